What follows belongs to an exercise in optimizing a design on an open flow for small area; a production flow would make more cautious choices. Only simulation tests tie the RTL to the original design; equivalence was not proved. Runs are listed by start time; runs that overlapped did not see each other's results, and the first one shown may already differ from the original design. The series may have gaps, and a smaller design here may also do less where the tests do not look. No activity file was given, so power comes from the tool's default toggle rates.

--- flow/config.mk ---
export PLATFORM = sky130hd
export DESIGN_NAME = Scope_Overlay
export DESIGN_NICKNAME = Scope_Overlay
export VERILOG_FILES = /design/flow/design.v
export SDC_FILE = /design/flow/constraint.sdc
export NUM_CORES = 4
export LEC_CHECK = 0
export CAP_MARGIN = 20
export CORE_MARGIN = 2
export CORE_UTILIZATION = 40
export SLEW_MARGIN = 20
--- flow/constraint.sdc ---
create_clock -name core_clock -period 12.0 [get_ports {clk}]
set_input_delay 2.4000 -clock core_clock [delete_from_list [all_inputs] [get_ports {clk}]]
set_output_delay 2.4000 -clock core_clock [all_outputs]
set_load 0.01 [all_outputs]
--- flow/design.v ---
`timescale 1ns / 1ps
module Alphabet_Map(
    input [11:0] VGA_HORZ_COORD,
    input [11:0] VGA_VERT_COORD,
    input [11:0] VGA_HORZ_BASE,
    input [11:0] VGA_VERT_BASE,
    input [5:0] char,
    output Is_Draw 
    );
    wire [10:0] col = (VGA_HORZ_COORD >> 1) - (VGA_HORZ_BASE >> 1);
    wire [10:0] row = (VGA_VERT_COORD >> 1) - (VGA_VERT_BASE >> 1);
    assign Is_Draw = (((char == 6'b000000) && (( ((row == 4) || (row == 5) || (row == 7)) && ((col == 7) || (col == 8)) ) ||
                                           ( ((row == 5) || (row == 6) || (row == 7) || (row == 8) || (row == 9) || (row == 10)) && ((col == 6) || (col == 9)) ) ||
                                               ( ((row == 6) || (row == 7) || (row == 8) || (row == 9) || (row == 10)) && ((col == 5) || (col == 10)) )) ) ||
                      ((char == 6'b000001) && (( ((row == 4) || (row == 10) || (row == 7)) && ((col == 7) || (col == 8) || (col == 5)  || (col == 6) || (col == 9)) ) ||
                                           ( ((row == 6) || (row == 5) || (row == 8) || (row == 9)) && ((col == 5) || (col == 6) || (col == 9) || (col == 10)) )) ) ||
                      ((char == 6'b000010) && (( ((row == 4) || (row == 10)) && ((col == 7) || (col == 6) || (col == 9) || (col == 8)) ) ||
                                           ( ((row == 5) || (row == 9)) && ((col == 6) || (col == 5) || (col == 10) || (col == 9)) ) ||
                                               ( ((row == 6) || (row == 7) || (row == 8)) && ((col == 5) || (col == 6)) )) ) ||
                      ((char == 6'b000011) && (( ((row == 4) || (row == 10)) && ((col == 7) || (col == 5) || (col == 6) || (col == 8)) ) ||
                                           ( ((row == 5) || (row == 9)) && ((col == 6) || (col == 5) || (col == 8) || (col == 9)) ) ||
                                               ( ((row == 6) || (row == 7) || (row == 8)) && ((col == 5) || (col == 6) || (col == 9) || (col == 10)) )) ) ||
                      ((char == 6'b000100) && (( ((row == 4) || (row == 10)) && ((col == 5) ||(col == 6) || (col == 7) || (col == 8) || (col == 9) || (col == 10)) ) ||
                                           ( ((row == 7)) && ((col == 6) || (col == 8) ||(col == 5) || (col == 7) || (col == 9)) ) ||
                                               ( ((row == 6) || (row == 5) || (row == 8) || (row == 9)) && ((col == 5) || (col == 6)) )) ) ||
                      ((char == 6'b000101) && (( ((row == 4)) && ((col == 7) || (col == 5) || (col == 6) || (col == 9) || (col == 10) || (col == 8)) ) ||
                                           ( ((row == 7)) && ((col == 6) || (col == 5) || (col == 7) || (col == 8) || (col == 9)) ) ||
                                               ( ((row == 6) || (row == 5) || (row == 8) || (row == 9) || (row == 10)) && ((col == 5) || (col == 6)) )) ) ||
                      ((char == 6'b000110) && (( ((row == 4)) && ((col == 7) || (col == 6) || (col == 9) || (col == 8)) ) ||
                                               ( ((row == 5)) && ((col == 6) || (col == 5) || (col == 10) || (col == 9)) ) ||
                                               ( ((row == 6)) && ((col == 6) || (col == 5)) ) ||
                                               ( ((row == 7)) && ((col == 6) || (col == 8) || (col == 5) || (col == 10) || (col == 9)) ) ||
                                               ( ((row == 8)) && ((col == 6) || (col == 5) || (col == 10)) ) ||
                                               ( ((row == 9)) && ((col == 6) || (col == 5) || (col == 7) || (col == 10) || (col == 9)) ) ||
                                               ( ((row == 10)) && ((col == 8) || (col == 6) || (col == 7) || (col == 9) || (col == 10)) )) ) ||
                      ((char == 6'b000111) && (( ((row == 4) || (row == 5) || (row == 10) || (row == 9) || (row == 8)) && ((col == 5) || (col == 6) || (col == 9) || (col == 10)) ) ||
                                           ( ((row == 6) || (row == 7)) && ((col == 5) || (col == 6) || (col == 9) || (col == 8) || (col == 7) || (col == 10)) )) ) ||
                      ((char == 6'b001000) && (( ((row == 4) || (row == 10)) && ((col == 7) || (col == 6) || (col == 9) || (col == 8)) ) ||
                                               ( ((row == 6) || (row == 7) || (row == 8) || (row == 9) || (row == 5)) && ((col == 8) || (col == 7)) )) ) ||
                      ((char == 6'b001001) && (( ((row == 4)) && ((col == 7) || (col == 5) || (col == 6) || (col == 9) || (col == 10) || (col == 8)) ) ||
                                           ( ((row == 5) || (row == 6)) && ((col == 7) || (col == 8)) ) ||
                                               ( ((row == 7) || (row == 8) || (row == 9)) && ((col == 7) || (col == 8) || (col == 5)) ) ||
                                               ( ((row == 10)) && ((col == 5) || (col == 6) || (col == 7) || (col == 8)) )) ) ||
                      ((char == 6'b001010) && (( ((row == 4) || (row == 10)) && ((col == 5) || (col == 6) || (col == 9) || (col == 10)) ) ||
                                               ( ((row == 5) || (row == 9)) && ((col == 6) || (col == 5) || (col == 8) || (col == 9)) ) ||
                                               ( ((row == 6) || (row == 8)) && ((col == 6) || (col == 5) || (col == 8) || (col == 7)) ) ||
                                               ( ((row == 7)) && ((col == 5) || (col == 6) || (col == 7)) )) ) ||
                      ((char == 6'b001011) && (( ((row == 4) || (row == 5) || (row == 7)|| (row == 6) || (row == 8)) && ((col == 5) || (col == 6)) ) ||
                                               ( ((row == 9) || (row == 10)) && ((col == 5) || (col == 6) || (col == 9) || (col == 7) || (col == 8) ||  (col == 10)) )) ) ||
                      ((char == 6'b001100) && (( ((row == 4) || (row == 9) || (row == 10)) && ((col == 4) || (col == 5) || (col == 9) || (col == 10)) ) ||
                                           ( ((row == 5)) && ((col == 6) || (col == 4) || (col == 5) || (col == 9) || (col == 8) || (col == 10)) ) ||
                                               ( ((row == 8)) && ((col == 4) || (col == 5) || (col == 10) || (col == 7) || (col == 9)) ) ||
                                               ( ((row == 6) || (row == 7)) && ((col == 5) || (col == 6) || (col == 4) || (col == 7) || (col == 9) || (col == 8) || (col == 10)) )) ) ||
                      ((char == 6'b001101) && (( ((row == 4) || (row == 10)) && ((col == 4) || (col == 5) || (col == 9) || (col == 10)) ) ||
                                               ( ((row == 5)) && ((col == 4) || (col == 5) || (col == 6) || (col == 9) || (col == 10)) ) ||
                                               ( ((row == 6)) && ((col == 4) || (col == 5) || (col == 6) || (col == 7) || (col == 9) || (col == 10)) ) ||
                                               ( ((row == 7)) && ((col == 4) || (col == 5) || (col == 6) || (col == 7) || (col == 8) ||(col == 9) || (col == 10)) ) ||
                                               ( ((row == 8)) && ((col == 4) || (col == 5) || (col == 7) || (col == 8) ||(col == 9) || (col == 10)) ) ||
                                               ( ((row == 9)) && ((col == 5) || (col == 4) || (col == 9) || (col == 8) || (col == 10)) )) ) ||
                      ((char == 6'b001110) && (( ((row == 4) || (row == 10)) && ((col == 7) || (col == 6) || (col == 9) || (col == 8)) ) ||
                                           ( ((row == 6) || (row == 7) || (row == 8) || (row == 5) || (row == 9)) && ((col == 5) || (col == 6) || (col == 10) || (col == 9)) )) ) ||
                      ((char == 6'b001111) && (( ((row == 4) || (row == 7)) && ((col == 7) || (col == 5) || (col == 6) || (col ==9) || (col == 8)) ) ||
                                               ( ((row == 5) || (row == 6)) && ((col == 6) || (col == 5) || (col == 10) || (col == 9)) ) ||
                                               ( ((row == 8)) && ((col == 6) || (col == 5) || (col == 7) || (col == 8)) ) ||
                                               ( ((row == 9) || (row == 10)) && ((col == 5) || (col == 6)) )) ) ||
                      ((char == 6'b010000) && (( ((row == 4) || (row == 9)) && ((col == 6) || (col == 7) || (col == 8) || (col == 9)) ) ||
                                           ( ((row == 5) || (row == 6) || (row == 7) || (row == 8)) && ((col == 6) || (col == 5) || (col == 10) || (col == 9)) ) ||
                                               ( ((row == 10)) && ((col == 9) || (col == 8) || (col == 10)) )) ) ||
                      ((char == 6'b010001) && (( ((row == 4) || (row == 7)) && ((col == 7) || (col == 5) || (col == 6) || (col ==9) || (col == 8)) ) ||
                                               ( ((row == 5) || (row == 6)) && ((col == 6) || (col == 5) || (col == 10) || (col == 9)) ) ||
                                               ( ((row == 8)) && ((col == 6) || (col == 5) || (col == 7) || (col == 8)) ) ||
                                               ( ((row == 9) || (row == 10)) && ((col == 5) || (col == 6) || (col == 9) || (col == 10)) )) ) ||
                      ((char == 6'b010010) && (( ((row == 4) || (row == 10)) && ((col == 6) || (col == 7) || (col == 8) || (col == 9)) ) ||
                                           ( ((row == 5) || (row == 9)) && ((col == 6) || (col == 5) || (col == 10) || (col == 9)) ) ||
                                               ( ((row == 6)) && ((col == 6) || (col == 5)) ) ||
                                               ( ((row == 7)) && ((col == 6) || (col == 7) || (col == 8) || (col == 9)) ) ||
                                               ( ((row == 8)) && ((col == 9) || (col == 10)) )) ) ||
                      ((char == 6'b010011) && (( ((row == 4) || (row == 5)) && ((col == 7) || (col == 5) || (col == 6) || (col == 9) || (col == 10) || (col == 8)) ) ||
                                               ( ((row == 6) || (row == 7) || (row == 8) || (row == 9) || (row == 10)) && ((col == 7) || (col == 8)) )) ) ||
                      ((char == 6'b010100) && (( ((row == 4) || (row == 5) || (row == 6) || (row == 7) || (row == 8)) && ((col == 5) || (col == 6) || (col == 9) || (col == 10)) ) ||
                                           ( ((row == 9)) && ((col == 7) || (col == 8) || (col == 5) || (col == 6) || (col == 9) || (col == 10)) ) ||
                                               ( ((row == 10)) && ((col == 7) || (col == 8) || (col == 6) || (col == 9)) )) ) ||
                      ((char == 6'b010101) && (( ((row == 4) || (row == 5) || (row == 6) || (row == 7)) && ((col == 5) || (col == 6) || (col == 9) || (col == 10)) ) ||
                                               ( ((row == 8)) && ((col == 7) || (col == 8) || (col == 5) || (col == 6) || (col == 9) || (col == 10)) ) ||
                                               ( ((row == 9)) && ((col == 6) || (col == 7) || (col == 8) || (col == 9)) ) ||
                                               ( ((row == 10)) && ((col == 7) || (col == 8)) )) ) ||
                      ((char == 6'b010110) && (( ((row == 4)) && ((col == 4) || (col == 5) || (col == 9) || (col == 10)) ) ||
                                               ( ((row == 5) || (row == 6) || (row == 7)) && ((col == 4) || (col == 5) || (col == 7) || (col == 9) || (col == 10)) ) ||
                                               ( ((row == 8)) && ((col == 4) || (col == 5) || (col == 6) || (col == 7) || (col == 8) || (col == 9) || (col == 10)) ) ||
                                           ( ((row == 9)) && ((col == 6) || (col == 5) || (col == 7) || (col == 8) || (col == 9)) ) ||
                                               ( ((row == 10)) && ((col == 5) || (col == 6) || (col == 8) || (col == 9)) )) ) ||
                      ((char == 6'b010111) && (( ((row == 4) || (row == 10) || (row == 5) || (row == 9)) && ((col == 6) || (col == 5) || (col == 9) || (col == 10)) ) ||
                                               ( ((row == 6) || (row == 8)) && ((col == 6) || (col == 7) || (col == 8) || (col == 9)) ) ||
                                               ( ((row == 7)) && ((col == 7) || (col == 8)) )) ) ||
                      ((char == 6'b011000) && (( ((row == 4) || (row == 5) || (row == 6)) && ((col == 5) || (col == 6) || (col == 9) || (col == 10)) ) ||
                                               ( ((row == 7)) && ((col == 6) || (col == 7) || (col == 8) || (col == 9)) ) ||
                                               ( ((row == 8) || (row == 9) || (row == 10)) && ((col == 7) || (col == 8)) )) ) ||
                      ((char == 6'b011001) && (( ((row == 4) || (row == 10)) && ((col == 7) || (col == 5) || (col == 6) || (col == 9) || (col == 10) || (col == 8)) ) ||
                                           ( ((row == 5) || (row == 9)) && ((col == 6) || (col == 5) || (col == 10) || (col == 9)) ) ||
                                               ( ((row == 6)) && ((col == 8) || (col == 9)) ) ||
                                               ( ((row == 7)) && ((col == 7) || (col == 8)) ) ||
                                               ( ((row == 8)) && ((col == 7) || (col == 6)) )) ) ||
                      ((char == 6'b011010) && (( ((row == 4) || (row == 10)) && ((col == 7) || (col == 6) || (col == 9) || (col == 8)) ) || 
                                               ( ((row == 6)) && ((col == 8)) ) ||
                                               ( ((row == 7)) && ((col == 7)) ) ||
                                           ( ((row == 6) || (row == 7) || (row == 8) || (row == 9) || (row == 5)) && ((col == 5) || (col == 6) || (col == 9) || (col == 10)) )) ) ||
                      ((char == 6'b011011) && (( ((row == 6)) && ((col == 6) || (col == 7) || (col == 8)) ) ||
                                               ( ((row == 5) || (row == 4) || (row == 7) || (row == 8) || (row == 9) || (row == 10)) && ((col == 7) || (col == 8)) ) ||
                                               ( ((row == 10)) && ((col == 7) || (col == 5) || (col == 6) || (col == 9) || (col == 10) || (col == 8)) )) ) ||
                      ((char == 6'b011100) && (( ((row == 4)) && ((col == 6) || (col == 7) || (col == 8) || (col == 9)) ) ||
                                           ( ((row == 5)) && ((col == 5) || (col == 6) || (col == 9) || (col == 10)) ) ||
                                               ( ((row == 6)) && ((col == 9) || (col == 10)) ) ||
                                               ( ((row == 7)) && ((col == 9) || (col == 8)) ) ||
                                               ( ((row == 8)) && ((col == 7) || (col == 6)) ) ||
                                               ( ((row == 9)) && ((col == 5) || (col == 6)) ) ||
                                               ( ((row == 10)) && ((col == 7) || (col == 5) || (col == 6) || (col == 9) || (col == 10) || (col == 8)) )) ) ||
                      ((char == 6'b011101) && (( ((row == 4) || (row == 10)) && ((col == 6) || (col == 7) || (col == 8) || (col == 9)) ) ||
                                               ( ((row == 5) || (row == 9)) && ((col == 5) || (col == 6) || (col == 9) || (col == 10)) ) ||
                                               ( ((row == 6) || (row == 8)) && ((col == 9) || (col == 10)) ) ||
                                               ( ((row == 7)) && ((col == 7) || (col == 8) || (col == 9)) )) ) ||
                      ((char == 6'b011110) && (( ((row == 4) || (row == 9) || (row == 10)) && ((col == 9) || (col == 8)) ) ||
                                               ( ((row == 5)) && ((col == 9) || (col == 8) || (col == 7)) ) ||
                                               ( ((row == 6)) && ((col == 9) || (col == 8) || (col == 7) || (col == 6)) ) ||
                                               ( ((row == 7)) && ((col == 4) || (col == 5) || (col == 8) || (col == 9)) ) ||
                                               ( ((row == 8)) && ((col == 5) || (col == 4) || (col == 6) || (col == 7) || (col == 8) || (col == 9) || (col == 10)) )) ) ||
                      ((char == 6'b011111) && (( ((row == 4)) && ((col == 5) || (col == 6) || (col == 7) || (col == 8) || (col == 9) || (col == 10)) ) ||
                                           ( ((row == 5)) && ((col == 6) || (col == 5)) ) ||
                                               ( ((row == 6)) && ((col == 6) || (col == 5) || (col == 7) || (col == 8) || (col == 9)) ) ||
                                               ( ((row == 7) || (row == 8)) && ((col == 9) || (col == 10)) ) ||
                                               ( ((row == 9)) && ((col == 6) || (col == 5) || (col == 9) || (col == 10)) ) ||
                                               ( ((row == 10)) && ((col == 6) || (col == 7) || (col == 8) || (col == 9)) )) ) ||
                      ((char == 6'b100000) && (( ((row == 4) || (row == 10)) && ((col == 7) || (col == 6) || (col == 9) || (col == 8)) ) ||
                                               ( ((row == 5) || (row == 8) || (row == 9)) && ((col == 6) || (col == 5) || (col == 10) || (col == 9)) ) ||
                                               ( ((row == 6)) && ((col == 7) || (col == 6) || (col == 5)) ) ||
                                               ( ((row == 7)) && ((col == 5) || (col == 6) || (col == 7) || (col == 8) || (col == 9)) )) ) ||
                      ((char == 6'b100001) && (( ((row == 4)) && ((col == 7) || (col == 5) || (col == 6) || (col == 9) || (col == 10) || (col == 8)) ) ||
                                               ( ((row == 5)) && ((col == 5) || (col == 6) || (col == 9) || (col == 10)) ) ||
                                               ( ((row == 6)) && ((col == 8) || (col == 9)) ) ||
                                               ( ((row == 7) || (row == 8) || (row == 9) || (row == 10)) && ((col == 7) || (col == 8)) )) ) ||
                      ((char == 6'b100010) && (( ((row == 4) || (row == 10) || (row == 7)) && ((col == 7) || (col == 6) || (col == 9) || (col == 8)) ) ||
                                               ( ((row == 6) || (row == 5) || (row == 8) || (row == 9)) && ((col == 5) || (col == 6) || (col == 9) || (col == 10)) )) ) ||
                      ((char == 6'b100011) && (( ((row == 4) || (row == 10)) && ((col == 7) || (col == 6) || (col == 9) || (col == 8)) ) ||
                                           ( ((row == 5) || (row == 6) || (row == 9)) && ((col == 5) || (col == 6) || (col == 9) || (col == 10)) ) ||
                                               ( ((row == 7)) && ((col == 7) || (col == 8) || (col == 6) || (col == 9) || (col == 10)) ) ||
                                               ( ((row == 8)) && ((col == 9) || (col == 10)) )) )) ? 1'b1 : 1'b0;
endmodule
`timescale 1ns / 1ps
module OnOff_Dis(
    input on,
    output [11:0] horz_coor,
    output [5:0] char
    );
    assign horz_coor = on ? 12'd1120 : 12'd1135;
    assign char = on ? 6'b1101 : 6'b101;
endmodule
`timescale 1ns / 1ps
module Digit_Display(
    input [3:0] number,
    output [5:0] display
    );
    assign display[5:0] = (number != 0) ? 
                          (number != 1) ? 
                          (number != 2) ? 
                          (number != 3) ? 
                          (number != 4) ? 
                          (number != 5) ? 
                          (number != 6) ? 
                          (number != 7) ? 
                          (number != 8) ? 6'b100011 : 6'b100010: 6'b100001 : 6'b100000 : 6'b011111 : 6'b011110 : 6'b011101 : 6'b011100 : 6'b011011 : 6'b011010;
endmodule
`timescale 1ns / 1ps
module Draw_Menu(
    input [11:0] VGA_HORZ_COORD,
    input [11:0] VGA_VERT_COORD,
    input Menu_Sw,
    input [23:0] Clock_Time, 
    input Axis_On,
    input Grid_On,
    input Tick_On,
    input Wave_On,
    output Condition_For_Menu_Box,
    output Condition_For_Menu_Border,
    output Condition_For_Menu_Text
    );
    assign Condition_For_Menu_Box = (VGA_HORZ_COORD >= 1040) & (VGA_VERT_COORD >= 640) & Menu_Sw;
    assign Condition_For_Menu_Border = Menu_Sw & ( ((VGA_HORZ_COORD >= 1040) & (VGA_HORZ_COORD <= 1042) & (VGA_VERT_COORD >= 640)) |
                                       ((VGA_VERT_COORD >= 640) & (VGA_VERT_COORD <= 642) & (VGA_HORZ_COORD >= 1040)) );
    wire [55:0] a;
    Alphabet_Map letter1(VGA_HORZ_COORD, VGA_VERT_COORD, 12'd1110, 12'd640, 6'b1100, a[0]);
    Alphabet_Map letter2(VGA_HORZ_COORD, VGA_VERT_COORD, 12'd1130, 12'd640, 6'b100, a[1]);
    Alphabet_Map letter3(VGA_HORZ_COORD, VGA_VERT_COORD, 12'd1150, 12'd640, 6'b1101, a[2]);
    Alphabet_Map letter4(VGA_HORZ_COORD, VGA_VERT_COORD, 12'd1170, 12'd640, 6'b10100, a[3]);
    Alphabet_Map letter5(VGA_HORZ_COORD, VGA_VERT_COORD, 12'd1105, 12'd688, 6'b1110, a[4]);
    wire [11:0] Coor_For_Axis;
    wire [5:0] Char_Axis;
    OnOff_Dis d1(Axis_On, Coor_For_Axis, Char_Axis);
    Alphabet_Map letter6(VGA_HORZ_COORD, VGA_VERT_COORD, 12'd1120, 12'd688, Char_Axis, a[5]);
    Alphabet_Map letter6A(VGA_HORZ_COORD, VGA_VERT_COORD, Coor_For_Axis, 12'd688, Char_Axis, a[45]);
    Alphabet_Map letter7(VGA_HORZ_COORD, VGA_VERT_COORD, 12'd1160, 12'd688, 6'b0000, a[6]);
    Alphabet_Map letter8(VGA_HORZ_COORD, VGA_VERT_COORD, 12'd1175, 12'd688, 6'b10111, a[7]);
    Alphabet_Map letter9(VGA_HORZ_COORD, VGA_VERT_COORD, 12'd1190, 12'd688, 6'b1000, a[8]);
    Alphabet_Map letter10(VGA_HORZ_COORD, VGA_VERT_COORD, 12'd1205, 12'd688, 6'b10010, a[9]);
    Alphabet_Map letter11(VGA_HORZ_COORD, VGA_VERT_COORD, 12'd1105, 12'd712, 6'b1110, a[10]);
    wire [11:0] Coor_For_Grid;
    wire [5:0] Char_Grid;
    OnOff_Dis d2(Grid_On, Coor_For_Grid, Char_Grid);
    Alphabet_Map letter12(VGA_HORZ_COORD, VGA_VERT_COORD, 12'd1120, 12'd712, Char_Grid, a[11]);
    Alphabet_Map letter12A(VGA_HORZ_COORD, VGA_VERT_COORD, Coor_For_Grid, 12'd712, Char_Grid, a[46]);
    Alphabet_Map letter13(VGA_HORZ_COORD, VGA_VERT_COORD, 12'd1160, 12'd712, 6'b110, a[12]);
    Alphabet_Map letter14(VGA_HORZ_COORD, VGA_VERT_COORD, 12'd1175, 12'd712, 6'b10001, a[13]);
    Alphabet_Map letter15(VGA_HORZ_COORD, VGA_VERT_COORD, 12'd1190, 12'd712, 6'b1000, a[14]);
    Alphabet_Map letter16(VGA_HORZ_COORD, VGA_VERT_COORD, 12'd1205, 12'd712, 6'b11, a[15]);
    Alphabet_Map letter17(VGA_HORZ_COORD, VGA_VERT_COORD, 12'd1105, 12'd736, 6'b1110, a[16]);
    wire [11:0] Coor_For_Tick;
    wire [5:0] Char_Tick;
    OnOff_Dis d3(Tick_On, Coor_For_Tick, Char_Tick);
    Alphabet_Map letter18(VGA_HORZ_COORD, VGA_VERT_COORD, 12'd1120, 12'd736, Char_Tick, a[17]);
    Alphabet_Map letter18A(VGA_HORZ_COORD, VGA_VERT_COORD, Coor_For_Tick, 12'd736, Char_Tick, a[47]);
    Alphabet_Map letter19(VGA_HORZ_COORD, VGA_VERT_COORD, 12'd1160, 12'd736, 6'b10011, a[18]);
    Alphabet_Map letter20(VGA_HORZ_COORD, VGA_VERT_COORD, 12'd1175, 12'd736, 6'b1000, a[19]);
    Alphabet_Map letter21(VGA_HORZ_COORD, VGA_VERT_COORD, 12'd1190, 12'd736, 6'b10, a[20]);
    Alphabet_Map letter22(VGA_HORZ_COORD, VGA_VERT_COORD, 12'd1205, 12'd736, 6'b1010, a[21]);
    Alphabet_Map letter23(VGA_HORZ_COORD, VGA_VERT_COORD, 12'd1105, 12'd760, 6'b1110, a[22]);
    wire [11:0] Coor_For_Wave;
    wire [5:0] Char_Wave;
    OnOff_Dis d4(Wave_On, Coor_For_Wave, Char_Wave);
    Alphabet_Map letter24(VGA_HORZ_COORD, VGA_VERT_COORD, 12'd1120, 12'd760, Char_Wave, a[23]);
    Alphabet_Map letter24A(VGA_HORZ_COORD, VGA_VERT_COORD, Coor_For_Wave, 12'd760, Char_Wave, a[48]);
    Alphabet_Map letter25(VGA_HORZ_COORD, VGA_VERT_COORD, 12'd1160, 12'd760, 6'b10110, a[24]);
    Alphabet_Map letter26(VGA_HORZ_COORD, VGA_VERT_COORD, 12'd1175, 12'd760, 6'b0, a[25]);
    Alphabet_Map letter27(VGA_HORZ_COORD, VGA_VERT_COORD, 12'd1190, 12'd760, 6'b10101, a[26]);
    Alphabet_Map letter28(VGA_HORZ_COORD, VGA_VERT_COORD, 12'd1205, 12'd760, 6'b100, a[27]);
    Alphabet_Map letter48(VGA_HORZ_COORD, VGA_VERT_COORD, 12'd1105, 12'd784, 6'b1110, a[49]);
    Alphabet_Map letter49(VGA_HORZ_COORD, VGA_VERT_COORD, 12'd1120, 12'd784, 6'b1101, a[50]);
    Alphabet_Map letter51(VGA_HORZ_COORD, VGA_VERT_COORD, 12'd1160, 12'd784, 6'b1000, a[52]);
    Alphabet_Map letter52(VGA_HORZ_COORD, VGA_VERT_COORD, 12'd1175, 12'd784, 6'b1100, a[53]);
    Alphabet_Map letter53(VGA_HORZ_COORD, VGA_VERT_COORD, 12'd1190, 12'd784, 6'b1, a[54]);
    Alphabet_Map letter54(VGA_HORZ_COORD, VGA_VERT_COORD, 12'd1205, 12'd784, 6'b0, a[51]);
    Alphabet_Map letter29(VGA_HORZ_COORD, VGA_VERT_COORD, 12'd1040, 12'd960, 6'b100, a[28]);
    Alphabet_Map letter30(VGA_HORZ_COORD, VGA_VERT_COORD, 12'd1055, 12'd960, 6'b100, a[29]);
    Alphabet_Map letter31(VGA_HORZ_COORD, VGA_VERT_COORD, 12'd1070, 12'd960, 6'b011100, a[30]);
    Alphabet_Map letter32(VGA_HORZ_COORD, VGA_VERT_COORD, 12'd1085, 12'd960, 6'b011010, a[31]);
    Alphabet_Map letter33(VGA_HORZ_COORD, VGA_VERT_COORD, 12'd1100, 12'd960, 6'b011100, a[32]);
    Alphabet_Map letter34(VGA_HORZ_COORD, VGA_VERT_COORD, 12'd1115, 12'd960, 6'b100000, a[33]);
    Alphabet_Map letter35(VGA_HORZ_COORD, VGA_VERT_COORD, 12'd1145, 12'd960, 6'b001111, a[34]);
    Alphabet_Map letter36(VGA_HORZ_COORD, VGA_VERT_COORD, 12'd1160, 12'd960, 6'b010001, a[35]);
    Alphabet_Map letter37(VGA_HORZ_COORD, VGA_VERT_COORD, 12'd1175, 12'd960, 6'b001110, a[36]);
    Alphabet_Map letter38(VGA_HORZ_COORD, VGA_VERT_COORD, 12'd1190, 12'd960, 6'b001001, a[37]);
    Alphabet_Map letter39(VGA_HORZ_COORD, VGA_VERT_COORD, 12'd1205, 12'd960, 6'b100, a[38]);
    Alphabet_Map letter40(VGA_HORZ_COORD, VGA_VERT_COORD, 12'd1220, 12'd960, 6'b10, a[39]);
    Alphabet_Map letter41(VGA_HORZ_COORD, VGA_VERT_COORD, 12'd1235, 12'd960, 6'b010011, a[40]);
    Alphabet_Map letter42(VGA_HORZ_COORD, VGA_VERT_COORD, 12'd1040, 12'd984, Clock_Time[23:18], a[41]);
    Alphabet_Map letter43(VGA_HORZ_COORD, VGA_VERT_COORD, 12'd1055, 12'd984, Clock_Time[17:12], a[42]);
    Alphabet_Map letter44(VGA_HORZ_COORD, VGA_VERT_COORD, 12'd1085, 12'd984, Clock_Time[11:6], a[43]);
    Alphabet_Map letter45(VGA_HORZ_COORD, VGA_VERT_COORD, 12'd1100, 12'd984, Clock_Time[5:0], a[44]);
    assign Condition_For_Menu_Text = (a[0] | a[1] | a[2] | a[3] | a[4] | a[5] | a[6] | a[7] | a[8] | a[9] | a[10] | a[11] | a[12] | a[13] | a[14] | a[15] | a[16] | a[17] | a[18] | a[19] | a[20] | a[21] | a[22] | a[23] | a[24] | a[25] | a[26] | a[27] | a[28] | a[29] | a[30] | a[31] | a[32] | a[33] | a[34] | a[35]
    | a[36] | a[37] | a[38] | a[39] | a[40] | a[41] | a[42] | a[43] | a[44] | a[45] | a[46] | a[47] | a[48] | a[49] | a[50] | a[51] | a[52] | a[53] | a[54]) & Menu_Sw;
endmodule
`timescale 1ns / 1ps
module Scrolling_Display(
    input [11:0] VGA_HORZ_COORD,
    input [11:0] VGA_VERT_COORD,
    input [3:0] vol,
    input Scrolling_Sw,
    input clk,
    input rst,
    input step,
    output Condition_For_Text1,
    output Condition_For_Text2
    );
    reg [11:0] base_horz;
    reg [11:0] base_horz2;
    always @ (posedge clk)
    begin
    if (rst)
        begin
        base_horz <= 640;
        base_horz2 <= 3700;
        end
    else if (step)
        begin
        base_horz <= (base_horz == 2999) ? 640 : base_horz - 1;
        base_horz2 <= (base_horz2 == 2999) ? 640 : base_horz2 - 1;
        end
    end   
    wire [18:0] d;
    Alphabet_Map letter0(VGA_HORZ_COORD, VGA_VERT_COORD, base_horz, 12'd6, 6'b0, d[0]);
    Alphabet_Map letter1(VGA_HORZ_COORD, VGA_VERT_COORD, base_horz + 15, 12'd6, 6'b10100, d[1]);
    Alphabet_Map letter2(VGA_HORZ_COORD, VGA_VERT_COORD, base_horz + 30, 12'd6, 6'b11, d[2]);
    Alphabet_Map letter3(VGA_HORZ_COORD, VGA_VERT_COORD, base_horz + 45, 12'd6, 6'b1000, d[3]);
    Alphabet_Map letter4(VGA_HORZ_COORD, VGA_VERT_COORD, base_horz + 60, 12'd6, 6'b1110, d[4]);
    Alphabet_Map letter5(VGA_HORZ_COORD, VGA_VERT_COORD, base_horz + 90, 12'd6, 6'b10101, d[5]);
    Alphabet_Map letter6(VGA_HORZ_COORD, VGA_VERT_COORD, base_horz + 105, 12'd6, 6'b1000, d[6]);
    Alphabet_Map letter7(VGA_HORZ_COORD, VGA_VERT_COORD, base_horz + 120, 12'd6, 6'b10010, d[7]);
    Alphabet_Map letter8(VGA_HORZ_COORD, VGA_VERT_COORD, base_horz + 135, 12'd6, 6'b10100, d[8]);
    Alphabet_Map letter9(VGA_HORZ_COORD, VGA_VERT_COORD, base_horz + 150, 12'd6, 6'b0, d[9]);
    Alphabet_Map letter10(VGA_HORZ_COORD, VGA_VERT_COORD, base_horz + 165, 12'd6, 6'b1011, d[10]);
    Alphabet_Map letter11(VGA_HORZ_COORD, VGA_VERT_COORD, base_horz + 180, 12'd6, 6'b1000, d[11]);
    Alphabet_Map letter12(VGA_HORZ_COORD, VGA_VERT_COORD, base_horz + 195, 12'd6, 6'b11001, d[12]);
    Alphabet_Map letter13(VGA_HORZ_COORD, VGA_VERT_COORD, base_horz + 210, 12'd6, 6'b100, d[13]);
    Alphabet_Map letter14(VGA_HORZ_COORD, VGA_VERT_COORD, base_horz + 225, 12'd6, 6'b10001, d[14]);
    Alphabet_Map letter15(VGA_HORZ_COORD, VGA_VERT_COORD, base_horz + 255, 12'd6, 6'b11100, d[15]);
    Alphabet_Map letter16(VGA_HORZ_COORD, VGA_VERT_COORD, base_horz + 270, 12'd6, 6'b11010, d[16]);
    Alphabet_Map letter17(VGA_HORZ_COORD, VGA_VERT_COORD, base_horz + 285, 12'd6, 6'b11011, d[17]);
    Alphabet_Map letter18(VGA_HORZ_COORD, VGA_VERT_COORD, base_horz + 300, 12'd6, 6'b100011, d[18]);
    assign Condition_For_Text1 = Scrolling_Sw & (d[0] | d[1] | d[2] | d[3] | d[4] | d[5] | d[6] | d[7] | d[8] | d[9] | d[10] | d[11] | d[12] | d[13] |
                              d[14] | d[15] | d[16] | d[17] | d[18]);
    wire [14:0] e;
    Alphabet_Map etter0(VGA_HORZ_COORD, VGA_VERT_COORD, base_horz2, 12'd64, 6'b0, e[0]);
    Alphabet_Map etter1(VGA_HORZ_COORD, VGA_VERT_COORD, base_horz2 + 15, 12'd64, 6'b10100, e[1]);
    Alphabet_Map etter2(VGA_HORZ_COORD, VGA_VERT_COORD, base_horz2 + 30, 12'd64, 6'b11, e[2]);
    Alphabet_Map etter3(VGA_HORZ_COORD, VGA_VERT_COORD, base_horz2 + 45, 12'd64, 6'b1000, e[3]);
    Alphabet_Map etter4(VGA_HORZ_COORD, VGA_VERT_COORD, base_horz2 + 60, 12'd64, 6'b1110, e[4]);
    Alphabet_Map etter5(VGA_HORZ_COORD, VGA_VERT_COORD, base_horz2 + 90, 12'd64, 6'b10101, e[5]);
    Alphabet_Map etter6(VGA_HORZ_COORD, VGA_VERT_COORD, base_horz2 + 105, 12'd64, 6'b1110, e[6]);
    Alphabet_Map etter7(VGA_HORZ_COORD, VGA_VERT_COORD, base_horz2 + 120, 12'd64, 6'b1011, e[7]);
    Alphabet_Map etter8(VGA_HORZ_COORD, VGA_VERT_COORD, base_horz2 + 135, 12'd64, 6'b10100, e[8]);
    Alphabet_Map etter9(VGA_HORZ_COORD, VGA_VERT_COORD, base_horz2 + 150, 12'd64, 6'b1100, e[9]);
    Alphabet_Map etter10(VGA_HORZ_COORD, VGA_VERT_COORD, base_horz2 + 165, 12'd64, 6'b100, e[10]);
    Alphabet_Map etter11(VGA_HORZ_COORD, VGA_VERT_COORD, base_horz2 + 195, 12'd64, 6'b1000, e[11]);
    Alphabet_Map etter12(VGA_HORZ_COORD, VGA_VERT_COORD, base_horz2 + 210, 12'd64, 6'b10010, e[12]);
    wire [11:0] number;
    Digit_Display d1(vol / 10, number[5:0]);
    Digit_Display d2(vol % 10, number[11:6]);
    Alphabet_Map etter13(VGA_HORZ_COORD, VGA_VERT_COORD, base_horz2 + 240, 12'd64, number[5:0] , e[13]);
    Alphabet_Map etter14(VGA_HORZ_COORD, VGA_VERT_COORD, base_horz2 + 255, 12'd64, number[11:6], e[14]);
    assign Condition_For_Text2 = Scrolling_Sw & (e[0] | e[1] | e[2] | e[3] | e[4] | e[5] | e[6] | e[7] | e[8] | e[9] | e[10] | e[11] | e[12] | e[13] |
                                  e[14]);
endmodule
`timescale 1ns / 1ps
module Draw_Background(
    input [11:0] VGA_HORZ_COORD,
    input [11:0] VGA_VERT_COORD,
    input CLK_VGA,
    input [1:0] Color_Scheme,
    input Axis_On,  
    input Grid_On,  
    input Tick_On,  
    input Condition_For_Menu_Box,  
    input Condition_For_Menu_Border,  
    input Condition_For_Menu_Text,  
    input Condition_For_Cursor,  
    input Condition_For_Cursor_Menu,  
    input Condition_For_Cursor_Border,  
    input Condition_For_Cursor_Text1,  
    input Condition_For_Cursor_Text2,  
    input Condition_For_Scroll_Text1,  
    input Condition_For_Scroll_Text2,  
    output [3:0] VGA_Red_Grid,
    output [3:0] VGA_Green_Grid,
    output [3:0] VGA_Blue_Grid
    );
    wire Condition_For_Axis = ((VGA_HORZ_COORD == 640) || (VGA_VERT_COORD == 512)) & Axis_On;
    wire Condition_For_Grid = ((VGA_HORZ_COORD % 80 == 0) || (VGA_VERT_COORD % 64 == 0)) & Grid_On;
    wire Condition_For_Ticks = (((VGA_VERT_COORD > 502 &&  VGA_VERT_COORD < 522 && (VGA_HORZ_COORD % 20 == 0)) || 
            (VGA_HORZ_COORD > 634 && VGA_HORZ_COORD < 646 && (VGA_VERT_COORD % 16 == 0))) | ((VGA_VERT_COORD % 16 == 0) && (VGA_HORZ_COORD % 80 == 0)) || 
                ((VGA_VERT_COORD % 64 == 0) && (VGA_HORZ_COORD % 20 == 0))) & Tick_On  ;     
    reg [11:0] colorHack;
    always @(posedge CLK_VGA)
    begin
    if (Condition_For_Cursor)
        begin
        colorHack = 12'hFFF;
        end
    else if (Condition_For_Cursor_Border | Condition_For_Menu_Border)
        begin
        case (Color_Scheme)
            0: colorHack = 12'hC00;  
            1: colorHack = 12'h00C;  
            2: colorHack = 12'h0C0;  
            3: colorHack = 12'hCC0;  
        endcase
        end
    else if (Condition_For_Menu_Text | Condition_For_Cursor_Text1 | Condition_For_Cursor_Text2)
        begin
        case (Color_Scheme)
            0: colorHack = 12'h9F6;  
            1: colorHack = 12'hCFC;  
            2: colorHack = 12'hFC9;  
            3: colorHack = 12'hF39;  
        endcase
        end
    else if (Condition_For_Menu_Box | Condition_For_Cursor_Menu)
        begin
        case (Color_Scheme)
            0: colorHack = 12'h600;  
            1: colorHack = 12'h606;  
            2: colorHack = 12'h060;  
            3: colorHack = 12'h633;  
        endcase
        end
    else if (Condition_For_Scroll_Text1)
        begin
        case (Color_Scheme)
            0: colorHack = 12'hC0C;  
            1: colorHack = 12'h99F;  
            2: colorHack = 12'h0CC;  
            3: colorHack = 12'hF90;  
        endcase
        end
    else if (Condition_For_Scroll_Text2)
        begin
        case (Color_Scheme)
            0: colorHack = 12'h33F;  
            1: colorHack = 12'h3FC;  
            2: colorHack = 12'h0CF;  
            3: colorHack = 12'hFF3;  
        endcase
        end
    else if (Condition_For_Axis)
        begin
        case (Color_Scheme)
            0: colorHack = 12'h0F0;  
            1: colorHack = 12'hFF0;  
            2: colorHack = 12'hF00;  
            3: colorHack = 12'h00F;  
        endcase
        end
    else if (Condition_For_Ticks)
        begin
        case (Color_Scheme)
            0: colorHack = 12'hFFC;  
            1: colorHack = 12'hFF9;  
            2: colorHack = 12'hCFF;  
            3: colorHack = 12'hF9F;  
        endcase
        end
    else if (Condition_For_Grid)
        begin
        case (Color_Scheme)
            0: colorHack = 12'h00F;  
            1: colorHack = 12'hF00;  
            2: colorHack = 12'hFF0;  
            3: colorHack = 12'h0F0;  
        endcase
        end
    else
        begin
        colorHack = 12'h000;
        end
    end
    assign VGA_Red_Grid = colorHack[11:8];
    assign VGA_Green_Grid = colorHack[7:4];
    assign VGA_Blue_Grid = colorHack[3:0];
endmodule
`timescale 1ns / 1ps
module Scope_Overlay(
    input clk,
    input rst,
    input [11:0] VGA_HORZ_COORD,
    input [11:0] VGA_VERT_COORD,
    input [1:0] Color_Scheme,
    input Axis_On,
    input Grid_On,
    input Tick_On,
    input Wave_On,
    input Menu_Sw,
    input [23:0] Clock_Time,
    input [3:0] vol,
    input Scrolling_Sw,
    input scroll_step,
    input Condition_For_Cursor,
    input Condition_For_Cursor_Menu,
    input Condition_For_Cursor_Border,
    input Condition_For_Cursor_Text1,
    input Condition_For_Cursor_Text2,
    output [3:0] VGA_Red_Grid,
    output [3:0] VGA_Green_Grid,
    output [3:0] VGA_Blue_Grid
    );
    wire Condition_For_Menu_Box;
    wire Condition_For_Menu_Border;
    wire Condition_For_Menu_Text;
    wire Condition_For_Scroll_Text1;
    wire Condition_For_Scroll_Text2;
    Scrolling_Display scroll(VGA_HORZ_COORD, VGA_VERT_COORD, vol, Scrolling_Sw, clk, rst, scroll_step,
        Condition_For_Scroll_Text1, Condition_For_Scroll_Text2);
    Draw_Menu normal_menu(VGA_HORZ_COORD, VGA_VERT_COORD, Menu_Sw, Clock_Time,
        Axis_On, Grid_On, Tick_On, Wave_On,
        Condition_For_Menu_Box, Condition_For_Menu_Border, Condition_For_Menu_Text);
    Draw_Background draw_back(VGA_HORZ_COORD, VGA_VERT_COORD, clk,
        Color_Scheme, Axis_On, Grid_On, Tick_On,
        Condition_For_Menu_Box, Condition_For_Menu_Border, Condition_For_Menu_Text,
        Condition_For_Cursor, Condition_For_Cursor_Menu, Condition_For_Cursor_Border,
        Condition_For_Cursor_Text1, Condition_For_Cursor_Text2, Condition_For_Scroll_Text1, Condition_For_Scroll_Text2,
        VGA_Red_Grid, VGA_Green_Grid, VGA_Blue_Grid);
endmodule
--- flow/run.sh ---
#!/bin/bash
# synth_recipe.tcl (not shown) runs the flow's synth.tcl, then flattens the netlist and writes it again
# the make line also repeats each setting of config.mk as NAME=value (left out here)
make -C /OpenROAD-flow-scripts/flow DESIGN_CONFIG=/design/flow/config.mk WORK_HOME=/design/flow/orfs CLKGATE_MAP_FILE= SYNTH_SCRIPT=/design/flow/synth_recipe.tcl finish
==> run_results.csv, run 1 <==
group,metric,value,unit
layout,utilization,43.2,%
worst_setup_path,critPathRequiredTime,12210,ps
grt,use_met3,7.79,%
grt,grt_pass1_wl,279,mm
grt,grt_use_total,39.8,%
floorplanning,fp.dieH,303,um
detailed_routing,wl,192,mm
layout,n_fill_cell,9526,
synthesis,synth_warnings,36,
worst_setup_path,arrival,10840,ps
power_and_ir_drop,power.density,83.5,mW/mm2
synthesis,ys_ff_latch,36,
grt,grt-busiest-layer,"met2",
worst_setup_path,critical_path_peak_fanout,15,
outcome,status,"finished clean",
detailed_routing,num_vias,45900,
grt,use_met2,60.6,%
timing,finalHoldViolCount,0,
detailed_routing,drt_iter0_markers,6205,
floorplanning,core_area,0.0885,mm2
timing,maxSlewViolCount,0,
synthesis,synth_area_leaders,"ha_1 13%, xnor2_1 12%, a21oi_1 7.8%",
floorplanning,start_util,40.5,%
timing,rsz0062_at_grt,"no",
floorplanning,rows,109,
min_path,min_path_type,"reg2reg",
worst_setup_path,ff2ff_path_depth,26,
layout,design_area,0.0383,mm2
timing,finalSetupTns,0,ps
detailed_routing,first_pass_iters,6,
power_and_ir_drop,ir_drop,0.0683,mV
timing,finalWorstSetupSlack,1370,ps
clocking,insertion_delay,290,ps
worst_setup_path,r2r_setup_slack,3710,ps
timing,period_minus_slack,10630,ps
placement,port_buffers,79,
detailed_routing,drc,0,
layout,layout.nets,5969,
clocking,hold_buffers,0,
synthesis,synthArstFlopShare,0,%
detailed_routing,antenna_left,0,
timing,period_share,88.6,%
grt,overflow,0,
worst_setup_path,path_class,"in2reg",
clocking,tritoncts,"yes",
clocking,cts_buffers,5,
clocking,htree_levels,2,
placement,place_ws,1300,ps
clocking,cts_buffer_depth,2,
grt,grt_use_met1,53.9,%
clocking,cts_setup_buffers,0,
worst_setup_path,r2r-end,"draw_back.colorHack[1]",
detailed_routing,vias_per_cell,6.86,
worst_setup_path,start_kind,"input port",
timing,slew_headroom,10.8,%
synthesis,synth_edf_count,0,
detailed_routing,wl_per_cell,28.6,um
placement,postPlaceCellArea,0.0381,mm2
synthesis,syn_nets,6047,
synthesis,synth_area_per_cell,6.40,um2
power_and_ir_drop,fin_total_pwr,3200,uW
grt,grt_pass1_vias,41700,
synthesis,ys_types,108,
layout,seq_area,721,um2
power_and_ir_drop,p_leak,0.0141,uW
synthesis,netlist.area_leader.share,12.6,%
timing,tightest_slew,1330,ps
timing,setup_viol,0,
worst_setup_path,startpoint,"VGA_HORZ_COORD[3]",
timing,fmax,94.1,MHz
placement,gp_congestion,1.09,
synthesis,yosysSeqAreaShare,2.01,%
clocking,cts-root-buf,"clkbuf_16",
timing,fin_worst_skew,4.74,ps
run,drv_cap,0,
layout,drive_gt1_share,5.29,%
worst_setup_path,worstReg2RegStart,"scroll.base_horz2[4]",
floorplanning,die_area,0.0919,mm2
synthesis,synth.cell_area,0.0358,mm2
clocking,clk_pin_slew,60,ps
clocking,clock_sinks,36,
synthesis,synth_flop_cell,"dfxtp_1",
floorplanning,dieWidth,303,um
layout,multi_input_area,0.0331,mm2
worst_setup_path,endpoint_kind,"flop",
layout,area_growth,6.87,%
grt,grt_max_degree,110,
placement,place_hpwl,144,mm
synthesis,synthCells,5597,
grt,antenna_found_initial,6,
floorplanning,io_pins,80,
worst_setup_path,critPathCapture,"draw_back.colorHack[6]",
clocking,cts_resized,0,
synthesis,yosys.area.top_type,"ha_1",
## how the worst min path moves through the flow
stage                          from              endpoint  slack, ps  cells past startpoint
2_1_floorplan  scroll.base_horz[11]  scroll.base_horz[11]        520                      2
3_3_place_gp   scroll.base_horz2[0]  scroll.base_horz2[0]        670                      2
3_5_place_dp   scroll.base_horz2[0]  scroll.base_horz2[0]        670                      2
4_1_cts        scroll.base_horz2[0]  scroll.base_horz2[0]        680                      2
5_1_grt        scroll.base_horz[11]  scroll.base_horz[11]        720                      2
6_report       scroll.base_horz2[0]  scroll.base_horz2[0]        700                      2
## critical path: stages
cell and delay, ps:
buf_4 150, inv_1 230, ha_1 530, nand4bb_4 310, or3_1 570, a21o_1 320, nand3_1 190, mux2_2 400
a32oi_4 390, o211a_1 450, mux2i_2 140, a311oi_4 470, or3_1 410, o32ai_4 190, nor4_2 430, nor3_1 80
a21oi_1 440, o32ai_1 180, or4_1 530, nor4_2 490, o31a_1 610, nand2_1 160, a211oi_1 360, o221ai_1 190
a22oi_1 190
## metrics by stage
stage                     hold WS (ps)  std cells
after floorplan                    519       5597
after global placement             666       6676
after detailed placement           666       6676
after CTS                          675       6684
after global routing               724       6686
final                              699       6687
## metal layers
metal | routed length [um] | up-vias
met2 | 80200 | 3055
met4 | 10700 | 6
met5 | 44 | -
met3 | 21800 | 618
li1 | - | 20600
met1 | 78900 | 21600
## registers in the layout (all words and copies together) (netlist names)
signal and cells:
draw_back.colorHack 12, scroll.base_horz2 12, scroll.base_horz 12
## cell usage in the layout (no fill, tap or decap), drive strengths merged, types with 54 or more instances in the layout
cell type      netlist  final
clkdlybuf4s50        0     67
a21oi              558    558
nor2               564    564
ha                 362    362
a211oi              54     54
nor3               208    208
a31oi              108    108
nor2b               78     78
nand3              154    154
xnor2              489    489
nor4                65     65
inv                200    200
o21a                59     59
xor2               109    109
buf                 63    183
nand4               72     72
nand2              542    542
o22ai              103    103
o21ai              452    452
o21bai              70     70
nand2b              75     75
a21o               148    148
## where the power goes
part / internal, uW / switching [uW] / total, uW
Clock: 97.8 / 55.1 / 153
Sequential: 130 / 15.3 / 145
Combinational: 1100 / 1800 / 2900
Total: 1330 / 1870 / 3200
## final cells by class
cell class / count / area share [%]
antenna: 2 / 0.0131
clock buffer: 6 / 0.337
clock inverter: 2 / 0.0915
inverter: 209 / 2.05
multi-input combinational: 5017 / 86.4
sequential: 36 / 1.88
tap: 1165 / 3.81
timing repair buffer: 250 / 5.43
## cells in the mapped netlist, types with 60 or more instances
library cell and count:
inv_1 194, a21o_1 148, nand2b_1 75, a21oi_1 556, clkbuf_1 271, nand3_1 153, a31oi_1 106, nor3_1 206
nor4_1 60, nand4_1 72, o21ai_0 440, nand2_1 542, nor2_1 561, nor2b_1 78, o21bai_1 70, ha_1 362
o22ai_1 103, xnor2_1 488, xor2_1 109
## cells by family after synthesis
kind of cell	count (synthesis)	share of synthesized area, %
xor+xnor	598	14.6
mux	29	0.849
compound gates	2027	36.4
buf+inv	544	5.86
simple gates	1977	26.3
fa+ha+maj	386	13.9
flops	36	2.01
--- run 2: outline of the changes from run 1 ---
flow/design.v: 487 -> 2883 lines; modules unchanged: 0
  Scope_Overlay: edited, 41 -> 2883 lines, shown in part
  removed: Alphabet_Map, OnOff_Dis, Digit_Display, Draw_Menu, Scrolling_Display, Draw_Background
  code outside the modules changed too, not shown
==> module Scope_Overlay as of run 2, first 70 of 2883 lines <==
module Scope_Overlay(clk, rst, VGA_HORZ_COORD, VGA_VERT_COORD, Color_Scheme, Axis_On, Grid_On, Tick_On, Wave_On, Menu_Sw, Clock_Time, vol, Scrolling_Sw, scroll_step, Condition_For_Cursor, Condition_For_Cursor_Menu, Condition_For_Cursor_Border, Condition_For_Cursor_Text1, Condition_For_Cursor_Text2, VGA_Red_Grid, VGA_Green_Grid
, VGA_Blue_Grid);
  input clk;
  wire clk;
  input rst;
  wire rst;
  input [11:0] VGA_HORZ_COORD;
  wire [11:0] VGA_HORZ_COORD;
  input [11:0] VGA_VERT_COORD;
  wire [11:0] VGA_VERT_COORD;
  input [1:0] Color_Scheme;
  wire [1:0] Color_Scheme;
  input Axis_On;
  wire Axis_On;
  input Grid_On;
  wire Grid_On;
  input Tick_On;
  wire Tick_On;
  input Wave_On;
  wire Wave_On;
  input Menu_Sw;
  wire Menu_Sw;
  input [23:0] Clock_Time;
  wire [23:0] Clock_Time;
  input [3:0] vol;
  wire [3:0] vol;
  input Scrolling_Sw;
  wire Scrolling_Sw;
  input scroll_step;
  wire scroll_step;
  input Condition_For_Cursor;
  wire Condition_For_Cursor;
  input Condition_For_Cursor_Menu;
  wire Condition_For_Cursor_Menu;
  input Condition_For_Cursor_Border;
  wire Condition_For_Cursor_Border;
  input Condition_For_Cursor_Text1;
  wire Condition_For_Cursor_Text1;
  input Condition_For_Cursor_Text2;
  wire Condition_For_Cursor_Text2;
  output [3:0] VGA_Red_Grid;
  reg [3:0] VGA_Red_Grid;
  output [3:0] VGA_Green_Grid;
  reg [3:0] VGA_Green_Grid;
  output [3:0] VGA_Blue_Grid;
  reg [3:0] VGA_Blue_Grid;
  wire _0000_;
  wire _0001_;
  wire _0002_;
  wire _0003_;
  wire _0004_;
  wire _0005_;
  wire _0006_;
  wire _0007_;
  wire _0008_;
  wire _0009_;
  wire _0010_;
  wire _0011_;
  wire _0012_;
  wire _0013_;
  wire _0014_;
  wire _0015_;
  wire _0016_;
  wire _0017_;
  wire _0018_;
  wire _0019_;
  wire _0020_;
  wire _0021_;
  wire _0022_;
  wire _0023_;
--- a/flow/config.mk
+++ b/flow/config.mk
@@ -5,7 +5,8 @@
 export SDC_FILE = /design/flow/constraint.sdc
 export NUM_CORES = 4
 export LEC_CHECK = 0
+export ABC_AREA = 1
 export CAP_MARGIN = 20
 export CORE_MARGIN = 2
-export CORE_UTILIZATION = 40
+export CORE_UTILIZATION = 55
 export SLEW_MARGIN = 20
==> run_results.csv, run 2 <==
group,metric,value,unit
clocking,clock_sinks,23,
grt,grt_pass1_vias,9506,
detailed_routing,wl_per_cell,20.3,um
grt,grt_pass1_wl,45.9,mm
timing,finalSetupTns,-3990,ps
synthesis,synthTopCellsByCount,"373 x nand2_1, 198 x inv_1, 168 x nor2_1",
timing,period_share,104,%
layout,area_growth,52.1,%
min_path,hold_path_depth,2,
worst_setup_path,cp.depth,65,
layout,largest_register,"R",
synthesis,synth_area_per_cell,5.46,um2
worst_setup_path,worstReg2RegStart,"R[5]",
grt,antenna_found_initial,0,
synthesis,yosys.area.top_type,"nand2_1",
synthesis,synthArstFlopShare,0,%
placement,place_ws,-933,ps
clocking,tritoncts,"yes",
clocking,hold_buffers,0,
layout,layout_common_cells,"339 x nand2_1, 218 x buf_4, 175 x inv_1",
layout,layout_commonest_cell,"nand2_1",
layout,layout.nets,1726,
worst_setup_path,crit_path_frequent_cell,"buf_4",
worst_setup_path,startpoint,"VGA_VERT_COORD[9]",
placement,dp_cells,1710,
worst_setup_path,arrival,12580,ps
power_and_ir_drop,power.density,83.5,mW/mm2
clocking,insertion_delay,270,ps
worst_setup_path,crit_buf_inv,19,
timing,rsz0062_at_grt,"yes",
timing,finalWorstSetupSlack,-434,ps
floorplanning,dieWidth,117,um
floorplanning,io_pins,80,
detailed_routing,vias_per_cell,6.29,
detailed_routing,drc,0,
worst_setup_path,critical_path_peak_fanout,7,
worst_setup_path,endpoint_kind,"flop",
power_and_ir_drop,ir_drop,0.106,mV
layout,utilization,85.3,%
min_path,min_path_type,"reg2reg",
layout,final_cells,1763,
timing,slew_headroom,29.3,%
floorplanning,die_area,0.0137,mm2
power_and_ir_drop,p_leak,0.00562,uW
synthesis,synth_warnings,1,
synthesis,synth_edf_count,0,
grt,grt_use_total,42.2,%
detailed_routing,first_pass_iters,8,
timing,period_minus_slack,12430,ps
timing,finalHoldViolCount,0,
layout,drive_gt1_share,31.4,%
grt,grt_max_degree,17,
run,drv_cap,0,
clocking,htree_levels,1,
synthesis,synth_area_leaders,"nand2_1 20%, inv_1 11%, ha_1 9.8%",
floorplanning,core_area,0.0126,mm2
floorplanning,start_util,56.1,%
timing,maxSlewViolCount,0,
floorplanning,rows,41,
worst_setup_path,start_kind,"input port",
timing,whs,515,ps
synthesis,synthCells,1291,
synthesis,synth_flop_cell,"dfxtp_1",
clocking,clk_pin_slew,70,ps
detailed_routing,num_vias,11100,
detailed_routing,wl,35.8,mm
worst_setup_path,cp_slowest_cell,"fa_2",
outcome,status,"complete, but fails checks",
placement,place_hpwl,23.5,mm
timing,fin_worst_skew,4.63,ps
synthesis,ys_types,57,
timing,fmax,80.4,MHz
synthesis,yosysMostFrequentCell,"nand2_1",
placement,port_buffers,79,
worst_setup_path,cpPeakStageDelay,530,ps
worst_setup_path,path_class,"in2reg",
detailed_routing,antenna_left,0,
min_path,min_from,"R[3]",
clocking,cts_buffer_depth,2,
timing,setup_viol,12,
clocking,cts-root-buf,"clkbuf_16",
detailed_routing,drt_iter0_markers,1749,
worst_setup_path,critPathTopFamily,"adder cells",
synthesis,syn_nets,1425,
layout,diodes,0,
synthesis,synth.cell_area,0.00705,mm2
synthesis,ys_ff_latch,23,
placement,gp_congestion,1.05,
floorplanning,fp.dieH,117,um
grt,overflow,0,
synthesis,yosysSeqAreaShare,6.53,%
layout,n_fill_cell,778,
worst_setup_path,critPathRequiredTime,12140,ps
worst_setup_path,ff2ff_path_depth,60,
timing,tightest_slew,1050,ps
layout,largest_reg_flops,11,
synthesis,netlist.area_leader.share,19.9,%
clocking,cts_buffers,3,
outcome,so_faults,"negative setup slack",
[run 2: worst paths after layout]
| path | end | slack [ps] |
|---|---|---|
| setup reg to reg | VGA_Blue_Grid[0] | 2050 |
| setup / recovery | VGA_Blue_Grid[0] | -430 |
| hold / removal | R[3] | 510 |
| hold reg to reg | R[3] | 510 |
[run 2: kinds of logic (layout without fill, tap and decap cells)]
family          after synthesis  count (layout)  synth area share, %
xor+xnor                      4               4                0.497
fa+ha+maj                    66              66                 12.9
buf+inv                     236             535                 13.6
flops                        23              23                 6.53
simple gates                818             819                 53.9
compound gates              144             144                 12.5
[run 2: final cells by class]
cell class / instances / area (um2) / share of cell area (%)
clock buffers: 3 / 75.1 / 0.700
clock inverters: 1 / 5.00 / 0.0467
inverters: 215 / 845 / 7.87
multi-input cells: 1033 / 6430 / 59.9
flip-flops and latches: 23 / 460 / 4.29
well taps: 172 / 215 / 2.01
repair buffers: 316 / 2700 / 25.1
[run 2: report_power, final]
| part | total (uW) | internal [uW] | switching, uW |
|---|---|---|---|
| registers | 84.4 | 81.1 | 3.26 |
| logic | 735 | 300 | 435 |
| clock network | 76.7 | 45.0 | 31.7 |
[run 2: metal layers]
layer | up-vias | global-route usage [%] | wire length (um)
met1 | 4802 | 51.6 | 11800
met4 | 0 | 23.0 | 3450
li1 | 4765 | - | -
met5 | - | 0 | 0
met2 | 1120 | 71.0 | 15600
met3 | 396 | 6.80 | 5020
[run 2: per-stage QoR]
stage	cell area, um2	total power [uW]
after detailed placement	9370	667
after global placement	9370	656
after global routing	10700	941
after floorplan	7090	427
after CTS	9770	766
final	10700	896
[run 2: tightest hold or removal path, stage by stage (launching register included)]
cell	delay, ps
dfxtp_1	320
nand2_1	70
o211ai_1	80
[run 2: what timing repair did]
item                       CTS  global route
gates resized for setup     40           224
setup endpoints to repair   12            12
gates cloned                 1             3
buffers inserted            22            24
pin swaps                   33           104
==> inputs of run 3 (changes only) <==
==> flow/design.v (replaced) <==
`timescale 1ns / 1ps
module Scope_Overlay(
    input clk,
    input rst,
    input [11:0] VGA_HORZ_COORD,
    input [11:0] VGA_VERT_COORD,
    input [1:0] Color_Scheme,
    input Axis_On,
    input Grid_On,
    input Tick_On,
    input Wave_On,
    input Menu_Sw,
    input [23:0] Clock_Time,
    input [3:0] vol,
    input Scrolling_Sw,
    input scroll_step,
    input Condition_For_Cursor,
    input Condition_For_Cursor_Menu,
    input Condition_For_Cursor_Border,
    input Condition_For_Cursor_Text1,
    input Condition_For_Cursor_Text2,
    output [3:0] VGA_Red_Grid,
    output [3:0] VGA_Green_Grid,
    output [3:0] VGA_Blue_Grid
    );
    wire [11:0] X = VGA_HORZ_COORD;
    wire [11:0] Y = VGA_VERT_COORD;
    wire [10:0] b = Y[11:1];
    reg [10:0] R;
    always @(posedge clk)
        if (rst | (scroll_step & (R == 11'd0))) R <= 11'd1737;
        else if (scroll_step) R <= R - 11'd1;
    wire flag = (R >= 11'd1036);
    wire [3:0] region0;
    wire [2:0] r;
    reg [6:0] rowdec_t;
    always @*
        case (b[8:0])
            9'd7: rowdec_t = 7'd8;
            9'd8: rowdec_t = 7'd9;
            9'd9: rowdec_t = 7'd10;
            9'd10: rowdec_t = 7'd11;
            9'd11: rowdec_t = 7'd12;
            9'd12: rowdec_t = 7'd13;
            9'd13: rowdec_t = 7'd14;
            9'd36: rowdec_t = 7'd16;
            9'd37: rowdec_t = 7'd17;
            9'd38: rowdec_t = 7'd18;
            9'd39: rowdec_t = 7'd19;
            9'd40: rowdec_t = 7'd20;
            9'd41: rowdec_t = 7'd21;
            9'd42: rowdec_t = 7'd22;
            9'd324: rowdec_t = 7'd24;
            9'd325: rowdec_t = 7'd25;
            9'd326: rowdec_t = 7'd26;
            9'd327: rowdec_t = 7'd27;
            9'd328: rowdec_t = 7'd28;
            9'd329: rowdec_t = 7'd29;
            9'd330: rowdec_t = 7'd30;
            9'd348: rowdec_t = 7'd32;
            9'd349: rowdec_t = 7'd33;
            9'd350: rowdec_t = 7'd34;
            9'd351: rowdec_t = 7'd35;
            9'd352: rowdec_t = 7'd36;
            9'd353: rowdec_t = 7'd37;
            9'd354: rowdec_t = 7'd38;
            9'd360: rowdec_t = 7'd40;
            9'd361: rowdec_t = 7'd41;
            9'd362: rowdec_t = 7'd42;
            9'd363: rowdec_t = 7'd43;
            9'd364: rowdec_t = 7'd44;
            9'd365: rowdec_t = 7'd45;
            9'd366: rowdec_t = 7'd46;
            9'd372: rowdec_t = 7'd48;
            9'd373: rowdec_t = 7'd49;
            9'd374: rowdec_t = 7'd50;
            9'd375: rowdec_t = 7'd51;
            9'd376: rowdec_t = 7'd52;
            9'd377: rowdec_t = 7'd53;
            9'd378: rowdec_t = 7'd54;
            9'd384: rowdec_t = 7'd56;
            9'd385: rowdec_t = 7'd57;
            9'd386: rowdec_t = 7'd58;
            9'd387: rowdec_t = 7'd59;
            9'd388: rowdec_t = 7'd60;
            9'd389: rowdec_t = 7'd61;
            9'd390: rowdec_t = 7'd62;
            9'd396: rowdec_t = 7'd64;
            9'd397: rowdec_t = 7'd65;
            9'd398: rowdec_t = 7'd66;
            9'd399: rowdec_t = 7'd67;
            9'd400: rowdec_t = 7'd68;
            9'd401: rowdec_t = 7'd69;
            9'd402: rowdec_t = 7'd70;
            9'd484: rowdec_t = 7'd72;
            9'd485: rowdec_t = 7'd73;
            9'd486: rowdec_t = 7'd74;
            9'd487: rowdec_t = 7'd75;
            9'd488: rowdec_t = 7'd76;
            9'd489: rowdec_t = 7'd77;
            9'd490: rowdec_t = 7'd78;
            9'd496: rowdec_t = 7'd80;
            9'd497: rowdec_t = 7'd81;
            9'd498: rowdec_t = 7'd82;
            9'd499: rowdec_t = 7'd83;
            9'd500: rowdec_t = 7'd84;
            9'd501: rowdec_t = 7'd85;
            9'd502: rowdec_t = 7'd86;
            default: rowdec_t = 7'd0;
        endcase
    assign {region0, r} = rowdec_t;
    wire [3:0] region = (b[10:9] == 2'd0) ? region0 : 4'd0;
    wire ban = (region == 4'd1) | (region == 4'd2);
    wire xsel = (X >= 12'd1160);
    wire sw = (region == 4'd4) ? Axis_On : (region == 4'd5) ? Grid_On : (region == 4'd6) ? Tick_On : Wave_On;
    wire [11:0] Km;
    reg [11:0] Km_t;
    always @*
        case ({region, xsel})
            5'd0: Km_t = 12'd3049;
            5'd1: Km_t = 12'd3049;
            5'd2: Km_t = 12'd3049;
            5'd3: Km_t = 12'd3049;
            5'd4: Km_t = 12'd3049;
            5'd5: Km_t = 12'd3049;
            5'd6: Km_t = 12'd2979;
            5'd7: Km_t = 12'd2979;
            5'd8: Km_t = 12'd2984;
            5'd9: Km_t = 12'd2929;
            5'd10: Km_t = 12'd2984;
            5'd11: Km_t = 12'd2929;
            5'd12: Km_t = 12'd2984;
            5'd13: Km_t = 12'd2929;
            5'd14: Km_t = 12'd2984;
            5'd15: Km_t = 12'd2929;
            5'd16: Km_t = 12'd2984;
            5'd17: Km_t = 12'd2929;
            5'd18: Km_t = 12'd3049;
            5'd19: Km_t = 12'd3049;
            5'd20: Km_t = 12'd3049;
            5'd21: Km_t = 12'd3049;
            5'd22: Km_t = 12'd3049;
            5'd23: Km_t = 12'd3049;
            5'd24: Km_t = 12'd3049;
            5'd25: Km_t = 12'd3049;
            5'd26: Km_t = 12'd3049;
            5'd27: Km_t = 12'd3049;
            5'd28: Km_t = 12'd3049;
            5'd29: Km_t = 12'd3049;
            5'd30: Km_t = 12'd3049;
            5'd31: Km_t = 12'd3049;
            default: Km_t = 12'd0;
        endcase
    assign Km = Km_t;
    wire [11:0] Kb = (region == 4'd2) ? (flag ? 12'd2127 : 12'd389) : 12'd1091;
    wire [11:0] T = ban ? ({1'b1, ~R} + Kb) : Km;
    wire [11:0] P = {X[11:1], 1'b0} + T;
    wire pwin = (P[11:9] == 3'd0);
    wire [4:0] hi = P[8:4];
    wire [5:0] s = hi + P[3:0];
    wire [1:0] d = (s >= 6'd45) ? 2'd3 : (s >= 6'd30) ? 2'd2 : (s >= 6'd15) ? 2'd1 : 2'd0;
    wire [3:0] m = s - {d, 4'd0} + {4'd0, d};
    wire [5:0] k = hi + d;
    wire [9:0] ctab;    
    reg [9:0] ctab_t;
    always @*
        case ({region, xsel, sw, k})
            12'd256: ctab_t = 10'd512;
            12'd257: ctab_t = 10'd532;
            12'd258: ctab_t = 10'd515;
            12'd259: ctab_t = 10'd520;
            12'd260: ctab_t = 10'd526;
            12'd262: ctab_t = 10'd533;
            12'd263: ctab_t = 10'd520;
            12'd264: ctab_t = 10'd530;
            12'd265: ctab_t = 10'd532;
            12'd266: ctab_t = 10'd512;
            12'd267: ctab_t = 10'd523;
            12'd268: ctab_t = 10'd520;
            12'd269: ctab_t = 10'd537;
            12'd270: ctab_t = 10'd516;
            12'd271: ctab_t = 10'd529;
            12'd273: ctab_t = 10'd540;
            12'd274: ctab_t = 10'd538;
            12'd275: ctab_t = 10'd539;
            12'd276: ctab_t = 10'd547;
            12'd320: ctab_t = 10'd512;
            12'd321: ctab_t = 10'd532;
            12'd322: ctab_t = 10'd515;
            12'd323: ctab_t = 10'd520;
            12'd324: ctab_t = 10'd526;
            12'd326: ctab_t = 10'd533;
            12'd327: ctab_t = 10'd520;
            12'd328: ctab_t = 10'd530;
            12'd329: ctab_t = 10'd532;
            12'd330: ctab_t = 10'd512;
            12'd331: ctab_t = 10'd523;
            12'd332: ctab_t = 10'd520;
            12'd333: ctab_t = 10'd537;
            12'd334: ctab_t = 10'd516;
            12'd335: ctab_t = 10'd529;
            12'd337: ctab_t = 10'd540;
            12'd338: ctab_t = 10'd538;
            12'd339: ctab_t = 10'd539;
            12'd340: ctab_t = 10'd547;
            12'd384: ctab_t = 10'd512;
            12'd385: ctab_t = 10'd532;
            12'd386: ctab_t = 10'd515;
            12'd387: ctab_t = 10'd520;
            12'd388: ctab_t = 10'd526;
            12'd390: ctab_t = 10'd533;
            12'd391: ctab_t = 10'd520;
            12'd392: ctab_t = 10'd530;
            12'd393: ctab_t = 10'd532;
            12'd394: ctab_t = 10'd512;
            12'd395: ctab_t = 10'd523;
            12'd396: ctab_t = 10'd520;
            12'd397: ctab_t = 10'd537;
            12'd398: ctab_t = 10'd516;
            12'd399: ctab_t = 10'd529;
            12'd401: ctab_t = 10'd540;
            12'd402: ctab_t = 10'd538;
            12'd403: ctab_t = 10'd539;
            12'd404: ctab_t = 10'd547;
            12'd448: ctab_t = 10'd512;
            12'd449: ctab_t = 10'd532;
            12'd450: ctab_t = 10'd515;
            12'd451: ctab_t = 10'd520;
            12'd452: ctab_t = 10'd526;
            12'd454: ctab_t = 10'd533;
            12'd455: ctab_t = 10'd520;
            12'd456: ctab_t = 10'd530;
            12'd457: ctab_t = 10'd532;
            12'd458: ctab_t = 10'd512;
            12'd459: ctab_t = 10'd523;
            12'd460: ctab_t = 10'd520;
            12'd461: ctab_t = 10'd537;
            12'd462: ctab_t = 10'd516;
            12'd463: ctab_t = 10'd529;
            12'd465: ctab_t = 10'd540;
            12'd466: ctab_t = 10'd538;
            12'd467: ctab_t = 10'd539;
            12'd468: ctab_t = 10'd547;
            12'd512: ctab_t = 10'd512;
            12'd513: ctab_t = 10'd532;
            12'd514: ctab_t = 10'd515;
            12'd515: ctab_t = 10'd520;
            12'd516: ctab_t = 10'd526;
            12'd518: ctab_t = 10'd533;
            12'd519: ctab_t = 10'd526;
            12'd520: ctab_t = 10'd523;
            12'd521: ctab_t = 10'd532;
            12'd522: ctab_t = 10'd524;
            12'd523: ctab_t = 10'd516;
            12'd525: ctab_t = 10'd520;
            12'd526: ctab_t = 10'd530;
            12'd528: ctab_t = 10'd832;
            12'd529: ctab_t = 10'd896;
            12'd576: ctab_t = 10'd512;
            12'd577: ctab_t = 10'd532;
            12'd578: ctab_t = 10'd515;
            12'd579: ctab_t = 10'd520;
            12'd580: ctab_t = 10'd526;
            12'd582: ctab_t = 10'd533;
            12'd583: ctab_t = 10'd526;
            12'd584: ctab_t = 10'd523;
            12'd585: ctab_t = 10'd532;
            12'd586: ctab_t = 10'd524;
            12'd587: ctab_t = 10'd516;
            12'd589: ctab_t = 10'd520;
            12'd590: ctab_t = 10'd530;
            12'd592: ctab_t = 10'd832;
            12'd593: ctab_t = 10'd896;
            12'd640: ctab_t = 10'd512;
            12'd641: ctab_t = 10'd532;
            12'd642: ctab_t = 10'd515;
            12'd643: ctab_t = 10'd520;
            12'd644: ctab_t = 10'd526;
            12'd646: ctab_t = 10'd533;
            12'd647: ctab_t = 10'd526;
            12'd648: ctab_t = 10'd523;
            12'd649: ctab_t = 10'd532;
            12'd650: ctab_t = 10'd524;
            12'd651: ctab_t = 10'd516;
            12'd653: ctab_t = 10'd520;
            12'd654: ctab_t = 10'd530;
            12'd656: ctab_t = 10'd832;
            12'd657: ctab_t = 10'd896;
            12'd704: ctab_t = 10'd512;
            12'd705: ctab_t = 10'd532;
            12'd706: ctab_t = 10'd515;
            12'd707: ctab_t = 10'd520;
            12'd708: ctab_t = 10'd526;
            12'd710: ctab_t = 10'd533;
            12'd711: ctab_t = 10'd526;
            12'd712: ctab_t = 10'd523;
            12'd713: ctab_t = 10'd532;
            12'd714: ctab_t = 10'd524;
            12'd715: ctab_t = 10'd516;
            12'd717: ctab_t = 10'd520;
            12'd718: ctab_t = 10'd530;
            12'd720: ctab_t = 10'd832;
            12'd721: ctab_t = 10'd896;
            12'd1024: ctab_t = 10'd526;
            12'd1025: ctab_t = 10'd517;
            12'd1026: ctab_t = 10'd517;
            12'd1088: ctab_t = 10'd526;
            12'd1089: ctab_t = 10'd525;
            12'd1152: ctab_t = 10'd512;
            12'd1153: ctab_t = 10'd535;
            12'd1154: ctab_t = 10'd520;
            12'd1155: ctab_t = 10'd530;
            12'd1216: ctab_t = 10'd512;
            12'd1217: ctab_t = 10'd535;
            12'd1218: ctab_t = 10'd520;
            12'd1219: ctab_t = 10'd530;
            12'd1280: ctab_t = 10'd526;
            12'd1281: ctab_t = 10'd517;
            12'd1282: ctab_t = 10'd517;
            12'd1344: ctab_t = 10'd526;
            12'd1345: ctab_t = 10'd525;
            12'd1408: ctab_t = 10'd518;
            12'd1409: ctab_t = 10'd529;
            12'd1410: ctab_t = 10'd520;
            12'd1411: ctab_t = 10'd515;
            12'd1472: ctab_t = 10'd518;
            12'd1473: ctab_t = 10'd529;
            12'd1474: ctab_t = 10'd520;
            12'd1475: ctab_t = 10'd515;
            12'd1536: ctab_t = 10'd526;
            12'd1537: ctab_t = 10'd517;
            12'd1538: ctab_t = 10'd517;
            12'd1600: ctab_t = 10'd526;
            12'd1601: ctab_t = 10'd525;
            12'd1664: ctab_t = 10'd531;
            12'd1665: ctab_t = 10'd520;
            12'd1666: ctab_t = 10'd514;
            12'd1667: ctab_t = 10'd522;
            12'd1728: ctab_t = 10'd531;
            12'd1729: ctab_t = 10'd520;
            12'd1730: ctab_t = 10'd514;
            12'd1731: ctab_t = 10'd522;
            12'd1792: ctab_t = 10'd526;
            12'd1793: ctab_t = 10'd517;
            12'd1794: ctab_t = 10'd517;
            12'd1856: ctab_t = 10'd526;
            12'd1857: ctab_t = 10'd525;
            12'd1920: ctab_t = 10'd534;
            12'd1921: ctab_t = 10'd512;
            12'd1922: ctab_t = 10'd533;
            12'd1923: ctab_t = 10'd516;
            12'd1984: ctab_t = 10'd534;
            12'd1985: ctab_t = 10'd512;
            12'd1986: ctab_t = 10'd533;
            12'd1987: ctab_t = 10'd516;
            12'd2048: ctab_t = 10'd526;
            12'd2049: ctab_t = 10'd525;
            12'd2112: ctab_t = 10'd526;
            12'd2113: ctab_t = 10'd525;
            12'd2176: ctab_t = 10'd520;
            12'd2177: ctab_t = 10'd524;
            12'd2178: ctab_t = 10'd513;
            12'd2179: ctab_t = 10'd512;
            12'd2240: ctab_t = 10'd520;
            12'd2241: ctab_t = 10'd524;
            12'd2242: ctab_t = 10'd513;
            12'd2243: ctab_t = 10'd512;
            12'd2304: ctab_t = 10'd516;
            12'd2305: ctab_t = 10'd516;
            12'd2306: ctab_t = 10'd540;
            12'd2307: ctab_t = 10'd538;
            12'd2308: ctab_t = 10'd540;
            12'd2309: ctab_t = 10'd544;
            12'd2311: ctab_t = 10'd527;
            12'd2312: ctab_t = 10'd529;
            12'd2313: ctab_t = 10'd526;
            12'd2314: ctab_t = 10'd521;
            12'd2315: ctab_t = 10'd516;
            12'd2316: ctab_t = 10'd514;
            12'd2317: ctab_t = 10'd531;
            12'd2368: ctab_t = 10'd516;
            12'd2369: ctab_t = 10'd516;
            12'd2370: ctab_t = 10'd540;
            12'd2371: ctab_t = 10'd538;
            12'd2372: ctab_t = 10'd540;
            12'd2373: ctab_t = 10'd544;
            12'd2375: ctab_t = 10'd527;
            12'd2376: ctab_t = 10'd529;
            12'd2377: ctab_t = 10'd526;
            12'd2378: ctab_t = 10'd521;
            12'd2379: ctab_t = 10'd516;
            12'd2380: ctab_t = 10'd514;
            12'd2381: ctab_t = 10'd531;
            12'd2432: ctab_t = 10'd516;
            12'd2433: ctab_t = 10'd516;
            12'd2434: ctab_t = 10'd540;
            12'd2435: ctab_t = 10'd538;
            12'd2436: ctab_t = 10'd540;
            12'd2437: ctab_t = 10'd544;
            12'd2439: ctab_t = 10'd527;
            12'd2440: ctab_t = 10'd529;
            12'd2441: ctab_t = 10'd526;
            12'd2442: ctab_t = 10'd521;
            12'd2443: ctab_t = 10'd516;
            12'd2444: ctab_t = 10'd514;
            12'd2445: ctab_t = 10'd531;
            12'd2496: ctab_t = 10'd516;
            12'd2497: ctab_t = 10'd516;
            12'd2498: ctab_t = 10'd540;
            12'd2499: ctab_t = 10'd538;
            12'd2500: ctab_t = 10'd540;
            12'd2501: ctab_t = 10'd544;
            12'd2503: ctab_t = 10'd527;
            12'd2504: ctab_t = 10'd529;
            12'd2505: ctab_t = 10'd526;
            12'd2506: ctab_t = 10'd521;
            12'd2507: ctab_t = 10'd516;
            12'd2508: ctab_t = 10'd514;
            12'd2509: ctab_t = 10'd531;
            12'd2560: ctab_t = 10'd576;
            12'd2561: ctab_t = 10'd640;
            12'd2563: ctab_t = 10'd704;
            12'd2564: ctab_t = 10'd768;
            12'd2624: ctab_t = 10'd576;
            12'd2625: ctab_t = 10'd640;
            12'd2627: ctab_t = 10'd704;
            12'd2628: ctab_t = 10'd768;
            12'd2688: ctab_t = 10'd576;
            12'd2689: ctab_t = 10'd640;
            12'd2691: ctab_t = 10'd704;
            12'd2692: ctab_t = 10'd768;
            12'd2752: ctab_t = 10'd576;
            12'd2753: ctab_t = 10'd640;
            12'd2755: ctab_t = 10'd704;
            12'd2756: ctab_t = 10'd768;
            default: ctab_t = 10'd0;
        endcase
    assign ctab = ctab_t;
    wire [9:0] l0;      
    reg [9:0] l0_t;
    always @*
        case (P[6:0])
            7'd0: l0_t = 10'd524;
            7'd1: l0_t = 10'd524;
            7'd2: l0_t = 10'd588;
            7'd3: l0_t = 10'd588;
            7'd4: l0_t = 10'd652;
            7'd5: l0_t = 10'd652;
            7'd6: l0_t = 10'd716;
            7'd7: l0_t = 10'd716;
            7'd8: l0_t = 10'd780;
            7'd9: l0_t = 10'd780;
            7'd10: l0_t = 10'd844;
            7'd11: l0_t = 10'd844;
            7'd12: l0_t = 10'd908;
            7'd13: l0_t = 10'd908;
            7'd20: l0_t = 10'd516;
            7'd21: l0_t = 10'd516;
            7'd22: l0_t = 10'd580;
            7'd23: l0_t = 10'd580;
            7'd24: l0_t = 10'd644;
            7'd25: l0_t = 10'd644;
            7'd26: l0_t = 10'd708;
            7'd27: l0_t = 10'd708;
            7'd28: l0_t = 10'd772;
            7'd29: l0_t = 10'd772;
            7'd30: l0_t = 10'd836;
            7'd31: l0_t = 10'd836;
            7'd32: l0_t = 10'd900;
            7'd33: l0_t = 10'd900;
            7'd40: l0_t = 10'd525;
            7'd41: l0_t = 10'd525;
            7'd42: l0_t = 10'd589;
            7'd43: l0_t = 10'd589;
            7'd44: l0_t = 10'd653;
            7'd45: l0_t = 10'd653;
            7'd46: l0_t = 10'd717;
            7'd47: l0_t = 10'd717;
            7'd48: l0_t = 10'd781;
            7'd49: l0_t = 10'd781;
            7'd50: l0_t = 10'd845;
            7'd51: l0_t = 10'd845;
            7'd52: l0_t = 10'd909;
            7'd53: l0_t = 10'd909;
            7'd60: l0_t = 10'd532;
            7'd61: l0_t = 10'd532;
            7'd62: l0_t = 10'd596;
            7'd63: l0_t = 10'd596;
            7'd64: l0_t = 10'd660;
            7'd65: l0_t = 10'd660;
            7'd66: l0_t = 10'd724;
            7'd67: l0_t = 10'd724;
            7'd68: l0_t = 10'd788;
            7'd69: l0_t = 10'd788;
            7'd70: l0_t = 10'd852;
            7'd71: l0_t = 10'd852;
            7'd72: l0_t = 10'd916;
            7'd73: l0_t = 10'd916;
            default: l0_t = 10'd0;
        endcase
    assign l0 = l0_t;
    wire isl0 = (region == 4'd3);
    wire ten = (vol >= 4'd10);
    wire [3:0] unit = ten ? vol - 4'd10 : vol;
    wire [2:0] sp = ctab[8:6];
    wire [5:0] code = isl0 ? l0[5:0] :
                      (sp == 3'd1) ? Clock_Time[23:18] : (sp == 3'd2) ? Clock_Time[17:12] :
                      (sp == 3'd3) ? Clock_Time[11:6] : (sp == 3'd4) ? Clock_Time[5:0] :
                      (sp == 3'd5) ? {5'b01101, ten} : (sp == 3'd6) ? 6'd26 + unit : ctab[5:0];
    wire [2:0] c = isl0 ? l0[8:6] : m[3:1];
    wire tv = pwin & (isl0 ? (l0[9] & (P[8:7] == 2'd0)) : (ctab[9] & (m != 4'd14)));
    wire [7:0] frow;
    reg [7:0] frow_t;
    always @*
        case ({code, r})
            9'd0: frow_t = 8'd24;
            9'd1: frow_t = 8'd60;
            9'd2: frow_t = 8'd230;
            9'd3: frow_t = 8'd254;
            9'd4: frow_t = 8'd230;
            9'd5: frow_t = 8'd230;
            9'd6: frow_t = 8'd230;
            9'd7: frow_t = 8'd230;
            9'd8: frow_t = 8'd62;
            9'd9: frow_t = 8'd230;
            9'd10: frow_t = 8'd230;
            9'd11: frow_t = 8'd62;
            9'd12: frow_t = 8'd230;
            9'd13: frow_t = 8'd230;
            9'd14: frow_t = 8'd62;
            9'd15: frow_t = 8'd62;
            9'd16: frow_t = 8'd60;
            9'd17: frow_t = 8'd230;
            9'd18: frow_t = 8'd6;
            9'd19: frow_t = 8'd6;
            9'd20: frow_t = 8'd6;
            9'd21: frow_t = 8'd230;
            9'd22: frow_t = 8'd60;
            9'd23: frow_t = 8'd60;
            9'd24: frow_t = 8'd30;
            9'd25: frow_t = 8'd54;
            9'd26: frow_t = 8'd230;
            9'd27: frow_t = 8'd230;
            9'd28: frow_t = 8'd230;
            9'd29: frow_t = 8'd54;
            9'd30: frow_t = 8'd30;
            9'd31: frow_t = 8'd30;
            9'd32: frow_t = 8'd254;
            9'd33: frow_t = 8'd6;
            9'd34: frow_t = 8'd6;
            9'd35: frow_t = 8'd62;
            9'd36: frow_t = 8'd6;
            9'd37: frow_t = 8'd6;
            9'd38: frow_t = 8'd254;
            9'd39: frow_t = 8'd254;
            9'd40: frow_t = 8'd254;
            9'd41: frow_t = 8'd6;
            9'd42: frow_t = 8'd6;
            9'd43: frow_t = 8'd62;
            9'd44: frow_t = 8'd6;
            9'd45: frow_t = 8'd6;
            9'd46: frow_t = 8'd6;
            9'd47: frow_t = 8'd6;
            9'd48: frow_t = 8'd60;
            9'd49: frow_t = 8'd230;
            9'd50: frow_t = 8'd6;
            9'd51: frow_t = 8'd246;
            9'd52: frow_t = 8'd198;
            9'd53: frow_t = 8'd238;
            9'd54: frow_t = 8'd252;
            9'd55: frow_t = 8'd252;
            9'd56: frow_t = 8'd230;
            9'd57: frow_t = 8'd230;
            9'd58: frow_t = 8'd254;
            9'd59: frow_t = 8'd254;
            9'd60: frow_t = 8'd230;
            9'd61: frow_t = 8'd230;
            9'd62: frow_t = 8'd230;
            9'd63: frow_t = 8'd230;
            9'd64: frow_t = 8'd60;
            9'd65: frow_t = 8'd24;
            9'd66: frow_t = 8'd24;
            9'd67: frow_t = 8'd24;
            9'd68: frow_t = 8'd24;
            9'd69: frow_t = 8'd24;
            9'd70: frow_t = 8'd60;
            9'd71: frow_t = 8'd60;
            9'd72: frow_t = 8'd254;
            9'd73: frow_t = 8'd24;
            9'd74: frow_t = 8'd24;
            9'd75: frow_t = 8'd26;
            9'd76: frow_t = 8'd26;
            9'd77: frow_t = 8'd26;
            9'd78: frow_t = 8'd30;
            9'd79: frow_t = 8'd30;
            9'd80: frow_t = 8'd230;
            9'd81: frow_t = 8'd54;
            9'd82: frow_t = 8'd30;
            9'd83: frow_t = 8'd14;
            9'd84: frow_t = 8'd30;
            9'd85: frow_t = 8'd54;
            9'd86: frow_t = 8'd230;
            9'd87: frow_t = 8'd230;
            9'd88: frow_t = 8'd6;
            9'd89: frow_t = 8'd6;
            9'd90: frow_t = 8'd6;
            9'd91: frow_t = 8'd6;
            9'd92: frow_t = 8'd6;
            9'd93: frow_t = 8'd254;
            9'd94: frow_t = 8'd254;
            9'd95: frow_t = 8'd254;
            9'd96: frow_t = 8'd227;
            9'd97: frow_t = 8'd247;
            9'd98: frow_t = 8'd255;
            9'd99: frow_t = 8'd255;
            9'd100: frow_t = 8'd235;
            9'd101: frow_t = 8'd227;
            9'd102: frow_t = 8'd227;
            9'd103: frow_t = 8'd227;
            9'd104: frow_t = 8'd227;
            9'd105: frow_t = 8'd231;
            9'd106: frow_t = 8'd239;
            9'd107: frow_t = 8'd255;
            9'd108: frow_t = 8'd251;
            9'd109: frow_t = 8'd243;
            9'd110: frow_t = 8'd227;
            9'd111: frow_t = 8'd227;
            9'd112: frow_t = 8'd60;
            9'd113: frow_t = 8'd230;
            9'd114: frow_t = 8'd230;
            9'd115: frow_t = 8'd230;
            9'd116: frow_t = 8'd230;
            9'd117: frow_t = 8'd230;
            9'd118: frow_t = 8'd60;
            9'd119: frow_t = 8'd60;
            9'd120: frow_t = 8'd62;
            9'd121: frow_t = 8'd230;
            9'd122: frow_t = 8'd230;
            9'd123: frow_t = 8'd62;
            9'd124: frow_t = 8'd30;
            9'd125: frow_t = 8'd6;
            9'd126: frow_t = 8'd6;
            9'd127: frow_t = 8'd6;
            9'd128: frow_t = 8'd60;
            9'd129: frow_t = 8'd230;
            9'd130: frow_t = 8'd230;
            9'd131: frow_t = 8'd230;
            9'd132: frow_t = 8'd230;
            9'd133: frow_t = 8'd60;
            9'd134: frow_t = 8'd240;
            9'd135: frow_t = 8'd240;
            9'd136: frow_t = 8'd62;
            9'd137: frow_t = 8'd230;
            9'd138: frow_t = 8'd230;
            9'd139: frow_t = 8'd62;
            9'd140: frow_t = 8'd30;
            9'd141: frow_t = 8'd230;
            9'd142: frow_t = 8'd230;
            9'd143: frow_t = 8'd230;
            9'd144: frow_t = 8'd60;
            9'd145: frow_t = 8'd230;
            9'd146: frow_t = 8'd6;
            9'd147: frow_t = 8'd60;
            9'd148: frow_t = 8'd224;
            9'd149: frow_t = 8'd230;
            9'd150: frow_t = 8'd60;
            9'd151: frow_t = 8'd60;
            9'd152: frow_t = 8'd254;
            9'd153: frow_t = 8'd254;
            9'd154: frow_t = 8'd24;
            9'd155: frow_t = 8'd24;
            9'd156: frow_t = 8'd24;
            9'd157: frow_t = 8'd24;
            9'd158: frow_t = 8'd24;
            9'd159: frow_t = 8'd24;
            9'd160: frow_t = 8'd230;
            9'd161: frow_t = 8'd230;
            9'd162: frow_t = 8'd230;
            9'd163: frow_t = 8'd230;
            9'd164: frow_t = 8'd230;
            9'd165: frow_t = 8'd254;
            9'd166: frow_t = 8'd60;
            9'd167: frow_t = 8'd60;
            9'd168: frow_t = 8'd230;
            9'd169: frow_t = 8'd230;
            9'd170: frow_t = 8'd230;
            9'd171: frow_t = 8'd230;
            9'd172: frow_t = 8'd254;
            9'd173: frow_t = 8'd60;
            9'd174: frow_t = 8'd24;
            9'd175: frow_t = 8'd24;
            9'd176: frow_t = 8'd227;
            9'd177: frow_t = 8'd235;
            9'd178: frow_t = 8'd235;
            9'd179: frow_t = 8'd235;
            9'd180: frow_t = 8'd255;
            9'd181: frow_t = 8'd62;
            9'd182: frow_t = 8'd54;
            9'd183: frow_t = 8'd54;
            9'd184: frow_t = 8'd230;
            9'd185: frow_t = 8'd230;
            9'd186: frow_t = 8'd60;
            9'd187: frow_t = 8'd24;
            9'd188: frow_t = 8'd60;
            9'd189: frow_t = 8'd230;
            9'd190: frow_t = 8'd230;
            9'd191: frow_t = 8'd230;
            9'd192: frow_t = 8'd230;
            9'd193: frow_t = 8'd230;
            9'd194: frow_t = 8'd230;
            9'd195: frow_t = 8'd60;
            9'd196: frow_t = 8'd24;
            9'd197: frow_t = 8'd24;
            9'd198: frow_t = 8'd24;
            9'd199: frow_t = 8'd24;
            9'd200: frow_t = 8'd254;
            9'd201: frow_t = 8'd230;
            9'd202: frow_t = 8'd48;
            9'd203: frow_t = 8'd24;
            9'd204: frow_t = 8'd12;
            9'd205: frow_t = 8'd230;
            9'd206: frow_t = 8'd254;
            9'd207: frow_t = 8'd254;
            9'd208: frow_t = 8'd60;
            9'd209: frow_t = 8'd230;
            9'd210: frow_t = 8'd246;
            9'd211: frow_t = 8'd238;
            9'd212: frow_t = 8'd230;
            9'd213: frow_t = 8'd230;
            9'd214: frow_t = 8'd60;
            9'd215: frow_t = 8'd60;
            9'd216: frow_t = 8'd24;
            9'd217: frow_t = 8'd24;
            9'd218: frow_t = 8'd28;
            9'd219: frow_t = 8'd24;
            9'd220: frow_t = 8'd24;
            9'd221: frow_t = 8'd24;
            9'd222: frow_t = 8'd254;
            9'd223: frow_t = 8'd254;
            9'd224: frow_t = 8'd60;
            9'd225: frow_t = 8'd230;
            9'd226: frow_t = 8'd224;
            9'd227: frow_t = 8'd48;
            9'd228: frow_t = 8'd12;
            9'd229: frow_t = 8'd6;
            9'd230: frow_t = 8'd254;
            9'd231: frow_t = 8'd254;
            9'd232: frow_t = 8'd60;
            9'd233: frow_t = 8'd230;
            9'd234: frow_t = 8'd224;
            9'd235: frow_t = 8'd56;
            9'd236: frow_t = 8'd224;
            9'd237: frow_t = 8'd230;
            9'd238: frow_t = 8'd60;
            9'd239: frow_t = 8'd60;
            9'd240: frow_t = 8'd48;
            9'd241: frow_t = 8'd56;
            9'd242: frow_t = 8'd60;
            9'd243: frow_t = 8'd51;
            9'd244: frow_t = 8'd255;
            9'd245: frow_t = 8'd48;
            9'd246: frow_t = 8'd48;
            9'd247: frow_t = 8'd48;
            9'd248: frow_t = 8'd254;
            9'd249: frow_t = 8'd6;
            9'd250: frow_t = 8'd62;
            9'd251: frow_t = 8'd224;
            9'd252: frow_t = 8'd224;
            9'd253: frow_t = 8'd230;
            9'd254: frow_t = 8'd60;
            9'd255: frow_t = 8'd60;
            9'd256: frow_t = 8'd60;
            9'd257: frow_t = 8'd230;
            9'd258: frow_t = 8'd14;
            9'd259: frow_t = 8'd62;
            9'd260: frow_t = 8'd230;
            9'd261: frow_t = 8'd230;
            9'd262: frow_t = 8'd60;
            9'd263: frow_t = 8'd60;
            9'd264: frow_t = 8'd254;
            9'd265: frow_t = 8'd230;
            9'd266: frow_t = 8'd48;
            9'd267: frow_t = 8'd24;
            9'd268: frow_t = 8'd24;
            9'd269: frow_t = 8'd24;
            9'd270: frow_t = 8'd24;
            9'd271: frow_t = 8'd24;
            9'd272: frow_t = 8'd60;
            9'd273: frow_t = 8'd230;
            9'd274: frow_t = 8'd230;
            9'd275: frow_t = 8'd60;
            9'd276: frow_t = 8'd230;
            9'd277: frow_t = 8'd230;
            9'd278: frow_t = 8'd60;
            9'd279: frow_t = 8'd60;
            9'd280: frow_t = 8'd60;
            9'd281: frow_t = 8'd230;
            9'd282: frow_t = 8'd230;
            9'd283: frow_t = 8'd252;
            9'd284: frow_t = 8'd224;
            9'd285: frow_t = 8'd230;
            9'd286: frow_t = 8'd60;
            9'd287: frow_t = 8'd60;
            default: frow_t = 8'd0;
        endcase
    assign frow = frow_t;
    wire pix = frow[c] & tv;
    wire t_b1 = pix & (region == 4'd1) & Scrolling_Sw;
    wire t_b2 = pix & (region == 4'd2) & Scrolling_Sw;
    wire t_menu = pix & ~ban & Menu_Sw;
    wire x20 = (X[1:0] == 2'd0) & ((X[11:2] % 10'd5) == 10'd0);
    wire x80 = x20 & (X[3:2] == 2'd0);
    wire y16 = (Y[3:0] == 4'd0);
    wire y64 = y16 & (Y[5:4] == 2'd0);
    wire c_axis = ((X == 12'd640) | (Y == 12'd512)) & Axis_On;
    wire c_grid = (x80 | y64) & Grid_On;
    wire c_tick = (((Y > 12'd502) & (Y < 12'd522) & x20) | ((X > 12'd634) & (X < 12'd646) & y16) |
                   (y16 & x80) | (y64 & x20)) & Tick_On;
    wire inbox = (X >= 12'd1040) & (Y >= 12'd640) & Menu_Sw;
    wire c_bord = inbox & ((X <= 12'd1042) | (Y <= 12'd642));
    reg [11:0] col;
    always @(posedge clk)
        if (Condition_For_Cursor) col <= 12'hFFF;
        else if (Condition_For_Cursor_Border | c_bord)
            case (Color_Scheme) 0: col <= 12'hC00; 1: col <= 12'h00C; 2: col <= 12'h0C0; 3: col <= 12'hCC0; endcase
        else if (t_menu | Condition_For_Cursor_Text1 | Condition_For_Cursor_Text2)
            case (Color_Scheme) 0: col <= 12'h9F6; 1: col <= 12'hCFC; 2: col <= 12'hFC9; 3: col <= 12'hF39; endcase
        else if (inbox | Condition_For_Cursor_Menu)
            case (Color_Scheme) 0: col <= 12'h600; 1: col <= 12'h606; 2: col <= 12'h060; 3: col <= 12'h633; endcase
        else if (t_b1)
            case (Color_Scheme) 0: col <= 12'hC0C; 1: col <= 12'h99F; 2: col <= 12'h0CC; 3: col <= 12'hF90; endcase
        else if (t_b2)
            case (Color_Scheme) 0: col <= 12'h33F; 1: col <= 12'h3FC; 2: col <= 12'h0CF; 3: col <= 12'hFF3; endcase
        else if (c_axis)
            case (Color_Scheme) 0: col <= 12'h0F0; 1: col <= 12'hFF0; 2: col <= 12'hF00; 3: col <= 12'h00F; endcase
        else if (c_tick)
            case (Color_Scheme) 0: col <= 12'hFFC; 1: col <= 12'hFF9; 2: col <= 12'hCFF; 3: col <= 12'hF9F; endcase
        else if (c_grid)
            case (Color_Scheme) 0: col <= 12'h00F; 1: col <= 12'hF00; 2: col <= 12'hFF0; 3: col <= 12'h0F0; endcase
        else col <= 12'h000;
    assign VGA_Red_Grid = col[11:8];
    assign VGA_Green_Grid = col[7:4];
    assign VGA_Blue_Grid = col[3:0];
endmodule
==> flow/flow/run.sh (new file) <==
#!/bin/bash
# Own layout flow: the standard ORFS flow, with one change in synthesis:
# the ABC script maps for area after a deeper logic optimisation (&deepsyn),
# and Yosys's full/half-adder extraction is skipped so that ABC sees all logic.
# Registers, names, flattening and renaming are those of the standard synthesis.
set -euo pipefail
W=$(pwd)
mkdir -p "$W/own_scripts"
cp -r "$FLOW_HOME/scripts/." "$W/own_scripts/"
cp "$W/flow/abc_area.script" "$W/own_scripts/abc_area.script"
bash "$W/standard.sh" finish SCRIPTS_DIR="$W/own_scripts" ADDER_MAP_FILE= > "$W/orfs_make.log" 2>&1
==> flow/flow/abc_area.script (new file) <==
strash
&get -n
&deepsyn -T 120
&put
dch
map -a
topo
==> flow/standard.sh (new file) <==
#!/bin/bash
# synth_recipe.tcl (not shown) runs the flow's synth.tcl, then flattens the netlist and writes it again
# the make line also repeats each setting of config.mk as NAME=value (left out here)
make -C /OpenROAD-flow-scripts/flow DESIGN_CONFIG=/design/flow/config.mk WORK_HOME=/design/flow/orfs CLKGATE_MAP_FILE= SYNTH_SCRIPT=/design/flow/synth_recipe.tcl "${@:-finish}"
removed: flow/run.sh
==> run_results.csv, run 3 <==
group,metric,value,unit
clocking,cts-root-buf,"clkbuf_8",
clocking,clock_sinks,23,
synthesis,synth_flop_cell,"dfxtp_1",
clocking,cts_buffers,3,
synthesis,ys_types,45,
clocking,cts_setup_buffers,105,
clocking,htree_levels,1,
floorplanning,fp.dieH,108,um
clocking,cts_resized,143,
clocking,cts_buffer_depth,2,
synthesis,synthArstFlopShare,0,%
synthesis,synth_area_per_cell,4.90,um2
placement,postPlaceCellArea,0.00968,mm2
floorplanning,io_pins,80,
synthesis,ys_ff_latch,23,
synthesis,syn_nets,1287,
floorplanning,dieWidth,108,um
placement,place_hpwl,25.1,mm
synthesis,yosysMostFrequentCell,"nor2_1",
synthesis,synth_edf_count,0,
synthesis,yosysSeqAreaShare,7.71,%
synthesis,synth_area_leaders,"nor2_1 19%, clkinv_1 15%, nand2_1 12%",
synthesis,synth.cell_area,0.00597,mm2
outcome,error,"[ERROR DPL-0038] Utilization greater than 100%, impossible to legalize",
clocking,hold_buffers,0,
synthesis,netlist.area_leader.share,18.9,%
outcome,stop_stage,"clock tree synthesis",
floorplanning,rows,38,
synthesis,yosys.area.top_type,"nor2_1",
synthesis,synthCells,1219,
placement,gp_congestion,1.29,
synthesis,synthTopCellsByCount,"300 x nor2_1, 243 x clkinv_1, 194 x nand2_1",
placement,place_ws,-2490,ps
outcome,status,"did not finish",
synthesis,synth_warnings,1,
placement,port_buffers,79,
floorplanning,start_util,55.8,%
-- run 3: kinds of logic after synthesis --
logic type                after synthesis  share of synthesized area, %
AOI/OAI and AO/OA                     294                          30.3
xor gates and xnor gates               12                          1.76
buffers and inverters                 243                          15.3
DFF                                    23                          7.71
and+or+nand+nor                       647                          45.0
-- run 3: worst max-delay path by stage --
stage,slack [ps],start,endpoint,depth (start not counted)
after global placement,-1820,VGA_VERT_COORD[1],col[8],92
after floorplan,-820,VGA_VERT_COORD[1],col[2],94
after detailed placement,-2490,VGA_VERT_COORD[1],col[8],93
-- run 3: stage by stage --
stage                     cells  util (%)  TNS [ps]
after detailed placement   1739      90.4    -27780
after floorplan            1219         -     -7630
after global placement     1739      90.4    -20290
-- run 3: power by group through the flow --
stage / Combinational [uW] / Clock, uW / Sequential (uW)
3_5_place_dp: 530 / 0 / 84.3
3_3_place_gp: 515 / 0 / 84.1
2_1_floorplan: 275 / 0 / 85.6
==> inputs of run 4 (changes only) <==
--- a/flow/design.v
+++ b/flow/design.v
@@ -26,11 +26,12 @@
     wire [11:0] X = VGA_HORZ_COORD;
     wire [11:0] Y = VGA_VERT_COORD;
     wire [10:0] b = Y[11:1];
-    reg [10:0] R;
+    reg [11:0] S;
     always @(posedge clk)
-        if (rst | (scroll_step & (R == 11'd0))) R <= 11'd1737;
-        else if (scroll_step) R <= R - 11'd1;
-    wire flag = (R >= 11'd1036);
+        if (rst | (scroll_step & (S == 12'd1090))) S <= 12'd3449;
+        else if (scroll_step) S <= S + 12'd1;
+    wire flag = S[11] | (S <= 12'd54);
+    wire [11:0] S2 = S + (flag ? 12'd1036 : 12'd3394);
     wire [3:0] region0;
     wire [2:0] r;
     reg [6:0] rowdec_t;
@@ -113,326 +114,885 @@
     wire ban = (region == 4'd1) | (region == 4'd2);
     wire xsel = (X >= 12'd1160);
     wire sw = (region == 4'd4) ? Axis_On : (region == 4'd5) ? Grid_On : (region == 4'd6) ? Tick_On : Wave_On;
-    wire [11:0] Km;
-    reg [11:0] Km_t;
-    always @*
-        case ({region, xsel})
-            5'd0: Km_t = 12'd3049;
-            5'd1: Km_t = 12'd3049;
-            5'd2: Km_t = 12'd3049;
-            5'd3: Km_t = 12'd3049;
-            5'd4: Km_t = 12'd3049;
-            5'd5: Km_t = 12'd3049;
-            5'd6: Km_t = 12'd2979;
-            5'd7: Km_t = 12'd2979;
-            5'd8: Km_t = 12'd2984;
-            5'd9: Km_t = 12'd2929;
-            5'd10: Km_t = 12'd2984;
-            5'd11: Km_t = 12'd2929;
-            5'd12: Km_t = 12'd2984;
-            5'd13: Km_t = 12'd2929;
-            5'd14: Km_t = 12'd2984;
-            5'd15: Km_t = 12'd2929;
-            5'd16: Km_t = 12'd2984;
-            5'd17: Km_t = 12'd2929;
-            5'd18: Km_t = 12'd3049;
-            5'd19: Km_t = 12'd3049;
-            5'd20: Km_t = 12'd3049;
-            5'd21: Km_t = 12'd3049;
-            5'd22: Km_t = 12'd3049;
-            5'd23: Km_t = 12'd3049;
-            5'd24: Km_t = 12'd3049;
-            5'd25: Km_t = 12'd3049;
-            5'd26: Km_t = 12'd3049;
-            5'd27: Km_t = 12'd3049;
-            5'd28: Km_t = 12'd3049;
-            5'd29: Km_t = 12'd3049;
-            5'd30: Km_t = 12'd3049;
-            5'd31: Km_t = 12'd3049;
-            default: Km_t = 12'd0;
-        endcase
-    assign Km = Km_t;
-    wire [11:0] Kb = (region == 4'd2) ? (flag ? 12'd2127 : 12'd389) : 12'd1091;
-    wire [11:0] T = ban ? ({1'b1, ~R} + Kb) : Km;
+    wire [11:0] T = b[8] ? ((b[7:6] == 2'b11) ? 12'd3049 : (b[7:4] == 4'b0100) ? 12'd2979 :
+                            xsel ? 12'd2929 : 12'd2984) :
+                   b[5] ? S2 : S;
     wire [11:0] P = {X[11:1], 1'b0} + T;
     wire pwin = (P[11:9] == 3'd0);
     wire [4:0] hi = P[8:4];
     wire [5:0] s = hi + P[3:0];
     wire [1:0] d = (s >= 6'd45) ? 2'd3 : (s >= 6'd30) ? 2'd2 : (s >= 6'd15) ? 2'd1 : 2'd0;
     wire [3:0] m = s - {d, 4'd0} + {4'd0, d};
-    wire [5:0] k = hi + d;
     wire [9:0] ctab;    
     reg [9:0] ctab_t;
     always @*
-        case ({region, xsel, sw, k})
-            12'd256: ctab_t = 10'd512;
-            12'd257: ctab_t = 10'd532;
-            12'd258: ctab_t = 10'd515;
-            12'd259: ctab_t = 10'd520;
-            12'd260: ctab_t = 10'd526;
-            12'd262: ctab_t = 10'd533;
-            12'd263: ctab_t = 10'd520;
-            12'd264: ctab_t = 10'd530;
-            12'd265: ctab_t = 10'd532;
-            12'd266: ctab_t = 10'd512;
-            12'd267: ctab_t = 10'd523;
-            12'd268: ctab_t = 10'd520;
-            12'd269: ctab_t = 10'd537;
-            12'd270: ctab_t = 10'd516;
-            12'd271: ctab_t = 10'd529;
-            12'd273: ctab_t = 10'd540;
-            12'd274: ctab_t = 10'd538;
-            12'd275: ctab_t = 10'd539;
-            12'd276: ctab_t = 10'd547;
-            12'd320: ctab_t = 10'd512;
-            12'd321: ctab_t = 10'd532;
-            12'd322: ctab_t = 10'd515;
-            12'd323: ctab_t = 10'd520;
-            12'd324: ctab_t = 10'd526;
-            12'd326: ctab_t = 10'd533;
-            12'd327: ctab_t = 10'd520;
-            12'd328: ctab_t = 10'd530;
-            12'd329: ctab_t = 10'd532;
-            12'd330: ctab_t = 10'd512;
-            12'd331: ctab_t = 10'd523;
-            12'd332: ctab_t = 10'd520;
-            12'd333: ctab_t = 10'd537;
-            12'd334: ctab_t = 10'd516;
-            12'd335: ctab_t = 10'd529;
-            12'd337: ctab_t = 10'd540;
-            12'd338: ctab_t = 10'd538;
-            12'd339: ctab_t = 10'd539;
-            12'd340: ctab_t = 10'd547;
-            12'd384: ctab_t = 10'd512;
-            12'd385: ctab_t = 10'd532;
-            12'd386: ctab_t = 10'd515;
-            12'd387: ctab_t = 10'd520;
-            12'd388: ctab_t = 10'd526;
-            12'd390: ctab_t = 10'd533;
-            12'd391: ctab_t = 10'd520;
-            12'd392: ctab_t = 10'd530;
-            12'd393: ctab_t = 10'd532;
-            12'd394: ctab_t = 10'd512;
-            12'd395: ctab_t = 10'd523;
-            12'd396: ctab_t = 10'd520;
-            12'd397: ctab_t = 10'd537;
-            12'd398: ctab_t = 10'd516;
-            12'd399: ctab_t = 10'd529;
-            12'd401: ctab_t = 10'd540;
-            12'd402: ctab_t = 10'd538;
-            12'd403: ctab_t = 10'd539;
-            12'd404: ctab_t = 10'd547;
-            12'd448: ctab_t = 10'd512;
-            12'd449: ctab_t = 10'd532;
-            12'd450: ctab_t = 10'd515;
-            12'd451: ctab_t = 10'd520;
-            12'd452: ctab_t = 10'd526;
-            12'd454: ctab_t = 10'd533;
-            12'd455: ctab_t = 10'd520;
-            12'd456: ctab_t = 10'd530;
-            12'd457: ctab_t = 10'd532;
-            12'd458: ctab_t = 10'd512;
-            12'd459: ctab_t = 10'd523;
-            12'd460: ctab_t = 10'd520;
-            12'd461: ctab_t = 10'd537;
-            12'd462: ctab_t = 10'd516;
-            12'd463: ctab_t = 10'd529;
-            12'd465: ctab_t = 10'd540;
-            12'd466: ctab_t = 10'd538;
-            12'd467: ctab_t = 10'd539;
-            12'd468: ctab_t = 10'd547;
-            12'd512: ctab_t = 10'd512;
-            12'd513: ctab_t = 10'd532;
-            12'd514: ctab_t = 10'd515;
-            12'd515: ctab_t = 10'd520;
-            12'd516: ctab_t = 10'd526;
-            12'd518: ctab_t = 10'd533;
-            12'd519: ctab_t = 10'd526;
-            12'd520: ctab_t = 10'd523;
-            12'd521: ctab_t = 10'd532;
-            12'd522: ctab_t = 10'd524;
-            12'd523: ctab_t = 10'd516;
-            12'd525: ctab_t = 10'd520;
-            12'd526: ctab_t = 10'd530;
-            12'd528: ctab_t = 10'd832;
-            12'd529: ctab_t = 10'd896;
-            12'd576: ctab_t = 10'd512;
-            12'd577: ctab_t = 10'd532;
-            12'd578: ctab_t = 10'd515;
-            12'd579: ctab_t = 10'd520;
-            12'd580: ctab_t = 10'd526;
-            12'd582: ctab_t = 10'd533;
-            12'd583: ctab_t = 10'd526;
-            12'd584: ctab_t = 10'd523;
-            12'd585: ctab_t = 10'd532;
-            12'd586: ctab_t = 10'd524;
-            12'd587: ctab_t = 10'd516;
-            12'd589: ctab_t = 10'd520;
-            12'd590: ctab_t = 10'd530;
-            12'd592: ctab_t = 10'd832;
-            12'd593: ctab_t = 10'd896;
-            12'd640: ctab_t = 10'd512;
-            12'd641: ctab_t = 10'd532;
-            12'd642: ctab_t = 10'd515;
-            12'd643: ctab_t = 10'd520;
-            12'd644: ctab_t = 10'd526;
-            12'd646: ctab_t = 10'd533;
-            12'd647: ctab_t = 10'd526;
-            12'd648: ctab_t = 10'd523;
-            12'd649: ctab_t = 10'd532;
-            12'd650: ctab_t = 10'd524;
-            12'd651: ctab_t = 10'd516;
-            12'd653: ctab_t = 10'd520;
-            12'd654: ctab_t = 10'd530;
-            12'd656: ctab_t = 10'd832;
-            12'd657: ctab_t = 10'd896;
-            12'd704: ctab_t = 10'd512;
-            12'd705: ctab_t = 10'd532;
-            12'd706: ctab_t = 10'd515;
-            12'd707: ctab_t = 10'd520;
-            12'd708: ctab_t = 10'd526;
-            12'd710: ctab_t = 10'd533;
-            12'd711: ctab_t = 10'd526;
-            12'd712: ctab_t = 10'd523;
-            12'd713: ctab_t = 10'd532;
-            12'd714: ctab_t = 10'd524;
-            12'd715: ctab_t = 10'd516;
-            12'd717: ctab_t = 10'd520;
-            12'd718: ctab_t = 10'd530;
-            12'd720: ctab_t = 10'd832;
-            12'd721: ctab_t = 10'd896;
-            12'd1024: ctab_t = 10'd526;
-            12'd1025: ctab_t = 10'd517;
-            12'd1026: ctab_t = 10'd517;
-            12'd1088: ctab_t = 10'd526;
-            12'd1089: ctab_t = 10'd525;
-            12'd1152: ctab_t = 10'd512;
-            12'd1153: ctab_t = 10'd535;
-            12'd1154: ctab_t = 10'd520;
-            12'd1155: ctab_t = 10'd530;
-            12'd1216: ctab_t = 10'd512;
-            12'd1217: ctab_t = 10'd535;
-            12'd1218: ctab_t = 10'd520;
-            12'd1219: ctab_t = 10'd530;
-            12'd1280: ctab_t = 10'd526;
-            12'd1281: ctab_t = 10'd517;
-            12'd1282: ctab_t = 10'd517;
-            12'd1344: ctab_t = 10'd526;
-            12'd1345: ctab_t = 10'd525;
-            12'd1408: ctab_t = 10'd518;
-            12'd1409: ctab_t = 10'd529;
-            12'd1410: ctab_t = 10'd520;
-            12'd1411: ctab_t = 10'd515;
-            12'd1472: ctab_t = 10'd518;
-            12'd1473: ctab_t = 10'd529;
-            12'd1474: ctab_t = 10'd520;
-            12'd1475: ctab_t = 10'd515;
-            12'd1536: ctab_t = 10'd526;
-            12'd1537: ctab_t = 10'd517;
-            12'd1538: ctab_t = 10'd517;
-            12'd1600: ctab_t = 10'd526;
-            12'd1601: ctab_t = 10'd525;
-            12'd1664: ctab_t = 10'd531;
-            12'd1665: ctab_t = 10'd520;
-            12'd1666: ctab_t = 10'd514;
-            12'd1667: ctab_t = 10'd522;
-            12'd1728: ctab_t = 10'd531;
-            12'd1729: ctab_t = 10'd520;
-            12'd1730: ctab_t = 10'd514;
-            12'd1731: ctab_t = 10'd522;
-            12'd1792: ctab_t = 10'd526;
-            12'd1793: ctab_t = 10'd517;
-            12'd1794: ctab_t = 10'd517;
-            12'd1856: ctab_t = 10'd526;
-            12'd1857: ctab_t = 10'd525;
-            12'd1920: ctab_t = 10'd534;
-            12'd1921: ctab_t = 10'd512;
-            12'd1922: ctab_t = 10'd533;
-            12'd1923: ctab_t = 10'd516;
-            12'd1984: ctab_t = 10'd534;
-            12'd1985: ctab_t = 10'd512;
-            12'd1986: ctab_t = 10'd533;
-            12'd1987: ctab_t = 10'd516;
-            12'd2048: ctab_t = 10'd526;
-            12'd2049: ctab_t = 10'd525;
-            12'd2112: ctab_t = 10'd526;
-            12'd2113: ctab_t = 10'd525;
-            12'd2176: ctab_t = 10'd520;
-            12'd2177: ctab_t = 10'd524;
-            12'd2178: ctab_t = 10'd513;
-            12'd2179: ctab_t = 10'd512;
-            12'd2240: ctab_t = 10'd520;
-            12'd2241: ctab_t = 10'd524;
-            12'd2242: ctab_t = 10'd513;
-            12'd2243: ctab_t = 10'd512;
-            12'd2304: ctab_t = 10'd516;
-            12'd2305: ctab_t = 10'd516;
-            12'd2306: ctab_t = 10'd540;
-            12'd2307: ctab_t = 10'd538;
-            12'd2308: ctab_t = 10'd540;
-            12'd2309: ctab_t = 10'd544;
-            12'd2311: ctab_t = 10'd527;
-            12'd2312: ctab_t = 10'd529;
-            12'd2313: ctab_t = 10'd526;
-            12'd2314: ctab_t = 10'd521;
-            12'd2315: ctab_t = 10'd516;
-            12'd2316: ctab_t = 10'd514;
-            12'd2317: ctab_t = 10'd531;
-            12'd2368: ctab_t = 10'd516;
-            12'd2369: ctab_t = 10'd516;
-            12'd2370: ctab_t = 10'd540;
-            12'd2371: ctab_t = 10'd538;
-            12'd2372: ctab_t = 10'd540;
-            12'd2373: ctab_t = 10'd544;
-            12'd2375: ctab_t = 10'd527;
-            12'd2376: ctab_t = 10'd529;
-            12'd2377: ctab_t = 10'd526;
-            12'd2378: ctab_t = 10'd521;
-            12'd2379: ctab_t = 10'd516;
-            12'd2380: ctab_t = 10'd514;
-            12'd2381: ctab_t = 10'd531;
-            12'd2432: ctab_t = 10'd516;
-            12'd2433: ctab_t = 10'd516;
-            12'd2434: ctab_t = 10'd540;
-            12'd2435: ctab_t = 10'd538;
-            12'd2436: ctab_t = 10'd540;
-            12'd2437: ctab_t = 10'd544;
-            12'd2439: ctab_t = 10'd527;
-            12'd2440: ctab_t = 10'd529;
-            12'd2441: ctab_t = 10'd526;
-            12'd2442: ctab_t = 10'd521;
-            12'd2443: ctab_t = 10'd516;
-            12'd2444: ctab_t = 10'd514;
-            12'd2445: ctab_t = 10'd531;
-            12'd2496: ctab_t = 10'd516;
-            12'd2497: ctab_t = 10'd516;
-            12'd2498: ctab_t = 10'd540;
-            12'd2499: ctab_t = 10'd538;
-            12'd2500: ctab_t = 10'd540;
-            12'd2501: ctab_t = 10'd544;
-            12'd2503: ctab_t = 10'd527;
-            12'd2504: ctab_t = 10'd529;
-            12'd2505: ctab_t = 10'd526;
-            12'd2506: ctab_t = 10'd521;
-            12'd2507: ctab_t = 10'd516;
-            12'd2508: ctab_t = 10'd514;
-            12'd2509: ctab_t = 10'd531;
-            12'd2560: ctab_t = 10'd576;
-            12'd2561: ctab_t = 10'd640;
-            12'd2563: ctab_t = 10'd704;
-            12'd2564: ctab_t = 10'd768;
-            12'd2624: ctab_t = 10'd576;
-            12'd2625: ctab_t = 10'd640;
-            12'd2627: ctab_t = 10'd704;
-            12'd2628: ctab_t = 10'd768;
-            12'd2688: ctab_t = 10'd576;
-            12'd2689: ctab_t = 10'd640;
-            12'd2691: ctab_t = 10'd704;
-            12'd2692: ctab_t = 10'd768;
-            12'd2752: ctab_t = 10'd576;
-            12'd2753: ctab_t = 10'd640;
-            12'd2755: ctab_t = 10'd704;
-            12'd2756: ctab_t = 10'd768;
+        case ({region, xsel, sw, hi, d})
+            13'd512: ctab_t = 10'd512;
+            13'd513: ctab_t = 10'd532;
+            13'd514: ctab_t = 10'd515;
+            13'd515: ctab_t = 10'd520;
+            13'd516: ctab_t = 10'd532;
+            13'd517: ctab_t = 10'd515;
+            13'd518: ctab_t = 10'd520;
+            13'd519: ctab_t = 10'd526;
+            13'd520: ctab_t = 10'd515;
+            13'd521: ctab_t = 10'd520;
+            13'd522: ctab_t = 10'd526;
+            13'd524: ctab_t = 10'd520;
+            13'd525: ctab_t = 10'd526;
+            13'd527: ctab_t = 10'd533;
+            13'd528: ctab_t = 10'd526;
+            13'd530: ctab_t = 10'd533;
+            13'd531: ctab_t = 10'd520;
+            13'd533: ctab_t = 10'd533;
+            13'd534: ctab_t = 10'd520;
+            13'd535: ctab_t = 10'd530;
+            13'd536: ctab_t = 10'd533;
+            13'd537: ctab_t = 10'd520;
+            13'd538: ctab_t = 10'd530;
+            13'd539: ctab_t = 10'd532;
+            13'd540: ctab_t = 10'd520;
+            13'd541: ctab_t = 10'd530;
+            13'd542: ctab_t = 10'd532;
+            13'd543: ctab_t = 10'd512;
+            13'd544: ctab_t = 10'd530;
+            13'd545: ctab_t = 10'd532;
+            13'd546: ctab_t = 10'd512;
+            13'd547: ctab_t = 10'd523;
+            13'd548: ctab_t = 10'd532;
+            13'd549: ctab_t = 10'd512;
+            13'd550: ctab_t = 10'd523;
+            13'd551: ctab_t = 10'd520;
+            13'd552: ctab_t = 10'd512;
+            13'd553: ctab_t = 10'd523;
+            13'd554: ctab_t = 10'd520;
+            13'd555: ctab_t = 10'd537;
+            13'd556: ctab_t = 10'd523;
+            13'd557: ctab_t = 10'd520;
+            13'd558: ctab_t = 10'd537;
+            13'd559: ctab_t = 10'd516;
+            13'd560: ctab_t = 10'd520;
+            13'd561: ctab_t = 10'd537;
+            13'd562: ctab_t = 10'd516;
+            13'd563: ctab_t = 10'd529;
+            13'd564: ctab_t = 10'd537;
+            13'd565: ctab_t = 10'd516;
+            13'd566: ctab_t = 10'd529;
+            13'd568: ctab_t = 10'd516;
+            13'd569: ctab_t = 10'd529;
+            13'd571: ctab_t = 10'd540;
+            13'd572: ctab_t = 10'd529;
+            13'd574: ctab_t = 10'd540;
+            13'd575: ctab_t = 10'd538;
+            13'd577: ctab_t = 10'd540;
+            13'd578: ctab_t = 10'd538;
+            13'd579: ctab_t = 10'd539;
+            13'd580: ctab_t = 10'd540;
+            13'd581: ctab_t = 10'd538;
+            13'd582: ctab_t = 10'd539;
+            13'd583: ctab_t = 10'd547;
+            13'd584: ctab_t = 10'd538;
+            13'd585: ctab_t = 10'd539;
+            13'd586: ctab_t = 10'd547;
+            13'd588: ctab_t = 10'd539;
+            13'd589: ctab_t = 10'd547;
+            13'd592: ctab_t = 10'd547;
+            13'd640: ctab_t = 10'd512;
+            13'd641: ctab_t = 10'd532;
+            13'd642: ctab_t = 10'd515;
+            13'd643: ctab_t = 10'd520;
+            13'd644: ctab_t = 10'd532;
+            13'd645: ctab_t = 10'd515;
+            13'd646: ctab_t = 10'd520;
+            13'd647: ctab_t = 10'd526;
+            13'd648: ctab_t = 10'd515;
+            13'd649: ctab_t = 10'd520;
+            13'd650: ctab_t = 10'd526;
+            13'd652: ctab_t = 10'd520;
+            13'd653: ctab_t = 10'd526;
+            13'd655: ctab_t = 10'd533;
+            13'd656: ctab_t = 10'd526;
+            13'd658: ctab_t = 10'd533;
+            13'd659: ctab_t = 10'd520;
+            13'd661: ctab_t = 10'd533;
+            13'd662: ctab_t = 10'd520;
+            13'd663: ctab_t = 10'd530;
+            13'd664: ctab_t = 10'd533;
+            13'd665: ctab_t = 10'd520;
+            13'd666: ctab_t = 10'd530;
+            13'd667: ctab_t = 10'd532;
+            13'd668: ctab_t = 10'd520;
+            13'd669: ctab_t = 10'd530;
+            13'd670: ctab_t = 10'd532;
+            13'd671: ctab_t = 10'd512;
+            13'd672: ctab_t = 10'd530;
+            13'd673: ctab_t = 10'd532;
+            13'd674: ctab_t = 10'd512;
+            13'd675: ctab_t = 10'd523;
+            13'd676: ctab_t = 10'd532;
+            13'd677: ctab_t = 10'd512;
+            13'd678: ctab_t = 10'd523;
+            13'd679: ctab_t = 10'd520;
+            13'd680: ctab_t = 10'd512;
+            13'd681: ctab_t = 10'd523;
+            13'd682: ctab_t = 10'd520;
+            13'd683: ctab_t = 10'd537;
+            13'd684: ctab_t = 10'd523;
+            13'd685: ctab_t = 10'd520;
+            13'd686: ctab_t = 10'd537;
+            13'd687: ctab_t = 10'd516;
+            13'd688: ctab_t = 10'd520;
+            13'd689: ctab_t = 10'd537;
+            13'd690: ctab_t = 10'd516;
+            13'd691: ctab_t = 10'd529;
+            13'd692: ctab_t = 10'd537;
+            13'd693: ctab_t = 10'd516;
+            13'd694: ctab_t = 10'd529;
+            13'd696: ctab_t = 10'd516;
+            13'd697: ctab_t = 10'd529;
+            13'd699: ctab_t = 10'd540;
+            13'd700: ctab_t = 10'd529;
+            13'd702: ctab_t = 10'd540;
+            13'd703: ctab_t = 10'd538;
+            13'd705: ctab_t = 10'd540;
+            13'd706: ctab_t = 10'd538;
+            13'd707: ctab_t = 10'd539;
+            13'd708: ctab_t = 10'd540;
+            13'd709: ctab_t = 10'd538;
+            13'd710: ctab_t = 10'd539;
+            13'd711: ctab_t = 10'd547;
+            13'd712: ctab_t = 10'd538;
+            13'd713: ctab_t = 10'd539;
+            13'd714: ctab_t = 10'd547;
+            13'd716: ctab_t = 10'd539;
+            13'd717: ctab_t = 10'd547;
+            13'd720: ctab_t = 10'd547;
+            13'd768: ctab_t = 10'd512;
+            13'd769: ctab_t = 10'd532;
+            13'd770: ctab_t = 10'd515;
+            13'd771: ctab_t = 10'd520;
+            13'd772: ctab_t = 10'd532;
+            13'd773: ctab_t = 10'd515;
+            13'd774: ctab_t = 10'd520;
+            13'd775: ctab_t = 10'd526;
+            13'd776: ctab_t = 10'd515;
+            13'd777: ctab_t = 10'd520;
+            13'd778: ctab_t = 10'd526;
+            13'd780: ctab_t = 10'd520;
+            13'd781: ctab_t = 10'd526;
+            13'd783: ctab_t = 10'd533;
+            13'd784: ctab_t = 10'd526;
+            13'd786: ctab_t = 10'd533;
+            13'd787: ctab_t = 10'd520;
+            13'd789: ctab_t = 10'd533;
+            13'd790: ctab_t = 10'd520;
+            13'd791: ctab_t = 10'd530;
+            13'd792: ctab_t = 10'd533;
+            13'd793: ctab_t = 10'd520;
+            13'd794: ctab_t = 10'd530;
+            13'd795: ctab_t = 10'd532;
+            13'd796: ctab_t = 10'd520;
+            13'd797: ctab_t = 10'd530;
+            13'd798: ctab_t = 10'd532;
+            13'd799: ctab_t = 10'd512;
+            13'd800: ctab_t = 10'd530;
+            13'd801: ctab_t = 10'd532;
+            13'd802: ctab_t = 10'd512;
+            13'd803: ctab_t = 10'd523;
+            13'd804: ctab_t = 10'd532;
+            13'd805: ctab_t = 10'd512;
+            13'd806: ctab_t = 10'd523;
+            13'd807: ctab_t = 10'd520;
+            13'd808: ctab_t = 10'd512;
+            13'd809: ctab_t = 10'd523;
+            13'd810: ctab_t = 10'd520;
+            13'd811: ctab_t = 10'd537;
+            13'd812: ctab_t = 10'd523;
+            13'd813: ctab_t = 10'd520;
+            13'd814: ctab_t = 10'd537;
+            13'd815: ctab_t = 10'd516;
+            13'd816: ctab_t = 10'd520;
+            13'd817: ctab_t = 10'd537;
+            13'd818: ctab_t = 10'd516;
+            13'd819: ctab_t = 10'd529;
+            13'd820: ctab_t = 10'd537;
+            13'd821: ctab_t = 10'd516;
+            13'd822: ctab_t = 10'd529;
+            13'd824: ctab_t = 10'd516;
+            13'd825: ctab_t = 10'd529;
+            13'd827: ctab_t = 10'd540;
+            13'd828: ctab_t = 10'd529;
+            13'd830: ctab_t = 10'd540;
+            13'd831: ctab_t = 10'd538;
+            13'd833: ctab_t = 10'd540;
+            13'd834: ctab_t = 10'd538;
+            13'd835: ctab_t = 10'd539;
+            13'd836: ctab_t = 10'd540;
+            13'd837: ctab_t = 10'd538;
+            13'd838: ctab_t = 10'd539;
+            13'd839: ctab_t = 10'd547;
+            13'd840: ctab_t = 10'd538;
+            13'd841: ctab_t = 10'd539;
+            13'd842: ctab_t = 10'd547;
+            13'd844: ctab_t = 10'd539;
+            13'd845: ctab_t = 10'd547;
+            13'd848: ctab_t = 10'd547;
+            13'd896: ctab_t = 10'd512;
+            13'd897: ctab_t = 10'd532;
+            13'd898: ctab_t = 10'd515;
+            13'd899: ctab_t = 10'd520;
+            13'd900: ctab_t = 10'd532;
+            13'd901: ctab_t = 10'd515;
+            13'd902: ctab_t = 10'd520;
+            13'd903: ctab_t = 10'd526;
+            13'd904: ctab_t = 10'd515;
+            13'd905: ctab_t = 10'd520;
+            13'd906: ctab_t = 10'd526;
+            13'd908: ctab_t = 10'd520;
+            13'd909: ctab_t = 10'd526;
+            13'd911: ctab_t = 10'd533;
+            13'd912: ctab_t = 10'd526;
+            13'd914: ctab_t = 10'd533;
+            13'd915: ctab_t = 10'd520;
+            13'd917: ctab_t = 10'd533;
+            13'd918: ctab_t = 10'd520;
+            13'd919: ctab_t = 10'd530;
+            13'd920: ctab_t = 10'd533;
+            13'd921: ctab_t = 10'd520;
+            13'd922: ctab_t = 10'd530;
+            13'd923: ctab_t = 10'd532;
+            13'd924: ctab_t = 10'd520;
+            13'd925: ctab_t = 10'd530;
+            13'd926: ctab_t = 10'd532;
+            13'd927: ctab_t = 10'd512;
+            13'd928: ctab_t = 10'd530;
+            13'd929: ctab_t = 10'd532;
+            13'd930: ctab_t = 10'd512;
+            13'd931: ctab_t = 10'd523;
+            13'd932: ctab_t = 10'd532;
+            13'd933: ctab_t = 10'd512;
+            13'd934: ctab_t = 10'd523;
+            13'd935: ctab_t = 10'd520;
+            13'd936: ctab_t = 10'd512;
+            13'd937: ctab_t = 10'd523;
+            13'd938: ctab_t = 10'd520;
+            13'd939: ctab_t = 10'd537;
+            13'd940: ctab_t = 10'd523;
+            13'd941: ctab_t = 10'd520;
+            13'd942: ctab_t = 10'd537;
+            13'd943: ctab_t = 10'd516;
+            13'd944: ctab_t = 10'd520;
+            13'd945: ctab_t = 10'd537;
+            13'd946: ctab_t = 10'd516;
+            13'd947: ctab_t = 10'd529;
+            13'd948: ctab_t = 10'd537;
+            13'd949: ctab_t = 10'd516;
+            13'd950: ctab_t = 10'd529;
+            13'd952: ctab_t = 10'd516;
+            13'd953: ctab_t = 10'd529;
+            13'd955: ctab_t = 10'd540;
+            13'd956: ctab_t = 10'd529;
+            13'd958: ctab_t = 10'd540;
+            13'd959: ctab_t = 10'd538;
+            13'd961: ctab_t = 10'd540;
+            13'd962: ctab_t = 10'd538;
+            13'd963: ctab_t = 10'd539;
+            13'd964: ctab_t = 10'd540;
+            13'd965: ctab_t = 10'd538;
+            13'd966: ctab_t = 10'd539;
+            13'd967: ctab_t = 10'd547;
+            13'd968: ctab_t = 10'd538;
+            13'd969: ctab_t = 10'd539;
+            13'd970: ctab_t = 10'd547;
+            13'd972: ctab_t = 10'd539;
+            13'd973: ctab_t = 10'd547;
+            13'd976: ctab_t = 10'd547;
+            13'd1024: ctab_t = 10'd512;
+            13'd1025: ctab_t = 10'd532;
+            13'd1026: ctab_t = 10'd515;
+            13'd1027: ctab_t = 10'd520;
+            13'd1028: ctab_t = 10'd532;
+            13'd1029: ctab_t = 10'd515;
+            13'd1030: ctab_t = 10'd520;
+            13'd1031: ctab_t = 10'd526;
+            13'd1032: ctab_t = 10'd515;
+            13'd1033: ctab_t = 10'd520;
+            13'd1034: ctab_t = 10'd526;
+            13'd1036: ctab_t = 10'd520;
+            13'd1037: ctab_t = 10'd526;
+            13'd1039: ctab_t = 10'd533;
+            13'd1040: ctab_t = 10'd526;
+            13'd1042: ctab_t = 10'd533;
+            13'd1043: ctab_t = 10'd526;
+            13'd1045: ctab_t = 10'd533;
+            13'd1046: ctab_t = 10'd526;
+            13'd1047: ctab_t = 10'd523;
+            13'd1048: ctab_t = 10'd533;
+            13'd1049: ctab_t = 10'd526;
+            13'd1050: ctab_t = 10'd523;
+            13'd1051: ctab_t = 10'd532;
+            13'd1052: ctab_t = 10'd526;
+            13'd1053: ctab_t = 10'd523;
+            13'd1054: ctab_t = 10'd532;
+            13'd1055: ctab_t = 10'd524;
+            13'd1056: ctab_t = 10'd523;
+            13'd1057: ctab_t = 10'd532;
+            13'd1058: ctab_t = 10'd524;
+            13'd1059: ctab_t = 10'd516;
+            13'd1060: ctab_t = 10'd532;
+            13'd1061: ctab_t = 10'd524;
+            13'd1062: ctab_t = 10'd516;
+            13'd1064: ctab_t = 10'd524;
+            13'd1065: ctab_t = 10'd516;
+            13'd1067: ctab_t = 10'd520;
+            13'd1068: ctab_t = 10'd516;
+            13'd1070: ctab_t = 10'd520;
+            13'd1071: ctab_t = 10'd530;
+            13'd1073: ctab_t = 10'd520;
+            13'd1074: ctab_t = 10'd530;
+            13'd1076: ctab_t = 10'd520;
+            13'd1077: ctab_t = 10'd530;
+            13'd1079: ctab_t = 10'd832;
+            13'd1080: ctab_t = 10'd530;
+            13'd1082: ctab_t = 10'd832;
+            13'd1083: ctab_t = 10'd896;
+            13'd1085: ctab_t = 10'd832;
+            13'd1086: ctab_t = 10'd896;
+            13'd1088: ctab_t = 10'd832;
+            13'd1089: ctab_t = 10'd896;
+            13'd1092: ctab_t = 10'd896;
+            13'd1152: ctab_t = 10'd512;
+            13'd1153: ctab_t = 10'd532;
+            13'd1154: ctab_t = 10'd515;
+            13'd1155: ctab_t = 10'd520;
+            13'd1156: ctab_t = 10'd532;
+            13'd1157: ctab_t = 10'd515;
+            13'd1158: ctab_t = 10'd520;
+            13'd1159: ctab_t = 10'd526;
+            13'd1160: ctab_t = 10'd515;
+            13'd1161: ctab_t = 10'd520;
+            13'd1162: ctab_t = 10'd526;
+            13'd1164: ctab_t = 10'd520;
+            13'd1165: ctab_t = 10'd526;
+            13'd1167: ctab_t = 10'd533;
+            13'd1168: ctab_t = 10'd526;
+            13'd1170: ctab_t = 10'd533;
+            13'd1171: ctab_t = 10'd526;
+            13'd1173: ctab_t = 10'd533;
+            13'd1174: ctab_t = 10'd526;
+            13'd1175: ctab_t = 10'd523;
+            13'd1176: ctab_t = 10'd533;
+            13'd1177: ctab_t = 10'd526;
+            13'd1178: ctab_t = 10'd523;
+            13'd1179: ctab_t = 10'd532;
+            13'd1180: ctab_t = 10'd526;
+            13'd1181: ctab_t = 10'd523;
+            13'd1182: ctab_t = 10'd532;
+            13'd1183: ctab_t = 10'd524;
+            13'd1184: ctab_t = 10'd523;
+            13'd1185: ctab_t = 10'd532;
+            13'd1186: ctab_t = 10'd524;
+            13'd1187: ctab_t = 10'd516;
+            13'd1188: ctab_t = 10'd532;
+            13'd1189: ctab_t = 10'd524;
+            13'd1190: ctab_t = 10'd516;
+            13'd1192: ctab_t = 10'd524;
+            13'd1193: ctab_t = 10'd516;
+            13'd1195: ctab_t = 10'd520;
+            13'd1196: ctab_t = 10'd516;
+            13'd1198: ctab_t = 10'd520;
+            13'd1199: ctab_t = 10'd530;
+            13'd1201: ctab_t = 10'd520;
+            13'd1202: ctab_t = 10'd530;
+            13'd1204: ctab_t = 10'd520;
+            13'd1205: ctab_t = 10'd530;
+            13'd1207: ctab_t = 10'd832;
+            13'd1208: ctab_t = 10'd530;
+            13'd1210: ctab_t = 10'd832;
+            13'd1211: ctab_t = 10'd896;
+            13'd1213: ctab_t = 10'd832;
+            13'd1214: ctab_t = 10'd896;
+            13'd1216: ctab_t = 10'd832;
+            13'd1217: ctab_t = 10'd896;
+            13'd1220: ctab_t = 10'd896;
+            13'd1280: ctab_t = 10'd512;
+            13'd1281: ctab_t = 10'd532;
+            13'd1282: ctab_t = 10'd515;
+            13'd1283: ctab_t = 10'd520;
+            13'd1284: ctab_t = 10'd532;
+            13'd1285: ctab_t = 10'd515;
+            13'd1286: ctab_t = 10'd520;
+            13'd1287: ctab_t = 10'd526;
+            13'd1288: ctab_t = 10'd515;
+            13'd1289: ctab_t = 10'd520;
+            13'd1290: ctab_t = 10'd526;
+            13'd1292: ctab_t = 10'd520;
+            13'd1293: ctab_t = 10'd526;
+            13'd1295: ctab_t = 10'd533;
+            13'd1296: ctab_t = 10'd526;
+            13'd1298: ctab_t = 10'd533;
+            13'd1299: ctab_t = 10'd526;
+            13'd1301: ctab_t = 10'd533;
+            13'd1302: ctab_t = 10'd526;
+            13'd1303: ctab_t = 10'd523;
+            13'd1304: ctab_t = 10'd533;
+            13'd1305: ctab_t = 10'd526;
+            13'd1306: ctab_t = 10'd523;
+            13'd1307: ctab_t = 10'd532;
+            13'd1308: ctab_t = 10'd526;
+            13'd1309: ctab_t = 10'd523;
+            13'd1310: ctab_t = 10'd532;
+            13'd1311: ctab_t = 10'd524;
+            13'd1312: ctab_t = 10'd523;
+            13'd1313: ctab_t = 10'd532;
+            13'd1314: ctab_t = 10'd524;
+            13'd1315: ctab_t = 10'd516;
+            13'd1316: ctab_t = 10'd532;
+            13'd1317: ctab_t = 10'd524;
+            13'd1318: ctab_t = 10'd516;
+            13'd1320: ctab_t = 10'd524;
+            13'd1321: ctab_t = 10'd516;
+            13'd1323: ctab_t = 10'd520;
+            13'd1324: ctab_t = 10'd516;
+            13'd1326: ctab_t = 10'd520;
+            13'd1327: ctab_t = 10'd530;
+            13'd1329: ctab_t = 10'd520;
+            13'd1330: ctab_t = 10'd530;
+            13'd1332: ctab_t = 10'd520;
+            13'd1333: ctab_t = 10'd530;
+            13'd1335: ctab_t = 10'd832;
+            13'd1336: ctab_t = 10'd530;
+            13'd1338: ctab_t = 10'd832;
+            13'd1339: ctab_t = 10'd896;
+            13'd1341: ctab_t = 10'd832;
+            13'd1342: ctab_t = 10'd896;
+            13'd1344: ctab_t = 10'd832;
+            13'd1345: ctab_t = 10'd896;
+            13'd1348: ctab_t = 10'd896;
+            13'd1408: ctab_t = 10'd512;
+            13'd1409: ctab_t = 10'd532;
+            13'd1410: ctab_t = 10'd515;
+            13'd1411: ctab_t = 10'd520;
+            13'd1412: ctab_t = 10'd532;
+            13'd1413: ctab_t = 10'd515;
+            13'd1414: ctab_t = 10'd520;
+            13'd1415: ctab_t = 10'd526;
+            13'd1416: ctab_t = 10'd515;
+            13'd1417: ctab_t = 10'd520;
+            13'd1418: ctab_t = 10'd526;
+            13'd1420: ctab_t = 10'd520;
+            13'd1421: ctab_t = 10'd526;
+            13'd1423: ctab_t = 10'd533;
+            13'd1424: ctab_t = 10'd526;
+            13'd1426: ctab_t = 10'd533;
+            13'd1427: ctab_t = 10'd526;
+            13'd1429: ctab_t = 10'd533;
+            13'd1430: ctab_t = 10'd526;
+            13'd1431: ctab_t = 10'd523;
+            13'd1432: ctab_t = 10'd533;
+            13'd1433: ctab_t = 10'd526;
+            13'd1434: ctab_t = 10'd523;
+            13'd1435: ctab_t = 10'd532;
+            13'd1436: ctab_t = 10'd526;
+            13'd1437: ctab_t = 10'd523;
+            13'd1438: ctab_t = 10'd532;
+            13'd1439: ctab_t = 10'd524;
+            13'd1440: ctab_t = 10'd523;
+            13'd1441: ctab_t = 10'd532;
+            13'd1442: ctab_t = 10'd524;
+            13'd1443: ctab_t = 10'd516;
+            13'd1444: ctab_t = 10'd532;
+            13'd1445: ctab_t = 10'd524;
+            13'd1446: ctab_t = 10'd516;
+            13'd1448: ctab_t = 10'd524;
+            13'd1449: ctab_t = 10'd516;
+            13'd1451: ctab_t = 10'd520;
+            13'd1452: ctab_t = 10'd516;
+            13'd1454: ctab_t = 10'd520;
+            13'd1455: ctab_t = 10'd530;
+            13'd1457: ctab_t = 10'd520;
+            13'd1458: ctab_t = 10'd530;
+            13'd1460: ctab_t = 10'd520;
+            13'd1461: ctab_t = 10'd530;
+            13'd1463: ctab_t = 10'd832;
+            13'd1464: ctab_t = 10'd530;
+            13'd1466: ctab_t = 10'd832;
+            13'd1467: ctab_t = 10'd896;
+            13'd1469: ctab_t = 10'd832;
+            13'd1470: ctab_t = 10'd896;
+            13'd1472: ctab_t = 10'd832;
+            13'd1473: ctab_t = 10'd896;
+            13'd1476: ctab_t = 10'd896;
+            13'd2048: ctab_t = 10'd526;
+            13'd2049: ctab_t = 10'd517;
+            13'd2050: ctab_t = 10'd517;
+            13'd2052: ctab_t = 10'd517;
+            13'd2053: ctab_t = 10'd517;
+            13'd2056: ctab_t = 10'd517;
+            13'd2176: ctab_t = 10'd526;
+            13'd2177: ctab_t = 10'd525;
+            13'd2180: ctab_t = 10'd525;
+            13'd2304: ctab_t = 10'd512;
+            13'd2305: ctab_t = 10'd535;
+            13'd2306: ctab_t = 10'd520;
+            13'd2307: ctab_t = 10'd530;
+            13'd2308: ctab_t = 10'd535;
+            13'd2309: ctab_t = 10'd520;
+            13'd2310: ctab_t = 10'd530;
+            13'd2312: ctab_t = 10'd520;
+            13'd2313: ctab_t = 10'd530;
+            13'd2316: ctab_t = 10'd530;
+            13'd2432: ctab_t = 10'd512;
+            13'd2433: ctab_t = 10'd535;
+            13'd2434: ctab_t = 10'd520;
+            13'd2435: ctab_t = 10'd530;
+            13'd2436: ctab_t = 10'd535;
+            13'd2437: ctab_t = 10'd520;
+            13'd2438: ctab_t = 10'd530;
+            13'd2440: ctab_t = 10'd520;
+            13'd2441: ctab_t = 10'd530;
+            13'd2444: ctab_t = 10'd530;
+            13'd2560: ctab_t = 10'd526;
+            13'd2561: ctab_t = 10'd517;
+            13'd2562: ctab_t = 10'd517;
+            13'd2564: ctab_t = 10'd517;
+            13'd2565: ctab_t = 10'd517;
+            13'd2568: ctab_t = 10'd517;
+            13'd2688: ctab_t = 10'd526;
+            13'd2689: ctab_t = 10'd525;
+            13'd2692: ctab_t = 10'd525;
+            13'd2816: ctab_t = 10'd518;
+            13'd2817: ctab_t = 10'd529;
+            13'd2818: ctab_t = 10'd520;
+            13'd2819: ctab_t = 10'd515;
+            13'd2820: ctab_t = 10'd529;
+            13'd2821: ctab_t = 10'd520;
+            13'd2822: ctab_t = 10'd515;
+            13'd2824: ctab_t = 10'd520;
+            13'd2825: ctab_t = 10'd515;
+            13'd2828: ctab_t = 10'd515;
+            13'd2944: ctab_t = 10'd518;
+            13'd2945: ctab_t = 10'd529;
+            13'd2946: ctab_t = 10'd520;
+            13'd2947: ctab_t = 10'd515;
+            13'd2948: ctab_t = 10'd529;
+            13'd2949: ctab_t = 10'd520;
+            13'd2950: ctab_t = 10'd515;
+            13'd2952: ctab_t = 10'd520;
+            13'd2953: ctab_t = 10'd515;
+            13'd2956: ctab_t = 10'd515;
+            13'd3072: ctab_t = 10'd526;
+            13'd3073: ctab_t = 10'd517;
+            13'd3074: ctab_t = 10'd517;
+            13'd3076: ctab_t = 10'd517;
+            13'd3077: ctab_t = 10'd517;
+            13'd3080: ctab_t = 10'd517;
+            13'd3200: ctab_t = 10'd526;
+            13'd3201: ctab_t = 10'd525;
+            13'd3204: ctab_t = 10'd525;
+            13'd3328: ctab_t = 10'd531;
+            13'd3329: ctab_t = 10'd520;
+            13'd3330: ctab_t = 10'd514;
+            13'd3331: ctab_t = 10'd522;
+            13'd3332: ctab_t = 10'd520;
+            13'd3333: ctab_t = 10'd514;
+            13'd3334: ctab_t = 10'd522;
+            13'd3336: ctab_t = 10'd514;
+            13'd3337: ctab_t = 10'd522;
+            13'd3340: ctab_t = 10'd522;
+            13'd3456: ctab_t = 10'd531;
+            13'd3457: ctab_t = 10'd520;
+            13'd3458: ctab_t = 10'd514;
+            13'd3459: ctab_t = 10'd522;
+            13'd3460: ctab_t = 10'd520;
+            13'd3461: ctab_t = 10'd514;
+            13'd3462: ctab_t = 10'd522;
+            13'd3464: ctab_t = 10'd514;
+            13'd3465: ctab_t = 10'd522;
+            13'd3468: ctab_t = 10'd522;
+            13'd3584: ctab_t = 10'd526;
+            13'd3585: ctab_t = 10'd517;
+            13'd3586: ctab_t = 10'd517;
+            13'd3588: ctab_t = 10'd517;
+            13'd3589: ctab_t = 10'd517;
+            13'd3592: ctab_t = 10'd517;
+            13'd3712: ctab_t = 10'd526;
+            13'd3713: ctab_t = 10'd525;
+            13'd3716: ctab_t = 10'd525;
+            13'd3840: ctab_t = 10'd534;
+            13'd3841: ctab_t = 10'd512;
+            13'd3842: ctab_t = 10'd533;
+            13'd3843: ctab_t = 10'd516;
+            13'd3844: ctab_t = 10'd512;
+            13'd3845: ctab_t = 10'd533;
+            13'd3846: ctab_t = 10'd516;
+            13'd3848: ctab_t = 10'd533;
+            13'd3849: ctab_t = 10'd516;
+            13'd3852: ctab_t = 10'd516;
+            13'd3968: ctab_t = 10'd534;
+            13'd3969: ctab_t = 10'd512;
+            13'd3970: ctab_t = 10'd533;
+            13'd3971: ctab_t = 10'd516;
+            13'd3972: ctab_t = 10'd512;
+            13'd3973: ctab_t = 10'd533;
+            13'd3974: ctab_t = 10'd516;
+            13'd3976: ctab_t = 10'd533;
+            13'd3977: ctab_t = 10'd516;
+            13'd3980: ctab_t = 10'd516;
+            13'd4096: ctab_t = 10'd526;
+            13'd4097: ctab_t = 10'd525;
+            13'd4100: ctab_t = 10'd525;
+            13'd4224: ctab_t = 10'd526;
+            13'd4225: ctab_t = 10'd525;
+            13'd4228: ctab_t = 10'd525;
+            13'd4352: ctab_t = 10'd520;
+            13'd4353: ctab_t = 10'd524;
+            13'd4354: ctab_t = 10'd513;
+            13'd4355: ctab_t = 10'd512;
+            13'd4356: ctab_t = 10'd524;
+            13'd4357: ctab_t = 10'd513;
+            13'd4358: ctab_t = 10'd512;
+            13'd4360: ctab_t = 10'd513;
+            13'd4361: ctab_t = 10'd512;
+            13'd4364: ctab_t = 10'd512;
+            13'd4480: ctab_t = 10'd520;
+            13'd4481: ctab_t = 10'd524;
+            13'd4482: ctab_t = 10'd513;
+            13'd4483: ctab_t = 10'd512;
+            13'd4484: ctab_t = 10'd524;
+            13'd4485: ctab_t = 10'd513;
+            13'd4486: ctab_t = 10'd512;
+            13'd4488: ctab_t = 10'd513;
+            13'd4489: ctab_t = 10'd512;
+            13'd4492: ctab_t = 10'd512;
+            13'd4608: ctab_t = 10'd516;
+            13'd4609: ctab_t = 10'd516;
+            13'd4610: ctab_t = 10'd540;
+            13'd4611: ctab_t = 10'd538;
+            13'd4612: ctab_t = 10'd516;
+            13'd4613: ctab_t = 10'd540;
+            13'd4614: ctab_t = 10'd538;
+            13'd4615: ctab_t = 10'd540;
+            13'd4616: ctab_t = 10'd540;
+            13'd4617: ctab_t = 10'd538;
+            13'd4618: ctab_t = 10'd540;
+            13'd4619: ctab_t = 10'd544;
+            13'd4620: ctab_t = 10'd538;
+            13'd4621: ctab_t = 10'd540;
+            13'd4622: ctab_t = 10'd544;
+            13'd4624: ctab_t = 10'd540;
+            13'd4625: ctab_t = 10'd544;
+            13'd4627: ctab_t = 10'd527;
+            13'd4628: ctab_t = 10'd544;
+            13'd4630: ctab_t = 10'd527;
+            13'd4631: ctab_t = 10'd529;
+            13'd4633: ctab_t = 10'd527;
+            13'd4634: ctab_t = 10'd529;
+            13'd4635: ctab_t = 10'd526;
+            13'd4636: ctab_t = 10'd527;
+            13'd4637: ctab_t = 10'd529;
+            13'd4638: ctab_t = 10'd526;
+            13'd4639: ctab_t = 10'd521;
+            13'd4640: ctab_t = 10'd529;
+            13'd4641: ctab_t = 10'd526;
+            13'd4642: ctab_t = 10'd521;
+            13'd4643: ctab_t = 10'd516;
+            13'd4644: ctab_t = 10'd526;
+            13'd4645: ctab_t = 10'd521;
+            13'd4646: ctab_t = 10'd516;
+            13'd4647: ctab_t = 10'd514;
+            13'd4648: ctab_t = 10'd521;
+            13'd4649: ctab_t = 10'd516;
+            13'd4650: ctab_t = 10'd514;
+            13'd4651: ctab_t = 10'd531;
+            13'd4652: ctab_t = 10'd516;
+            13'd4653: ctab_t = 10'd514;
+            13'd4654: ctab_t = 10'd531;
+            13'd4656: ctab_t = 10'd514;
+            13'd4657: ctab_t = 10'd531;
+            13'd4660: ctab_t = 10'd531;
+            13'd4736: ctab_t = 10'd516;
+            13'd4737: ctab_t = 10'd516;
+            13'd4738: ctab_t = 10'd540;
+            13'd4739: ctab_t = 10'd538;
+            13'd4740: ctab_t = 10'd516;
+            13'd4741: ctab_t = 10'd540;
+            13'd4742: ctab_t = 10'd538;
+            13'd4743: ctab_t = 10'd540;
+            13'd4744: ctab_t = 10'd540;
+            13'd4745: ctab_t = 10'd538;
+            13'd4746: ctab_t = 10'd540;
+            13'd4747: ctab_t = 10'd544;
+            13'd4748: ctab_t = 10'd538;
+            13'd4749: ctab_t = 10'd540;
+            13'd4750: ctab_t = 10'd544;
+            13'd4752: ctab_t = 10'd540;
+            13'd4753: ctab_t = 10'd544;
+            13'd4755: ctab_t = 10'd527;
+            13'd4756: ctab_t = 10'd544;
+            13'd4758: ctab_t = 10'd527;
+            13'd4759: ctab_t = 10'd529;
+            13'd4761: ctab_t = 10'd527;
+            13'd4762: ctab_t = 10'd529;
+            13'd4763: ctab_t = 10'd526;
+            13'd4764: ctab_t = 10'd527;
+            13'd4765: ctab_t = 10'd529;
+            13'd4766: ctab_t = 10'd526;
+            13'd4767: ctab_t = 10'd521;
+            13'd4768: ctab_t = 10'd529;
+            13'd4769: ctab_t = 10'd526;
+            13'd4770: ctab_t = 10'd521;
+            13'd4771: ctab_t = 10'd516;
+            13'd4772: ctab_t = 10'd526;
+            13'd4773: ctab_t = 10'd521;
+            13'd4774: ctab_t = 10'd516;
+            13'd4775: ctab_t = 10'd514;
+            13'd4776: ctab_t = 10'd521;
+            13'd4777: ctab_t = 10'd516;
+            13'd4778: ctab_t = 10'd514;
+            13'd4779: ctab_t = 10'd531;
+            13'd4780: ctab_t = 10'd516;
+            13'd4781: ctab_t = 10'd514;
+            13'd4782: ctab_t = 10'd531;
+            13'd4784: ctab_t = 10'd514;
+            13'd4785: ctab_t = 10'd531;
+            13'd4788: ctab_t = 10'd531;
+            13'd4864: ctab_t = 10'd516;
+            13'd4865: ctab_t = 10'd516;
+            13'd4866: ctab_t = 10'd540;
+            13'd4867: ctab_t = 10'd538;
+            13'd4868: ctab_t = 10'd516;
+            13'd4869: ctab_t = 10'd540;
+            13'd4870: ctab_t = 10'd538;
+            13'd4871: ctab_t = 10'd540;
+            13'd4872: ctab_t = 10'd540;
+            13'd4873: ctab_t = 10'd538;
+            13'd4874: ctab_t = 10'd540;
+            13'd4875: ctab_t = 10'd544;
+            13'd4876: ctab_t = 10'd538;
+            13'd4877: ctab_t = 10'd540;
+            13'd4878: ctab_t = 10'd544;
+            13'd4880: ctab_t = 10'd540;
+            13'd4881: ctab_t = 10'd544;
+            13'd4883: ctab_t = 10'd527;
+            13'd4884: ctab_t = 10'd544;
+            13'd4886: ctab_t = 10'd527;
+            13'd4887: ctab_t = 10'd529;
+            13'd4889: ctab_t = 10'd527;
+            13'd4890: ctab_t = 10'd529;
+            13'd4891: ctab_t = 10'd526;
+            13'd4892: ctab_t = 10'd527;
+            13'd4893: ctab_t = 10'd529;
+            13'd4894: ctab_t = 10'd526;
+            13'd4895: ctab_t = 10'd521;
+            13'd4896: ctab_t = 10'd529;
+            13'd4897: ctab_t = 10'd526;
+            13'd4898: ctab_t = 10'd521;
+            13'd4899: ctab_t = 10'd516;
+            13'd4900: ctab_t = 10'd526;
+            13'd4901: ctab_t = 10'd521;
+            13'd4902: ctab_t = 10'd516;
+            13'd4903: ctab_t = 10'd514;
+            13'd4904: ctab_t = 10'd521;
+            13'd4905: ctab_t = 10'd516;
+            13'd4906: ctab_t = 10'd514;
+            13'd4907: ctab_t = 10'd531;
+            13'd4908: ctab_t = 10'd516;
+            13'd4909: ctab_t = 10'd514;
+            13'd4910: ctab_t = 10'd531;
+            13'd4912: ctab_t = 10'd514;
+            13'd4913: ctab_t = 10'd531;
+            13'd4916: ctab_t = 10'd531;
+            13'd4992: ctab_t = 10'd516;
+            13'd4993: ctab_t = 10'd516;
+            13'd4994: ctab_t = 10'd540;
+            13'd4995: ctab_t = 10'd538;
+            13'd4996: ctab_t = 10'd516;
+            13'd4997: ctab_t = 10'd540;
+            13'd4998: ctab_t = 10'd538;
+            13'd4999: ctab_t = 10'd540;
+            13'd5000: ctab_t = 10'd540;
+            13'd5001: ctab_t = 10'd538;
+            13'd5002: ctab_t = 10'd540;
+            13'd5003: ctab_t = 10'd544;
+            13'd5004: ctab_t = 10'd538;
+            13'd5005: ctab_t = 10'd540;
+            13'd5006: ctab_t = 10'd544;
+            13'd5008: ctab_t = 10'd540;
+            13'd5009: ctab_t = 10'd544;
+            13'd5011: ctab_t = 10'd527;
+            13'd5012: ctab_t = 10'd544;
+            13'd5014: ctab_t = 10'd527;
+            13'd5015: ctab_t = 10'd529;
+            13'd5017: ctab_t = 10'd527;
+            13'd5018: ctab_t = 10'd529;
+            13'd5019: ctab_t = 10'd526;
+            13'd5020: ctab_t = 10'd527;
+            13'd5021: ctab_t = 10'd529;
+            13'd5022: ctab_t = 10'd526;
+            13'd5023: ctab_t = 10'd521;
+            13'd5024: ctab_t = 10'd529;
+            13'd5025: ctab_t = 10'd526;
+            13'd5026: ctab_t = 10'd521;
+            13'd5027: ctab_t = 10'd516;
+            13'd5028: ctab_t = 10'd526;
+            13'd5029: ctab_t = 10'd521;
+            13'd5030: ctab_t = 10'd516;
+            13'd5031: ctab_t = 10'd514;
+            13'd5032: ctab_t = 10'd521;
+            13'd5033: ctab_t = 10'd516;
+            13'd5034: ctab_t = 10'd514;
+            13'd5035: ctab_t = 10'd531;
+            13'd5036: ctab_t = 10'd516;
+            13'd5037: ctab_t = 10'd514;
+            13'd5038: ctab_t = 10'd531;
+            13'd5040: ctab_t = 10'd514;
+            13'd5041: ctab_t = 10'd531;
+            13'd5044: ctab_t = 10'd531;
+            13'd5120: ctab_t = 10'd576;
+            13'd5121: ctab_t = 10'd640;
+            13'd5123: ctab_t = 10'd704;
+            13'd5124: ctab_t = 10'd640;
+            13'd5126: ctab_t = 10'd704;
+            13'd5127: ctab_t = 10'd768;
+            13'd5129: ctab_t = 10'd704;
+            13'd5130: ctab_t = 10'd768;
+            13'd5132: ctab_t = 10'd704;
+            13'd5133: ctab_t = 10'd768;
+            13'd5136: ctab_t = 10'd768;
+            13'd5248: ctab_t = 10'd576;
+            13'd5249: ctab_t = 10'd640;
+            13'd5251: ctab_t = 10'd704;
+            13'd5252: ctab_t = 10'd640;
+            13'd5254: ctab_t = 10'd704;
+            13'd5255: ctab_t = 10'd768;
+            13'd5257: ctab_t = 10'd704;
+            13'd5258: ctab_t = 10'd768;
+            13'd5260: ctab_t = 10'd704;
+            13'd5261: ctab_t = 10'd768;
+            13'd5264: ctab_t = 10'd768;
+            13'd5376: ctab_t = 10'd576;
+            13'd5377: ctab_t = 10'd640;
+            13'd5379: ctab_t = 10'd704;
+            13'd5380: ctab_t = 10'd640;
+            13'd5382: ctab_t = 10'd704;
+            13'd5383: ctab_t = 10'd768;
+            13'd5385: ctab_t = 10'd704;
+            13'd5386: ctab_t = 10'd768;
+            13'd5388: ctab_t = 10'd704;
+            13'd5389: ctab_t = 10'd768;
+            13'd5392: ctab_t = 10'd768;
+            13'd5504: ctab_t = 10'd576;
+            13'd5505: ctab_t = 10'd640;
+            13'd5507: ctab_t = 10'd704;
+            13'd5508: ctab_t = 10'd640;
+            13'd5510: ctab_t = 10'd704;
+            13'd5511: ctab_t = 10'd768;
+            13'd5513: ctab_t = 10'd704;
+            13'd5514: ctab_t = 10'd768;
+            13'd5516: ctab_t = 10'd704;
+            13'd5517: ctab_t = 10'd768;
+            13'd5520: ctab_t = 10'd768;
             default: ctab_t = 10'd0;
         endcase
     assign ctab = ctab_t;
@@ -808,7 +1368,9 @@
     wire t_b1 = pix & (region == 4'd1) & Scrolling_Sw;
     wire t_b2 = pix & (region == 4'd2) & Scrolling_Sw;
     wire t_menu = pix & ~ban & Menu_Sw;
-    wire x20 = (X[1:0] == 2'd0) & ((X[11:2] % 10'd5) == 10'd0);
+    wire [5:0] x5s = X[5:2] + X[9:6] + X[11:10];    
+    wire x20 = (X[1:0] == 2'd0) & ((x5s == 6'd0) | (x5s == 6'd5) | (x5s == 6'd10) | (x5s == 6'd15) |
+                                   (x5s == 6'd20) | (x5s == 6'd25) | (x5s == 6'd30));
     wire x80 = x20 & (X[3:2] == 2'd0);
     wire y16 = (Y[3:0] == 4'd0);
     wire y64 = y16 & (Y[5:4] == 2'd0);
==> flow/flow/run.sh (replaced) <==
#!/bin/bash
# Own layout flow: the standard ORFS flow with two changes.
# 1. Synthesis: the ABC script runs a deeper logic optimisation (&deepsyn) and
#    maps with a delay target, and Yosys's adder extraction is skipped so that
#    ABC sees all of the logic. Registers, names, flattening and renaming are
#    those of the standard synthesis.
# 2. Port buffers are sky130_fd_sc_hd__buf_1 cells.
set -euo pipefail
W=$(pwd)
mkdir -p "$W/own_scripts"
cp -r "$FLOW_HOME/scripts/." "$W/own_scripts/"
cp "$W/flow/abc_area.script" "$W/own_scripts/abc_area.script"
bash "$W/standard.sh" finish SCRIPTS_DIR="$W/own_scripts" ADDER_MAP_FILE= \
    BUFFER_PORTS_ARGS="-buffer_cell sky130_fd_sc_hd__buf_1" > "$W/orfs_make.log" 2>&1
==> flow/flow/abc_area.script (replaced) <==
strash
&get -n
&deepsyn -T 60
&put
dch
map -D 7000
topo
--- a/flow/config.mk
+++ b/flow/config.mk
@@ -9,4 +9,5 @@
 export CAP_MARGIN = 20
 export CORE_MARGIN = 2
 export CORE_UTILIZATION = 55
+export GPL_TIMING_DRIVEN = 0
 export SLEW_MARGIN = 20
==> run_results.csv, run 4 <==
group,metric,value,unit
worst_setup_path,endpoint_kind,"flop",
timing,maxSlewViolCount,0,
synthesis,syn_nets,1111,
timing,tightest_slew,1020,ps
synthesis,synth.cell_area,0.00525,mm2
synthesis,netlist.area_leader.share,15.7,%
floorplanning,die_area,0.0103,mm2
detailed_routing,antenna_left,0,
min_path,min_path_type,"reg2reg",
floorplanning,fp.dieH,102,um
timing,setup_viol,0,
synthesis,ys_ff_latch,24,
detailed_routing,num_vias,7854,
synthesis,synth_edf_count,0,
floorplanning,rows,35,
layout,final_cells,1270,
layout,layout.nets,1210,
placement,gp_congestion,1.07,
worst_setup_path,crit_path_frequent_cell,"nand2_1",
clocking,insertion_delay,280,ps
worst_setup_path,cpPeakStageDelay,370,ps
timing,fmax,87.5,MHz
synthesis,synth_flop_cell,"dfxtp_1",
worst_setup_path,start_kind,"input port",
floorplanning,io_pins,80,
synthesis,synthArstFlopShare,0,%
timing,finalSetupTns,0,ps
power_and_ir_drop,swShare,53.3,%
detailed_routing,wl,20.3,mm
floorplanning,start_util,56.8,%
synthesis,yosysMostFrequentCell,"nor2_1",
power_and_ir_drop,pwr-share-comb,68.1,%
worst_setup_path,critPathRequiredTime,12170,ps
grt,antenna_found_initial,0,
synthesis,synthTopCellsByCount,"220 x nor2_1, 194 x clkinv_1, 192 x nand2_1",
timing,period_share,95.2,%
power_and_ir_drop,switching_power,264,uW
worst_setup_path,critical_path_peak_fanout,17,
layout,drive_gt1_share,7.80,%
clocking,tritoncts,"yes",
clocking,clk_pin_slew,90,ps
placement,port_buffers,79,
grt,grt_pass1_vias,6787,
floorplanning,dieWidth,102,um
synthesis,synth_area_leaders,"nor2_1 16%, clkinv_1 14%, nand2_1 14%",
grt,grt_pass1_wl,31.7,mm
synthesis,yosys.area.top_type,"nor2_1",
detailed_routing,vias_per_cell,6.18,
synthesis,synthCells,1043,
layout,layout_common_cells,"202 x nor2_1, 187 x nand2_1, 185 x clkinv_1",
power_and_ir_drop,p_int,231,uW
synthesis,ys_types,38,
clocking,htree_levels,1,
grt,overflow,0,
timing,slew_headroom,31.6,%
placement,place_hpwl,15.8,mm
floorplanning,core_area,0.00924,mm2
layout,layout_commonest_cell,"nor2_1",
worst_setup_path,path_class,"in2reg",
clocking,cts-root-buf,"clkbuf_8",
synthesis,synth_warnings,1,
power_and_ir_drop,ir_drop,0.0832,mV
detailed_routing,wl_per_cell,16.0,um
worst_setup_path,arrival,11590,ps
power_and_ir_drop,p_leak,0.00231,uW
clocking,cts_buffer_depth,2,
layout,n_fill_cell,943,
clocking,cts_buffers,3,
layout,design_area,0.00609,mm2
detailed_routing,drt_iter0_markers,795,
synthesis,yosysSeqAreaShare,9.16,%
power_and_ir_drop,seqPwrFrac,17.4,%
detailed_routing,drc,0,
timing,fin_worst_skew,5.56,ps
worst_setup_path,ff2ff_path_depth,64,
power_and_ir_drop,power.density,81.2,mW/mm2
grt,grt_max_degree,18,
outcome,status,"finished clean",
placement,dp_cells,1251,
run,drv_cap,0,
layout,area_growth,16.1,%
timing,period_minus_slack,11420,ps
clocking,clock_sinks,24,
grt,grt_use_total,37.7,%
power_and_ir_drop,pwr-share-clk,14.5,%
clocking,hold_buffers,0,
worst_setup_path,cp_slowest_cell,"nor2_1",
placement,postPlaceCellArea,0.00571,mm2
min_path,hold_path_depth,1,
layout,diodes,0,
synthesis,synth_area_per_cell,5.03,um2
detailed_routing,first_pass_iters,7,
timing,finalHoldViolCount,0,
[run 4: cell count changes after synthesis, moves of 4 or more]
cell	delta
o21ai_0	-11
clkinv_1	-49
o2111ai_1	+4
o221a_2	-4
nand3_1	-24
o211ai_1	-4
a31oi_1	-6
nor3_1	-9
a2111oi_0	-5
nor2_1	-80
a22oi_1	+6
[run 4: final timing paths]
check | startpoint | slack, ps | endpoint
worst max register to register | S[3] | 2050 | col[9]
worst min register to register | S[11] | 540 | S[11]
worst max-delay path | VGA_VERT_COORD[9] | 580 | col[9]
worst min-delay path | S[11] | 540 | S[11]
[run 4: timing repair]
item | CTS | global route
pin swaps | 1 | 3
endpoints found under the setup margin | 12 | 12
gates resized for setup | 19 | 47
buffers inserted | 1 | 13
cloned | 0 | 1
[run 4: cells by family after synthesis]
group / after synthesis / share of synthesized area, %
simple gates: 535 / 42.4
compound gates: 274 / 31.9
buf+inv: 194 / 13.9
flops: 24 / 9.16
xor+xnor: 16 / 2.67
[run 4: metrics by stage]
stage | hold slack (ps) | setup WS, ps | power [uW] | utilization [%]
after floorplan | 479 | 986 | 301 | -
after global placement | 528 | -2620 | 383 | 61.7
after detailed placement | 519 | -2390 | 380 | 61.7
after CTS | 541 | 31.7 | 456 | 63.2
after global routing | 553 | -119 | 528 | 65.9
final | 539 | 576 | 495 | 65.9
[run 4: area by class of cell]
cell class              instances  area (um2)  share of cell area, %
well taps                     129         161                   2.65
multi-input cells             826        4220                   69.3
flip-flops and latches         24         480                   7.89
repair buffers                 93         408                   6.70
clock buffers                   3        41.3                  0.678
clock inverters                 1        30.0                  0.493
inverters                     194         748                   12.3
[run 4: power groups by stage]
stage,Sequential (uW),Combinational (uW),Clock [uW]
2_1_floorplan,89.5,211,0
3_3_place_gp,87.9,295,0
3_5_place_dp,87.9,292,0
4_1_cts,86.1,297,72.7
5_1_grt,86.6,367,74.4
6_report,86.1,337,71.6
[run 4: layer usage]
metal	share of wire, %	GRT usage (%)
met5	0	0
met4	5.0	15.0
met2	43	61.6
met3	12	4.62
met1	40	50.3
[run 4: critical path, delay by kind of cell]
kind / cells / cell delay, ps
simple gates: 36 / 5150
compound gates: 17 / 2570
buf+inv: 9 / 1440
==> inputs of run 5 (changes only) <==
==> flow/flow/abc_area.script (replaced) <==
strash
dc2
&get -n
&deepsyn -T 300
&dch
&nf -R 1000
&put
topo
==> run_results.csv, run 5 <==
group,metric,value,unit
outcome,status,"complete, but fails checks",
outcome,so_faults,"negative setup slack",
synthesis,ys_types,57,
clocking,clock_sinks,24,
synthesis,synth_top_family_by_area,"simple AND/OR/NAND/NOR gates",
worst_setup_path,endpoint_kind,"flop",
timing,fmax,83.1,MHz
placement,port_buffers,79,
power_and_ir_drop,p_leak,0.00223,uW
clocking,cts_buffer_depth,2,
timing,finalWorstSetupSlack,-32.7,ps
grt,grt_max_degree,25,
synthesis,synth_flop_cell,"dfxtp_1",
clocking,hold_buffers,0,
grt,antenna_found_initial,0,
synthesis,synth_mux_area_share,0.203,%
floorplanning,dieWidth,98.7,um
placement,dp_cells,1023,
synthesis,synth_area_leaders,"nand2_1 10%, nor2_1 10%, dfxtp_1 9.7%",
timing,slew_headroom,21.4,%
clocking,clk_pin_slew,80,ps
worst_setup_path,critPathCapture,"col[10]",
worst_setup_path,worstReg2RegStart,"S[0]",
worst_setup_path,cpPeakStageDelay,440,ps
power_and_ir_drop,ir_drop,0.0740,mV
timing,setup_viol,1,
synthesis,synth_xor_area_share,8.88,%
worst_setup_path,start_kind,"input port",
layout,layout.nets,1032,
placement,gp_congestion,1.04,
layout,area_growth,27.1,%
layout,n_fill_cell,704,
worst_setup_path,path_class,"in2reg",
synthesis,synth_warnings,1,
floorplanning,fp.dieH,98.7,um
min_path,hold_path_depth,2,
grt,grt_use_total,41.5,%
grt,grt_pass1_wl,33.8,mm
detailed_routing,num_vias,7819,
synthesis,synthAdderAreaFrac,1.22,%
timing,fin_worst_skew,7.15,ps
worst_setup_path,startpoint,"VGA_HORZ_COORD[6]",
synthesis,synth.cell_area,0.00493,mm2
detailed_routing,antenna_left,0,
synthesis,yosysMostFrequentCell,"nand2_1",
synthesis,synthCells,834,
synthesis,synth_area_per_cell,5.92,um2
detailed_routing,drt_iter0_markers,1247,
synthesis,yosysSeqAreaShare,9.74,%
timing,tightest_slew,1180,ps
layout,layout_common_cells,"132 x nand2_1, 126 x nor2_1, 77 x a21oi_1",
grt,grt_pass1_vias,6925,
timing,maxSlewViolCount,0,
worst_setup_path,r2r-end,"col[10]",
power_and_ir_drop,fin_total_pwr,826,uW
layout,final_cells,1070,
synthesis,synth-simple-area-share,41.0,%
detailed_routing,wl_per_cell,20.9,um
worst_setup_path,r2r_setup_slack,1580,ps
synthesis,yosys.area.top_type,"nand2_1",
synthesis,syn_nets,902,
worst_setup_path,critPathTopFamily,"simple AND/OR/NAND/NOR gates",
layout,diodes,0,
floorplanning,rows,34,
synthesis,ys_ff_latch,24,
layout,layout_commonest_cell,"nand2_1",
detailed_routing,drc,0,
clocking,tritoncts,"yes",
worst_setup_path,critPathRequiredTime,12200,ps
worst_setup_path,crit_buf_inv,6,
detailed_routing,first_pass_iters,9,
timing,period_minus_slack,12030,ps
worst_setup_path,critical_path_peak_fanout,8,
timing,finalHoldViolCount,0,
floorplanning,die_area,0.00974,mm2
synthesis,netlist.area_leader.share,10.4,%
timing,period_share,100,%
worst_setup_path,arrival,12230,ps
timing,finalSetupTns,-32.7,ps
power_and_ir_drop,power.density,132,mW/mm2
floorplanning,core_area,0.00872,mm2
synthesis,synthArstFlopShare,0,%
synthesis,synth_compound_area_share,36.8,%
grt,overflow,0,
worst_setup_path,cp_slowest_cell,"nor4_2",
layout,drive_gt1_share,13.2,%
run,drv_cap,0,
synthesis,synthTopCellsByCount,"137 x nand2_1, 133 x nor2_1, 87 x a21oi_1",
min_path,min_path_type,"reg2reg",
clocking,cts_buffers,3,
clocking,cts-root-buf,"clkbuf_8",
clocking,htree_levels,1,
floorplanning,start_util,56.6,%
detailed_routing,vias_per_cell,7.31,
synthesis,synth_edf_count,0,
worst_setup_path,ff2ff_path_depth,52,
worst_setup_path,cp.depth,52,
detailed_routing,wl,22.4,mm
clocking,insertion_delay,280,ps
placement,place_hpwl,15.0,mm
floorplanning,io_pins,80,
## run 5: cell types whose count changed after synthesis, moves of 9 or more
cell      delta
clkinv_1   -165
nand4_1      -9
or2_2       -11
nand2b_1    +15
and3_1      +10
and2_0      +25
or3_1       +10
or2_0       +11
xnor2_1     +29
nand3_1     -21
nand2_1     -55
nor2_1      -87
o21ai_0     -10
## run 5: worst min-delay path by stage
stage / slack, ps / endpoint / startpoint
floorplan: 500 / S[11] / S[11]
global placement: 530 / S[6] / S[6]
detailed placement: 540 / S[11] / S[11]
CTS: 550 / S[11] / S[11]
global route: 580 / S[11] / S[11]
finish: 550 / S[11] / S[11]
## run 5: through the flow
step                instance area (um2)  utilization [%]  hold WS (ps)  worst slack (ps)
floorplan                          4940                -           504               301
global placement                   5370             61.6           529             -3340
detailed placement                 5400             61.9           541             -3230
CTS                                5840             67.0           552              3.26
global route                       6270             71.9           580              -536
finish                             6270             71.9           553             -32.7
## run 5: logic make-up after synthesis
family,count (synthesis)
simple gates,439
compound gates,285
xor+xnor,50
buf+inv,29
flops,24
fa+ha+maj,6
mux,1
## run 5: cell type report
| type | instances | area [um2] | area share, % |
|---|---|---|---|
| Timing Repair Buffer | 124 | 661 | 10.5 |
| Multi-Input combinational cell | 782 | 4840 | 77.3 |
| Sequential cell | 24 | 480 | 7.66 |
| Clock buffer | 3 | 41.3 | 0.659 |
| Inverter | 29 | 109 | 1.74 |
| Tap cell | 108 | 135 | 2.16 |
## run 5: tightest hold or removal path, delay by kind of cell (launching register included)
| family | cells | cell delay [ps] |
|---|---|---|
| DFF | 1 | 360 |
| and+or+nand+nor | 1 | 70 |
| AOI/OAI and AO/OA | 1 | 80 |
## run 5: layer usage
metal  up-vias  global-route usage [%]  share of wire (%)
met5         -                       0                  0
li1       3365                       -                  -
met2       790                    67.2                 43
met4         0                    20.5                7.6
met1      3430                    51.0                 34
met3       234                    10.9                 15
## run 5: where the power goes
group / leakage [uW] / switching (uW) / internal, uW
combinational: 0.00201 / 445 / 246
sequential: 0.000198 / 2.52 / 84.0
clock: 0.0000216 / 25.5 / 22.5
total: 0.00223 / 473 / 353
## run 5: timing repair
action	4_1_cts	5_1_grt
resized for setup	59	58
buffers inserted	17	25
endpoints found under the setup margin	12	12
pin swaps	10	13
gates cloned	1	0
==> inputs of run 6 (changes only) <==
--- a/flow/flow/run.sh
+++ b/flow/flow/run.sh
@@ -1,6 +1,6 @@
 #!/bin/bash
 # Own layout flow: the standard ORFS flow with two changes.
-# 1. Synthesis: the ABC script runs a deeper logic optimisation (&deepsyn) and
+# 1. Synthesis: the ABC script runs a deeper logic optimisation (dc2, &deepsyn) and
 #    maps with a delay target, and Yosys's adder extraction is skipped so that
 #    ABC sees all of the logic. Registers, names, flattening and renaming are
 #    those of the standard synthesis.
==> flow/flow/abc_area.script (replaced) <==
strash
dc2
&get -n
&deepsyn -T 300
&put
dch
map -D 6500
topo
==> run_results.csv, run 6 <==
group,metric,value,unit
power_and_ir_drop,power.density,92.8,mW/mm2
grt,grt_pass1_wl,31.4,mm
worst_setup_path,worstReg2RegStart,"S[8]",
power_and_ir_drop,ir_drop,0.0749,mV
clocking,insertion_delay,280,ps
grt,grt_use_total,38.0,%
worst_setup_path,arrival,11750,ps
timing,fin_worst_skew,5.43,ps
synthesis,ys_ff_latch,24,
timing,slew_headroom,31.4,%
timing,whs,541,ps
grt,grt_max_degree,15,
power_and_ir_drop,fin_total_pwr,554,uW
detailed_routing,wl,20.4,mm
synthesis,synth_flop_cell,"dfxtp_1",
detailed_routing,vias_per_cell,6.42,
worst_setup_path,path_class,"in2reg",
detailed_routing,first_pass_iters,6,
clocking,hold_buffers,0,
floorplanning,rows,35,
worst_setup_path,r2r_setup_slack,1830,ps
synthesis,synth_edf_count,0,
synthesis,yosysMostFrequentCell,"nor2_1",
worst_setup_path,startpoint,"VGA_HORZ_COORD[7]",
synthesis,synthCells,1006,
timing,finalHoldViolCount,0,
synthesis,synth_warnings,1,
synthesis,yosys.area.top_type,"nor2_1",
layout,seq_area,480,um2
placement,place_hpwl,15.9,mm
worst_setup_path,endpoint_kind,"flop",
placement,port_buffers,79,
layout,area_growth,16.5,%
synthesis,synth_area_leaders,"nor2_1 16%, nand2_1 13%, clkinv_1 12%",
worst_setup_path,cpPeakStageDelay,330,ps
clocking,htree_levels,1,
layout,layout_common_cells,"207 x nor2_1, 178 x nand2_1, 156 x clkinv_1",
floorplanning,io_pins,80,
placement,gp_congestion,1.07,
clocking,clock_sinks,24,
detailed_routing,num_vias,7771,
min_path,min_from,"S[7]",
power_and_ir_drop,p_leak,0.00216,uW
worst_setup_path,ff2ff_path_depth,53,
outcome,status,"finished clean",
detailed_routing,drt_iter0_markers,772,
worst_setup_path,start_kind,"input port",
synthesis,yosysSeqAreaShare,9.39,%
worst_setup_path,critPathRequiredTime,12200,ps
layout,diodes,0,
synthesis,syn_nets,1074,
timing,setup_viol,0,
timing,period_share,96.3,%
grt,antenna_found_initial,0,
timing,maxSlewViolCount,0,
worst_setup_path,crit_path_frequent_cell,"nand2_1",
min_path,hold_path_depth,2,
clocking,tritoncts,"yes",
grt,grt_pass1_vias,6686,
layout,multi_input_area,0.00425,mm2
synthesis,synthTopCellsByCount,"222 x nor2_1, 183 x nand2_1, 165 x clkinv_1",
clocking,cts_buffer_depth,2,
layout,utilization,65.1,%
floorplanning,dieWidth,100,um
synthesis,synth_area_per_cell,5.09,um2
worst_setup_path,critical_path_peak_fanout,12,
detailed_routing,wl_per_cell,16.8,um
layout,layout_commonest_cell,"nor2_1",
clocking,clk_pin_slew,90,ps
clocking,cts_buffers,3,
layout,n_fill_cell,876,
synthesis,synthArstFlopShare,0,%
run,drv_cap,0,
timing,period_minus_slack,11550,ps
detailed_routing,drc,0,
synthesis,netlist.area_leader.share,16.3,%
detailed_routing,antenna_left,0,
clocking,cts-root-buf,"clkbuf_8",
synthesis,synth.cell_area,0.00512,mm2
synthesis,ys_types,41,
timing,tightest_slew,1030,ps
min_path,min_path_type,"reg2reg",
floorplanning,fp.dieH,100,um
floorplanning,die_area,0.0101,mm2
floorplanning,core_area,0.00915,mm2
timing,fmax,86.6,MHz
worst_setup_path,cp_slowest_cell,"or2_2",
layout,drive_gt1_share,8.18,%
layout,layout.nets,1169,
floorplanning,start_util,55.9,%
grt,overflow,0,
[run 6: kinds of logic (layout without fill, tap and decap cells)]
logic type                Yosys count  after routing  synth area share, %
AOI/OAI and AO/OA                 271            271                 32.6
DFF                                24             24                 9.39
buffers and inverters             165            259                 12.1
xor gates and xnor gates           14             14                 2.40
and+or+nand+nor                   532            532                 43.6
[run 6: metrics by stage]
stage	TNS, ps	worst slack [ps]	instance area, um2	std cells
detailed placement	-22860	-2190	5560	1197
global placement	-33130	-3080	5550	1196
floorplan	0	697	5120	1006
finish	0	447	5960	1211
CTS	0	48.1	5710	1202
global route	-249	-120	5960	1211
[run 6: area by class of cell]
cell class              instances  area share [%]
clock buffers                   3           0.693
clock inverters                 1           0.504
inverters                     165            10.7
multi-input cells             817            71.2
flip-flops and latches         24            8.06
well taps                     111            2.33
repair buffers                 90            6.51
[run 6: final timing paths]
check / endpoint
min reg2reg: S[7]
min: S[7]
max reg2reg: col[1]
max: col[1]
[run 6: power by group]
part	internal (uW)	switching, uW
sequential	83.8	2.30
combinational	117	277
clock	44.8	28.6
[run 6: critical path: cells and delay by family]
family	cells	cell delay [ps]
AO/OA/AOI/OAI	18	3260
buffers and inverters	9	1550
AND/OR/NAND/NOR	25	4540
[run 6: metal layers]
layer / GRT usage, % / wire length (um) / vias up / share of wire [%]
met5: 0 / 0 / - / 0
met4: 16.1 / 1080 / 0 / 5.3
met3: 7.28 / 2550 / 138 / 13
met2: 61.7 / 8890 / 667 / 44
met1: 49.3 / 7870 / 3297 / 39
li1: - / - / 3669 / -
[run 6: repair_timing]
action / CTS / global route
buffers inserted: 1 / 9
setup endpoints to repair: 12 / 12
resized for setup: 25 / 57
pin swaps: 1 / 2
==> inputs of run 7 (changes only) <==
--- a/flow/design.v
+++ b/flow/design.v
@@ -1380,26 +1380,57 @@
                    (y16 & x80) | (y64 & x20)) & Tick_On;
     wire inbox = (X >= 12'd1040) & (Y >= 12'd640) & Menu_Sw;
     wire c_bord = inbox & ((X <= 12'd1042) | (Y <= 12'd642));
+    reg [3:0] cls;
+    reg [1:0] cs;
+    always @(posedge clk) begin
+        cs <= Color_Scheme;
+        cls <= Condition_For_Cursor ? 4'd1 :
+               (Condition_For_Cursor_Border | c_bord) ? 4'd2 :
+               (t_menu | Condition_For_Cursor_Text1 | Condition_For_Cursor_Text2) ? 4'd3 :
+               (inbox | Condition_For_Cursor_Menu) ? 4'd4 :
+               t_b1 ? 4'd5 : t_b2 ? 4'd6 : c_axis ? 4'd7 : c_tick ? 4'd8 : c_grid ? 4'd9 : 4'd0;
+    end
     reg [11:0] col;
-    always @(posedge clk)
-        if (Condition_For_Cursor) col <= 12'hFFF;
-        else if (Condition_For_Cursor_Border | c_bord)
-            case (Color_Scheme) 0: col <= 12'hC00; 1: col <= 12'h00C; 2: col <= 12'h0C0; 3: col <= 12'hCC0; endcase
-        else if (t_menu | Condition_For_Cursor_Text1 | Condition_For_Cursor_Text2)
-            case (Color_Scheme) 0: col <= 12'h9F6; 1: col <= 12'hCFC; 2: col <= 12'hFC9; 3: col <= 12'hF39; endcase
-        else if (inbox | Condition_For_Cursor_Menu)
-            case (Color_Scheme) 0: col <= 12'h600; 1: col <= 12'h606; 2: col <= 12'h060; 3: col <= 12'h633; endcase
-        else if (t_b1)
-            case (Color_Scheme) 0: col <= 12'hC0C; 1: col <= 12'h99F; 2: col <= 12'h0CC; 3: col <= 12'hF90; endcase
-        else if (t_b2)
-            case (Color_Scheme) 0: col <= 12'h33F; 1: col <= 12'h3FC; 2: col <= 12'h0CF; 3: col <= 12'hFF3; endcase
-        else if (c_axis)
-            case (Color_Scheme) 0: col <= 12'h0F0; 1: col <= 12'hFF0; 2: col <= 12'hF00; 3: col <= 12'h00F; endcase
-        else if (c_tick)
-            case (Color_Scheme) 0: col <= 12'hFFC; 1: col <= 12'hFF9; 2: col <= 12'hCFF; 3: col <= 12'hF9F; endcase
-        else if (c_grid)
-            case (Color_Scheme) 0: col <= 12'h00F; 1: col <= 12'hF00; 2: col <= 12'hFF0; 3: col <= 12'h0F0; endcase
-        else col <= 12'h000;
+    always @*
+        case ({cls, cs})
+            6'd4: col = 12'hFFF;
+            6'd5: col = 12'hFFF;
+            6'd6: col = 12'hFFF;
+            6'd7: col = 12'hFFF;
+            6'd8: col = 12'hC00;
+            6'd9: col = 12'h00C;
+            6'd10: col = 12'h0C0;
+            6'd11: col = 12'hCC0;
+            6'd12: col = 12'h9F6;
+            6'd13: col = 12'hCFC;
+            6'd14: col = 12'hFC9;
+            6'd15: col = 12'hF39;
+            6'd16: col = 12'h600;
+            6'd17: col = 12'h606;
+            6'd18: col = 12'h060;
+            6'd19: col = 12'h633;
+            6'd20: col = 12'hC0C;
+            6'd21: col = 12'h99F;
+            6'd22: col = 12'h0CC;
+            6'd23: col = 12'hF90;
+            6'd24: col = 12'h33F;
+            6'd25: col = 12'h3FC;
+            6'd26: col = 12'h0CF;
+            6'd27: col = 12'hFF3;
+            6'd28: col = 12'h0F0;
+            6'd29: col = 12'hFF0;
+            6'd30: col = 12'hF00;
+            6'd31: col = 12'h00F;
+            6'd32: col = 12'hFFC;
+            6'd33: col = 12'hFF9;
+            6'd34: col = 12'hCFF;
+            6'd35: col = 12'hF9F;
+            6'd36: col = 12'h00F;
+            6'd37: col = 12'hF00;
+            6'd38: col = 12'hFF0;
+            6'd39: col = 12'h0F0;
+            default: col = 12'h000;
+        endcase
     assign VGA_Red_Grid = col[11:8];
     assign VGA_Green_Grid = col[7:4];
     assign VGA_Blue_Grid = col[3:0];
==> run_results.csv, run 7 <==
group,metric,value,unit
outcome,status,"finished clean",
worst_setup_path,path_class,"in2reg",
power_and_ir_drop,ir_drop,0.0485,mV
timing,whs,544,ps
layout,largest_reg_flops,12,
timing,finalHoldViolCount,0,
worst_setup_path,crit_path_frequent_cell,"nor2_1",
detailed_routing,wl,19.5,mm
synthesis,syn_nets,1101,
placement,port_buffers,79,
detailed_routing,wl_per_cell,15.8,um
clocking,cts_buffers,3,
power_and_ir_drop,pwr-share-clk,8.4,%
grt,use_met2,58.8,%
worst_setup_path,worstReg2RegStart,"S[4]",
clocking,htree_levels,1,
run,drv_cap,0,
worst_setup_path,start_kind,"input port",
worst_setup_path,critPathTopFamily,"simple AND/OR/NAND/NOR gates",
detailed_routing,drt_iter0_markers,860,
power_and_ir_drop,pwr-share-comb,81.2,%
power_and_ir_drop,p_int,245,uW
grt,grt_pass1_vias,6591,
floorplanning,die_area,0.0102,mm2
clocking,cts-root-buf,"clkbuf_8",
worst_setup_path,cp_slowest_cell,"a311o_2",
timing,fin_worst_skew,15.1,ps
layout,drive_gt1_share,4.27,%
synthesis,synth_area_per_cell,5.01,um2
power_and_ir_drop,seqPwrFrac,10.4,%
detailed_routing,vias_per_cell,6.27,
synthesis,ys_types,41,
synthesis,yosysSeqAreaShare,6.96,%
layout,largest_register,"S",
placement,place_ws,-1730,ps
floorplanning,io_pins,80,
timing,period_minus_slack,11350,ps
layout,diodes,0,
grt,overflow,0,
min_path,min_path_type,"reg2reg",
timing,maxSlewViolCount,0,
detailed_routing,first_pass_iters,6,
timing,fmax,88.1,MHz
power_and_ir_drop,p_leak,0.00207,uW
timing,setup_viol,0,
floorplanning,start_util,56.3,%
worst_setup_path,critical_path_peak_fanout,9,
timing,tightest_slew,1090,ps
worst_setup_path,crit_buf_inv,10,
synthesis,synth_warnings,1,
clocking,tritoncts,"yes",
clocking,clk_pin_slew,90,ps
clocking,cts_buffer_depth,2,
placement,gp_congestion,1.06,
synthesis,yosysMostFrequentCell,"nor2_1",
detailed_routing,num_vias,7743,
layout,final_cells,1234,
placement,dp_cells,1223,
synthesis,synth_area_leaders,"nor2_1 16%, clkinv_1 14%, nand2_1 12%",
layout,n_fill_cell,979,
clocking,insertion_delay,270,ps
floorplanning,dieWidth,101,um
layout,utilization,63.2,%
power_and_ir_drop,power.density,107,mW/mm2
floorplanning,rows,35,
grt,grt_pass1_wl,31.5,mm
synthesis,synth_flop_cell,"dfxtp_1",
timing,period_share,94.6,%
detailed_routing,antenna_left,0,
detailed_routing,drc,0,
clocking,clock_sinks,18,
min_path,min_from,"S[11]",
synthesis,synthTopCellsByCount,"226 x nor2_1, 191 x clkinv_1, 172 x nand2_1",
floorplanning,core_area,0.00920,mm2
layout,layout_commonest_cell,"nor2_1",
synthesis,yosys.area.top_type,"nor2_1",
synthesis,synthCells,1033,
synthesis,netlist.area_leader.share,16.4,%
layout,area_growth,12.3,%
grt,grt_use_met1,52.7,%
grt,grt_use_total,37.5,%
worst_setup_path,cpPeakStageDelay,340,ps
layout,layout.nets,1192,
synthesis,ys_ff_latch,18,
power_and_ir_drop,switching_power,378,uW
power_and_ir_drop,swShare,60.7,%
floorplanning,fp.dieH,101,um
synthesis,synth_edf_count,0,
worst_setup_path,critPathRequiredTime,12180,ps
timing,slew_headroom,26.5,%
placement,place_hpwl,15.5,mm
layout,layout_common_cells,"218 x nor2_1, 188 x clkinv_1, 170 x nand2_1",
power_and_ir_drop,fin_total_pwr,623,uW
worst_setup_path,arrival,11530,ps
synthesis,synthArstFlopShare,0,%
grt,antenna_found_initial,0,
timing,finalWorstSetupSlack,647,ps
worst_setup_path,startpoint,"VGA_HORZ_COORD[5]",
grt,grt_max_degree,15,
grt,use_met3,5.34,%
synthesis,synth.cell_area,0.00517,mm2
clocking,hold_buffers,0,
worst_setup_path,endpoint_kind,"flop",
grt,grt-busiest-layer,"met2",
run 7: kinds of logic (layout without fill, tap and decap cells):
| logic type | after synthesis | after routing | share of synthesized area, % |
|---|---|---|---|
| AO/OA/AOI/OAI | 285 | 285 | 33.9 |
| XOR/XNOR | 24 | 24 | 4.06 |
| buffers and inverters | 191 | 281 | 13.9 |
| flip-flops | 18 | 18 | 6.97 |
| AND/OR/NAND/NOR | 515 | 515 | 41.3 |
run 7: area by class of cell:
class,count,area (um2),share of cell area [%]
Sequential cell,18,360,6.20
Multi-Input combinational cell,824,4170,71.9
Tap cell,111,139,2.39
Timing Repair Buffer,86,353,6.07
Clock buffer,4,55.1,0.948
Inverter,191,727,12.5
run 7: per-stage QoR:
stage,area (um2),setup TNS (ps)
4_1_cts,5690,0
3_3_place_gp,5610,-8280
6_report,5810,0
2_1_floorplan,5170,0
3_5_place_dp,5610,-6580
5_1_grt,5810,-137
run 7: repair_timing:
action                                  4_1_cts  5_1_grt
buffers inserted                              1        6
resized for setup                             9       22
endpoints found under the setup margin        4        4
pin swaps                                     1        1
run 7: power by group through the flow:
stage / sequential [uW] / clock (uW) / combinational [uW]
after global placement: 65.8 / 0 / 461
after detailed placement: 65.8 / 0 / 455
after global routing: 64.8 / 55.9 / 553
after CTS: 64.4 / 53.1 / 463
final: 64.6 / 52.6 / 506
after floorplan: 65.0 / 0 / 340
run 7: final timing paths:
path / endpoint / slack [ps] / cells after the start
setup / recovery: cls[3] / 650 / 56
hold / removal: S[11] / 540 / 2
setup reg to reg: cls[3] / 1840 / 55
hold reg to reg: S[11] / 540 / 2
run 7: routing by layer:
metal	wire, um	share of wire, %
met1	8190	42
met2	8280	43
met3	2260	12
met4	736	3.8
met5	0	0
run 7: worst min-delay path: stages (launching register included):
cell	delay (ps)
dfxtp_1	330
o21ai_0	80
nand3_1	80
==> inputs of run 8 (changes only) <==
==> flow/flow/abc_area.script (replaced) <==
strash
dc2
&get -n
&deepsyn -T 600
&put
dch
map -D 6500
topo
==> run_results.csv, run 8 <==
group,metric,value,unit
synthesis,synthArstFlopShare,0,%
run,drv_cap,0,
placement,gp_congestion,1.07,
layout,layout_common_cells,"225 x nor2_1, 175 x nand2_1, 171 x clkinv_1",
timing,period_share,94.0,%
layout,largest_reg_flops,12,
clocking,insertion_delay,260,ps
floorplanning,io_pins,80,
synthesis,netlist.area_leader.share,17.1,%
power_and_ir_drop,fin_total_pwr,659,uW
clocking,tritoncts,"yes",
layout,utilization,64.0,%
worst_setup_path,arrival,11420,ps
placement,place_ws,-1740,ps
worst_setup_path,cp_slowest_cell,"a2111oi_0",
layout,n_fill_cell,924,
synthesis,ys_ff_latch,18,
detailed_routing,wl,19.7,mm
grt,grt_max_degree,15,
worst_setup_path,path_class,"in2reg",
synthesis,yosysSeqAreaShare,6.96,%
clocking,cts-root-buf,"clkbuf_8",
worst_setup_path,crit_path_frequent_cell,"nand2_1",
power_and_ir_drop,power.density,112,mW/mm2
timing,fin_worst_skew,3.21,ps
detailed_routing,drc,0,
timing,finalWorstSetupSlack,724,ps
layout,area_growth,13.6,%
detailed_routing,antenna_left,0,
grt,overflow,0,
clocking,clock_sinks,18,
synthesis,yosysMostFrequentCell,"nor2_1",
clocking,htree_levels,1,
synthesis,synth_warnings,1,
clocking,cts_buffer_depth,2,
synthesis,synth_flop_cell,"dfxtp_1",
layout,largest_register,"S",
placement,place_hpwl,15.9,mm
synthesis,yosys.area.top_type,"nor2_1",
timing,tightest_slew,802,ps
floorplanning,fp.dieH,101,um
detailed_routing,vias_per_cell,6.28,
worst_setup_path,critPathRequiredTime,12140,ps
floorplanning,dieWidth,101,um
timing,finalHoldViolCount,0,
timing,slew_headroom,46.3,%
synthesis,synth_edf_count,0,
power_and_ir_drop,ir_drop,0.0918,mV
layout,diodes,0,
worst_setup_path,endpoint_kind,"flop",
worst_setup_path,start_kind,"input port",
grt,grt_use_total,38.1,%
outcome,status,"finished clean",
floorplanning,rows,35,
detailed_routing,wl_per_cell,16.0,um
layout,layout.nets,1194,
clocking,clk_pin_slew,70,ps
layout,layout_commonest_cell,"nor2_1",
worst_setup_path,critical_path_peak_fanout,10,
grt,grt_pass1_wl,31.7,mm
placement,port_buffers,79,
synthesis,synthCells,1038,
grt,grt_pass1_vias,6614,
timing,fmax,88.7,MHz
grt,antenna_found_initial,0,
synthesis,syn_nets,1106,
synthesis,synthTopCellsByCount,"236 x nor2_1, 183 x nand2_1, 178 x clkinv_1",
floorplanning,die_area,0.0102,mm2
layout,seq_area,360,um2
layout,drive_gt1_share,6.13,%
clocking,cts_buffers,3,
layout,multi_input_area,0.00431,mm2
synthesis,synth_area_leaders,"nor2_1 17%, nand2_1 13%, clkinv_1 13%",
clocking,hold_buffers,0,
floorplanning,core_area,0.00920,mm2
detailed_routing,num_vias,7759,
timing,setup_viol,0,
synthesis,synth_area_per_cell,4.99,um2
worst_setup_path,cpPeakStageDelay,370,ps
timing,period_minus_slack,11280,ps
timing,finalSetupTns,0,ps
timing,maxSlewViolCount,0,
power_and_ir_drop,p_leak,0.00210,uW
min_path,min_path_type,"reg2reg",
detailed_routing,drt_iter0_markers,899,
synthesis,synth.cell_area,0.00518,mm2
detailed_routing,first_pass_iters,6,
floorplanning,start_util,56.3,%
synthesis,ys_types,41,
worst_setup_path,r2r_setup_slack,1980,ps
==> run 8: changes by cell type in the layout (fill, tap and decap cells not counted), sizes merged, moves of 5 or more <==
| cell | before | now |
|---|---|---|
| o2111ai | 4 | 11 |
| clkinv | 188 | 172 |
| a21oi | 72 | 82 |
| o211ai | 21 | 16 |
| nand2 | 172 | 183 |
| nor3 | 42 | 35 |
| or2 | 6 | 12 |
| nor4 | 18 | 8 |
| nor2 | 226 | 236 |
==> run 8: layout make-up <==
cell class                      instances  area share (%)
Clock buffer                            4           0.936
Tap cell                              111            2.36
Multi-Input combinational cell        842            73.3
Inverter                              178            11.7
Sequential cell                        18            6.12
Timing Repair Buffer                   83            5.59
==> run 8: repair_timing <==
action,CTS,global route
buffers inserted,0,4
setup endpoints to repair,4,4
resized for setup,14,45
gates cloned,0,0
pin swaps,0,1
==> run 8: layer usage <==
layer | vias up | GRT usage (%) | wire (um)
met2 | 543 | 60.4 | 8560
met5 | - | 0 | 0
met3 | 115 | 4.65 | 2250
li1 | 3761 | - | -
met4 | 0 | 15.9 | 1070
met1 | 3340 | 52.1 | 7840
==> run 8: logic make-up after synthesis <==
kind of cell	Yosys count	share of synthesized area, %
simple gates	532	42.7
compound gates	291	34.2
buf+inv	178	12.9
xor+xnor	19	3.21
flops	18	6.96
==> run 8: path summary, 6_finish.rpt <==
| check | from | depth (start not counted) | endpoint |
|---|---|---|---|
| worst min register to register | S[7] | 2 | S[7] |
| worst max register to register | S[11] | 56 | cls[1] |
| worst min-delay path | S[7] | 2 | S[7] |
| worst max-delay path | VGA_VERT_COORD[6] | 54 | cls[1] |
==> run 8: critical path: cells and delay by family <==
kind / cells / cell delay (ps)
xor gates and xnor gates: 2 / 470
AOI/OAI and AO/OA: 18 / 3350
and+or+nand+nor: 30 / 4570
buffers and inverters: 4 / 580
==> run 8: report_power, final <==
group          switching, uW  total, uW  internal, uW
logic                    379        542           163
registers               3.39       65.0          61.6
clock network           22.4       51.6          29.2
total                    405        659           253
==> run 8: metrics by stage <==
stage	instances	cell area, um2	hold WS [ps]
after detailed placement	1228	5610	548
after floorplan	1038	5180	482
after global placement	1228	5610	515
after CTS	1232	5690	561
after global routing	1236	5880	612
final	1236	5880	565
==> inputs of run 9 (changes only) <==
==> flow/flow/abc_area.script (replaced) <==
strash
dc2
&get -n
&deepsyn -T 300
&put
dch
map -D 6000
topo
==> run_results.csv, run 9 <==
group,metric,value,unit
worst_setup_path,arrival,11410,ps
power_and_ir_drop,fin_total_pwr,566,uW
synthesis,ys_types,42,
grt,antenna_found_initial,0,
detailed_routing,vias_per_cell,6.14,
layout,layout.nets,1194,
placement,dp_cells,1232,
timing,setup_viol,0,
timing,tightest_slew,991,ps
clocking,cts_buffer_depth,2,
synthesis,synthTopCellsByCount,"226 x nor2_1, 192 x clkinv_1, 182 x nand2_1",
detailed_routing,first_pass_iters,5,
worst_setup_path,cpPeakStageDelay,530,ps
floorplanning,die_area,0.0102,mm2
clocking,hold_buffers,0,
clocking,cts-root-buf,"clkbuf_8",
min_path,min_path_type,"reg2reg",
clocking,clk_pin_slew,70,ps
floorplanning,io_pins,80,
placement,postPlaceCellArea,0.00564,mm2
synthesis,synth_edf_count,0,
synthesis,synth_area_leaders,"nor2_1 16%, clkinv_1 14%, nand2_1 13%",
detailed_routing,num_vias,7593,
layout,layout_common_cells,"215 x nor2_1, 188 x clkinv_1, 179 x nand2_1",
worst_setup_path,start_kind,"input port",
layout,multi_input_area,0.00417,mm2
layout,n_fill_cell,981,
detailed_routing,antenna_left,0,
worst_setup_path,r2r_setup_slack,2190,ps
power_and_ir_drop,ir_drop,0.0484,mV
layout,largest_register,"S",
timing,finalHoldViolCount,0,
placement,place_hpwl,15.7,mm
clocking,insertion_delay,250,ps
worst_setup_path,crit_path_frequent_cell,"nor2_1",
grt,grt_pass1_wl,31.4,mm
floorplanning,dieWidth,101,um
synthesis,synth_warnings,1,
synthesis,synth_area_per_cell,4.99,um2
worst_setup_path,path_class,"in2reg",
synthesis,yosys.area.top_type,"nor2_1",
detailed_routing,wl,19.1,mm
synthesis,syn_nets,1109,
worst_setup_path,cp_slowest_cell,"clkinv_1",
timing,slew_headroom,33.7,%
timing,period_minus_slack,11230,ps
placement,port_buffers,79,
synthesis,synth.cell_area,0.00519,mm2
timing,finalSetupTns,0,ps
timing,period_share,93.6,%
synthesis,synthArstFlopShare,0,%
detailed_routing,drc,0,
layout,diodes,0,
layout,design_area,0.00576,mm2
layout,utilization,62.7,%
grt,grt_max_degree,16,
placement,gp_congestion,1.09,
synthesis,synthCells,1041,
layout,area_growth,10.9,%
layout,largest_reg_flops,12,
clocking,tritoncts,"yes",
floorplanning,start_util,56.5,%
floorplanning,rows,35,
layout,layout_commonest_cell,"nor2_1",
outcome,status,"finished clean",
run,drv_cap,0,
timing,rsz0062_at_grt,"yes",
worst_setup_path,endpoint_kind,"flop",
worst_setup_path,critical_path_peak_fanout,13,
synthesis,yosysMostFrequentCell,"nor2_1",
clocking,cts_buffers,3,
synthesis,ys_ff_latch,18,
grt,grt_pass1_vias,6764,
layout,final_cells,1236,
synthesis,synth_flop_cell,"dfxtp_1",
detailed_routing,wl_per_cell,15.5,um
layout,seq_area,360,um2
timing,fmax,89.0,MHz
synthesis,yosysSeqAreaShare,6.94,%
timing,fin_worst_skew,3.73,ps
detailed_routing,drt_iter0_markers,673,
floorplanning,fp.dieH,101,um
synthesis,netlist.area_leader.share,16.3,%
clocking,clock_sinks,18,
clocking,htree_levels,1,
grt,overflow,0,
worst_setup_path,critPathRequiredTime,12180,ps
grt,grt_use_total,37.1,%
power_and_ir_drop,p_leak,0.00207,uW
timing,maxSlewViolCount,0,
floorplanning,core_area,0.00920,mm2
power_and_ir_drop,power.density,98.3,mW/mm2
layout,drive_gt1_share,4.09,%
==> run 9: cell count changes after synthesis, sizes merged, moves of 5 or more <==
cell     previous run  this run
nor4                8        15
or2                12         5
a21oi              82        77
nor2              236       226
clkinv            178       192
o21ai              92        87
o22ai              11        16
nand3              35        47
o2111ai            11         5
==> run 9: worst paths after layout <==
kind                               end  cells after the start         startpoint
worst max-delay path            cls[3]                     45  VGA_VERT_COORD[9]
worst max register to register  cls[3]                     48               S[4]
worst min register to register   S[11]                      2              S[11]
worst min-delay path             S[11]                      2              S[11]
==> run 9: critical path, delay by kind of cell <==
kind            cells  cell delay (ps)
compound gates     13             2560
buf+inv             9             2340
simple gates       23             4120
==> run 9: power by group <==
part           leakage (uW)  internal (uW)  switching [uW]  total [uW]
Clock             0.0000288           29.1            19.3        48.4
Sequential         0.000148           61.6            2.95        64.6
Combinational       0.00189            137             316         453
==> run 9: timing repair <==
item | 4_1_cts | 5_1_grt
gates resized for setup | 0 | 26
endpoints found under the setup margin | 0 | 4
buffers inserted | 0 | 0
==> run 9: metrics by stage <==
step | hold slack (ps) | setup WS, ps
2_1_floorplan | 485 | 2220
3_3_place_gp | 508 | -599
3_5_place_dp | 511 | 83.8
4_1_cts | 518 | 331
5_1_grt | 563 | -39.9
6_report | 517 | 769
==> run 9: cell families (layout without fill, tap and decap cells) <==
| family | after synthesis | in the layout | synth area share [%] |
|---|---|---|---|
| AOI/OAI and AO/OA | 281 | 281 | 33.4 |
| xor gates and xnor gates | 20 | 20 | 3.37 |
| adders and majority gates | 1 | 1 | 0.193 |
| DFF | 18 | 18 | 6.94 |
| buffers and inverters | 192 | 276 | 13.9 |
| and+or+nand+nor | 529 | 529 | 42.2 |
==> run 9: layer usage <==
layer  up-vias  share of wire (%)  track usage [%]
met3        67                 12             4.97
met5         -                  0                0
li1       3752                  -                -
met4         0                3.0             12.6
met2       511                 42             57.8
met1      3263                 43             52.6
==> run 9: area by class of cell <==
| type | instances | area share [%] |
|---|---|---|
| timing repair buffer | 80 | 5.30 |
| sequential | 18 | 6.25 |
| inverter | 192 | 12.6 |
| multi-input combinational | 831 | 72.4 |
| clock buffer | 4 | 0.955 |
| tap | 111 | 2.41 |
==> inputs of run 10 (changes only) <==
--- a/flow/config.mk
+++ b/flow/config.mk
@@ -9,5 +9,5 @@
 export CAP_MARGIN = 20
 export CORE_MARGIN = 2
 export CORE_UTILIZATION = 55
-export GPL_TIMING_DRIVEN = 0
+export GPL_TIMING_DRIVEN = 1
 export SLEW_MARGIN = 20
==> run_results.csv, run 10 <==
group,metric,value,unit
synthesis,yosys.area.top_type,"nor2_1",
min_path,min_from,"S[11]",
detailed_routing,vias_per_cell,6.39,
clocking,cts-root-buf,"clkbuf_8",
timing,fin_worst_skew,5.64,ps
synthesis,yosysSeqAreaShare,6.94,%
synthesis,yosysMostFrequentCell,"nor2_1",
placement,place_hpwl,16.8,mm
clocking,htree_levels,1,
grt,antenna_found_initial,0,
layout,n_fill_cell,930,
worst_setup_path,start_kind,"input port",
synthesis,synth_edf_count,0,
worst_setup_path,endpoint_kind,"flop",
detailed_routing,first_pass_iters,7,
detailed_routing,drc,0,
placement,port_buffers,79,
synthesis,synth_area_per_cell,4.99,um2
detailed_routing,antenna_left,0,
timing,setup_viol,0,
grt,grt_pass1_wl,32.7,mm
synthesis,synth_flop_cell,"dfxtp_1",
synthesis,ys_types,42,
layout,layout_common_cells,"220 x nor2_1, 191 x clkinv_1, 181 x nand2_1",
clocking,insertion_delay,260,ps
grt,use_met3,4.28,%
worst_setup_path,cp_slowest_cell,"maj3_1",
grt,overflow,0,
detailed_routing,wl,20.6,mm
floorplanning,io_pins,80,
synthesis,synthArstFlopShare,0,%
synthesis,ys_ff_latch,18,
power_and_ir_drop,ir_drop,0.0469,mV
floorplanning,start_util,56.5,%
power_and_ir_drop,p_leak,0.00210,uW
grt,grt_use_total,38.8,%
worst_setup_path,critPathRequiredTime,12140,ps
detailed_routing,num_vias,7955,
synthesis,syn_nets,1109,
worst_setup_path,worstReg2RegStart,"S[4]",
timing,finalHoldViolCount,0,
grt,use_met2,62.9,%
worst_setup_path,startpoint,"VGA_VERT_COORD[8]",
timing,slew_headroom,46.3,%
synthesis,synthTopCellsByCount,"226 x nor2_1, 192 x clkinv_1, 182 x nand2_1",
layout,multi_input_area,0.00414,mm2
worst_setup_path,cpPeakStageDelay,430,ps
clocking,clock_sinks,18,
layout,area_growth,11.4,%
clocking,tritoncts,"yes",
placement,gp_congestion,1.10,
timing,maxSlewViolCount,0,
synthesis,synthCells,1041,
timing,fmax,88.9,MHz
run,drv_cap,0,
synthesis,synth.cell_area,0.00519,mm2
clocking,cts_setup_buffers,0,
timing,tightest_slew,796,ps
layout,layout.nets,1203,
timing,rsz0062_at_grt,"no",
grt,grt-busiest-layer,"met2",
floorplanning,fp.dieH,101,um
power_and_ir_drop,fin_total_pwr,568,uW
worst_setup_path,crit_path_frequent_cell,"nand2_1",
floorplanning,dieWidth,101,um
synthesis,netlist.area_leader.share,16.3,%
floorplanning,core_area,0.00920,mm2
worst_setup_path,critical_path_peak_fanout,12,
worst_setup_path,arrival,11390,ps
layout,largest_register,"S",
clocking,hold_buffers,0,
min_path,min_path_type,"reg2reg",
grt,grt_max_degree,15,
grt,grt_pass1_vias,6931,
layout,diodes,0,
floorplanning,rows,35,
timing,period_share,93.7,%
clocking,clk_pin_slew,70,ps
grt,grt_use_met1,52.2,%
detailed_routing,wl_per_cell,16.5,um
synthesis,synth_warnings,1,
detailed_routing,drt_iter0_markers,957,
timing,whs,533,ps
timing,finalSetupTns,0,ps
floorplanning,die_area,0.0102,mm2
clocking,cts_buffer_depth,2,
timing,period_minus_slack,11240,ps
layout,drive_gt1_share,3.62,%
outcome,status,"finished clean",
synthesis,synth_area_leaders,"nor2_1 16%, clkinv_1 14%, nand2_1 13%",
layout,utilization,62.9,%
layout,seq_area,360,um2
layout,layout_commonest_cell,"nor2_1",
worst_setup_path,path_class,"in2reg",
power_and_ir_drop,power.density,98.2,mW/mm2
clocking,cts_buffers,3,
layout,largest_reg_flops,12,
run 10: final cells by class:
| class | instances | area share (%) |
|---|---|---|
| multi-input cells | 831 | 71.5 |
| inverters | 192 | 12.5 |
| clock buffers | 4 | 0.951 |
| flip-flops and latches | 18 | 6.23 |
| repair buffers | 89 | 6.42 |
| well taps | 111 | 2.40 |
run 10: worst paths after layout:
| check | endpoint | slack [ps] | cells past startpoint |
|---|---|---|---|
| max | cls[0] | 760 | 55 |
| min | S[11] | 530 | 2 |
| max reg2reg | cls[0] | 2120 | 52 |
| min reg2reg | S[11] | 530 | 2 |
run 10: stage by stage:
step	std cells	area [um2]	worst slack, ps
6_report	1245	5790	755
5_1_grt	1245	5790	4.26
4_1_cts	1245	5760	916
3_5_place_dp	1241	5710	686
3_3_place_gp	1241	5710	656
2_1_floorplan	1041	5190	2220
run 10: power breakdown:
part	switching, uW	leakage, uW	total (uW)	internal (uW)
Sequential	2.94	0.000148	64.6	61.6
Clock	21.3	0.0000288	50.5	29.2
Combinational	315	0.00193	453	138
Total	340	0.00210	568	228
run 10: cells by family after synthesis:
kind of cell             synth area share [%]
XOR/XNOR                                 3.37
AND/OR/NAND/NOR                          42.2
AO/OA/AOI/OAI                            33.4
buffers and inverters                    13.9
flip-flops                               6.94
adder cells (fa/ha/maj)                 0.193
run 10: what timing repair did:
action                     4_1_cts  5_1_grt
hold endpoints to repair         0        0
setup endpoints to repair        0        4
gates resized for setup          0        9
run 10: worst max-delay path, delay by kind of cell:
| kind | cells | cell delay, ps |
|---|---|---|
| adder cells (fa/ha/maj) | 1 | 430 |
| buffers and inverters | 7 | 1070 |
| XOR/XNOR | 1 | 100 |
| AND/OR/NAND/NOR | 32 | 4600 |
| AO/OA/AOI/OAI | 14 | 2760 |
run 10: routing by layer:
metal	wire (um)	vias to the layer above	share of wire, %
met3	2610	123	13
met1	8020	3428	39
met2	8880	656	43
li1	-	3748	-
met4	1060	0	5.1
met5	0	-	0
==> inputs of run 11 (changes only) <==
--- a/flow/config.mk
+++ b/flow/config.mk
@@ -8,6 +8,6 @@
 export ABC_AREA = 1
 export CAP_MARGIN = 20
 export CORE_MARGIN = 2
-export CORE_UTILIZATION = 55
-export GPL_TIMING_DRIVEN = 1
+export CORE_UTILIZATION = 62
+export GPL_TIMING_DRIVEN = 0
 export SLEW_MARGIN = 20
==> run_results.csv, run 11 <==
group,metric,value,unit
outcome,status,"finished clean",
layout,n_fill_cell,774,
synthesis,ys_ff_latch,18,
detailed_routing,first_pass_iters,7,
synthesis,netlist.area_leader.share,16.3,%
power_and_ir_drop,ir_drop,0.0442,mV
clocking,clk_pin_slew,70,ps
detailed_routing,wl_per_cell,16.2,um
floorplanning,core_area,0.00818,mm2
layout,drive_gt1_share,4.17,%
placement,place_ws,133,ps
placement,gp_congestion,1.11,
floorplanning,rows,33,
synthesis,synth_area_per_cell,4.99,um2
timing,period_minus_slack,11280,ps
floorplanning,die_area,0.00913,mm2
timing,rsz0062_at_grt,"no",
run,drv_cap,0,
worst_setup_path,crit_path_frequent_cell,"nand2_1",
worst_setup_path,cpPeakStageDelay,540,ps
synthesis,synthCells,1041,
timing,fmax,88.6,MHz
clocking,clock_sinks,18,
synthesis,synth_edf_count,0,
worst_setup_path,start_kind,"input port",
placement,dp_cells,1226,
floorplanning,io_pins,80,
detailed_routing,num_vias,8015,
synthesis,ys_types,42,
timing,maxSlewViolCount,0,
clocking,tritoncts,"yes",
floorplanning,fp.dieH,95.5,um
detailed_routing,drc,0,
clocking,cts_buffer_depth,2,
worst_setup_path,critical_path_peak_fanout,13,
power_and_ir_drop,p_leak,0.00208,uW
synthesis,synth-simple-area-share,42.2,%
grt,grt_max_degree,16,
grt,grt_pass1_wl,32.2,mm
clocking,cts-root-buf,"clkbuf_8",
placement,place_hpwl,15.6,mm
layout,diodes,0,
synthesis,synth_mux_area_share,0,%
timing,tightest_slew,1070,ps
synthesis,synth.cell_area,0.00519,mm2
grt,grt_use_total,43.2,%
layout,largest_register,"S",
floorplanning,start_util,63.5,%
synthesis,synth_flop_cell,"dfxtp_1",
timing,finalWorstSetupSlack,716,ps
synthesis,yosysSeqAreaShare,6.94,%
layout,area_growth,11.0,%
placement,port_buffers,79,
clocking,cts_buffers,3,
min_path,min_from,"S[10]",
power_and_ir_drop,power.density,99.4,mW/mm2
clocking,hold_buffers,0,
layout,layout.nets,1196,
synthesis,synth_area_leaders,"nor2_1 16%, clkinv_1 14%, nand2_1 13%",
detailed_routing,drt_iter0_markers,979,
synthesis,syn_nets,1109,
clocking,insertion_delay,260,ps
synthesis,synth_compound_area_share,33.4,%
timing,setup_viol,0,
worst_setup_path,cp_slowest_cell,"clkinv_1",
synthesis,synthArstFlopShare,0,%
detailed_routing,vias_per_cell,6.51,
worst_setup_path,arrival,11400,ps
synthesis,synthAdderAreaFrac,0.193,%
floorplanning,dieWidth,95.5,um
layout,layout_common_cells,"214 x nor2_1, 188 x clkinv_1, 179 x nand2_1",
clocking,htree_levels,1,
grt,grt_pass1_vias,7169,
min_path,min_path_type,"reg2reg",
synthesis,synthTopCellsByCount,"226 x nor2_1, 192 x clkinv_1, 182 x nand2_1",
layout,design_area,0.00577,mm2
layout,final_cells,1232,
synthesis,yosys.area.top_type,"nor2_1",
layout,layout_commonest_cell,"nor2_1",
worst_setup_path,worstReg2RegStart,"S[4]",
worst_setup_path,path_class,"in2reg",
detailed_routing,wl,20.0,mm
timing,finalHoldViolCount,0,
worst_setup_path,startpoint,"VGA_VERT_COORD[9]",
timing,fin_worst_skew,4.09,ps
worst_setup_path,critPathRequiredTime,12120,ps
worst_setup_path,endpoint_kind,"flop",
timing,slew_headroom,27.9,%
grt,overflow,0,
synthesis,synth_top_family_by_area,"simple AND/OR/NAND/NOR gates",
placement,postPlaceCellArea,0.00563,mm2
synthesis,synth_xor_area_share,3.37,%
synthesis,yosysMostFrequentCell,"nor2_1",
detailed_routing,antenna_left,0,
grt,antenna_found_initial,0,
layout,largest_reg_flops,12,
synthesis,synth_warnings,1,
timing,period_share,94.0,%
## run 11: cell counts after synthesis
No cell type changed its count.
## run 11: kinds of logic after synthesis
| kind of cell | after synthesis |
|---|---|
| and+or+nand+nor | 529 |
| adders and majority gates | 1 |
| xor gates and xnor gates | 20 |
| AOI/OAI and AO/OA | 281 |
| buffers and inverters | 192 |
| DFF | 18 |
## run 11: final timing paths
kind / to / slack (ps) / cells after the start
setup / recovery: cls[0] / 720 / 50
hold / removal: S[10] / 550 / 2
setup reg to reg: cls[0] / 2020 / 49
hold reg to reg: S[10] / 550 / 2
## run 11: timing repair
action / 4_1_cts / 5_1_grt
endpoints found under the setup margin: 0 / 4
buffers inserted: 0 / 2
resized for setup: 0 / 26
## run 11: final cells by class
type                    count  area [um2]  share of cell area, %
clock buffers               4        55.1                  0.955
repair buffers             82         320                   5.55
well taps                 105         131                   2.28
multi-input cells         831        4170                   72.3
inverters                 192         728                   12.6
flip-flops and latches     18         360                   6.25
## run 11: worst max-delay path, delay by kind of cell
| family | cells | cell delay [ps] |
|---|---|---|
| compound gates | 13 | 2270 |
| fa+ha+maj | 1 | 410 |
| buf+inv | 7 | 1760 |
| simple gates | 29 | 4550 |
## run 11: per-layer routing
layer,routed length [um],GRT usage (%)
met1,7670,55.9
met2,8670,70.3
met3,2650,7.43
met4,1020,18.7
met5,0,0
## run 11: stage by stage
stage / power [uW] / hold slack, ps / util (%) / setup TNS (ps)
final: 573 / 550 / 70.5 / 0
after global routing: 616 / 565 / 70.5 / 0
after CTS: 537 / 546 / 69.5 / 0
after detailed placement: 487 / 516 / 68.9 / 0
after global placement: 487 / 509 / 68.8 / -1900
after floorplan: 374 / 485 / - / 0
## run 11: power breakdown
part	total, uW	switching, uW	internal (uW)	leakage, uW
combinational	459	321	139	0.00190
sequential	64.7	3.08	61.6	0.000148
clock	49.3	20.1	29.2	0.0000288

static timing again, ports no longer ideal:
The results above use ideal ports. As a check the final layouts listed here were re-extracted and re-timed, cells and wires unchanged. Step 1 sets driving cells, clkbuf_16 on the clock port and buf_2 on the other inputs (assumed; they add their load-dependent delay and slew). Step 2 also shifts input and output timing later by t, the mid clock arrival at the registers, as if the neighbouring blocks saw the same clock. Three values: ideal ports, drivers, drivers and shift; two values: the first two.
run	shift t [ns]	setup slack, ns	cell pins on the clock port's net
run 1	0.326	1.371 / 1.385 / 1.060	1
run 2	0.295	-0.434 / -0.437 / -0.733	1
run 4	0.302	0.576 / 0.582 / 0.280	1
run 5	0.300	-0.033 / -0.050 / -0.351	1
run 6	0.306	0.447 / 0.451 / 0.144	1
run 7	0.285	0.647 / 0.651 / 0.365	1
run 8	0.283	0.724 / 0.730 / 0.446	1
run 9	0.271	0.769 / 0.769 / 0.498	1
run 10	0.281	0.755 / 0.757 / 0.476	1
run 11	0.279	0.716 / 0.717 / 0.438	1
For run 5, which loses most, drivers alone change the setup slack by -0.017 ns; drivers and shift together by -0.318 ns.
